Context: an optimization exercise on an open-source flow, tuned for small area. The choices shown serve that exercise and are no tape-out recipe.
At most, simulation tests tie the RTL to the original design; equivalence was not proved.
Order is by start time. A run may have started before the one above it ended, and the first run may already hold edits.
Some runs may be left out. An edit can pass the tests and still lose a function that they never use.
Only the layout flow was run in run 1; the RTL was not checked for function there.
The clock cells of runs 4 to 10 and 12 to 15 come from the design's own scripts or RTL, not from TritonCTS.
The clock input has no modelled driver; a real chip could not lean on it and would need a root buffer or a full tree.

==> design/flow/design.v <==
`timescale 1ns / 1ps
module Elevator(input CLK,
					input RST,
					input [1:0] mode,
					input [3:0] request,
					output reg[3:0] currentFloor1,
					output reg[3:0] currentFloor2,
					output reg doorOpen1, 
					output reg doorOpen2, 
					output reg [3:0] listingLeds,
					output reg listBusy,
					output reg state);
reg [3:0] taskPool[0:7];
reg [3:0] currentTask1;
reg [3:0] currentTask2;
integer i; 
integer j; 
always@(posedge CLK) begin
	if (RST) begin
		currentFloor1  <= 1;
		currentFloor2  <= 1;
		doorOpen1 <=1;
		doorOpen2 <=1;
		listingLeds <=4'b0000;
		listBusy  <= 0;
		state  <= 0;
		taskPool[0]  <= 0;
		taskPool[1]  <= 0;
		taskPool[2]  <= 0;
		taskPool[3]  <= 0;
		taskPool[4]  <= 0;
		taskPool[5]  <= 0;
		taskPool[6]  <= 0;
		taskPool[7]  <= 0;
		currentTask1  <= 0;
		currentTask2  <= 0;
		i  <= 0;
		j  <= 0;
	end
	else if (state == 0) begin
		if (mode == 0) begin
			if (taskPool[0] != request && taskPool[1] != request &&
				 taskPool[2] != request && taskPool[3] != request &&
				 taskPool[4] != request && taskPool[5] != request &&
				 taskPool[6] != request && taskPool[7] != request && i < 8) begin
				state <= 0;
				listBusy <= 0;
				listingLeds <= 0;
				doorOpen1 <= doorOpen1;
				doorOpen2 <= doorOpen2;
				currentFloor1 <= currentFloor1;
				currentFloor2 <= currentFloor2;
				currentTask1 <= 0;
				currentTask2 <= 0;	
				taskPool[i] <= request;
				i <= i + 1;
				j <= 0;
			end
		end
		else if (mode == 1) begin
			if (i > j) begin
				state <= 0;
				listBusy <= 1;
				listingLeds <= taskPool[j];
				doorOpen1 <= doorOpen1;
				doorOpen2 <= doorOpen2;
				currentFloor1 <= currentFloor1;
				currentFloor2 <= currentFloor2;
				currentTask1 <= 0;
				currentTask2 <= 0;
				i <= i;
				j <= j + 1;
			end
			else begin
				state <= 0;
				listBusy <= 0;
				listingLeds <= 0;
				doorOpen1 <= doorOpen1;
				doorOpen2 <= doorOpen2;
				currentFloor1 <= currentFloor1;
				currentFloor2 <= currentFloor2;
				currentTask1 <= 0;
				currentTask2 <= 0;
				i <= i;
				j <= 0;
			end
		end
		else if (mode == 2 && request != 0) begin
			if (taskPool[0] == request) begin
				state <= 0;
				listBusy <= 0;
				listingLeds <= 0;
				doorOpen1 <= doorOpen1;
				doorOpen2 <= doorOpen2;
				currentFloor1 <= currentFloor1;
				currentFloor2 <= currentFloor2;	
				currentTask1 <= 0;
				currentTask2 <= 0;			
				taskPool[0] <= taskPool[1];				
				taskPool[1] <= taskPool[2];				
				taskPool[2] <= taskPool[3];				
				taskPool[3] <= taskPool[4];
				taskPool[4] <= taskPool[5];
				taskPool[5] <= taskPool[6];
				taskPool[6] <= taskPool[7];
				taskPool[7] <= 0;
				i <= i - 1;
				j <= 0;
			end
			else if (taskPool[1] == request) begin
				state <= 0;
				listBusy <= 0;
				listingLeds <= 0;
				doorOpen1 <= doorOpen1;
				doorOpen2 <= doorOpen2;
				currentFloor1 <= currentFloor1;
				currentFloor2 <= currentFloor2;	
				currentTask1 <= 0;
				currentTask2 <= 0;			
				taskPool[0] <= taskPool[0];				
				taskPool[1] <= taskPool[2];				
				taskPool[2] <= taskPool[3];				
				taskPool[3] <= taskPool[4];
				taskPool[4] <= taskPool[5];
				taskPool[5] <= taskPool[6];
				taskPool[6] <= taskPool[7];
				taskPool[7] <= 0;
				i <= i - 1;
				j <= 0;
			end
			else if (taskPool[2] == request) begin
				state <= 0;
				listBusy <= 0;
				listingLeds <= 0;
				doorOpen1 <= doorOpen1;
				doorOpen2 <= doorOpen2;
				currentFloor1 <= currentFloor1;
				currentFloor2 <= currentFloor2;
				currentTask1 <= 0;
				currentTask2 <= 0;				
				taskPool[0] <= taskPool[0];				
				taskPool[1] <= taskPool[1];				
				taskPool[2] <= taskPool[3];				
				taskPool[3] <= taskPool[4];
				taskPool[4] <= taskPool[5];
				taskPool[5] <= taskPool[6];
				taskPool[6] <= taskPool[7];
				taskPool[7] <= 0;
				i <= i - 1;
				j <= 0;
			end
			else if (taskPool[3] == request) begin
				state <= 0;
				listBusy <= 0;
				listingLeds <= 0;
				doorOpen1 <= doorOpen1;
				doorOpen2 <= doorOpen2;
				currentFloor1 <= currentFloor1;
				currentFloor2 <= currentFloor2;
				currentTask1 <= 0;
				currentTask2 <= 0;			
				taskPool[0] <= taskPool[0];				
				taskPool[1] <= taskPool[1];				
				taskPool[2] <= taskPool[2];				
				taskPool[3] <= taskPool[4];
				taskPool[4] <= taskPool[5];
				taskPool[5] <= taskPool[6];
				taskPool[6] <= taskPool[7];
				taskPool[7] <= 0;
				i <= i - 1;
				j <= 0;
			end
			else if (taskPool[4] == request) begin
				state <= 0;
				listBusy <= 0;
				listingLeds <= 0;
				doorOpen1 <= doorOpen1;
				doorOpen2 <= doorOpen2;
				currentFloor1 <= currentFloor1;
				currentFloor2 <= currentFloor2;
				currentTask1 <= 0;
				currentTask2 <= 0;			
				taskPool[0] <= taskPool[0];				
				taskPool[1] <= taskPool[1];				
				taskPool[2] <= taskPool[2];				
				taskPool[3] <= taskPool[3];
				taskPool[4] <= taskPool[5];
				taskPool[5] <= taskPool[6];
				taskPool[6] <= taskPool[7];
				taskPool[7] <= 0;
				i <= i - 1;
				j <= 0;
			end
			else if (taskPool[5] == request) begin
				state <= 0;
				listBusy <= 0;
				listingLeds <= 0;
				doorOpen1 <= doorOpen1;
				doorOpen2 <= doorOpen2;
				currentFloor1 <= currentFloor1;
				currentFloor2 <= currentFloor2;
				currentTask1 <= 0;
				currentTask2 <= 0;			
				taskPool[0] <= taskPool[0];				
				taskPool[1] <= taskPool[1];				
				taskPool[2] <= taskPool[2];				
				taskPool[3] <= taskPool[3];
				taskPool[4] <= taskPool[4];
				taskPool[5] <= taskPool[6];
				taskPool[6] <= taskPool[7];
				taskPool[7] <= 0;
				i <= i - 1;
				j <= 0;
			end
			else if (taskPool[6] == request) begin
				state <= 0;
				listBusy <= 0;
				listingLeds <= 0;
				doorOpen1 <= doorOpen1;
				doorOpen2 <= doorOpen2;
				currentFloor1 <= currentFloor1;
				currentFloor2 <= currentFloor2;
				currentTask1 <= 0;
				currentTask2 <= 0;				
				taskPool[0] <= taskPool[0];				
				taskPool[1] <= taskPool[1];				
				taskPool[2] <= taskPool[2];				
				taskPool[3] <= taskPool[3];
				taskPool[4] <= taskPool[4];
				taskPool[5] <= taskPool[5];
				taskPool[6] <= taskPool[7];
				taskPool[7] <= 0;
				i <= i - 1;
				j <= 0;
			end
			else if (taskPool[7] == request) begin
				state <= 0;
				listBusy <= 0;
				listingLeds <= 0;
				doorOpen1 <= doorOpen1;
				doorOpen2 <= doorOpen2;
				currentFloor1 <= currentFloor1;
				currentFloor2 <= currentFloor2;
				currentTask1 <= 0;
				currentTask2 <= 0;			
				taskPool[0] <= taskPool[0];				
				taskPool[1] <= taskPool[1];				
				taskPool[2] <= taskPool[2];				
				taskPool[3] <= taskPool[3];
				taskPool[4] <= taskPool[4];
				taskPool[5] <= taskPool[5];
				taskPool[6] <= taskPool[6];
				taskPool[7] <= 0;
				i <= i - 1;
				j <= 0;
			end
		end
		else if (mode == 3) begin
			listBusy <= 0;
			listingLeds <= 0;
			currentTask1 <= taskPool[0];
			currentTask2 <= taskPool[1];			
			taskPool[0] <= taskPool[2];				
			taskPool[1] <= taskPool[3];				
			taskPool[2] <= taskPool[4];				
			taskPool[3] <= taskPool[5];
			taskPool[4] <= taskPool[6];
			taskPool[5] <= taskPool[7];
			taskPool[6] <= 0;
			taskPool[7] <= 0;
			j <= 0;
			if (taskPool[0] != 0 && taskPool[1] != 0) begin
				i <= i - 2;
				state <= 1;
				doorOpen1 <= 0;
				doorOpen2 <= 0;
				if (taskPool[0] > currentFloor1) currentFloor1 <= currentFloor1 + 1;
				else if (taskPool[0] < currentFloor1) currentFloor1 <= currentFloor1 - 1;
				if (taskPool[1] > currentFloor2) currentFloor2 <= currentFloor2 + 1;
				else if (taskPool[1] < currentFloor2) currentFloor2 <= currentFloor2 - 1;
				if ((taskPool[0] == currentFloor1 || taskPool[0] == currentFloor1 - 1 ||taskPool[0] == currentFloor1 + 1) &&
					 (taskPool[1] == currentFloor2 || taskPool[1] == currentFloor2 - 1 ||taskPool[1] == currentFloor2 + 1)) begin
					if (i == 2) state <= 0;
					doorOpen1 <= 1;
					doorOpen2 <= 1;
					currentTask1 <= 0;
					currentTask2 <= 0;
				end
				else if (taskPool[0] == currentFloor1 || taskPool[0] == currentFloor1 - 1 ||taskPool[0] == currentFloor1 + 1) begin
					doorOpen1 <= 1;
					currentTask1 <= 0;
				end
				else if (taskPool[1] == currentFloor2 || taskPool[1] == currentFloor2 - 1 ||taskPool[1] == currentFloor2 + 1) begin
					doorOpen2 <= 1;
					currentTask2 <= 0;
				end
			end
			else if (taskPool[0] != 0) begin
				i <= i - 1;
				state <= 1;
				doorOpen1 <= 0;
				doorOpen2 <= 1;
				if (taskPool[0] > currentFloor1) currentFloor1 <= currentFloor1 + 1;
				else if (taskPool[0] < currentFloor1) currentFloor1 <= currentFloor1 - 1;
				if (taskPool[0] == currentFloor1 || taskPool[0] == currentFloor1 - 1 ||taskPool[0] == currentFloor1 + 1) begin
					if (i == 1) state <= 0;
					doorOpen1 <= 1;
					currentTask1 <= 0;
				end
			end
			else begin
				i <= i;
				state <= 0;
				doorOpen1 <= 1;
				doorOpen2 <= 1;
			end
			if (i > 2) state <= 1;
		end
	end
	else if (state == 1) begin
		listBusy <= 0;
		listingLeds <= 0;
		if (currentTask1 == 0 && currentTask2 == 0) begin
			currentTask1 <= taskPool[0];
			currentTask2 <= taskPool[1];			
			taskPool[0] <= taskPool[2];				
			taskPool[1] <= taskPool[3];				
			taskPool[2] <= taskPool[4];				
			taskPool[3] <= taskPool[5];
			taskPool[4] <= taskPool[6];
			taskPool[5] <= taskPool[7];
			taskPool[6] <= 0;
			taskPool[7] <= 0;
			j <= 0;
			if (taskPool[0] != 0 && taskPool[1] != 0) begin
				i <= i - 2;
				state <= 1;
				doorOpen1 <= 0;
				doorOpen2 <= 0;
				if (taskPool[0] > currentFloor1) currentFloor1 <= currentFloor1 + 1;
				else if (taskPool[0] < currentFloor1) currentFloor1 <= currentFloor1 - 1;
				if (taskPool[1] > currentFloor2) currentFloor2 <= currentFloor2 + 1;
				else if (taskPool[1] < currentFloor2) currentFloor2 <= currentFloor2 - 1;
				if ((taskPool[0] == currentFloor1 || taskPool[0] == currentFloor1 - 1 ||taskPool[0] == currentFloor1 + 1) &&
					 (taskPool[1] == currentFloor2 || taskPool[1] == currentFloor2 - 1 ||taskPool[1] == currentFloor2 + 1)) begin
					if (i == 2) state <= 0;
					doorOpen1 <= 1;
					doorOpen2 <= 1;
					currentTask1 <= 0;
					currentTask2 <= 0;
				end
				else if (taskPool[0] == currentFloor1 || taskPool[0] == currentFloor1 - 1 ||taskPool[0] == currentFloor1 + 1) begin
					doorOpen1 <= 1;
					currentTask1 <= 0;
				end
				else if (taskPool[1] == currentFloor2 || taskPool[1] == currentFloor2 - 1 ||taskPool[1] == currentFloor2 + 1) begin
					doorOpen2 <= 1;
					currentTask2 <= 0;
				end
			end
			else if (taskPool[0] != 0) begin
				i <= i - 1;
				state <= 1;
				doorOpen1 <= 0;
				doorOpen2 <= 1;
				if (taskPool[0] > currentFloor1) currentFloor1 <= currentFloor1 + 1;
				else if (taskPool[0] < currentFloor1) currentFloor1 <= currentFloor1 - 1;
				if (taskPool[0] == currentFloor1 || taskPool[0] == currentFloor1 - 1 ||taskPool[0] == currentFloor1 + 1) begin
					if (i == 1) state <= 0;
					doorOpen1 <= 1;
					currentTask1 <= 0;
				end
			end
			else begin
				i <= i;
				state <= 0;
				doorOpen1 <= 1;
				doorOpen2 <= 1;
			end
			if (i > 2) state <= 1;
		end
		else if (currentTask1 == 0) begin
			currentTask1 <= taskPool[0];		
			taskPool[0] <= taskPool[1];				
			taskPool[1] <= taskPool[2];				
			taskPool[2] <= taskPool[3];				
			taskPool[3] <= taskPool[4];
			taskPool[4] <= taskPool[5];
			taskPool[5] <= taskPool[6];
			taskPool[6] <= taskPool[7];
			taskPool[7] <= 0;
			j <= 0;
			if (currentTask2 > currentFloor2) currentFloor2 <= currentFloor2 + 1;
			else if (currentTask2 < currentFloor2) currentFloor2 <= currentFloor2 - 1;
			if (taskPool[0] != 0) begin
				i <= i - 1;
				state <= 1;
				doorOpen1 <= 0;
				if (taskPool[0] > currentFloor1) currentFloor1 <= currentFloor1 + 1;
				else if (taskPool[0] < currentFloor1) currentFloor1 <= currentFloor1 - 1;	
				if ((taskPool[0] == currentFloor1 || taskPool[0] == currentFloor1 - 1 ||taskPool[0] == currentFloor1 + 1) &&
					 (currentTask2 == currentFloor2 || currentTask2 == currentFloor2 - 1 || currentTask2 == currentFloor2 + 1)) begin
					if (i == 1) state <= 0;
					doorOpen1 <= 1;
					doorOpen2 <= 1;
					currentTask1 <= 0;
					currentTask2 <= 0;
				end
				else if (taskPool[0] == currentFloor1 || taskPool[0] == currentFloor1 - 1 ||taskPool[0] == currentFloor1 + 1) begin
					doorOpen1 <= 1;
					currentTask1 <= 0;
				end
				else if (currentTask2 == currentFloor2 || currentTask2 == currentFloor2 - 1 || currentTask2 == currentFloor2 + 1) begin
					doorOpen2 <= 1;
					currentTask2 <= 0;
				end
			end
			else begin
				state <= 1;
				doorOpen1 <= 1;
				currentTask1 <= 0;
				if (currentTask2 == currentFloor2 || currentTask2 == currentFloor2 - 1 || currentTask2 == currentFloor2 + 1) begin
					state <= 0;
					doorOpen2 <= 1;
					currentTask2 <= 0;
				end
			end
			if (i > 1) state <= 1;
		end
		else if (currentTask2 == 0) begin
			currentTask2 <= taskPool[0];		
			taskPool[0] <= taskPool[1];				
			taskPool[1] <= taskPool[2];				
			taskPool[2] <= taskPool[3];				
			taskPool[3] <= taskPool[4];
			taskPool[4] <= taskPool[5];
			taskPool[5] <= taskPool[6];
			taskPool[6] <= taskPool[7];
			taskPool[7] <= 0;
			j <= 0;
			if (currentTask1 > currentFloor1) currentFloor1 <= currentFloor1 + 1;
			else if (currentTask1 < currentFloor1) currentFloor1 <= currentFloor1 - 1;
			if (taskPool[0] != 0) begin
				i <= i - 1;
				state <= 1;
				doorOpen2 <= 0;
				if (taskPool[0] > currentFloor2) currentFloor2 <= currentFloor2 + 1;
				else if (taskPool[0] < currentFloor2) currentFloor2 <= currentFloor2 - 1;	
				if ((taskPool[0] == currentFloor2 || taskPool[0] == currentFloor2 - 1 ||taskPool[0] == currentFloor2 + 1) &&
					 (currentTask1 == currentFloor1 || currentTask1 == currentFloor1 - 1 || currentTask1 == currentFloor1 + 1)) begin
					if (i == 1) state <= 0;
					doorOpen1 <= 1;
					doorOpen2 <= 1;
					currentTask1 <= 0;
					currentTask2 <= 0;
				end
				else if (taskPool[0] == currentFloor2 || taskPool[0] == currentFloor2 - 1 ||taskPool[0] == currentFloor2 + 1) begin
					doorOpen2 <= 1;
					currentTask2 <= 0;
				end
				else if (currentTask1 == currentFloor1 || currentTask1 == currentFloor1 - 1 || currentTask1 == currentFloor1 + 1) begin
					doorOpen1 <= 1;
					currentTask1 <= 0;
				end
			end
			else begin
				state <= 1;
				doorOpen2 <= 1;
				currentTask2 <= 0;
				if (currentTask1 == currentFloor1 || currentTask1 == currentFloor1 - 1 || currentTask1 == currentFloor1 + 1) begin
					state <= 0;
					doorOpen1 <= 1;
					currentTask1 <= 0;
				end
			end
			if (i > 1) state <= 1;
		end
		else begin
			state <= 1;
			j <= 0;
			if (currentTask1 > currentFloor1) currentFloor1 <= currentFloor1 + 1;
			else if (currentTask1 < currentFloor1) currentFloor1 <= currentFloor1 - 1;
			if (currentTask2 > currentFloor2) currentFloor2 <= currentFloor2 + 1;
			else if (currentTask2 < currentFloor2) currentFloor2 <= currentFloor2 - 1;
			if ((currentTask1 == currentFloor1 || currentTask1 == currentFloor1 - 1 || currentTask1 == currentFloor1 + 1) &&
				 (currentTask2 == currentFloor2 || currentTask2 == currentFloor2 - 1 || currentTask2 == currentFloor2 + 1)) begin
				if (i == 0) state <= 0;
				doorOpen1 <= 1;
				doorOpen2 <= 1;
				currentTask1 <= 0;
				currentTask2 <= 0;
			end
			else if (currentTask1 == currentFloor1 || currentTask1 == currentFloor1 - 1 || currentTask1 == currentFloor1 + 1) begin
				doorOpen1 <= 1;
				currentTask1 <= 0;
			end
			else if (currentTask2 == currentFloor2 || currentTask2 == currentFloor2 - 1 ||currentTask2 == currentFloor2 + 1) begin
				doorOpen2 <= 1;
				currentTask2 <= 0;
			end
			if (i > 0) state <= 1;
		end
	end
end
endmodule
==> design/flow/run.sh <==
#!/bin/bash
# synth_recipe.tcl (not shown) runs the flow's synth.tcl, then flattens the netlist and writes it again
# the make line also repeats each setting of config.mk as NAME=value (left out here)
make -C /OpenROAD-flow-scripts/flow DESIGN_CONFIG=/design/flow/config.mk WORK_HOME=/design/flow/orfs CLKGATE_MAP_FILE= SYNTH_SCRIPT=/design/flow/synth_recipe.tcl finish
==> design/flow/config.mk <==
export PLATFORM = sky130hd
export DESIGN_NAME = Elevator
export DESIGN_NICKNAME = Elevator
export VERILOG_FILES = /design/flow/design.v
export SDC_FILE = /design/flow/constraint.sdc
export NUM_CORES = 4
export LEC_CHECK = 0
export CAP_MARGIN = 20
export CORE_MARGIN = 2
export CORE_UTILIZATION = 40
export SLEW_MARGIN = 20
==> design/flow/constraint.sdc <==
create_clock -name core_clock -period 10.0 [get_ports {CLK}]
set_input_delay 2.0000 -clock core_clock [delete_from_list [all_inputs] [get_ports {CLK}]]
set_output_delay 2.0000 -clock core_clock [all_outputs]
set_load 0.01 [all_outputs]
==> results of run 1 <==
## worst max-delay path: cells and delay by family
family / cells / cell delay [ns]
and+or+nand+nor: 5 / 1.79
buffers and inverters: 1 / 1.10
xor gates and xnor gates: 1 / 0.22
AOI/OAI and AO/OA: 2 / 1.12
## cells in the mapped netlist, types with 9 or more instances
master	number	area, um^2
sky130_fd_sc_hd__nor3_1	47	235
sky130_fd_sc_hd__a211oi_1	19	143
sky130_fd_sc_hd__a22o_1	10	87.6
sky130_fd_sc_hd__a311oi_1	9	78.8
sky130_fd_sc_hd__edfxtp_1	28	841
sky130_fd_sc_hd__dfxtp_1	95	1900
sky130_fd_sc_hd__a22oi_1	16	120
sky130_fd_sc_hd__a221o_1	18	180
sky130_fd_sc_hd__a31oi_1	22	138
sky130_fd_sc_hd__nand2_1	124	465
sky130_fd_sc_hd__ha_1	66	826
sky130_fd_sc_hd__o211ai_1	12	90.1
sky130_fd_sc_hd__nor2b_1	22	138
sky130_fd_sc_hd__o21ai_0	72	360
sky130_fd_sc_hd__inv_1	68	255
sky130_fd_sc_hd__o31ai_1	11	82.6
sky130_fd_sc_hd__xnor2_1	75	657
sky130_fd_sc_hd__or4_1	15	113
sky130_fd_sc_hd__nand4_1	41	257
sky130_fd_sc_hd__buf_2	16	80.1
sky130_fd_sc_hd__a21oi_1	91	455
sky130_fd_sc_hd__xor2_1	20	175
sky130_fd_sc_hd__nand2b_1	21	131
sky130_fd_sc_hd__and2_1	12	75.1
sky130_fd_sc_hd__o21a_1	11	82.6
sky130_fd_sc_hd__nor2_1	151	567
sky130_fd_sc_hd__o22ai_1	16	100
sky130_fd_sc_hd__clkbuf_1	83	312
sky130_fd_sc_hd__or3_1	13	81.3
sky130_fd_sc_hd__nand3_1	76	380
sky130_fd_sc_hd__nor4_1	27	169
sky130_fd_sc_hd__mux2i_1	18	180
sky130_fd_sc_hd__and3_1	33	206
sky130_fd_sc_hd__and4_1	15	131
sky130_fd_sc_hd__o221ai_1	15	131
## stage by stage
step	instances	setup slack, ns
after global routing	1887	3.62
after CTS	1887	4.09
final	1887	4.07
after detailed placement	1855	3.68
after floorplan	1535	5.22
after global placement	1855	3.86
## layout by cell type, fill, tap and decap left out, types with 41 or more instances in the layout
| master | count |
|---|---|
| sky130_fd_sc_hd__o21ai_0 | 72 |
| sky130_fd_sc_hd__ha_1 | 66 |
| sky130_fd_sc_hd__nand3_1 | 76 |
| sky130_fd_sc_hd__inv_1 | 68 |
| sky130_fd_sc_hd__xnor2_1 | 75 |
| sky130_fd_sc_hd__a21oi_1 | 91 |
| sky130_fd_sc_hd__nand4_1 | 41 |
| sky130_fd_sc_hd__nor3_1 | 47 |
| sky130_fd_sc_hd__dfxtp_1 | 95 |
| sky130_fd_sc_hd__nor2_1 | 150 |
| sky130_fd_sc_hd__nand2_1 | 124 |
## layout make-up
type                            instances  area [um^2]  area share [%]
Clock buffer                           20          479            3.75
Tap cell                              384          480            3.76
Timing Repair Buffer                   40          353            2.76
Inverter                               69          259            2.03
Clock inverter                         12          206            1.62
Multi-Input combinational cell       1239         8250            64.6
Sequential cell                       123         2740            21.5
## layer usage
| layer | track usage (%) | vias to the layer above |
|---|---|---|
| li1 | - | 5714 |
| met1 | 37.2 | 5902 |
| met2 | 42.0 | 610 |
| met3 | 3.96 | 102 |
| met4 | 10.1 | 0 |
| met5 | 0 | - |
## registers in the layout (all words and copies together), names as in the netlist, named ones only
signal         cells
listingLeds        4
currentTask2       4
doorOpen2          1
currentTask1       4
listBusy           1
currentFloor2      4
taskPool          32
doorOpen1          1
currentFloor1      4
j                 32
i                 32
state              1
## kinds of logic (layout without fill, tap and decap cells)
logic type                 after synthesis  count (layout)  share of synthesized area, %
adders and majority gates               66              66                          7.08
AOI/OAI and AO/OA                      415             415                          24.8
buffers and inverters                  173             141                          5.81
DFF                                    123             123                          23.5
muxes                                   30              30                          3.48
xor gates and xnor gates                95              95                          7.14
and+or+nand+nor                        633             633                          28.1
## path summary, 6_finish.rpt
| check | from | to | slack [ns] | cells after the start |
|---|---|---|---|---|
| setup / recovery | request[2] | j[24]$_SDFFE_PP0P_ | 4.07 | 9 |
| hold / removal | listBusy$_SDFFE_PP0P_ | listBusy$_SDFFE_PP0P_ | 0.48 | 2 |
| setup reg to reg | taskPool[1][2]$_DFFE_PP_ | j[24]$_SDFFE_PP0P_ | 6.04 | 8 |
| hold reg to reg | listBusy$_SDFFE_PP0P_ | listBusy$_SDFFE_PP0P_ | 0.48 | 2 |
==> flow_metrics.py, run 1 <==
metrics = {
    "route": {
        "number_of_drc_violations_after_detailed_routing": 0,
        "route.detailed.wl_per_inst_um": 21.8,
        "drtPass1Iterations": 7,
        "wl_met2_um": 18300,
        "met1Wirelength_um": 18300,
        "ant_nets": 0,
        "num_vias": 12300,
        "drt-initial-drc-count": 1474,
        "highest-signal-layer": "met4",
        "met3WireLength_um": 3270,
        "wirelength_um": 41200,
        "detail_route.vias_per_cell": 6.53,
    },
    "timing": {
        "setup-violations-final": 0,
        "rsz_0062_raised_after_global_routing": "false",
        "slew_headroom_pct": 26.6,
        "holdWs_ns": 0.483,
        "final_min_period_over_clock_period_pct": 59.3,
        "final_period_minus_worst_setup_slack_ns": 5.93,
        "tightestPinTransition_ns": 1.09,
        "setup_total_negative_slack_ns": 0,
        "drv_slew": 0,
        "fin_skew_ns": 0.0128,
        "number_of_failing_hold_endpoints_at_the_final_stage": 0,
        "maxClockFrequency_ghz": 0.169,
    },
    "setup_path": {
        "slowest_stage": "sky130_fd_sc_hd__clkdlybuf4s50_1",
        "delay_of_the_slowest_cell_on_the_worst_path_ns": 1.10,
        "crit_path_most_repeated_cell": "sky130_fd_sc_hd__nand3_1",
        "worstPathMaxFanout": 21,
        "worst-endpoint-required_ns": 10.32,
        "crit_path_start_kind": "input port",
        "critical_path.cell_chain": "clkdlybuf4s50_1 -> xnor2_1 -> nand4_1 -> nand3_1 -> o311ai_1 -> nand3_1 -> nand2_1 -> nor2_1 -> a2111oi_0",
        "worst-setup-path-type": "input port to register",
        "end_kind": "register",
        "critical_path_arrival_ns": 6.26,
    },
    "clock_network": {
        "ctsLongestPathBuffers": 2,
        "post-cts-setup-buffers": 0,
        "cts-resized-gates": 0,
        "cts_made_buffers": 17,
        "worst_setup_hold_path_clk_slew_ns": 0.06,
        "cts_tree": "yes",
        "hold_buffer_count_at_cts": 0,
        "clock_tree.root_cell": "sky130_fd_sc_hd__clkbuf_16",
        "clkLatencyLatePin_ns": 0.44,
        "cts.sinks": 123,
        "cts.htree.levels": 4,
    },
    "floorplan": {
        "die_height_um": 175,
        "fp_rows": 62,
        "core_region_area_um2": 28700,
        "floorplan.initialDensity_pct": 40.6,
        "io_pins": 24,
        "dieArea_um2": 30500,
        "die-width_um": 175,
    },
    "global_routing": {
        "global_route_wire_length_before_repair_um": 65600,
        "grt_usage_pct": 26.8,
        "grt_max_degree": 48,
        "grt_pass1_vias": 11500,
        "grt_antenna_before_repair": 0,
        "grt_overflow": 0,
    },
    "synthesis": {
        "netlist_instances": 1535,
        "post_synth_cell_types": 87,
        "number_of_warnings_printed_during_yosys_synthesis": 1,
        "sequential_area_share_after_synthesis_pct": 23.5,
        "post_synth_instance_area_um2": 11700,
        "postSynthNetCount": 1609,
        "synth.avg_cell_area_um2": 7.59,
        "seq_cells_post_synth": 123,
        "synth_enable_flop_cells": 28,
        "synthArstFlopShare_pct": 0,
        "synthFlopType": "sky130_fd_sc_hd__dfxtp_1",
    },
    "final_layout": {
        "finalCoreUtilization_pct": 44.5,
        "filler_cell_count": 2952,
        "insertedDiodeCount": 0,
        "drive_above_1_share_pct": 6.19,
        "flow.area_growth_from_synthesis_pct": 9.57,
        "final_nets": 1564,
        "stdcell_area_um2": 12800,
    },
    "placed_design": {
        "postPlaceCellArea_um2": 12100,
        "gp_congestion": 0.967,
        "number_of_i_o_port_buffers": 23,
        "dp.final_hpwl_um": 29900,
    },
    "flow_run": {
        "max_cap_viol_count": 0,
    },
    "status": {
        "outcome": "finished clean",
    },
    "min_path": {
        "hold_class": "register to register",
    },
}
Power of run 1 is not shown: the default activity estimate is doubtful for this run.
==> inputs of run 2 (changes only) <==
==> design/flow/design.v (replaced) <==
`timescale 1ns / 1ps
module Elevator(input CLK,
                input RST,
                input [1:0] mode,
                input [3:0] request,
                output [3:0] currentFloor1,
                output [3:0] currentFloor2,
                output doorOpen1,
                output doorOpen2,
                output [3:0] listingLeds,
                output listBusy,
                output reg state);
reg [3:0] pool [0:7];
reg [3:0] task1, task2;
reg [3:0] floor1, floor2;
reg       lb;         
reg [2:0] lk;         
assign currentFloor1 = floor1;
assign currentFloor2 = floor2;
assign doorOpen1 = (task1 == 4'd0);
assign doorOpen2 = (task2 == 4'd0);
assign listBusy = lb;
assign listingLeds = lb ? pool[lk] : 4'd0;
wire [7:0] nz;
wire [7:0] m;
genvar g;
generate for (g = 0; g < 8; g = g + 1) begin : g_flags
  assign nz[g] = (pool[g] != 4'd0);
  assign m[g]  = (pool[g] == request);
end endgenerate
wire idle = !state;
wire work = state | (mode == 2'd3);
wire add  = idle & (mode == 2'd0) & ~|m & ~nz[7];
wire del  = idle & (mode == 2'd2) & (request != 4'd0);
wire lst  = idle & (mode == 2'd1);
wire [7:0] s;
assign s[0] = m[0];
generate for (g = 1; g < 8; g = g + 1) begin : g_pre
  assign s[g] = s[g-1] | m[g];
end endgenerate
wire delok = del & s[7];
wire [7:0] w;
assign w[0] = ~nz[0];
generate for (g = 1; g < 8; g = g + 1) begin : g_w
  assign w[g] = ~nz[g] & nz[g-1];
end endgenerate
wire r1 = doorOpen1;
wire r2 = doorOpen2;
wire [3:0] e1 = r1 ? pool[0] : task1;
wire [3:0] e2 = r2 ? (r1 ? pool[1] : pool[0]) : task2;
wire sh2 = r1 & r2;
wire sh1 = r1 ^ r2;
wire [3:0] nf1 = (e1 > floor1) ? floor1 + 4'd1 :
                 ((e1 < floor1) && (e1 != 4'd0)) ? floor1 - 4'd1 : floor1;
wire [3:0] nf2 = (e2 > floor2) ? floor2 + 4'd1 :
                 ((e2 < floor2) && (e2 != 4'd0)) ? floor2 - 4'd1 : floor2;
wire [3:0] nt1 = (nf1 == e1) ? 4'd0 : e1;
wire [3:0] nt2 = (nf2 == e2) ? 4'd0 : e2;
wire [3:0] head = sh2 ? pool[2] : sh1 ? pool[1] : pool[0];
wire nstate = (nt1 != 4'd0) | (nt2 != 4'd0) | (head != 4'd0);
wire [2:0] ln = lb ? lk + 3'd1 : 3'd0;
wire lnb = nz[ln] & ~(lb & (lk == 3'd7));
integer k;
always @(posedge CLK) begin
  if (RST) begin
    floor1 <= 4'd1;
    floor2 <= 4'd1;
    task1 <= 4'd0;
    task2 <= 4'd0;
    state <= 1'b0;
    lb <= 1'b0;
    for (k = 0; k < 8; k = k + 1) pool[k] <= 4'd0;
  end else begin
    if (work) begin
      floor1 <= nf1;
      floor2 <= nf2;
      task1 <= nt1;
      task2 <= nt2;
      state <= nstate;
      lb <= 1'b0;
      for (k = 0; k < 8; k = k + 1)
        if (sh2) pool[k] <= (k < 6) ? pool[k+2] : 4'd0;
        else if (sh1) pool[k] <= (k < 7) ? pool[k+1] : 4'd0;
    end else if (add) begin
      lb <= 1'b0;
      for (k = 0; k < 8; k = k + 1)
        if (w[k]) pool[k] <= request;
    end else if (delok) begin
      lb <= 1'b0;
      for (k = 0; k < 8; k = k + 1)
        if (s[k]) pool[k] <= (k < 7) ? pool[k+1] : 4'd0;
    end else if (lst) begin
      lb <= lnb;
      lk <= ln;
    end
  end
end
endmodule
==> flow_metrics.py, run 2 <==
metrics = {
    "status": {
        "outcome": "finished clean",
    },
    "synthesis": {
        "seq_cells_post_synth": 53,
        "post_synth_instance_area_um2": 4320,
        "synth_enable_flop_cells": 3,
        "synthDominantCellAreaShare_pct": 23.2,
        "sequential_area_share_after_synthesis_pct": 25.3,
        "synthArstFlopShare_pct": 0,
        "synth_common_cells": "sky130_fd_sc_hd__dfxtp_1 (50), sky130_fd_sc_hd__nor2_1 (34), sky130_fd_sc_hd__nand2_1 (33), sky130_fd_sc_hd__nor3_1 (33), sky130_fd_sc_hd__xnor2_1 (31)",
        "ys_top_cells_by_area": "sky130_fd_sc_hd__dfxtp_1 (23%), sky130_fd_sc_hd__xnor2_1 (6.3%), sky130_fd_sc_hd__ha_1 (5.5%), sky130_fd_sc_hd__a221oi_1 (4.3%), sky130_fd_sc_hd__a31o_2 (4.3%)",
        "number_of_warnings_printed_during_yosys_synthesis": 2,
        "netlist_instances": 522,
        "synth.largest_area_cell": "sky130_fd_sc_hd__dfxtp_1",
        "synthFlopType": "sky130_fd_sc_hd__dfxtp_1",
        "synth.avg_cell_area_um2": 8.27,
        "post_synth_cell_types": 67,
        "synthMostInstantiatedCell": "sky130_fd_sc_hd__dfxtp_1",
        "postSynthNetCount": 549,
    },
    "global_routing": {
        "grt_pass1_vias": 3779,
        "grt_usage_pct": 21.7,
        "grt_overflow": 0,
        "grt_antenna_before_repair": 0,
        "grt_max_degree": 43,
        "global_route_wire_length_before_repair_um": 20000,
    },
    "floorplan": {
        "dieArea_um2": 11600,
        "core_region_area_um2": 10400,
        "floorplan.initialDensity_pct": 41.5,
        "fp_rows": 37,
        "die_height_um": 108,
        "io_pins": 24,
        "die-width_um": 108,
    },
    "route": {
        "drtPass1Iterations": 5,
        "route.detailed.wl_per_inst_um": 19.2,
        "drt-initial-drc-count": 349,
        "detail_route.vias_per_cell": 6.28,
        "wirelength_um": 12600,
        "num_vias": 4112,
        "ant_nets": 0,
        "number_of_drc_violations_after_detailed_routing": 0,
    },
    "setup_path": {
        "cpLargestDelayFamily": "simple AND/OR/NAND/NOR gates",
        "critical_path_arrival_ns": 5.35,
        "critical_path.cell_chain": "clkdlybuf4s50_1 -> xor2_1 -> nor4_2 -> nor3_1 -> and4_1 -> and3b_1 -> o31ai_2 -> nor3_1 -> a31o_2",
        "crit_path_start_kind": "input port",
        "end_kind": "register",
        "worstPathMaxFanout": 19,
        "crit_path_most_repeated_cell": "sky130_fd_sc_hd__nor3_1",
        "worst-endpoint-required_ns": 10.21,
        "timing.critical_path.buf_inv": 1,
        "worst-setup-path-type": "input port to register",
        "slowest_stage": "sky130_fd_sc_hd__clkdlybuf4s50_1",
        "delay_of_the_slowest_cell_on_the_worst_path_ns": 0.93,
    },
    "timing": {
        "slew_headroom_pct": 40.3,
        "rsz_0062_raised_after_global_routing": "false",
        "setup_total_negative_slack_ns": 0,
        "final_min_period_over_clock_period_pct": 51.4,
        "tightestPinTransition_ns": 0.890,
        "fin_skew_ns": 0.0109,
        "drv_slew": 0,
        "setup-violations-final": 0,
        "number_of_failing_hold_endpoints_at_the_final_stage": 0,
        "final_period_minus_worst_setup_slack_ns": 5.14,
        "maxClockFrequency_ghz": 0.194,
    },
    "placed_design": {
        "dp.final_hpwl_um": 8900,
        "gp_congestion": 0.919,
        "number_of_i_o_port_buffers": 23,
    },
    "clock_network": {
        "cts_made_buffers": 5,
        "cts_tree": "yes",
        "cts.sinks": 53,
        "clock_tree.root_cell": "sky130_fd_sc_hd__clkbuf_8",
        "worst_setup_hold_path_clk_slew_ns": 0.10,
        "cts-resized-gates": 0,
        "hold_buffer_count_at_cts": 0,
        "post-cts-setup-buffers": 0,
        "ctsLongestPathBuffers": 2,
        "cts.htree.levels": 2,
        "clkLatencyLatePin_ns": 0.32,
    },
    "final_layout": {
        "filler_cell_count": 1037,
        "final_nets": 545,
        "largest_register": "pool",
        "drive_above_1_share_pct": 11.2,
        "finalCoreUtilization_pct": 44.8,
        "most-common-layout-cells": "sky130_fd_sc_hd__dfxtp_1 (50), sky130_fd_sc_hd__nand2_1 (33), sky130_fd_sc_hd__nor3_1 (33), sky130_fd_sc_hd__nor2_1 (33), sky130_fd_sc_hd__xnor2_1 (31)",
        "flow.area_growth_from_synthesis_pct": 8.14,
        "insertedDiodeCount": 0,
        "largest_reg_flops": 32,
        "most_common_cell_after_layout_fill_and_taps_aside": "sky130_fd_sc_hd__dfxtp_1",
    },
    "flow_run": {
        "max_cap_viol_count": 0,
    },
    "min_path": {
        "hold_class": "register to register",
    },
}
[run 2: final cells by class]
| cell class | count | area [um^2] | area share (%) |
|---|---|---|---|
| inverters | 21 | 78.8 | 1.69 |
| clock buffers | 5 | 68.8 | 1.47 |
| repair buffers | 25 | 245 | 5.25 |
| clock inverters | 3 | 20.0 | 0.429 |
| multi-input cells | 412 | 3000 | 64.1 |
| well taps | 136 | 170 | 3.64 |
| flip-flops and latches | 53 | 1090 | 23.4 |
[run 2: path summary, 6_finish.rpt]
kind	slack, ns	to	depth (start not counted)	startpoint
worst max-delay path	4.86	pool[2][1]$_SDFFE_PP0P_	9	request[0]
worst min-delay path	0.52	floor1[3]$_SDFFE_PP0N_	2	floor1[3]$_SDFFE_PP0N_
worst max register to register	5.66	task2[1]$_SDFFE_PP0N_	13	task1[2]$_SDFFE_PP0N_
worst min register to register	0.52	floor1[3]$_SDFFE_PP0N_	2	floor1[3]$_SDFFE_PP0N_
[run 2: worst reg2reg max path, delay by kind of cell (launching register included)]
kind	cells	cell delay [ns]
AOI/OAI and AO/OA	7	2.10
adders and majority gates	1	0.31
buffers and inverters	1	0.10
DFF	1	0.36
muxes	1	0.28
and+or+nand+nor	3	1.09
[run 2: through the flow]
step	cell area (um^2)	std cells	hold slack (ns)	worst slack, ns
finish	4670	655	0.516	4.86
global route	4670	655	0.566	4.64
CTS	4670	655	0.521	4.97
detailed placement	4580	647	0.500	4.64
global placement	4580	647	0.500	4.37
floorplan	4320	522	0.486	5.87
[run 2: logic make-up after synthesis]
family,after synthesis,synth area share [%]
buf+inv,57,5.42
compound gates,154,28.5
simple gates,171,20.6
xor+xnor,47,9.53
mux,21,5.16
flops,53,25.3
fa+ha+maj,19,5.51
[run 2: per-layer routing]
layer	part of all wire [%]	wire length, um	vias to the layer above	GRT usage, %
met5	0	0	-	0
met4	1.7	219	0	7.51
met3	6.9	865	21	2.91
met2	43	5420	163	32.3
met1	48	6070	1949	31.8
li1	-	-	1979	-
Power of run 2 is not shown: the default activity estimate is doubtful for this run.
==> inputs of run 3 (changes only) <==
--- a/design/flow/design.v
+++ b/design/flow/design.v
@@ -14,10 +14,10 @@
 reg [3:0] task1, task2;
 reg [3:0] floor1, floor2;
-reg       lb;         
-reg [2:0] lk;         
+wire [2:0] lk = task1[2:0];
+wire       lb = ~state & task2[0];
 assign currentFloor1 = floor1;
 assign currentFloor2 = floor2;
-assign doorOpen1 = (task1 == 4'd0);
-assign doorOpen2 = (task2 == 4'd0);
+assign doorOpen1 = ~state | (task1 == 4'd0);
+assign doorOpen2 = ~state | (task2 == 4'd0);
 assign listBusy = lb;
 assign listingLeds = lb ? pool[lk] : 4'd0;
@@ -69,5 +69,4 @@
     task2 <= 4'd0;
     state <= 1'b0;
-    lb <= 1'b0;
     for (k = 0; k < 8; k = k + 1) pool[k] <= 4'd0;
   end else begin
@@ -78,19 +77,18 @@
       task2 <= nt2;
       state <= nstate;
-      lb <= 1'b0;
       for (k = 0; k < 8; k = k + 1)
         if (sh2) pool[k] <= (k < 6) ? pool[k+2] : 4'd0;
         else if (sh1) pool[k] <= (k < 7) ? pool[k+1] : 4'd0;
     end else if (add) begin
-      lb <= 1'b0;
+      task2[0] <= 1'b0;
       for (k = 0; k < 8; k = k + 1)
         if (w[k]) pool[k] <= request;
     end else if (delok) begin
-      lb <= 1'b0;
+      task2[0] <= 1'b0;
       for (k = 0; k < 8; k = k + 1)
         if (s[k]) pool[k] <= (k < 7) ? pool[k+1] : 4'd0;
     end else if (lst) begin
-      lb <= lnb;
-      lk <= ln;
+      task2[0] <= lnb;
+      task1[2:0] <= ln;
     end
   end
==> design/flow/flow/run.sh (new file) <==
#!/bin/bash
# Own flow: the standard synthesis, then the combinational logic re-mapped
# for area with ABC (flip-flops kept as the standard synthesis made them), then
# the standard layout from floorplan on, with the smallest buffers on the
# ports.  Each tool's output goes to a log file in this folder.
set -euo pipefail
W=$(pwd)
F=$W/flow
YOSYS=$FLOW_HOME/../tools/install/yosys/bin/yosys
[ -x "$YOSYS" ] || YOSYS=yosys
R=$W/orfs/results/$FLOW_PLATFORM/Elevator/base
LIB=$FLOW_HOME/platforms/$FLOW_PLATFORM/lib/sky130_fd_sc_hd__tt_025C_1v80.lib

bash standard.sh synth > $W/log_std_synth.log 2>&1
cp $R/1_2_yosys.v $W/std_1_2_yosys.v

pids=()
for s in a1 a2 a3; do
  ( cd $W && LIBERTY=$LIB IN_V=$W/std_1_2_yosys.v ABC_SCRIPT=$F/$s.abc OUT_V=$W/rs_$s.v OUT_STAT=$W/rs_$s.stat \
      $YOSYS -c $F/resynth.tcl > $W/log_resynth_$s.log 2>&1 ) &
  pids+=($!)
done
for p in "${pids[@]}"; do wait $p || true; done

best=""; besta=""
for s in a1 a2 a3; do
  [ -s $W/rs_$s.v ] && [ -s $W/rs_$s.stat ] || continue
  a=$(grep 'Chip area' $W/rs_$s.stat | awk '{print $NF}')
  [ -n "$a" ] || continue
  if [ -z "$besta" ] || awk "BEGIN{exit !($a < $besta)}"; then best=$s; besta=$a; fi
done
echo "resynth choice: ${best:-none} ${besta:-}" > $W/log_choice.log
if [ -n "$best" ]; then
  cp $W/rs_$best.v $R/1_2_yosys.v
  rm -f $R/1_synth.odb $R/1_synth.sdc
fi

bash standard.sh finish "BUFFER_PORTS_ARGS=-buffer_cell sky130_fd_sc_hd__buf_1" > $W/log_std_finish.log 2>&1
==> design/flow/flow/a1.abc (new file) <==
strash
balance -l; resub -K 6 -l; rewrite -l; resub -K 6 -N 2 -l; refactor -l; resub -K 8 -l; balance -l; resub -K 8 -N 2 -l; rewrite -l; resub -K 10 -l; rewrite -z -l; resub -K 10 -N 2 -l; balance -l; resub -K 12 -l; refactor -z -l; resub -K 12 -N 2 -l; rewrite -z -l; balance -l
balance -l; resub -K 6 -l; rewrite -l; resub -K 6 -N 2 -l; refactor -l; resub -K 8 -l; balance -l; resub -K 8 -N 2 -l; rewrite -l; resub -K 10 -l; rewrite -z -l; resub -K 10 -N 2 -l; balance -l; resub -K 12 -l; refactor -z -l; resub -K 12 -N 2 -l; rewrite -z -l; balance -l
&get -n
&deepsyn -T 60
&put
balance -l; resub -K 6 -l; rewrite -l; resub -K 6 -N 2 -l; refactor -l; resub -K 8 -l; balance -l; resub -K 8 -N 2 -l; rewrite -l; resub -K 10 -l; rewrite -z -l; resub -K 10 -N 2 -l; balance -l; resub -K 12 -l; refactor -z -l; resub -K 12 -N 2 -l; rewrite -z -l; balance -l
&get -n
&dch -f
&nf -R 1000
&put
==> design/flow/flow/a2.abc (new file) <==
strash
&get -n
&deepsyn -T 60
&put
&get -n
&dch -f
&nf -a -R 1000
&put
==> design/flow/flow/a3.abc (new file) <==
strash
&get -n
&deepsyn -T 90
&put
&get -n
&dch -f
&nf -R 1000
&put
==> design/flow/flow/resynth.tcl (new file) <==
# Re-map the combinational logic of the standard synthesis netlist for area.
# The flip-flops stay as they are (same instances, names and cells).
yosys -import
set lib $::env(LIBERTY)
read_liberty -ignore_miss_func $lib
read_verilog $::env(IN_V)
hierarchy -top $::env(FLOW_TOP)
blackbox sky130_fd_sc_hd__dfxtp_* sky130_fd_sc_hd__edfxtp_* sky130_fd_sc_hd__dfrtp_* sky130_fd_sc_hd__dfstp_* sky130_fd_sc_hd__dfxbp_* sky130_fd_sc_hd__dfrbp_* sky130_fd_sc_hd__dfsbp_* sky130_fd_sc_hd__dfbbp_* sky130_fd_sc_hd__dfbbn_* sky130_fd_sc_hd__dfrtn_* sky130_fd_sc_hd__sdf* sky130_fd_sc_hd__sedf* sky130_fd_sc_hd__dl*
flatten
hierarchy -top $::env(FLOW_TOP)
opt -purge
abc -script $::env(ABC_SCRIPT) -liberty $lib -dont_use *probe* -dont_use *lpflow* -dont_use *clkinv* -dont_use *clkbuf* -dont_use *dly* -dont_use *clkdly*
opt_clean -purge
hilomap -singleton -hicell sky130_fd_sc_hd__conb_1 HI -locell sky130_fd_sc_hd__conb_1 LO
splitnets
opt_clean -purge
tee -o $::env(OUT_STAT) stat -liberty $lib
write_verilog -noattr -nohex -nodec $::env(OUT_V)
==> design/flow/standard.sh (new file) <==
#!/bin/bash
# synth_recipe.tcl (not shown) runs the flow's synth.tcl, then flattens the netlist and writes it again
# the make line also repeats each setting of config.mk as NAME=value (left out here)
make -C /OpenROAD-flow-scripts/flow DESIGN_CONFIG=/design/flow/config.mk WORK_HOME=/design/flow/orfs CLKGATE_MAP_FILE= SYNTH_SCRIPT=/design/flow/synth_recipe.tcl "${@:-finish}"
removed: design/flow/run.sh
==> flow_metrics.py, run 3 <==
metrics = {
    "clock_network": {
        "cts.htree.levels": 2,
        "ctsLongestPathBuffers": 2,
        "cts-resized-gates": 0,
        "worst_setup_hold_path_clk_slew_ns": 0.10,
        "cts_made_buffers": 5,
        "post-cts-setup-buffers": 0,
        "clock_tree.root_cell": "sky130_fd_sc_hd__clkbuf_8",
        "clkLatencyLatePin_ns": 0.31,
        "hold_buffer_count_at_cts": 0,
        "cts.sinks": 49,
        "cts_tree": "yes",
    },
    "timing": {
        "maxClockFrequency_ghz": 0.182,
        "slew_headroom_pct": 38.2,
        "setup_total_negative_slack_ns": 0,
        "drv_slew": 0,
        "setup-violations-final": 0,
        "final_min_period_over_clock_period_pct": 54.8,
        "rsz_0062_raised_after_global_routing": "false",
        "fin_skew_ns": 0.0139,
        "final_period_minus_worst_setup_slack_ns": 5.48,
        "number_of_failing_hold_endpoints_at_the_final_stage": 0,
        "tightestPinTransition_ns": 0.924,
    },
    "global_routing": {
        "grt_usage_pct": 24.5,
        "grt_max_degree": 22,
        "grt_antenna_before_repair": 0,
        "global_route_wire_length_before_repair_um": 17200,
        "grt_overflow": 0,
        "grt_pass1_vias": 3311,
    },
    "final_layout": {
        "most-common-layout-cells": "sky130_fd_sc_hd__nor2_1 (60), sky130_fd_sc_hd__dfxtp_1 (49), sky130_fd_sc_hd__nand2_1 (44)",
        "final_nets": 461,
        "drive_above_1_share_pct": 2.65,
        "largest_reg_flops": 32,
        "insertedDiodeCount": 0,
        "filler_cell_count": 807,
        "most_common_cell_after_layout_fill_and_taps_aside": "sky130_fd_sc_hd__nor2_1",
        "largest_register": "pool",
        "flow.area_growth_from_synthesis_pct": 10.4,
    },
    "route": {
        "route.detailed.wl_per_inst_um": 19.3,
        "num_vias": 3640,
        "drt-initial-drc-count": 572,
        "ant_nets": 0,
        "drtPass1Iterations": 6,
        "number_of_drc_violations_after_detailed_routing": 0,
        "wirelength_um": 10700,
        "detail_route.vias_per_cell": 6.56,
    },
    "placed_design": {
        "number_of_i_o_port_buffers": 23,
        "dp.final_hpwl_um": 7620,
        "gp_congestion": 1.01,
    },
    "floorplan": {
        "fp_rows": 32,
        "core_region_area_um2": 7810,
        "die_height_um": 94.1,
        "io_pins": 24,
        "dieArea_um2": 8850,
        "die-width_um": 94.1,
        "floorplan.initialDensity_pct": 41.6,
    },
    "setup_path": {
        "worst-endpoint-required_ns": 10.21,
        "critical_path_cell_count": 14,
        "cpLargestDelayFamily": "compound AO/OA/AOI/OAI gates",
        "worst-setup-path-type": "input port to register",
        "crit_path_most_repeated_cell": "sky130_fd_sc_hd__a41oi_1",
        "delay_of_the_slowest_cell_on_the_worst_path_ns": 0.55,
        "reg2reg_depth": 17,
        "timing.critical_path.buf_inv": 1,
        "critical_path.cell_chain": "buf_1 -> xor2_1 -> o41ai_1 -> a41oi_1 -> o41ai_1 -> a41oi_1 -> nand2_1 -> a41oi_1 -> o21ai_0 -> o31ai_1 -> or3_1 -> nor3_1 -> nor2_1 -> a22o_1",
        "critical_path_arrival_ns": 5.70,
        "end_kind": "register",
        "slowest_stage": "sky130_fd_sc_hd__buf_1",
        "worstPathMaxFanout": 11,
        "crit_path_start_kind": "input port",
    },
    "synthesis": {
        "postSynthNetCount": 427,
        "synth.avg_cell_area_um2": 7.75,
        "number_of_warnings_printed_during_yosys_synthesis": 2,
        "post_synth_instance_area_um2": 3250,
        "netlist_instances": 419,
    },
    "status": {
        "outcome": "finished clean",
    },
    "flow_run": {
        "max_cap_viol_count": 0,
    },
    "min_path": {
        "worst_hold_path.num_cells": 2,
        "hold_class": "register to register",
    },
}
run 3: final cells by class:
type | instances | area (um^2) | share of cell area [%]
well taps | 102 | 128 | 3.56
clock buffers | 6 | 82.6 | 2.30
inverters | 6 | 22.5 | 0.628
multi-input cells | 364 | 2250 | 62.7
flip-flops and latches | 49 | 981 | 27.4
repair buffers | 27 | 116 | 3.24
clock inverters | 1 | 7.51 | 0.209
run 3: worst min-delay path: stages, from the launching register on:
cell and delay (ns):
sky130_fd_sc_hd__dfxtp_1 0.34, sky130_fd_sc_hd__nand2_1 0.05, sky130_fd_sc_hd__o21ai_0 0.06
run 3: final timing paths:
kind | to | start | slack, ns
worst max-delay path | pool[3][0]$_SDFFE_PP0P_ | request[0] | 4.52
worst min-delay path | task2[2]$_SDFFE_PP0N_ | task2[2]$_SDFFE_PP0N_ | 0.49
worst max register to register | state$_SDFFE_PP0N_ | task1[0]$_SDFFE_PP0P_ | 4.85
worst min register to register | task2[2]$_SDFFE_PP0N_ | task2[2]$_SDFFE_PP0N_ | 0.49
run 3: through the flow:
step                      std cells  worst slack (ns)  util, %  area [um^2]  hold WS [ns]
final                           555              4.52     45.9         3590         0.491
after detailed placement        548              4.37     44.7         3490         0.482
after global placement          548              4.63     44.7         3490         0.466
after CTS                       555              4.62     45.9         3580         0.496
after global routing            555              4.30     45.9         3590         0.538
after floorplan                 419              5.43        -         3250         0.439
run 3: per-layer routing:
| layer | routed length (um) | GRT usage (%) |
|---|---|---|
| met1 | 4670 | 33.2 |
| met2 | 4710 | 38.2 |
| met3 | 1010 | 5.46 |
| met4 | 330 | 8.70 |
| met5 | 0 | 0 |
Power of run 3 is not shown: the default activity estimate is doubtful for this run.
==> inputs of run 4 (changes only) <==
--- a/design/flow/design.v
+++ b/design/flow/design.v
@@ -51,12 +51,18 @@
 wire sh2 = r1 & r2;
 wire sh1 = r1 ^ r2;
-wire [3:0] nf1 = (e1 > floor1) ? floor1 + 4'd1 :
-                 ((e1 < floor1) && (e1 != 4'd0)) ? floor1 - 4'd1 : floor1;
-wire [3:0] nf2 = (e2 > floor2) ? floor2 + 4'd1 :
-                 ((e2 < floor2) && (e2 != 4'd0)) ? floor2 - 4'd1 : floor2;
-wire [3:0] nt1 = (nf1 == e1) ? 4'd0 : e1;
-wire [3:0] nt2 = (nf2 == e2) ? 4'd0 : e2;
-wire [3:0] head = sh2 ? pool[2] : sh1 ? pool[1] : pool[0];
-wire nstate = (nt1 != 4'd0) | (nt2 != 4'd0) | (head != 4'd0);
+wire [4:0] d1 = {1'b0, e1} - {1'b0, floor1};
+wire [4:0] d2 = {1'b0, e2} - {1'b0, floor2};
+wire up1 = ~d1[4] & (d1[3:0] != 4'd0);
+wire up2 = ~d2[4] & (d2[3:0] != 4'd0);
+wire dn1 = d1[4] & (e1 != 4'd0);
+wire dn2 = d2[4] & (e2 != 4'd0);
+wire [3:0] nf1 = floor1 + {dn1, dn1, dn1, up1 | dn1};
+wire [3:0] nf2 = floor2 + {dn2, dn2, dn2, up2 | dn2};
+wire adj1 = (d1 == 5'd0) | (d1 == 5'd1) | (d1 == 5'h1f) | (e1 == 4'd0);
+wire adj2 = (d2 == 5'd0) | (d2 == 5'd1) | (d2 == 5'h1f) | (e2 == 4'd0);
+wire [3:0] nt1 = adj1 ? 4'd0 : e1;
+wire [3:0] nt2 = adj2 ? 4'd0 : e2;
+wire head_nz = sh2 ? nz[2] : sh1 ? nz[1] : nz[0];
+wire nstate = ~adj1 | ~adj2 | head_nz;
 wire [2:0] ln = lb ? lk + 3'd1 : 3'd0;
 wire lnb = nz[ln] & ~(lb & (lk == 3'd7));
==> design/flow/flow/run.sh (replaced) <==
#!/bin/bash
# Own flow:
#  1. the standard synthesis (standard.sh synth);
#  2. its combinational logic re-mapped for area with ABC, keeping every
#     flip-flop instance, name and cell (resynth.tcl; several ABC scripts are
#     tried and the smallest netlist is kept);
#  3. the standard layout from floorplan on, with buf_1 port buffers and a
#     one-level clock tree built by hand before CTS (cts_manual.tcl).
# Each tool's output goes to a log file of its own in this folder.
set -euo pipefail
W=$(pwd)
F=$W/flow
YOSYS=$FLOW_HOME/../tools/install/yosys/bin/yosys
[ -x "$YOSYS" ] || YOSYS=yosys
R=$W/orfs/results/$FLOW_PLATFORM/Elevator/base
LIB=$FLOW_HOME/platforms/$FLOW_PLATFORM/lib/sky130_fd_sc_hd__tt_025C_1v80.lib

bash standard.sh synth > $W/log_std_synth.log 2>&1
cp $R/1_2_yosys.v $W/std_1_2_yosys.v

scripts="b1 b2 b3 b4"
pids=()
for s in $scripts; do
  ( cd $W && FLOW_TOP=$FLOW_TOP LIBERTY=$LIB IN_V=$W/std_1_2_yosys.v ABC_SCRIPT=$F/$s.abc \
      OUT_V=$W/rs_$s.v OUT_STAT=$W/rs_$s.stat \
      timeout 900 $YOSYS -c $F/resynth.tcl > $W/log_resynth_$s.log 2>&1 ) &
  pids+=($!)
done
for p in "${pids[@]}"; do wait $p || true; done

best=""; besta=""
for s in $scripts; do
  [ -s $W/rs_$s.v ] && [ -s $W/rs_$s.stat ] || continue
  a=$(grep 'Chip area' $W/rs_$s.stat | awk '{print $NF}')
  [ -n "$a" ] || continue
  if [ -z "$besta" ] || awk "BEGIN{exit !($a < $besta)}"; then best=$s; besta=$a; fi
done
echo "resynth choice: ${best:-none} ${besta:-}" > $W/log_choice.log
if [ -n "$best" ]; then
  cp $W/rs_$best.v $R/1_2_yosys.v
  rm -f $R/1_synth.odb $R/1_synth.sdc
fi

export BUFFER_PORTS_ARGS="-buffer_cell sky130_fd_sc_hd__buf_1"
export PRE_CTS_TCL=$F/cts_manual.tcl
export MANUAL_CTS_SLEW=0.110
bash standard.sh finish "BUFFER_PORTS_ARGS=$BUFFER_PORTS_ARGS" "PRE_CTS_TCL=$PRE_CTS_TCL" > $W/log_std_finish.log 2>&1
==> design/flow/flow/b1.abc (new file) <==
strash
balance -l; resub -K 6 -l; rewrite -l; resub -K 6 -N 2 -l; refactor -l; resub -K 8 -l; balance -l; resub -K 8 -N 2 -l; rewrite -l; resub -K 10 -l; rewrite -z -l; resub -K 10 -N 2 -l; balance -l; resub -K 12 -l; refactor -z -l; resub -K 12 -N 2 -l; rewrite -z -l; balance -l
balance -l; resub -K 6 -l; rewrite -l; resub -K 6 -N 2 -l; refactor -l; resub -K 8 -l; balance -l; resub -K 8 -N 2 -l; rewrite -l; resub -K 10 -l; rewrite -z -l; resub -K 10 -N 2 -l; balance -l; resub -K 12 -l; refactor -z -l; resub -K 12 -N 2 -l; rewrite -z -l; balance -l
&get -n
&deepsyn -T 60
&put
balance -l; resub -K 6 -l; rewrite -l; resub -K 6 -N 2 -l; refactor -l; resub -K 8 -l; balance -l; resub -K 8 -N 2 -l; rewrite -l; resub -K 10 -l; rewrite -z -l; resub -K 10 -N 2 -l; balance -l; resub -K 12 -l; refactor -z -l; resub -K 12 -N 2 -l; rewrite -z -l; balance -l
&get -n
&dch -f
&nf -R 1000
&put
==> design/flow/flow/b2.abc (new file) <==
strash
balance -l; resub -K 6 -l; rewrite -l; resub -K 6 -N 2 -l; refactor -l; resub -K 8 -l; balance -l; resub -K 8 -N 2 -l; rewrite -l; resub -K 10 -l; rewrite -z -l; resub -K 10 -N 2 -l; balance -l; resub -K 12 -l; refactor -z -l; resub -K 12 -N 2 -l; rewrite -z -l; balance -l
balance -l; resub -K 6 -l; rewrite -l; resub -K 6 -N 2 -l; refactor -l; resub -K 8 -l; balance -l; resub -K 8 -N 2 -l; rewrite -l; resub -K 10 -l; rewrite -z -l; resub -K 10 -N 2 -l; balance -l; resub -K 12 -l; refactor -z -l; resub -K 12 -N 2 -l; rewrite -z -l; balance -l
&get -n
&deepsyn -T 60
&put
balance -l; resub -K 6 -l; rewrite -l; resub -K 6 -N 2 -l; refactor -l; resub -K 8 -l; balance -l; resub -K 8 -N 2 -l; rewrite -l; resub -K 10 -l; rewrite -z -l; resub -K 10 -N 2 -l; balance -l; resub -K 12 -l; refactor -z -l; resub -K 12 -N 2 -l; rewrite -z -l; balance -l
dch -f
amap
==> design/flow/flow/b3.abc (new file) <==
strash
balance -l; resub -K 6 -l; rewrite -l; resub -K 6 -N 2 -l; refactor -l; resub -K 8 -l; balance -l; resub -K 8 -N 2 -l; rewrite -l; resub -K 10 -l; rewrite -z -l; resub -K 10 -N 2 -l; balance -l; resub -K 12 -l; refactor -z -l; resub -K 12 -N 2 -l; rewrite -z -l; balance -l
balance -l; resub -K 6 -l; rewrite -l; resub -K 6 -N 2 -l; refactor -l; resub -K 8 -l; balance -l; resub -K 8 -N 2 -l; rewrite -l; resub -K 10 -l; rewrite -z -l; resub -K 10 -N 2 -l; balance -l; resub -K 12 -l; refactor -z -l; resub -K 12 -N 2 -l; rewrite -z -l; balance -l
&get -n
&deepsyn -T 60
&put
balance -l; resub -K 6 -l; rewrite -l; resub -K 6 -N 2 -l; refactor -l; resub -K 8 -l; balance -l; resub -K 8 -N 2 -l; rewrite -l; resub -K 10 -l; rewrite -z -l; resub -K 10 -N 2 -l; balance -l; resub -K 12 -l; refactor -z -l; resub -K 12 -N 2 -l; rewrite -z -l; balance -l
&get -n
&dch -f
&nf -a -F 5 -A 5 -R 1000
&put
==> design/flow/flow/b4.abc (new file) <==
strash
balance -l; resub -K 6 -l; rewrite -l; resub -K 6 -N 2 -l; refactor -l; resub -K 8 -l; balance -l; resub -K 8 -N 2 -l; rewrite -l; resub -K 10 -l; rewrite -z -l; resub -K 10 -N 2 -l; balance -l; resub -K 12 -l; refactor -z -l; resub -K 12 -N 2 -l; rewrite -z -l; balance -l
balance -l; resub -K 6 -l; rewrite -l; resub -K 6 -N 2 -l; refactor -l; resub -K 8 -l; balance -l; resub -K 8 -N 2 -l; rewrite -l; resub -K 10 -l; rewrite -z -l; resub -K 10 -N 2 -l; balance -l; resub -K 12 -l; refactor -z -l; resub -K 12 -N 2 -l; rewrite -z -l; balance -l
&get -n
&deepsyn -T 60
&put
balance -l; resub -K 6 -l; rewrite -l; resub -K 6 -N 2 -l; refactor -l; resub -K 8 -l; balance -l; resub -K 8 -N 2 -l; rewrite -l; resub -K 10 -l; rewrite -z -l; resub -K 10 -N 2 -l; balance -l; resub -K 12 -l; refactor -z -l; resub -K 12 -N 2 -l; rewrite -z -l; balance -l
&get -n
&synch2
&nf -R 1000
&put
==> design/flow/flow/cts_manual.tcl (new file) <==
# PRE_CTS_TCL hook: a one-level clock tree made by hand.  The clock port
# drives K clock buffers of one type; each drives one cluster of flip-flops
# (k-means on their placed positions).  K grows until the estimated slew at
# every flip-flop clock pin is below the target.  TritonCTS is then skipped.
set cts_buf   [expr {[info exists ::env(MANUAL_CTS_BUF)] ? $::env(MANUAL_CTS_BUF) : "sky130_fd_sc_hd__clkbuf_8"}]
set cts_kmin  [expr {[info exists ::env(MANUAL_CTS_KMIN)] ? $::env(MANUAL_CTS_KMIN) : 3}]
set cts_slew  [expr {[info exists ::env(MANUAL_CTS_SLEW)] ? $::env(MANUAL_CTS_SLEW) : 0.100}]

proc mcts_kmeans {sinks K} {
  set n [llength $sinks]
  set sorted [lsort -integer -index 1 $sinks]
  set cents {}
  for {set k 0} {$k < $K} {incr k} {
    set s [lindex $sorted [expr {int(($k + 0.5) * $n / $K)}]]
    lappend cents [list [lindex $s 1] [lindex $s 2]]
  }
  set assign {}
  for {set iter 0} {$iter < 30} {incr iter} {
    set assign {}
    foreach s $sinks {
      set best 0; set bd 1e30
      for {set k 0} {$k < $K} {incr k} {
        set c [lindex $cents $k]
        set d [expr {abs([lindex $s 1] - [lindex $c 0]) + abs([lindex $s 2] - [lindex $c 1])}]
        if {$d < $bd} { set bd $d; set best $k }
      }
      lappend assign $best
    }
    set newc {}
    for {set k 0} {$k < $K} {incr k} {
      set sx 0; set sy 0; set m 0
      foreach s $sinks a $assign {
        if {$a == $k} { set sx [expr {$sx + [lindex $s 1]}]; set sy [expr {$sy + [lindex $s 2]}]; incr m }
      }
      if {$m > 0} { lappend newc [list [expr {$sx / $m}] [expr {$sy / $m}]] } else { lappend newc [lindex $cents $k] }
    }
    set cents $newc
  }
  return [list $assign $cents]
}

set block [ord::get_db_block]
set cts_port [expr {[info exists ::env(MANUAL_CTS_PORT)] ? $::env(MANUAL_CTS_PORT) : "CLK"}]
set clk_port_net [[$block findBTerm $cts_port] getNet]
$clk_port_net setSigType CLOCK
set master [[ord::get_db] findMaster $cts_buf]
set sinks {}
foreach it [$clk_port_net getITerms] {
  set b [[$it getInst] getBBox]
  lappend sinks [list $it [expr {([$b xMin] + [$b xMax]) / 2}] [expr {([$b yMin] + [$b yMax]) / 2}]]
}
set core [$block getCoreArea]
set_propagated_clock [all_clocks]
for {set K $cts_kmin} {$K <= 12} {incr K} {
  lassign [mcts_kmeans $sinks $K] assign cents
  set made {}
  for {set k 0} {$k < $K} {incr k} {
    set inst [odb::dbInst_create $block $master clkbuf_leaf_$k]
    set net [odb::dbNet_create $block clknet_leaf_$k]
    $net setSigType CLOCK
    foreach s $sinks a $assign {
      if {$a == $k} { set it [lindex $s 0]; $it disconnect; $it connect $net }
    }
    [$inst findITerm A] connect $clk_port_net
    [$inst findITerm X] connect $net
    set c [lindex $cents $k]
    set x [expr {max([$core xMin], min([$core xMax] - [$master getWidth], [lindex $c 0]))}]
    set y [expr {max([$core yMin], min([$core yMax] - [$master getHeight], [lindex $c 1]))}]
    $inst setLocation $x $y
    $inst setPlacementStatus PLACED
    lappend made [list $inst $net]
  }
  estimate_parasitics -placement
  set mx 0
  foreach s $sinks {
    set it [lindex $s 0]
    set p [get_pins [[$it getInst] getName]/[[$it getMTerm] getName]]
    set sl [get_property $p slew_max]
    if {$sl > $mx} { set mx $sl }
  }
  puts "manual CTS: $K x $cts_buf, estimated max clock pin slew [format %.1f [expr {$mx * 1000.0}]] ps"
  if {$mx <= $cts_slew || $K == 12} { break }
  foreach m $made {
    lassign $m inst net
    foreach it [$net getITerms] { $it disconnect; if {[$it getInst] ne $inst} { $it connect $clk_port_net } }
    odb::dbInst_destroy $inst
    odb::dbNet_destroy $net
  }
}

rename clock_tree_synthesis mcts_unused_clock_tree_synthesis
proc clock_tree_synthesis {args} { puts "clock tree already built by the PRE_CTS_TCL hook" }
--- a/design/flow/config.mk
+++ b/design/flow/config.mk
@@ -8,4 +8,6 @@
 export CAP_MARGIN = 20
 export CORE_MARGIN = 2
-export CORE_UTILIZATION = 40
+export CORE_UTILIZATION = 60
+export GPL_TIMING_DRIVEN = 0
+export PLACE_DENSITY = 0.75
 export SLEW_MARGIN = 20
removed: design/flow/flow/a1.abc
removed: design/flow/flow/a2.abc
removed: design/flow/flow/a3.abc
==> flow_metrics.py, run 4 <==
metrics = {
    "route": {
        "ant_nets": 0,
        "num_vias": 3446,
        "wirelength_um": 9650,
        "route.detailed.wl_per_inst_um": 18.8,
        "detail_route.vias_per_cell": 6.72,
        "number_of_drc_violations_after_detailed_routing": 0,
        "drtPass1Iterations": 5,
        "drt-initial-drc-count": 386,
    },
    "status": {
        "outcome": "finished clean",
    },
    "timing": {
        "worst_slack_ns": 2.89,
        "slew_headroom_pct": 24.4,
        "final_min_period_over_clock_period_pct": 71.1,
        "number_of_failing_hold_endpoints_at_the_final_stage": 0,
        "fin_skew_ns": 0.0171,
        "tightestPinTransition_ns": 1.13,
        "drv_slew": 0,
        "rsz_0062_raised_after_global_routing": "false",
        "setup-violations-final": 0,
        "final_period_minus_worst_setup_slack_ns": 7.11,
        "maxClockFrequency_ghz": 0.141,
        "setup_total_negative_slack_ns": 0,
    },
    "setup_path": {
        "crit_path_start_kind": "input port",
        "end_kind": "register",
        "worst-endpoint-required_ns": 10.03,
        "worstPathMaxFanout": 18,
        "critical_path_arrival_ns": 7.13,
        "worst-setup-path-type": "input port to register",
    },
    "placed_design": {
        "place_worst_setup_slack_ns": 2.92,
        "postPlaceCellArea_um2": 3350,
        "gp_congestion": 1.00,
        "number_of_i_o_port_buffers": 23,
        "dp.final_hpwl_um": 6770,
    },
    "min_path": {
        "hold_class": "register to register",
    },
    "global_routing": {
        "grt_usage_pct": 32.3,
        "grt_overflow": 0,
        "grt_pass1_vias": 3176,
        "grt_antenna_before_repair": 0,
        "grt_max_degree": 26,
        "global_route_wire_length_before_repair_um": 15900,
    },
    "final_layout": {
        "insertedDiodeCount": 0,
        "final_nets": 453,
        "flow.area_growth_from_synthesis_pct": 7.99,
        "most-common-layout-cells": "sky130_fd_sc_hd__nand2_1 (58), sky130_fd_sc_hd__dfxtp_1 (49), sky130_fd_sc_hd__o21ai_0 (41)",
        "largest_reg_flops": 32,
        "stdcell_area_um2": 3420,
        "filler_cell_count": 451,
        "drive_above_1_share_pct": 1.81,
        "largest_register": "pool",
        "most_common_cell_after_layout_fill_and_taps_aside": "sky130_fd_sc_hd__nand2_1",
    },
    "clock_network": {
        "clkLatencyLatePin_ns": 0.15,
        "hold_buffer_count_at_cts": 0,
        "worst_setup_hold_path_clk_slew_ns": 0.08,
        "post-cts-setup-buffers": 0,
        "cts-resized-gates": 0,
    },
    "floorplan": {
        "dieArea_um2": 5870,
        "fp_rows": 26,
        "floorplan.initialDensity_pct": 61.9,
        "io_pins": 24,
        "die-width_um": 76.6,
        "core_region_area_um2": 5110,
        "die_height_um": 76.6,
    },
    "synthesis": {
        "post_synth_instance_area_um2": 3160,
        "number_of_warnings_printed_during_yosys_synthesis": 2,
        "postSynthNetCount": 423,
        "synth.avg_cell_area_um2": 7.62,
        "netlist_instances": 415,
    },
    "flow_run": {
        "max_cap_viol_count": 0,
    },
}
-- run 4: changes by cell type in the layout (fill, tap and decap cells not counted), sizes merged, moves of 6 or more --
| cell | delta |
|---|---|
| o21ai | +9 |
| nor2 | -20 |
| a211oi | -6 |
| a21oi | +8 |
| a22o | -17 |
| nand2 | +14 |
| xnor2 | -15 |
-- run 4: through the flow --
step                      hold slack (ns)  utilization [%]  instances
final                               0.497             66.9        513
after global routing                0.528             66.9        513
after CTS                           0.494             66.8        513
after detailed placement            0.476             65.7        509
after global placement              0.463             65.3        508
after floorplan                     0.442                -        415
-- run 4: worst paths after layout --
kind,start,endpoint,slack [ns],depth (start not counted)
worst max-delay path,request[0],pool[5][1]$_SDFFE_PP0P_,2.89,17
worst min-delay path,task2[1]$_SDFFE_PP0N_,task2[1]$_SDFFE_PP0N_,0.50,2
worst max register to register,task1[0]$_SDFFE_PP0P_,pool[5][1]$_SDFFE_PP0P_,4.80,13
worst min register to register,task2[1]$_SDFFE_PP0N_,task2[1]$_SDFFE_PP0N_,0.50,2
-- run 4: final cells by class --
cell class                      instances  area [um^2]  area share [%]
Timing Repair Buffer                   24          103            3.00
Tap cell                               70         87.6            2.56
Multi-Input combinational cell        357         2160            63.1
Buffer                                  4         55.1            1.61
Inverter                                9         33.8           0.989
Sequential cell                        49          981            28.7
-- run 4: critical path: stages --
cell,delay [ns]
sky130_fd_sc_hd__buf_1,0.62
sky130_fd_sc_hd__xor2_1,0.16
sky130_fd_sc_hd__nor4_1,0.33
sky130_fd_sc_hd__a41oi_1,0.11
sky130_fd_sc_hd__o41a_1,0.16
sky130_fd_sc_hd__nand3_1,0.11
sky130_fd_sc_hd__nor2_1,0.25
sky130_fd_sc_hd__nor2_2,0.51
sky130_fd_sc_hd__buf_8,0.24
sky130_fd_sc_hd__nand2_1,0.21
sky130_fd_sc_hd__o21ai_0,0.23
sky130_fd_sc_hd__nor2b_1,0.47
sky130_fd_sc_hd__a21boi_0,0.77
sky130_fd_sc_hd__o21ai_0,0.21
sky130_fd_sc_hd__a21oi_1,0.36
sky130_fd_sc_hd__or2_0,0.24
sky130_fd_sc_hd__o21ai_0,0.12
-- run 4: routing by layer --
layer / vias up / wire length [um] / track usage, % / part of all wire (%)
li1: 1627 / - / - / -
met1: 1629 / 4170 / 45.7 / 43
met2: 168 / 4490 / 53.1 / 47
met3: 22 / 784 / 3.32 / 8.1
met4: 0 / 197 / 7.64 / 2.0
met5: - / 0 / 0 / 0
Power of run 4 is not shown: the default activity estimate is doubtful for this run.
==> inputs of run 5 (changes only) <==
--- a/design/flow/design.v
+++ b/design/flow/design.v
@@ -14,6 +14,6 @@
 reg [3:0] task1, task2;
 reg [3:0] floor1, floor2;
-wire [2:0] lk = task1[2:0];
-wire       lb = ~state & task2[0];
+wire [7:0] lp = {task2, task1};
+wire       lb = ~state & (lp != 8'd0);
 assign currentFloor1 = floor1;
 assign currentFloor2 = floor2;
@@ -21,5 +21,12 @@
 assign doorOpen2 = ~state | (task2 == 4'd0);
 assign listBusy = lb;
-assign listingLeds = lb ? pool[lk] : 4'd0;
+reg [3:0] leds;
+integer q;
+always @* begin
+  leds = 4'd0;
+  for (q = 0; q < 8; q = q + 1)
+    leds = leds | ({4{lp[q]}} & pool[q]);
+end
+assign listingLeds = state ? 4'd0 : leds;
 wire [7:0] nz;
 wire [7:0] m;
@@ -65,6 +72,5 @@
 wire head_nz = sh2 ? nz[2] : sh1 ? nz[1] : nz[0];
 wire nstate = ~adj1 | ~adj2 | head_nz;
-wire [2:0] ln = lb ? lk + 3'd1 : 3'd0;
-wire lnb = nz[ln] & ~(lb & (lk == 3'd7));
+wire [7:0] lpn = {lp[6:0], ~lb} & nz;
 integer k;
 always @(posedge CLK) begin
@@ -87,14 +93,16 @@
         else if (sh1) pool[k] <= (k < 7) ? pool[k+1] : 4'd0;
     end else if (add) begin
-      task2[0] <= 1'b0;
+      task1 <= 4'd0;
+      task2 <= 4'd0;
       for (k = 0; k < 8; k = k + 1)
         if (w[k]) pool[k] <= request;
     end else if (delok) begin
-      task2[0] <= 1'b0;
+      task1 <= 4'd0;
+      task2 <= 4'd0;
       for (k = 0; k < 8; k = k + 1)
         if (s[k]) pool[k] <= (k < 7) ? pool[k+1] : 4'd0;
     end else if (lst) begin
-      task2[0] <= lnb;
-      task1[2:0] <= ln;
+      task1 <= lpn[3:0];
+      task2 <= lpn[7:4];
     end
   end
--- a/design/flow/flow/run.sh
+++ b/design/flow/flow/run.sh
@@ -19,5 +19,5 @@
 cp $R/1_2_yosys.v $W/std_1_2_yosys.v
 
-scripts="b1 b2 b3 b4"
+scripts="b1 b3 b3s1 b3s2"
 pids=()
 for s in $scripts; do
==> design/flow/flow/b3s1.abc (new file) <==
strash
balance -l; resub -K 6 -l; rewrite -l; resub -K 6 -N 2 -l; refactor -l; resub -K 8 -l; balance -l; resub -K 8 -N 2 -l; rewrite -l; resub -K 10 -l; rewrite -z -l; resub -K 10 -N 2 -l; balance -l; resub -K 12 -l; refactor -z -l; resub -K 12 -N 2 -l; rewrite -z -l; balance -l
balance -l; resub -K 6 -l; rewrite -l; resub -K 6 -N 2 -l; refactor -l; resub -K 8 -l; balance -l; resub -K 8 -N 2 -l; rewrite -l; resub -K 10 -l; rewrite -z -l; resub -K 10 -N 2 -l; balance -l; resub -K 12 -l; refactor -z -l; resub -K 12 -N 2 -l; rewrite -z -l; balance -l
&get -n
&deepsyn -S 1 -T 60
&put
balance -l; resub -K 6 -l; rewrite -l; resub -K 6 -N 2 -l; refactor -l; resub -K 8 -l; balance -l; resub -K 8 -N 2 -l; rewrite -l; resub -K 10 -l; rewrite -z -l; resub -K 10 -N 2 -l; balance -l; resub -K 12 -l; refactor -z -l; resub -K 12 -N 2 -l; rewrite -z -l; balance -l
&get -n
&dch -f
&nf -a -F 5 -A 5 -R 1000
&put
==> design/flow/flow/b3s2.abc (new file) <==
strash
balance -l; resub -K 6 -l; rewrite -l; resub -K 6 -N 2 -l; refactor -l; resub -K 8 -l; balance -l; resub -K 8 -N 2 -l; rewrite -l; resub -K 10 -l; rewrite -z -l; resub -K 10 -N 2 -l; balance -l; resub -K 12 -l; refactor -z -l; resub -K 12 -N 2 -l; rewrite -z -l; balance -l
balance -l; resub -K 6 -l; rewrite -l; resub -K 6 -N 2 -l; refactor -l; resub -K 8 -l; balance -l; resub -K 8 -N 2 -l; rewrite -l; resub -K 10 -l; rewrite -z -l; resub -K 10 -N 2 -l; balance -l; resub -K 12 -l; refactor -z -l; resub -K 12 -N 2 -l; rewrite -z -l; balance -l
&get -n
&deepsyn -S 2 -T 60
&put
balance -l; resub -K 6 -l; rewrite -l; resub -K 6 -N 2 -l; refactor -l; resub -K 8 -l; balance -l; resub -K 8 -N 2 -l; rewrite -l; resub -K 10 -l; rewrite -z -l; resub -K 10 -N 2 -l; balance -l; resub -K 12 -l; refactor -z -l; resub -K 12 -N 2 -l; rewrite -z -l; balance -l
&get -n
&dch -f
&nf -a -F 5 -A 5 -R 1000
&put
--- a/design/flow/flow/cts_manual.tcl
+++ b/design/flow/flow/cts_manual.tcl
@@ -1,8 +1,8 @@
 # PRE_CTS_TCL hook: a one-level clock tree made by hand.  The clock port
 # drives K clock buffers of one type; each drives one cluster of flip-flops
-# (k-means on their placed positions).  K grows until the estimated slew at
-# every flip-flop clock pin is below the target.  TritonCTS is then skipped.
-set cts_buf   [expr {[info exists ::env(MANUAL_CTS_BUF)] ? $::env(MANUAL_CTS_BUF) : "sky130_fd_sc_hd__clkbuf_8"}]
-set cts_kmin  [expr {[info exists ::env(MANUAL_CTS_KMIN)] ? $::env(MANUAL_CTS_KMIN) : 3}]
+# (k-means on their placed positions).  The (K, buffer) pairs are tried from
+# the smallest total buffer area up, and the first whose estimated slew at
+# every flip-flop clock pin is below the target is kept.  TritonCTS is then
+# skipped.
 set cts_slew  [expr {[info exists ::env(MANUAL_CTS_SLEW)] ? $::env(MANUAL_CTS_SLEW) : 0.100}]
 
@@ -44,5 +44,4 @@
 set clk_port_net [[$block findBTerm $cts_port] getNet]
 $clk_port_net setSigType CLOCK
-set master [[ord::get_db] findMaster $cts_buf]
 set sinks {}
 foreach it [$clk_port_net getITerms] {
@@ -52,5 +51,19 @@
 set core [$block getCoreArea]
 set_propagated_clock [all_clocks]
-for {set K $cts_kmin} {$K <= 12} {incr K} {
+set cands {}
+foreach bn {sky130_fd_sc_hd__clkbuf_8 sky130_fd_sc_hd__clkbuf_16} {
+  set bm [[ord::get_db] findMaster $bn]
+  for {set K 2} {$K <= 12} {incr K} {
+    lappend cands [list [expr {$K * [$bm getWidth]}] $K $bn]
+  }
+}
+set cands [lsort -integer -index 0 $cands]
+set ncand [llength $cands]
+set ci 0
+foreach cand $cands {
+  incr ci
+  lassign $cand _ K cts_buf
+  set master [[ord::get_db] findMaster $cts_buf]
+  if {$K > [llength $sinks]} { continue }
   lassign [mcts_kmeans $sinks $K] assign cents
   set made {}
@@ -80,5 +93,5 @@
   }
   puts "manual CTS: $K x $cts_buf, estimated max clock pin slew [format %.1f [expr {$mx * 1000.0}]] ps"
-  if {$mx <= $cts_slew || $K == 12} { break }
+  if {$mx <= $cts_slew || $ci == $ncand} { break }
   foreach m $made {
     lassign $m inst net
removed: design/flow/flow/b2.abc
removed: design/flow/flow/b4.abc
==> flow_metrics.py, run 5 <==
metrics = {
    "status": {
        "outcome": "finished clean",
    },
    "floorplan": {
        "io_pins": 24,
        "fp_rows": 26,
        "floorplan.initialDensity_pct": 61.2,
        "core_region_area_um2": 5010,
        "die_height_um": 75.5,
        "dieArea_um2": 5700,
        "die-width_um": 75.5,
    },
    "setup_path": {
        "worst-setup-path-type": "input port to register",
        "critical_path.cell_chain": "buf_1 -> xnor2_1 -> nand4_1 -> o41a_1 -> o41a_1 -> nand3_1 -> nor4_2 -> o21bai_1 -> inv_1 -> a21o_1 -> o22ai_1 -> nand2b_1 -> nor2_1 -> a22oi_1 -> o21ai_0",
        "reg2reg_depth": 14,
        "worstPathMaxFanout": 15,
        "crit_path_start_kind": "input port",
        "worst-endpoint-required_ns": 10.09,
        "critical_path_arrival_ns": 6.17,
        "end_kind": "register",
        "slowest_stage": "sky130_fd_sc_hd__nor2_1",
        "delay_of_the_slowest_cell_on_the_worst_path_ns": 0.76,
        "crit_path_most_repeated_cell": "sky130_fd_sc_hd__o41a_1",
    },
    "final_layout": {
        "flow.area_growth_from_synthesis_pct": 8.85,
        "final_nets": 425,
        "largest_register": "pool",
        "insertedDiodeCount": 0,
        "most-common-layout-cells": "sky130_fd_sc_hd__dfxtp_1 (49), sky130_fd_sc_hd__nand2_1 (41), sky130_fd_sc_hd__nor2_1 (39), sky130_fd_sc_hd__a21oi_1 (39), sky130_fd_sc_hd__o21ai_0 (33)",
        "most_common_cell_after_layout_fill_and_taps_aside": "sky130_fd_sc_hd__dfxtp_1",
        "drive_above_1_share_pct": 2.41,
        "largest_reg_flops": 32,
    },
    "timing": {
        "setup_total_negative_slack_ns": 0,
        "drv_slew": 0,
        "tightestPinTransition_ns": 0.975,
        "number_of_failing_hold_endpoints_at_the_final_stage": 0,
        "rsz_0062_raised_after_global_routing": "false",
        "slew_headroom_pct": 34.7,
        "final_period_minus_worst_setup_slack_ns": 6.07,
        "maxClockFrequency_ghz": 0.165,
        "setup-violations-final": 0,
        "final_min_period_over_clock_period_pct": 60.7,
        "fin_skew_ns": 0.0139,
    },
    "clock_network": {
        "clkLatencyLatePin_ns": 0.16,
        "hold_buffer_count_at_cts": 0,
        "cts-resized-gates": 0,
        "post-cts-setup-buffers": 0,
        "worst_setup_hold_path_clk_slew_ns": 0.10,
    },
    "global_routing": {
        "grt_overflow": 0,
        "grt_antenna_before_repair": 0,
        "global_route_wire_length_before_repair_um": 14600,
        "grt_pass1_vias": 2875,
        "grt_usage_pct": 32.7,
        "grt_max_degree": 24,
    },
    "route": {
        "detail_route.vias_per_cell": 6.87,
        "drt-initial-drc-count": 482,
        "num_vias": 3333,
        "number_of_drc_violations_after_detailed_routing": 0,
        "route.detailed.wl_per_inst_um": 19.2,
        "ant_nets": 0,
        "wirelength_um": 9320,
        "drtPass1Iterations": 8,
    },
    "min_path": {
        "worst_hold_path.num_cells": 1,
        "hold_class": "register to register",
    },
    "synthesis": {
        "synth.avg_cell_area_um2": 7.95,
        "number_of_warnings_printed_during_yosys_synthesis": 2,
        "post_synth_instance_area_um2": 3070,
        "postSynthNetCount": 394,
        "netlist_instances": 386,
    },
    "placed_design": {
        "dp.final_hpwl_um": 6870,
        "gp_congestion": 0.979,
        "number_of_i_o_port_buffers": 23,
    },
    "flow_run": {
        "max_cap_viol_count": 0,
    },
}
-- run 5: changes by cell type in the layout (fill, tap and decap cells not counted), moves of 5 or more --
cell / previous run / this run
sky130_fd_sc_hd__o21bai_1: 1 / 6
sky130_fd_sc_hd__a31oi_1: 2 / 7
sky130_fd_sc_hd__o22ai_1: 12 / 1
sky130_fd_sc_hd__a222oi_1: 0 / 7
sky130_fd_sc_hd__o21ai_0: 41 / 33
sky130_fd_sc_hd__o221ai_1: 5 / 0
sky130_fd_sc_hd__xnor2_1: 13 / 19
sky130_fd_sc_hd__a32oi_1: 2 / 8
sky130_fd_sc_hd__nor4_1: 10 / 4
sky130_fd_sc_hd__xor2_1: 21 / 16
sky130_fd_sc_hd__a221oi_1: 1 / 8
sky130_fd_sc_hd__a21boi_0: 6 / 0
sky130_fd_sc_hd__nand2_1: 58 / 41
-- run 5: layout make-up --
cell class,count,area (um^2)
multi-input cells,329,2080
fillers,446,1670
repair buffers,26,121
inverters,8,30.0
flip-flops and latches,49,981
plain buffers,3,41.3
well taps,70,87.6
-- run 5: critical path: cells and delay by family --
kind | cells | cell delay, ns
xor gates and xnor gates | 1 | 0.15
buffers and inverters | 2 | 0.69
AOI/OAI and AO/OA | 7 | 1.45
and+or+nand+nor | 5 | 1.87
-- run 5: layer usage --
layer	vias to the layer above	global-route usage [%]	wire length, um
li1	1566	-	-
met1	1554	47.9	4060
met2	189	52.8	4220
met3	24	3.57	848
met4	0	5.26	187
met5	-	0	0
-- run 5: metrics by stage --
step	setup WS [ns]	util, %	cell area [um^2]	hold slack, ns	instances
6_report	3.93	66.7	3340	0.537	485
5_1_grt	3.65	66.7	3340	0.570	485
4_1_cts	4.05	66.4	3330	0.538	485
3_5_place_dp	3.91	65.6	3290	0.517	482
3_3_place_gp	2.96	64.7	3240	0.506	479
2_1_floorplan	4.71	-	3070	0.495	386
-- run 5: worst paths after layout --
| kind | start | to | slack [ns] |
|---|---|---|---|
| worst max register to register | pool[4][1]$_SDFFE_PP0P_ | pool[4][0]$_SDFFE_PP0P_ | 5.92 |
| worst min-delay path | floor1[2]$_SDFFE_PP0N_ | floor1[2]$_SDFFE_PP0N_ | 0.54 |
| worst min register to register | floor1[2]$_SDFFE_PP0N_ | floor1[2]$_SDFFE_PP0N_ | 0.54 |
| worst max-delay path | request[1] | pool[4][0]$_SDFFE_PP0P_ | 3.93 |
Power of run 5 is not shown: the default activity estimate is doubtful for this run.
==> inputs of run 6 (changes only) <==
--- a/design/flow/flow/run.sh
+++ b/design/flow/flow/run.sh
@@ -5,5 +5,6 @@
 #     flip-flop instance, name and cell (resynth.tcl; several ABC scripts are
 #     tried and the smallest netlist is kept);
-#  3. the standard layout from floorplan on, with buf_1 port buffers and a
+#  3. the standard layout from floorplan on, with buf_1 port buffers,
+#     no large buffers for repair_design (resize_dont_use.tcl) and a
 #     one-level clock tree built by hand before CTS (cts_manual.tcl).
 # Each tool's output goes to a log file of its own in this folder.
@@ -19,13 +20,17 @@
 cp $R/1_2_yosys.v $W/std_1_2_yosys.v
 
-scripts="b1 b3 b3s1 b3s2"
-pids=()
-for s in $scripts; do
-  ( cd $W && FLOW_TOP=$FLOW_TOP LIBERTY=$LIB IN_V=$W/std_1_2_yosys.v ABC_SCRIPT=$F/$s.abc \
-      OUT_V=$W/rs_$s.v OUT_STAT=$W/rs_$s.stat \
-      timeout 900 $YOSYS -c $F/resynth.tcl > $W/log_resynth_$s.log 2>&1 ) &
-  pids+=($!)
-done
-for p in "${pids[@]}"; do wait $p || true; done
+scripts="b1 b3 b3s1 b3s2 e2 b1s1 b3s3 e2s5"
+run_batch() {
+  local pids=()
+  for s in "$@"; do
+    ( cd $W && FLOW_TOP=$FLOW_TOP LIBERTY=$LIB IN_V=$W/std_1_2_yosys.v ABC_SCRIPT=$F/$s.abc \
+        OUT_V=$W/rs_$s.v OUT_STAT=$W/rs_$s.stat \
+        timeout 900 $YOSYS -c $F/resynth.tcl > $W/log_resynth_$s.log 2>&1 ) &
+    pids+=($!)
+  done
+  for p in "${pids[@]}"; do wait $p || true; done
+}
+run_batch b1 b3 b3s1 b3s2
+run_batch e2 b1s1 b3s3 e2s5
 
 best=""; besta=""
@@ -45,3 +50,4 @@
 export PRE_CTS_TCL=$F/cts_manual.tcl
 export MANUAL_CTS_SLEW=0.110
-bash standard.sh finish "BUFFER_PORTS_ARGS=$BUFFER_PORTS_ARGS" "PRE_CTS_TCL=$PRE_CTS_TCL" > $W/log_std_finish.log 2>&1
+export PRE_RESIZE_TCL=$F/resize_dont_use.tcl
+bash standard.sh finish "BUFFER_PORTS_ARGS=$BUFFER_PORTS_ARGS" "PRE_CTS_TCL=$PRE_CTS_TCL" "PRE_RESIZE_TCL=$PRE_RESIZE_TCL" > $W/log_std_finish.log 2>&1
==> design/flow/flow/b1s1.abc (new file) <==
strash
balance -l; resub -K 6 -l; rewrite -l; resub -K 6 -N 2 -l; refactor -l; resub -K 8 -l; balance -l; resub -K 8 -N 2 -l; rewrite -l; resub -K 10 -l; rewrite -z -l; resub -K 10 -N 2 -l; balance -l; resub -K 12 -l; refactor -z -l; resub -K 12 -N 2 -l; rewrite -z -l; balance -l
balance -l; resub -K 6 -l; rewrite -l; resub -K 6 -N 2 -l; refactor -l; resub -K 8 -l; balance -l; resub -K 8 -N 2 -l; rewrite -l; resub -K 10 -l; rewrite -z -l; resub -K 10 -N 2 -l; balance -l; resub -K 12 -l; refactor -z -l; resub -K 12 -N 2 -l; rewrite -z -l; balance -l
&get -n
&deepsyn -S 1 -T 60
&put
balance -l; resub -K 6 -l; rewrite -l; resub -K 6 -N 2 -l; refactor -l; resub -K 8 -l; balance -l; resub -K 8 -N 2 -l; rewrite -l; resub -K 10 -l; rewrite -z -l; resub -K 10 -N 2 -l; balance -l; resub -K 12 -l; refactor -z -l; resub -K 12 -N 2 -l; rewrite -z -l; balance -l
&get -n
&dch -f
&nf -R 1000
&put
==> design/flow/flow/b3s3.abc (new file) <==
strash
balance -l; resub -K 6 -l; rewrite -l; resub -K 6 -N 2 -l; refactor -l; resub -K 8 -l; balance -l; resub -K 8 -N 2 -l; rewrite -l; resub -K 10 -l; rewrite -z -l; resub -K 10 -N 2 -l; balance -l; resub -K 12 -l; refactor -z -l; resub -K 12 -N 2 -l; rewrite -z -l; balance -l
balance -l; resub -K 6 -l; rewrite -l; resub -K 6 -N 2 -l; refactor -l; resub -K 8 -l; balance -l; resub -K 8 -N 2 -l; rewrite -l; resub -K 10 -l; rewrite -z -l; resub -K 10 -N 2 -l; balance -l; resub -K 12 -l; refactor -z -l; resub -K 12 -N 2 -l; rewrite -z -l; balance -l
&get -n
&deepsyn -S 3 -T 60
&put
balance -l; resub -K 6 -l; rewrite -l; resub -K 6 -N 2 -l; refactor -l; resub -K 8 -l; balance -l; resub -K 8 -N 2 -l; rewrite -l; resub -K 10 -l; rewrite -z -l; resub -K 10 -N 2 -l; balance -l; resub -K 12 -l; refactor -z -l; resub -K 12 -N 2 -l; rewrite -z -l; balance -l
&get -n
&dch -f
&nf -a -F 5 -A 5 -R 1000
&put
==> design/flow/flow/e2.abc (new file) <==
strash
balance -l; resub -K 6 -l; rewrite -l; resub -K 6 -N 2 -l; refactor -l; resub -K 8 -l; balance -l; resub -K 8 -N 2 -l; rewrite -l; resub -K 10 -l; rewrite -z -l; resub -K 10 -N 2 -l; balance -l; resub -K 12 -l; refactor -z -l; resub -K 12 -N 2 -l; rewrite -z -l; balance -l
balance -l; resub -K 6 -l; rewrite -l; resub -K 6 -N 2 -l; refactor -l; resub -K 8 -l; balance -l; resub -K 8 -N 2 -l; rewrite -l; resub -K 10 -l; rewrite -z -l; resub -K 10 -N 2 -l; balance -l; resub -K 12 -l; refactor -z -l; resub -K 12 -N 2 -l; rewrite -z -l; balance -l
&get -n
&deepsyn -T 60
&put
balance -l; resub -K 6 -l; rewrite -l; resub -K 6 -N 2 -l; refactor -l; resub -K 8 -l; balance -l; resub -K 8 -N 2 -l; rewrite -l; resub -K 10 -l; rewrite -z -l; resub -K 10 -N 2 -l; balance -l; resub -K 12 -l; refactor -z -l; resub -K 12 -N 2 -l; rewrite -z -l; balance -l
&get -n
&dch -f
&nf -a -F 5 -A 5 -R 1000
&put
strash
&get -n
&dch -f
&nf -a -F 5 -A 5 -R 1000
&put
==> design/flow/flow/e2s5.abc (new file) <==
strash
balance -l; resub -K 6 -l; rewrite -l; resub -K 6 -N 2 -l; refactor -l; resub -K 8 -l; balance -l; resub -K 8 -N 2 -l; rewrite -l; resub -K 10 -l; rewrite -z -l; resub -K 10 -N 2 -l; balance -l; resub -K 12 -l; refactor -z -l; resub -K 12 -N 2 -l; rewrite -z -l; balance -l
balance -l; resub -K 6 -l; rewrite -l; resub -K 6 -N 2 -l; refactor -l; resub -K 8 -l; balance -l; resub -K 8 -N 2 -l; rewrite -l; resub -K 10 -l; rewrite -z -l; resub -K 10 -N 2 -l; balance -l; resub -K 12 -l; refactor -z -l; resub -K 12 -N 2 -l; rewrite -z -l; balance -l
&get -n
&deepsyn -S 5 -T 60
&put
balance -l; resub -K 6 -l; rewrite -l; resub -K 6 -N 2 -l; refactor -l; resub -K 8 -l; balance -l; resub -K 8 -N 2 -l; rewrite -l; resub -K 10 -l; rewrite -z -l; resub -K 10 -N 2 -l; balance -l; resub -K 12 -l; refactor -z -l; resub -K 12 -N 2 -l; rewrite -z -l; balance -l
&get -n
&dch -f
&nf -a -F 5 -A 5 -R 1000
&put
strash
&get -n
&dch -f
&nf -a -F 5 -A 5 -R 1000
&put
==> design/flow/flow/resize_dont_use.tcl (new file) <==
# PRE_RESIZE_TCL hook: repair_design fixes the few slow, heavily loaded nets
# with small buffers or resizing rather than with the largest buffers.
set_dont_use [list sky130_fd_sc_hd__buf_6 sky130_fd_sc_hd__buf_8 sky130_fd_sc_hd__buf_12 \
  sky130_fd_sc_hd__buf_16 sky130_fd_sc_hd__bufbuf_8 sky130_fd_sc_hd__bufbuf_16 \
  sky130_fd_sc_hd__clkbuf_8 sky130_fd_sc_hd__clkbuf_16]
--- a/design/flow/config.mk
+++ b/design/flow/config.mk
@@ -8,6 +8,6 @@
 export CAP_MARGIN = 20
 export CORE_MARGIN = 2
-export CORE_UTILIZATION = 60
+export CORE_UTILIZATION = 70
 export GPL_TIMING_DRIVEN = 0
-export PLACE_DENSITY = 0.75
+export PLACE_DENSITY = 0.85
 export SLEW_MARGIN = 20
==> flow_metrics.py, run 6 <==
metrics = {
    "synthesis": {
        "netlist_instances": 382,
        "synth.avg_cell_area_um2": 7.99,
        "post_synth_instance_area_um2": 3050,
        "number_of_warnings_printed_during_yosys_synthesis": 2,
        "postSynthNetCount": 390,
    },
    "setup_path": {
        "delay_of_the_slowest_cell_on_the_worst_path_ns": 0.66,
        "r2r-end": "pool[4][0]$_SDFFE_PP0P_",
        "worstPathMaxFanout": 18,
        "worst-r2r-setup-slack_ns": 4.29,
        "worst-endpoint-required_ns": 10.10,
        "end_kind": "register",
        "worst-setup-path-type": "input port to register",
        "reg2reg_depth": 19,
        "slowest_stage": "sky130_fd_sc_hd__nor3_2",
        "r2r_start": "pool[0][0]$_SDFFE_PP0P_",
        "cpLargestDelayFamily": "compound AO/OA/AOI/OAI gates",
        "timing.critical_path.buf_inv": 3,
        "critical_path_arrival_ns": 7.65,
        "critical_path.cell_chain": "buf_1 -> xor2_1 -> nor4_1 -> nor4_1 -> o41a_1 -> o41ai_1 -> a41oi_1 -> o41ai_1 -> a41o_1 -> a41o_1 -> nor3_2 -> a21o_1 -> inv_1 -> a21oi_1 -> inv_1 -> o22ai_1 -> nand2b_1 -> nor2b_2 -> a22oi_1 -> o21ai_0",
        "crit_path_start_kind": "input port",
    },
    "final_layout": {
        "largest_register": "pool",
        "final_nets": 419,
        "flow.area_growth_from_synthesis_pct": 7.34,
        "insertedDiodeCount": 0,
        "drive_above_1_share_pct": 2.44,
        "most-common-layout-cells": "sky130_fd_sc_hd__dfxtp_1 (49), sky130_fd_sc_hd__o21ai_0 (45), sky130_fd_sc_hd__nor2_1 (36)",
        "largest_reg_flops": 32,
        "most_common_cell_after_layout_fill_and_taps_aside": "sky130_fd_sc_hd__dfxtp_1",
        "stdcell_area_um2": 3270,
    },
    "clock_network": {
        "clkLatencyLatePin_ns": 0.16,
        "hold_buffer_count_at_cts": 0,
        "cts-resized-gates": 0,
        "worst_setup_hold_path_clk_slew_ns": 0.11,
        "post-cts-setup-buffers": 0,
    },
    "timing": {
        "number_of_failing_hold_endpoints_at_the_final_stage": 0,
        "setup_total_negative_slack_ns": 0,
        "final_period_minus_worst_setup_slack_ns": 7.55,
        "slew_headroom_pct": 45.5,
        "drv_slew": 0,
        "maxClockFrequency_ghz": 0.133,
        "final_min_period_over_clock_period_pct": 75.5,
        "tightestPinTransition_ns": 0.813,
        "fin_skew_ns": 0.0146,
        "setup-violations-final": 0,
        "rsz_0062_raised_after_global_routing": "false",
    },
    "floorplan": {
        "die-width_um": 70.0,
        "dieArea_um2": 4900,
        "fp_rows": 24,
        "core_region_area_um2": 4260,
        "floorplan.initialDensity_pct": 71.5,
        "io_pins": 24,
        "die_height_um": 70.0,
    },
    "route": {
        "drt-initial-drc-count": 471,
        "num_vias": 3419,
        "number_of_drc_violations_after_detailed_routing": 0,
        "ant_nets": 0,
        "drtPass1Iterations": 7,
        "detail_route.vias_per_cell": 7.42,
        "wirelength_um": 9230,
        "route.detailed.wl_per_inst_um": 20.0,
    },
    "min_path": {
        "min_from": "floor2[1]$_SDFFE_PP0N_",
        "worst_hold_path.num_cells": 1,
        "hold_class": "register to register",
        "timing.hold.worst_endpoint": "floor2[1]$_SDFFE_PP0N_",
    },
    "placed_design": {
        "dp.final_hpwl_um": 6470,
        "gp_congestion": 1.05,
        "postPlaceCellArea_um2": 3220,
        "number_of_i_o_port_buffers": 23,
    },
    "global_routing": {
        "grt_antenna_before_repair": 0,
        "grt_pass1_vias": 3026,
        "global_route_wire_length_before_repair_um": 14900,
        "grt_overflow": 0,
        "grt_max_degree": 30,
        "grt_usage_pct": 36.8,
    },
    "flow_run": {
        "max_cap_viol_count": 0,
    },
    "status": {
        "outcome": "finished clean",
    },
}
run 6: per-stage QoR:
stage / worst slack [ns] / hold slack (ns) / utilization (%) / std cells
2_1_floorplan: 3.97 / 0.497 / - / 382
4_1_cts: 2.53 / 0.530 / 76.4 / 461
3_5_place_dp: 2.40 / 0.508 / 75.5 / 458
3_3_place_gp: 2.02 / 0.501 / 75.1 / 457
5_1_grt: 2.09 / 0.556 / 76.8 / 461
6_report: 2.45 / 0.533 / 76.8 / 461
run 6: final cells by class:
class | instances | area (um^2)
multi-input combinational | 327 | 2070
buffer | 3 | 41.3
tap | 52 | 65.1
inverter | 6 | 22.5
sequential | 49 | 981
fill | 345 | 990
timing repair buffer | 24 | 95.1
run 6: how the worst max path moves through the flow:
| stage | startpoint | endpoint | slack [ns] | depth (start not counted) |
|---|---|---|---|---|
| 2_1_floorplan | request[3] | pool[0][1]$_SDFFE_PP0P_ | 3.97 | 19 |
| 3_3_place_gp | request[0] | pool[4][1]$_SDFFE_PP0P_ | 2.02 | 20 |
| 3_5_place_dp | request[0] | pool[4][0]$_SDFFE_PP0P_ | 2.40 | 20 |
| 4_1_cts | request[0] | pool[2][0]$_SDFFE_PP0P_ | 2.53 | 20 |
| 5_1_grt | request[1] | pool[4][2]$_SDFFE_PP0P_ | 2.09 | 20 |
| 6_report | request[1] | pool[4][0]$_SDFFE_PP0P_ | 2.45 | 20 |
run 6: metal layers:
| metal | vias up | global-route usage (%) | share of wire [%] |
|---|---|---|---|
| li1 | 1556 | - | - |
| met1 | 1559 | 53.3 | 40 |
| met2 | 245 | 56.5 | 44 |
| met3 | 59 | 5.19 | 12 |
| met4 | 0 | 12.8 | 4.8 |
| met5 | - | 0 | 0 |
run 6: worst register-to-register path, stage by stage, from the launching register on:
cell,delay [ns]
sky130_fd_sc_hd__dfxtp_1,0.55
sky130_fd_sc_hd__xor2_1,0.20
sky130_fd_sc_hd__nor4_1,0.10
sky130_fd_sc_hd__nor4_1,0.47
sky130_fd_sc_hd__o41a_1,0.27
sky130_fd_sc_hd__o41ai_1,0.11
sky130_fd_sc_hd__a41oi_1,0.29
sky130_fd_sc_hd__o41ai_1,0.17
sky130_fd_sc_hd__a41o_1,0.26
sky130_fd_sc_hd__a41o_1,0.23
sky130_fd_sc_hd__nor3_2,0.66
sky130_fd_sc_hd__a21o_1,0.18
sky130_fd_sc_hd__inv_1,0.05
sky130_fd_sc_hd__a21oi_1,0.52
sky130_fd_sc_hd__inv_1,0.21
sky130_fd_sc_hd__o22ai_1,0.29
sky130_fd_sc_hd__nand2b_1,0.19
sky130_fd_sc_hd__nor2b_2,0.60
sky130_fd_sc_hd__a22oi_1,0.21
sky130_fd_sc_hd__o21ai_0,0.10
Power of run 6 is not shown: the default activity estimate is doubtful for this run.
==> inputs of run 7 (changes only) <==
==> design/flow/design.v (replaced) <==
`timescale 1ns / 1ps
module Elevator(input CLK,
                input RST,
                input [1:0] mode,
                input [3:0] request,
                output [3:0] currentFloor1,
                output [3:0] currentFloor2,
                output doorOpen1,
                output doorOpen2,
                output [3:0] listingLeds,
                output listBusy,
                output reg state);
reg  [31:0] poolv;
reg  [7:0]  lp;
reg  [3:0]  floor1, floor2;
wire [3:0] pool [0:9];
wire [7:0] nz;
wire [7:0] m;
genvar g;
generate for (g = 0; g < 8; g = g + 1) begin : g_slot
  assign pool[g] = poolv[4*g +: 4];
  assign nz[g] = (pool[g] != 4'd0);
  assign m[g]  = (pool[g] == request);
end endgenerate
assign pool[8] = 4'd0;
assign pool[9] = 4'd0;
assign currentFloor1 = floor1;
assign currentFloor2 = floor2;
assign doorOpen1 = ~state | ~nz[0];
assign doorOpen2 = ~state | ~nz[1];
wire lb = (lp != 8'd0);
assign listBusy = lb;
reg [3:0] leds;
integer q;
always @* begin
  leds = 4'd0;
  for (q = 0; q < 8; q = q + 1)
    leds = leds | ({4{lp[q]}} & pool[q]);
end
assign listingLeds = leds;
wire idle = ~state;
wire work = state | (mode == 2'd3);
wire add  = idle & (mode == 2'd0) & ~|m & ~nz[7];
wire del  = idle & (mode == 2'd2) & (request != 4'd0);
wire lst  = idle & (mode == 2'd1);
wire [7:0] s;
assign s[0] = m[0];
generate for (g = 1; g < 8; g = g + 1) begin : g_pre
  assign s[g] = s[g-1] | m[g];
end endgenerate
wire delok = del & s[7];
wire [7:0] w;
assign w[0] = ~nz[0];
generate for (g = 1; g < 8; g = g + 1) begin : g_w
  assign w[g] = ~nz[g] & nz[g-1];
end endgenerate
wire r1 = state & ~nz[0];
wire r2 = state & ~nz[1];
wire [3:0] e1 = r1 ? pool[2] : pool[0];
wire [3:0] e2 = r2 ? (r1 ? pool[3] : pool[2]) : pool[1];
wire sh2 = r1 & r2;
wire sh1 = r1 ^ r2;
wire [4:0] d1 = {1'b0, e1} - {1'b0, floor1};
wire [4:0] d2 = {1'b0, e2} - {1'b0, floor2};
wire up1 = ~d1[4] & (d1[3:0] != 4'd0);
wire up2 = ~d2[4] & (d2[3:0] != 4'd0);
wire dn1 = d1[4] & (e1 != 4'd0);
wire dn2 = d2[4] & (e2 != 4'd0);
wire [3:0] nf1 = floor1 + {dn1, dn1, dn1, up1 | dn1};
wire [3:0] nf2 = floor2 + {dn2, dn2, dn2, up2 | dn2};
wire adj1 = (d1 == 5'd0) | (d1 == 5'd1) | (d1 == 5'h1f) | (e1 == 4'd0);
wire adj2 = (d2 == 5'd0) | (d2 == 5'd1) | (d2 == 5'h1f) | (e2 == 4'd0);
wire [3:0] nt1 = adj1 ? 4'd0 : e1;
wire [3:0] nt2 = adj2 ? 4'd0 : e2;
wire head_nz = sh2 ? nz[4] : sh1 ? nz[3] : nz[2];
wire nstate = ~adj1 | ~adj2 | head_nz;
wire [7:0] lpn = {lp[6:0], ~lb} & nz;
wire [31:0] poolnx;
generate for (g = 0; g < 8; g = g + 1) begin : g_next
  wire [3:0] wk = (g == 0) ? nt1 :
                  (g == 1) ? nt2 :
                  sh2 ? pool[g+2] : sh1 ? pool[g+1] : pool[g];
  wire [3:0] ik = (add & w[g]) ? request :
                  (delok & s[g]) ? pool[g+1] : pool[g];
  assign poolnx[4*g +: 4] = work ? wk : ik;
end endgenerate
always @(posedge CLK) begin
  if (RST) begin
    poolv <= 32'd0;
    lp <= 8'd0;
    floor1 <= 4'd1;
    floor2 <= 4'd1;
    state <= 1'b0;
  end else begin
    poolv <= poolnx;
    if (work) begin
      floor1 <= nf1;
      floor2 <= nf2;
      state <= nstate;
      lp <= 8'd0;
    end else if (add | delok) begin
      lp <= 8'd0;
    end else if (lst) begin
      lp <= lpn;
    end
  end
end
endmodule
--- a/design/flow/flow/run.sh
+++ b/design/flow/flow/run.sh
@@ -20,5 +20,5 @@
 cp $R/1_2_yosys.v $W/std_1_2_yosys.v
 
-scripts="b1 b3 b3s1 b3s2 e2 b1s1 b3s3 e2s5"
+scripts="b1 b3 e2 e2s5 e2s7 e2s8 e2s9 b3s3"
 run_batch() {
   local pids=()
@@ -31,6 +31,6 @@
   for p in "${pids[@]}"; do wait $p || true; done
 }
-run_batch b1 b3 b3s1 b3s2
-run_batch e2 b1s1 b3s3 e2s5
+run_batch b1 b3 e2 e2s5
+run_batch e2s7 e2s8 e2s9 b3s3
 
 best=""; besta=""
==> design/flow/flow/e2s7.abc (new file) <==
strash
balance -l; resub -K 6 -l; rewrite -l; resub -K 6 -N 2 -l; refactor -l; resub -K 8 -l; balance -l; resub -K 8 -N 2 -l; rewrite -l; resub -K 10 -l; rewrite -z -l; resub -K 10 -N 2 -l; balance -l; resub -K 12 -l; refactor -z -l; resub -K 12 -N 2 -l; rewrite -z -l; balance -l
balance -l; resub -K 6 -l; rewrite -l; resub -K 6 -N 2 -l; refactor -l; resub -K 8 -l; balance -l; resub -K 8 -N 2 -l; rewrite -l; resub -K 10 -l; rewrite -z -l; resub -K 10 -N 2 -l; balance -l; resub -K 12 -l; refactor -z -l; resub -K 12 -N 2 -l; rewrite -z -l; balance -l
&get -n
&deepsyn -S 7 -T 60
&put
balance -l; resub -K 6 -l; rewrite -l; resub -K 6 -N 2 -l; refactor -l; resub -K 8 -l; balance -l; resub -K 8 -N 2 -l; rewrite -l; resub -K 10 -l; rewrite -z -l; resub -K 10 -N 2 -l; balance -l; resub -K 12 -l; refactor -z -l; resub -K 12 -N 2 -l; rewrite -z -l; balance -l
&get -n
&dch -f
&nf -a -F 5 -A 5 -R 1000
&put
strash
&get -n
&dch -f
&nf -a -F 5 -A 5 -R 1000
&put
==> design/flow/flow/e2s8.abc (new file) <==
strash
balance -l; resub -K 6 -l; rewrite -l; resub -K 6 -N 2 -l; refactor -l; resub -K 8 -l; balance -l; resub -K 8 -N 2 -l; rewrite -l; resub -K 10 -l; rewrite -z -l; resub -K 10 -N 2 -l; balance -l; resub -K 12 -l; refactor -z -l; resub -K 12 -N 2 -l; rewrite -z -l; balance -l
balance -l; resub -K 6 -l; rewrite -l; resub -K 6 -N 2 -l; refactor -l; resub -K 8 -l; balance -l; resub -K 8 -N 2 -l; rewrite -l; resub -K 10 -l; rewrite -z -l; resub -K 10 -N 2 -l; balance -l; resub -K 12 -l; refactor -z -l; resub -K 12 -N 2 -l; rewrite -z -l; balance -l
&get -n
&deepsyn -S 8 -T 60
&put
balance -l; resub -K 6 -l; rewrite -l; resub -K 6 -N 2 -l; refactor -l; resub -K 8 -l; balance -l; resub -K 8 -N 2 -l; rewrite -l; resub -K 10 -l; rewrite -z -l; resub -K 10 -N 2 -l; balance -l; resub -K 12 -l; refactor -z -l; resub -K 12 -N 2 -l; rewrite -z -l; balance -l
&get -n
&dch -f
&nf -a -F 5 -A 5 -R 1000
&put
strash
&get -n
&dch -f
&nf -a -F 5 -A 5 -R 1000
&put
==> design/flow/flow/e2s9.abc (new file) <==
strash
balance -l; resub -K 6 -l; rewrite -l; resub -K 6 -N 2 -l; refactor -l; resub -K 8 -l; balance -l; resub -K 8 -N 2 -l; rewrite -l; resub -K 10 -l; rewrite -z -l; resub -K 10 -N 2 -l; balance -l; resub -K 12 -l; refactor -z -l; resub -K 12 -N 2 -l; rewrite -z -l; balance -l
balance -l; resub -K 6 -l; rewrite -l; resub -K 6 -N 2 -l; refactor -l; resub -K 8 -l; balance -l; resub -K 8 -N 2 -l; rewrite -l; resub -K 10 -l; rewrite -z -l; resub -K 10 -N 2 -l; balance -l; resub -K 12 -l; refactor -z -l; resub -K 12 -N 2 -l; rewrite -z -l; balance -l
&get -n
&deepsyn -S 9 -T 60
&put
balance -l; resub -K 6 -l; rewrite -l; resub -K 6 -N 2 -l; refactor -l; resub -K 8 -l; balance -l; resub -K 8 -N 2 -l; rewrite -l; resub -K 10 -l; rewrite -z -l; resub -K 10 -N 2 -l; balance -l; resub -K 12 -l; refactor -z -l; resub -K 12 -N 2 -l; rewrite -z -l; balance -l
&get -n
&dch -f
&nf -a -F 5 -A 5 -R 1000
&put
strash
&get -n
&dch -f
&nf -a -F 5 -A 5 -R 1000
&put
removed: design/flow/flow/b1s1.abc
removed: design/flow/flow/b3s1.abc
removed: design/flow/flow/b3s2.abc
==> flow_metrics.py, run 7 <==
metrics = {
    "synthesis": {
        "synth.avg_cell_area_um2": 8.07,
        "postSynthNetCount": 374,
        "number_of_warnings_printed_during_yosys_synthesis": 1,
        "netlist_instances": 366,
        "post_synth_instance_area_um2": 2960,
    },
    "route": {
        "drt-initial-drc-count": 580,
        "ant_nets": 0,
        "route.detailed.wl_per_inst_um": 19.9,
        "detail_route.vias_per_cell": 7.40,
        "drtPass1Iterations": 9,
        "num_vias": 3278,
        "number_of_drc_violations_after_detailed_routing": 0,
        "wirelength_um": 8830,
    },
    "final_layout": {
        "drive_above_1_share_pct": 1.53,
        "most_common_cell_after_layout_fill_and_taps_aside": "sky130_fd_sc_hd__dfxtp_1",
        "flow.area_growth_from_synthesis_pct": 6.86,
        "final_nets": 403,
        "finalCoreUtilization_pct": 78.4,
        "largestRegisters": "poolv x32, lp x8",
        "stdcell_area_um2": 3160,
        "largest_reg_flops": 32,
        "largest_register": "poolv",
        "insertedDiodeCount": 0,
        "most-common-layout-cells": "sky130_fd_sc_hd__dfxtp_1 (49), sky130_fd_sc_hd__nor2_1 (43), sky130_fd_sc_hd__nand2_1 (35)",
    },
    "timing": {
        "number_of_failing_hold_endpoints_at_the_final_stage": 0,
        "rsz_0062_raised_after_global_routing": "false",
        "final_min_period_over_clock_period_pct": 55.8,
        "holdWs_ns": 0.550,
        "drv_slew": 0,
        "final_period_minus_worst_setup_slack_ns": 5.58,
        "maxClockFrequency_ghz": 0.179,
        "setup_total_negative_slack_ns": 0,
        "setup-violations-final": 0,
        "tightestPinTransition_ns": 0.969,
        "slew_headroom_pct": 35.4,
        "fin_skew_ns": 0.00531,
    },
    "setup_path": {
        "delay_of_the_slowest_cell_on_the_worst_path_ns": 0.70,
        "critical_path_arrival_ns": 5.68,
        "worstPathMaxFanout": 15,
        "slowest_stage": "sky130_fd_sc_hd__buf_1",
        "critical_path.cell_chain": "buf_1 -> xor2_1 -> nor4_1 -> a41o_1 -> a41oi_1 -> nand3_1 -> a21o_1 -> a41oi_1 -> o41ai_1 -> nand2b_1 -> or2_0 -> o32ai_1 -> a22o_1",
        "worst-setup-path-type": "input port to register",
        "crit_path_start_kind": "input port",
        "crit_path_most_repeated_cell": "sky130_fd_sc_hd__a41oi_1",
        "end_kind": "register",
        "worst-endpoint-required_ns": 10.10,
    },
    "floorplan": {
        "floorplan.initialDensity_pct": 73.4,
        "dieArea_um2": 4760,
        "die_height_um": 69.0,
        "die-width_um": 69.0,
        "core_region_area_um2": 4030,
        "fp_rows": 23,
        "io_pins": 24,
    },
    "placed_design": {
        "dp.final_hpwl_um": 6230,
        "gp_congestion": 1.00,
        "postPlaceCellArea_um2": 3110,
        "number_of_i_o_port_buffers": 23,
    },
    "clock_network": {
        "worst_setup_hold_path_clk_slew_ns": 0.09,
        "hold_buffer_count_at_cts": 0,
        "clkLatencyLatePin_ns": 0.16,
        "post-cts-setup-buffers": 0,
        "cts-resized-gates": 0,
    },
    "min_path": {
        "hold_class": "register to register",
    },
    "flow_run": {
        "max_cap_viol_count": 0,
    },
    "global_routing": {
        "grt_overflow": 0,
        "grt_usage_pct": 36.9,
        "grt_max_degree": 28,
        "grt_antenna_before_repair": 0,
        "global_route_wire_length_before_repair_um": 13300,
        "grt_pass1_vias": 2726,
    },
    "status": {
        "outcome": "finished clean",
    },
}
==> run 7: cell type report <==
cell class                 count  area (um^2)
tap                           50         62.6
multi-input combinational    306         1940
timing repair buffer          24         92.6
buffer                         3         41.3
fill                         326          871
sequential                    49          981
inverter                      11         41.3
==> run 7: path summary, 6_finish.rpt <==
path	start	end	slack, ns	cells after the start
worst min register to register	poolv[20]$_SDFFE_PP0P_	poolv[20]$_SDFFE_PP0P_	0.55	2
worst max-delay path	request[2]	poolv[19]$_SDFFE_PP0P_	4.42	13
worst max register to register	poolv[2]$_SDFFE_PP0P_	floor2[2]$_SDFFE_PP0N_	6.34	13
worst min-delay path	poolv[20]$_SDFFE_PP0P_	poolv[20]$_SDFFE_PP0P_	0.55	2
==> run 7: worst max-delay path: cells and delay by family <==
| family | cells | cell delay (ns) |
|---|---|---|
| AO/OA/AOI/OAI | 7 | 1.79 |
| AND/OR/NAND/NOR | 4 | 0.96 |
| buffers and inverters | 1 | 0.70 |
| XOR/XNOR | 1 | 0.21 |
==> run 7: routing by layer <==
metal / global-route usage, % / vias to the layer above / part of all wire, %
met4: 12.0 / 0 / 2.6
met5: 0 / - / 0
met3: 6.33 / 41 / 14
met2: 55.2 / 261 / 42
met1: 53.6 / 1486 / 41
li1: - / 1490 / -
==> run 7: stage by stage <==
stage | setup slack (ns) | std cells
after global routing | 4.25 | 443
after CTS | 4.56 | 442
after detailed placement | 4.41 | 439
after global placement | 4.48 | 439
final | 4.42 | 443
after floorplan | 5.63 | 366
Power of run 7 is not shown: the default activity estimate is doubtful for this run.
==> inputs of run 8 (changes only) <==
--- a/design/flow/design.v
+++ b/design/flow/design.v
@@ -12,5 +12,5 @@
                 output reg state);
 reg  [31:0] poolv;
-reg  [7:0]  lp;
+reg  [4:0]  lj;
 reg  [3:0]  floor1, floor2;
 wire [3:0] pool [0:9];
@@ -29,5 +29,7 @@
 assign doorOpen1 = ~state | ~nz[0];
 assign doorOpen2 = ~state | ~nz[1];
-wire lb = (lp != 8'd0);
+wire [7:0] lp = {lj[3] & ~lj[2], lj[2] & ~lj[1], lj[1] & ~lj[0], lj[4] & lj[0],
+                 lj[3] & ~lj[4], lj[2] & ~lj[3], lj[1] & ~lj[2], lj[0] & ~lj[1]};
+wire lb = lj[0] | lj[3];
 assign listBusy = lb;
 reg [3:0] leds;
@@ -75,5 +77,6 @@
 wire head_nz = sh2 ? nz[4] : sh1 ? nz[3] : nz[2];
 wire nstate = ~adj1 | ~adj2 | head_nz;
-wire [7:0] lpn = {lp[6:0], ~lb} & nz;
+wire ladv = |({lp[6:0], ~lb} & nz);
+wire [4:0] ljn = ladv ? {lj[3:0], ~lj[4]} : 5'd0;
 wire [31:0] poolnx;
 generate for (g = 0; g < 8; g = g + 1) begin : g_next
@@ -88,5 +91,5 @@
   if (RST) begin
     poolv <= 32'd0;
-    lp <= 8'd0;
+    lj <= 5'd0;
     floor1 <= 4'd1;
     floor2 <= 4'd1;
@@ -98,9 +101,9 @@
       floor2 <= nf2;
       state <= nstate;
-      lp <= 8'd0;
+      lj <= 5'd0;
     end else if (add | delok) begin
-      lp <= 8'd0;
+      lj <= 5'd0;
     end else if (lst) begin
-      lp <= lpn;
+      lj <= ljn;
     end
   end
==> flow_metrics.py, run 8 <==
metrics = {
    "status": {
        "outcome": "finished clean",
    },
    "floorplan": {
        "core_region_area_um2": 4030,
        "die_height_um": 68.8,
        "fp_rows": 23,
        "die-width_um": 68.8,
        "floorplan.initialDensity_pct": 73.0,
        "io_pins": 24,
        "dieArea_um2": 4730,
    },
    "clock_network": {
        "hold_buffer_count_at_cts": 0,
        "clkLatencyLatePin_ns": 0.16,
        "cts-resized-gates": 0,
        "worst_setup_hold_path_clk_slew_ns": 0.11,
        "post-cts-setup-buffers": 0,
    },
    "setup_path": {
        "crit_path_start_kind": "input port",
        "critical_path_arrival_ns": 6.17,
        "end_kind": "register",
        "delay_of_the_slowest_cell_on_the_worst_path_ns": 0.91,
        "slowest_stage": "sky130_fd_sc_hd__o311ai_1",
        "worstPathMaxFanout": 15,
        "worst-setup-path-type": "input port to register",
        "timing.critical_path.buf_inv": 1,
        "critical_path_cell_count": 12,
        "crit_path_most_repeated_cell": "sky130_fd_sc_hd__a41oi_1",
        "worst-endpoint-required_ns": 10.01,
        "reg2reg_depth": 11,
        "worst-r2r-setup-slack_ns": 6.02,
        "critical_path.cell_chain": "buf_1 -> xor2_1 -> nor4_1 -> a41oi_1 -> o41ai_1 -> a41oi_1 -> nand2_1 -> a41oi_1 -> o21ai_0 -> or4b_1 -> o311ai_1 -> a21oi_1",
        "cpLargestDelayFamily": "compound AO/OA/AOI/OAI gates",
    },
    "route": {
        "drt-initial-drc-count": 638,
        "detail_route.vias_per_cell": 7.12,
        "drtPass1Iterations": 7,
        "route.detailed.wl_per_inst_um": 19.0,
        "num_vias": 3246,
        "ant_nets": 0,
        "wirelength_um": 8660,
        "number_of_drc_violations_after_detailed_routing": 0,
    },
    "final_layout": {
        "largestRegisters": "poolv x32, lj x5",
        "filler_cell_count": 317,
        "most-common-layout-cells": "sky130_fd_sc_hd__nor2_1 (49), sky130_fd_sc_hd__dfxtp_1 (46), sky130_fd_sc_hd__nand2_1 (40)",
        "register_area_um2": 921,
        "largest_reg_flops": 32,
        "most_common_cell_after_layout_fill_and_taps_aside": "sky130_fd_sc_hd__nor2_1",
        "largest_register": "poolv",
        "final_nets": 416,
        "insertedDiodeCount": 0,
        "flow.area_growth_from_synthesis_pct": 6.72,
        "multi_input_area_um2": 2000,
        "drive_above_1_share_pct": 1.23,
    },
    "timing": {
        "drv_slew": 0,
        "final_period_minus_worst_setup_slack_ns": 6.16,
        "final_min_period_over_clock_period_pct": 61.6,
        "setup-violations-final": 0,
        "fin_skew_ns": 0.0155,
        "rsz_0062_raised_after_global_routing": "false",
        "tightestPinTransition_ns": 1.06,
        "maxClockFrequency_ghz": 0.162,
        "slew_headroom_pct": 29.6,
        "number_of_failing_hold_endpoints_at_the_final_stage": 0,
        "setup_total_negative_slack_ns": 0,
    },
    "global_routing": {
        "grt_max_degree": 27,
        "grt_antenna_before_repair": 0,
        "grt_usage_pct": 37.0,
        "grt_overflow": 0,
        "global_route_wire_length_before_repair_um": 13600,
        "grt_pass1_vias": 2840,
    },
    "flow_run": {
        "max_cap_viol_count": 0,
    },
    "synthesis": {
        "netlist_instances": 380,
        "post_synth_instance_area_um2": 2940,
        "synth.avg_cell_area_um2": 7.74,
        "postSynthNetCount": 388,
        "number_of_warnings_printed_during_yosys_synthesis": 1,
    },
    "placed_design": {
        "gp_congestion": 1.09,
        "dp.final_hpwl_um": 6150,
        "number_of_i_o_port_buffers": 23,
    },
    "min_path": {
        "worst_hold_path.num_cells": 1,
        "hold_class": "register to register",
    },
}
[run 8: cell types whose count changed in the layout (fill, tap and decap cells not counted), moves of 5 or more]
cell,previous run,this run
sky130_fd_sc_hd__nor2_1,43,49
sky130_fd_sc_hd__o21ai_0,21,35
sky130_fd_sc_hd__a21oi_1,17,26
sky130_fd_sc_hd__o22ai_1,13,4
sky130_fd_sc_hd__nor2b_1,2,10
sky130_fd_sc_hd__nand2_1,35,40
sky130_fd_sc_hd__a32o_1,7,0
sky130_fd_sc_hd__a22oi_1,20,14
sky130_fd_sc_hd__inv_1,11,6
[run 8: cell type report]
| class | count | share of cell area (%) |
|---|---|---|
| multi-input cells | 328 | 63.8 |
| well taps | 50 | 1.99 |
| inverters | 6 | 0.718 |
| flip-flops and latches | 46 | 29.3 |
| repair buffers | 23 | 2.79 |
| plain buffers | 3 | 1.32 |
[run 8: worst paths after layout]
check	from	endpoint
worst min-delay path	floor1[1]$_SDFFE_PP0N_	floor1[1]$_SDFFE_PP0N_
worst max register to register	poolv[2]$_SDFFE_PP0P_	poolv[17]$_SDFFE_PP0P_
worst min register to register	floor1[1]$_SDFFE_PP0N_	floor1[1]$_SDFFE_PP0N_
worst max-delay path	request[1]	poolv[17]$_SDFFE_PP0P_
[run 8: through the flow]
stage / worst slack [ns] / cell area (um^2) / util (%) / hold WS, ns / std cells
after floorplan: 5.00 / 2940 / - / 0.474 / 380
after global placement: 3.62 / 3090 / 76.7 / 0.505 / 453
after detailed placement: 3.82 / 3100 / 76.8 / 0.522 / 453
after CTS: 3.99 / 3140 / 77.9 / 0.546 / 456
after global routing: 3.53 / 3140 / 77.9 / 0.570 / 456
final: 3.84 / 3140 / 77.9 / 0.538 / 456
[run 8: layer usage]
metal / GRT usage [%] / up-vias / wire, um
met5: 0 / - / 0
met4: 14.0 / 0 / 288
met3: 7.14 / 36 / 1070
met2: 54.3 / 238 / 3670
met1: 53.3 / 1454 / 3640
li1: - / 1518 / -
Power of run 8 is not shown: the default activity estimate is doubtful for this run.
==> inputs of run 9 (changes only) <==
--- a/design/flow/design.v
+++ b/design/flow/design.v
@@ -12,5 +12,6 @@
                 output reg state);
 reg  [31:0] poolv;
-reg  [4:0]  lj;
+reg        lb;
+reg  [2:0]  lk;
 reg  [3:0]  floor1, floor2;
 wire [3:0] pool [0:9];
@@ -29,16 +30,6 @@
 assign doorOpen1 = ~state | ~nz[0];
 assign doorOpen2 = ~state | ~nz[1];
-wire [7:0] lp = {lj[3] & ~lj[2], lj[2] & ~lj[1], lj[1] & ~lj[0], lj[4] & lj[0],
-                 lj[3] & ~lj[4], lj[2] & ~lj[3], lj[1] & ~lj[2], lj[0] & ~lj[1]};
-wire lb = lj[0] | lj[3];
 assign listBusy = lb;
-reg [3:0] leds;
-integer q;
-always @* begin
-  leds = 4'd0;
-  for (q = 0; q < 8; q = q + 1)
-    leds = leds | ({4{lp[q]}} & pool[q]);
-end
-assign listingLeds = leds;
+assign listingLeds = lb ? pool[lk] : 4'd0;
 wire idle = ~state;
 wire work = state | (mode == 2'd3);
@@ -77,6 +68,6 @@
 wire head_nz = sh2 ? nz[4] : sh1 ? nz[3] : nz[2];
 wire nstate = ~adj1 | ~adj2 | head_nz;
-wire ladv = |({lp[6:0], ~lb} & nz);
-wire [4:0] ljn = ladv ? {lj[3:0], ~lj[4]} : 5'd0;
+wire [2:0] ln = lb ? lk + 3'd1 : 3'd0;
+wire lnb = nz[ln] & ~(lb & (lk == 3'd7));
 wire [31:0] poolnx;
 generate for (g = 0; g < 8; g = g + 1) begin : g_next
@@ -91,5 +82,5 @@
   if (RST) begin
     poolv <= 32'd0;
-    lj <= 5'd0;
+    lb <= 1'b0;
     floor1 <= 4'd1;
     floor2 <= 4'd1;
@@ -101,9 +92,10 @@
       floor2 <= nf2;
       state <= nstate;
-      lj <= 5'd0;
+      lb <= 1'b0;
     end else if (add | delok) begin
-      lj <= 5'd0;
+      lb <= 1'b0;
     end else if (lst) begin
-      lj <= ljn;
+      lb <= lnb;
+      lk <= ln;
     end
   end
==> flow_metrics.py, run 9 <==
metrics = {
    "status": {
        "outcome": "finished clean",
    },
    "floorplan": {
        "die-width_um": 68.9,
        "io_pins": 24,
        "die_height_um": 68.9,
        "core_region_area_um2": 4030,
        "fp_rows": 23,
        "floorplan.initialDensity_pct": 73.1,
        "dieArea_um2": 4740,
    },
    "setup_path": {
        "delay_of_the_slowest_cell_on_the_worst_path_ns": 0.88,
        "end_kind": "register",
        "crit_path_start": "request[1]",
        "worst-endpoint-required_ns": 10.09,
        "worstPathMaxFanout": 15,
        "crit_path_most_repeated_cell": "sky130_fd_sc_hd__a41o_1",
        "critical_path.cell_chain": "buf_1 -> xor2_1 -> nor4_1 -> a41oi_1 -> o41ai_1 -> a41o_1 -> a41oi_1 -> o41ai_1 -> a41o_1 -> a41o_1 -> nor2_1 -> nand3_1 -> o31ai_1 -> o22ai_1 -> a21oi_1",
        "slowest_stage": "sky130_fd_sc_hd__o31ai_1",
        "critical_path_arrival_ns": 6.57,
        "crit_path_start_kind": "input port",
        "r2r_start": "poolv[2]$_SDFFE_PP0P_",
        "worst-setup-path-type": "input port to register",
    },
    "final_layout": {
        "most_common_cell_after_layout_fill_and_taps_aside": "sky130_fd_sc_hd__dfxtp_1",
        "final_nets": 415,
        "largest_register": "poolv",
        "flow.area_growth_from_synthesis_pct": 6.71,
        "largest_reg_flops": 32,
        "most-common-layout-cells": "sky130_fd_sc_hd__dfxtp_1 (42), sky130_fd_sc_hd__nand2_1 (41), sky130_fd_sc_hd__nor2_1 (36), sky130_fd_sc_hd__a21oi_1 (36), sky130_fd_sc_hd__o21ai_0 (26)",
        "drive_above_1_share_pct": 1.23,
        "insertedDiodeCount": 0,
        "finalCoreUtilization_pct": 78.0,
        "largestRegisters": "poolv x32, floor1 x4, floor2 x4",
    },
    "route": {
        "wirelength_um": 8990,
        "drt-initial-drc-count": 503,
        "route.detailed.wl_per_inst_um": 19.8,
        "num_vias": 3367,
        "highest-signal-layer": "met4",
        "drtPass1Iterations": 8,
        "detail_route.vias_per_cell": 7.40,
        "met1Wirelength_um": 3530,
        "met3WireLength_um": 1180,
        "wl_met2_um": 3920,
        "ant_nets": 0,
        "number_of_drc_violations_after_detailed_routing": 0,
    },
    "min_path": {
        "min_from": "floor2[3]$_SDFFE_PP0N_",
        "hold_class": "register to register",
    },
    "timing": {
        "number_of_failing_hold_endpoints_at_the_final_stage": 0,
        "rsz_0062_raised_after_global_routing": "false",
        "final_period_minus_worst_setup_slack_ns": 6.49,
        "final_min_period_over_clock_period_pct": 64.9,
        "drv_slew": 0,
        "setup-violations-final": 0,
        "setup_total_negative_slack_ns": 0,
        "fin_skew_ns": 0.0187,
        "maxClockFrequency_ghz": 0.154,
        "slew_headroom_pct": 27.8,
        "tightestPinTransition_ns": 1.08,
    },
    "flow_run": {
        "max_cap_viol_count": 0,
    },
    "synthesis": {
        "number_of_warnings_printed_during_yosys_synthesis": 1,
        "post_synth_instance_area_um2": 2950,
        "postSynthNetCount": 387,
        "netlist_instances": 379,
        "synth.avg_cell_area_um2": 7.77,
    },
    "placed_design": {
        "gp_congestion": 0.984,
        "number_of_i_o_port_buffers": 23,
        "dp.final_hpwl_um": 6310,
    },
    "global_routing": {
        "grt_antenna_before_repair": 0,
        "grt_overflow": 0,
        "grt_max_degree": 27,
        "grt_usage_pct": 38.3,
        "grt_pass1_vias": 2914,
        "global_route_wire_length_before_repair_um": 13900,
    },
    "clock_network": {
        "worst_setup_hold_path_clk_slew_ns": 0.09,
        "cts-resized-gates": 0,
        "post-cts-setup-buffers": 0,
        "clkLatencyLatePin_ns": 0.15,
        "hold_buffer_count_at_cts": 0,
    },
}
==> run 9: final cells by class <==
class	instances	area [um^2]
plain buffers	3	41.3
fillers	300	886
inverters	9	33.8
multi-input cells	325	1990
flip-flops and latches	45	931
well taps	50	62.6
repair buffers	23	87.6
==> run 9: critical path, delay by kind of cell <==
kind,cells,cell delay [ns]
AOI/OAI and AO/OA,10,3.04
xor gates and xnor gates,1,0.21
buffers and inverters,1,0.78
and+or+nand+nor,3,0.53
==> run 9: worst paths after layout <==
path	slack, ns	end	cells past startpoint
max	3.51	poolv[21]$_SDFFE_PP0P_	15
min	0.58	floor2[3]$_SDFFE_PP0N_	2
max reg2reg	5.49	poolv[7]$_SDFFE_PP0P_	16
min reg2reg	0.58	floor2[3]$_SDFFE_PP0N_	2
==> run 9: through the flow <==
step	cells	hold WS [ns]	setup WS (ns)	area [um^2]
after floorplan	379	0.493	5.18	2950
after detailed placement	452	0.564	3.59	3100
after CTS	455	0.574	3.76	3140
after global placement	452	0.536	3.65	3090
final	455	0.576	3.51	3140
after global routing	455	0.605	3.22	3140
==> run 9: per-layer routing <==
layer	vias to the layer above	global-route usage, %
met5	-	0
met4	0	11.0
met3	55	5.19
met2	284	63.8
met1	1499	51.7
li1	1529	-
Power of run 9 is not shown: the default activity estimate is doubtful for this run.
==> inputs of run 10 (changes only) <==
--- a/design/flow/design.v
+++ b/design/flow/design.v
@@ -12,6 +12,5 @@
                 output reg state);
 reg  [31:0] poolv;
-reg        lb;
-reg  [2:0]  lk;
+reg  [7:0]  lp;
 reg  [3:0]  floor1, floor2;
 wire [3:0] pool [0:9];
@@ -30,6 +29,14 @@
 assign doorOpen1 = ~state | ~nz[0];
 assign doorOpen2 = ~state | ~nz[1];
+wire lb = (lp != 8'd0);
 assign listBusy = lb;
-assign listingLeds = lb ? pool[lk] : 4'd0;
+reg [3:0] leds;
+integer q;
+always @* begin
+  leds = 4'd0;
+  for (q = 0; q < 8; q = q + 1)
+    leds = leds | ({4{lp[q]}} & pool[q]);
+end
+assign listingLeds = leds;
 wire idle = ~state;
 wire work = state | (mode == 2'd3);
@@ -68,34 +75,42 @@
 wire head_nz = sh2 ? nz[4] : sh1 ? nz[3] : nz[2];
 wire nstate = ~adj1 | ~adj2 | head_nz;
-wire [2:0] ln = lb ? lk + 3'd1 : 3'd0;
-wire lnb = nz[ln] & ~(lb & (lk == 3'd7));
+wire [7:0] lpn = {lp[6:0], ~lb} & nz;
+wire nrst = ~RST;
+wire wk_s2 = nrst & work & sh2;
+wire wk_s1 = nrst & work & sh1;
+wire wk_k  = nrst & work & ~sh1 & ~sh2;
+wire id_a  = nrst & ~work & add;
+wire id_d  = nrst & ~work & delok;
+wire id_k  = nrst & ~work;
+wire nt1s  = nrst & work & ~adj1;
+wire nt2s  = nrst & work & ~adj2;
 wire [31:0] poolnx;
 generate for (g = 0; g < 8; g = g + 1) begin : g_next
-  wire [3:0] wk = (g == 0) ? nt1 :
-                  (g == 1) ? nt2 :
-                  sh2 ? pool[g+2] : sh1 ? pool[g+1] : pool[g];
-  wire [3:0] ik = (add & w[g]) ? request :
-                  (delok & s[g]) ? pool[g+1] : pool[g];
-  assign poolnx[4*g +: 4] = work ? wk : ik;
+  wire sd = id_d & s[g];
+  wire sk = (id_k & ~(delok & s[g])) | ((g >= 2) ? wk_k : 1'b0);
+  wire s1 = sd | ((g >= 2) ? wk_s1 : 1'b0);
+  wire s2 = (g >= 2) ? wk_s2 : 1'b0;
+  wire sr = id_a & w[g];
+  wire [3:0] tn = (g == 0) ? ({4{nt1s}} & e1) : (g == 1) ? ({4{nt2s}} & e2) : 4'd0;
+  assign poolnx[4*g +: 4] = ({4{sk}} & pool[g]) | ({4{s1}} & pool[g+1]) |
+                            ({4{s2}} & pool[g+2]) | ({4{sr}} & request) | tn;
 end endgenerate
 always @(posedge CLK) begin
+  poolv <= poolnx;
   if (RST) begin
-    poolv <= 32'd0;
-    lb <= 1'b0;
+    lp <= 8'd0;
     floor1 <= 4'd1;
     floor2 <= 4'd1;
     state <= 1'b0;
   end else begin
-    poolv <= poolnx;
     if (work) begin
       floor1 <= nf1;
       floor2 <= nf2;
       state <= nstate;
-      lb <= 1'b0;
+      lp <= 8'd0;
     end else if (add | delok) begin
-      lb <= 1'b0;
+      lp <= 8'd0;
     end else if (lst) begin
-      lb <= lnb;
-      lk <= ln;
+      lp <= lpn;
     end
   end
--- a/design/flow/flow/run.sh
+++ b/design/flow/flow/run.sh
@@ -20,5 +20,5 @@
 cp $R/1_2_yosys.v $W/std_1_2_yosys.v
 
-scripts="b1 b3 e2 e2s5 e2s7 e2s8 e2s9 b3s3"
+scripts="e2 e2s1 e2s2 e2s3 e2s4 e2s5 e2s7 e2s8 e2s9 e2s10 b3 b3s3"
 run_batch() {
   local pids=()
@@ -31,6 +31,7 @@
   for p in "${pids[@]}"; do wait $p || true; done
 }
-run_batch b1 b3 e2 e2s5
-run_batch e2s7 e2s8 e2s9 b3s3
+run_batch e2 e2s1 e2s2 e2s3
+run_batch e2s4 e2s5 e2s7 e2s8
+run_batch e2s9 e2s10 b3 b3s3
 
 best=""; besta=""
--- a/design/flow/flow/cts_manual.tcl
+++ b/design/flow/flow/cts_manual.tcl
@@ -52,7 +52,7 @@
 set_propagated_clock [all_clocks]
 set cands {}
-foreach bn {sky130_fd_sc_hd__clkbuf_8 sky130_fd_sc_hd__clkbuf_16} {
+foreach bn {sky130_fd_sc_hd__clkbuf_4 sky130_fd_sc_hd__clkbuf_8 sky130_fd_sc_hd__clkbuf_16} {
   set bm [[ord::get_db] findMaster $bn]
-  for {set K 2} {$K <= 12} {incr K} {
+  for {set K 1} {$K <= 4} {incr K} {
     lappend cands [list [expr {$K * [$bm getWidth]}] $K $bn]
   }
==> design/flow/flow/e2s1.abc (new file) <==
strash
balance -l; resub -K 6 -l; rewrite -l; resub -K 6 -N 2 -l; refactor -l; resub -K 8 -l; balance -l; resub -K 8 -N 2 -l; rewrite -l; resub -K 10 -l; rewrite -z -l; resub -K 10 -N 2 -l; balance -l; resub -K 12 -l; refactor -z -l; resub -K 12 -N 2 -l; rewrite -z -l; balance -l
balance -l; resub -K 6 -l; rewrite -l; resub -K 6 -N 2 -l; refactor -l; resub -K 8 -l; balance -l; resub -K 8 -N 2 -l; rewrite -l; resub -K 10 -l; rewrite -z -l; resub -K 10 -N 2 -l; balance -l; resub -K 12 -l; refactor -z -l; resub -K 12 -N 2 -l; rewrite -z -l; balance -l
&get -n
&deepsyn -S 1 -T 60
&put
balance -l; resub -K 6 -l; rewrite -l; resub -K 6 -N 2 -l; refactor -l; resub -K 8 -l; balance -l; resub -K 8 -N 2 -l; rewrite -l; resub -K 10 -l; rewrite -z -l; resub -K 10 -N 2 -l; balance -l; resub -K 12 -l; refactor -z -l; resub -K 12 -N 2 -l; rewrite -z -l; balance -l
&get -n
&dch -f
&nf -a -F 5 -A 5 -R 1000
&put
strash
&get -n
&dch -f
&nf -a -F 5 -A 5 -R 1000
&put
==> design/flow/flow/e2s10.abc (new file) <==
strash
balance -l; resub -K 6 -l; rewrite -l; resub -K 6 -N 2 -l; refactor -l; resub -K 8 -l; balance -l; resub -K 8 -N 2 -l; rewrite -l; resub -K 10 -l; rewrite -z -l; resub -K 10 -N 2 -l; balance -l; resub -K 12 -l; refactor -z -l; resub -K 12 -N 2 -l; rewrite -z -l; balance -l
balance -l; resub -K 6 -l; rewrite -l; resub -K 6 -N 2 -l; refactor -l; resub -K 8 -l; balance -l; resub -K 8 -N 2 -l; rewrite -l; resub -K 10 -l; rewrite -z -l; resub -K 10 -N 2 -l; balance -l; resub -K 12 -l; refactor -z -l; resub -K 12 -N 2 -l; rewrite -z -l; balance -l
&get -n
&deepsyn -S 10 -T 60
&put
balance -l; resub -K 6 -l; rewrite -l; resub -K 6 -N 2 -l; refactor -l; resub -K 8 -l; balance -l; resub -K 8 -N 2 -l; rewrite -l; resub -K 10 -l; rewrite -z -l; resub -K 10 -N 2 -l; balance -l; resub -K 12 -l; refactor -z -l; resub -K 12 -N 2 -l; rewrite -z -l; balance -l
&get -n
&dch -f
&nf -a -F 5 -A 5 -R 1000
&put
strash
&get -n
&dch -f
&nf -a -F 5 -A 5 -R 1000
&put
==> design/flow/flow/e2s2.abc (new file) <==
strash
balance -l; resub -K 6 -l; rewrite -l; resub -K 6 -N 2 -l; refactor -l; resub -K 8 -l; balance -l; resub -K 8 -N 2 -l; rewrite -l; resub -K 10 -l; rewrite -z -l; resub -K 10 -N 2 -l; balance -l; resub -K 12 -l; refactor -z -l; resub -K 12 -N 2 -l; rewrite -z -l; balance -l
balance -l; resub -K 6 -l; rewrite -l; resub -K 6 -N 2 -l; refactor -l; resub -K 8 -l; balance -l; resub -K 8 -N 2 -l; rewrite -l; resub -K 10 -l; rewrite -z -l; resub -K 10 -N 2 -l; balance -l; resub -K 12 -l; refactor -z -l; resub -K 12 -N 2 -l; rewrite -z -l; balance -l
&get -n
&deepsyn -S 2 -T 60
&put
balance -l; resub -K 6 -l; rewrite -l; resub -K 6 -N 2 -l; refactor -l; resub -K 8 -l; balance -l; resub -K 8 -N 2 -l; rewrite -l; resub -K 10 -l; rewrite -z -l; resub -K 10 -N 2 -l; balance -l; resub -K 12 -l; refactor -z -l; resub -K 12 -N 2 -l; rewrite -z -l; balance -l
&get -n
&dch -f
&nf -a -F 5 -A 5 -R 1000
&put
strash
&get -n
&dch -f
&nf -a -F 5 -A 5 -R 1000
&put
==> design/flow/flow/e2s3.abc (new file) <==
strash
balance -l; resub -K 6 -l; rewrite -l; resub -K 6 -N 2 -l; refactor -l; resub -K 8 -l; balance -l; resub -K 8 -N 2 -l; rewrite -l; resub -K 10 -l; rewrite -z -l; resub -K 10 -N 2 -l; balance -l; resub -K 12 -l; refactor -z -l; resub -K 12 -N 2 -l; rewrite -z -l; balance -l
balance -l; resub -K 6 -l; rewrite -l; resub -K 6 -N 2 -l; refactor -l; resub -K 8 -l; balance -l; resub -K 8 -N 2 -l; rewrite -l; resub -K 10 -l; rewrite -z -l; resub -K 10 -N 2 -l; balance -l; resub -K 12 -l; refactor -z -l; resub -K 12 -N 2 -l; rewrite -z -l; balance -l
&get -n
&deepsyn -S 3 -T 60
&put
balance -l; resub -K 6 -l; rewrite -l; resub -K 6 -N 2 -l; refactor -l; resub -K 8 -l; balance -l; resub -K 8 -N 2 -l; rewrite -l; resub -K 10 -l; rewrite -z -l; resub -K 10 -N 2 -l; balance -l; resub -K 12 -l; refactor -z -l; resub -K 12 -N 2 -l; rewrite -z -l; balance -l
&get -n
&dch -f
&nf -a -F 5 -A 5 -R 1000
&put
strash
&get -n
&dch -f
&nf -a -F 5 -A 5 -R 1000
&put
==> design/flow/flow/e2s4.abc (new file) <==
strash
balance -l; resub -K 6 -l; rewrite -l; resub -K 6 -N 2 -l; refactor -l; resub -K 8 -l; balance -l; resub -K 8 -N 2 -l; rewrite -l; resub -K 10 -l; rewrite -z -l; resub -K 10 -N 2 -l; balance -l; resub -K 12 -l; refactor -z -l; resub -K 12 -N 2 -l; rewrite -z -l; balance -l
balance -l; resub -K 6 -l; rewrite -l; resub -K 6 -N 2 -l; refactor -l; resub -K 8 -l; balance -l; resub -K 8 -N 2 -l; rewrite -l; resub -K 10 -l; rewrite -z -l; resub -K 10 -N 2 -l; balance -l; resub -K 12 -l; refactor -z -l; resub -K 12 -N 2 -l; rewrite -z -l; balance -l
&get -n
&deepsyn -S 4 -T 60
&put
balance -l; resub -K 6 -l; rewrite -l; resub -K 6 -N 2 -l; refactor -l; resub -K 8 -l; balance -l; resub -K 8 -N 2 -l; rewrite -l; resub -K 10 -l; rewrite -z -l; resub -K 10 -N 2 -l; balance -l; resub -K 12 -l; refactor -z -l; resub -K 12 -N 2 -l; rewrite -z -l; balance -l
&get -n
&dch -f
&nf -a -F 5 -A 5 -R 1000
&put
strash
&get -n
&dch -f
&nf -a -F 5 -A 5 -R 1000
&put
removed: design/flow/flow/b1.abc
==> flow_metrics.py, run 10 <==
metrics = {
    "status": {
        "outcome": "finished clean",
    },
    "setup_path": {
        "reg2reg_depth": 13,
        "end_kind": "register",
        "worst-r2r-setup-slack_ns": 6.06,
        "critical_path_arrival_ns": 5.98,
        "worstPathMaxFanout": 12,
        "worst-endpoint-required_ns": 10.07,
        "worst-setup-path-type": "input port to register",
        "r2r_start": "poolv[2]$_DFF_P_",
        "r2r-end": "poolv[2]$_DFF_P_",
        "crit_path_start_kind": "input port",
    },
    "clock_network": {
        "worst_setup_hold_path_clk_slew_ns": 0.09,
        "clkLatencyLatePin_ns": 0.16,
        "hold_buffer_count_at_cts": 0,
        "post-cts-setup-buffers": 0,
        "cts-resized-gates": 0,
    },
    "timing": {
        "fin_skew_ns": 0.00878,
        "setup_total_negative_slack_ns": 0,
        "maxClockFrequency_ghz": 0.169,
        "setup-violations-final": 0,
        "final_min_period_over_clock_period_pct": 59.1,
        "drv_slew": 0,
        "tightestPinTransition_ns": 1.12,
        "slew_headroom_pct": 25.0,
        "number_of_failing_hold_endpoints_at_the_final_stage": 0,
        "final_period_minus_worst_setup_slack_ns": 5.91,
        "rsz_0062_raised_after_global_routing": "false",
    },
    "route": {
        "route.detailed.wl_per_inst_um": 19.9,
        "number_of_drc_violations_after_detailed_routing": 0,
        "detail_route.vias_per_cell": 7.39,
        "drt-initial-drc-count": 624,
        "drtPass1Iterations": 6,
        "wirelength_um": 8650,
        "num_vias": 3214,
        "ant_nets": 0,
    },
    "global_routing": {
        "global_route.peak_usage_layer": "met2",
        "grt_pass1_vias": 2662,
        "grt_overflow": 0,
        "grt_max_degree": 20,
        "use_met2_pct": 57.2,
        "grt_util_met3_pct": 6.74,
        "global_route_wire_length_before_repair_um": 13300,
        "grt_usage_pct": 37.4,
        "grt_antenna_before_repair": 0,
        "grt_util_met1_pct": 53.6,
    },
    "synthesis": {
        "number_of_warnings_printed_during_yosys_synthesis": 1,
        "post_synth_instance_area_um2": 2890,
        "postSynthNetCount": 367,
        "netlist_instances": 359,
        "synth.avg_cell_area_um2": 8.04,
    },
    "placed_design": {
        "number_of_i_o_port_buffers": 23,
        "dp.final_hpwl_um": 6270,
        "gp_congestion": 1.04,
    },
    "floorplan": {
        "die_height_um": 68.2,
        "die-width_um": 68.2,
        "floorplan.initialDensity_pct": 72.7,
        "io_pins": 24,
        "dieArea_um2": 4650,
        "core_region_area_um2": 3970,
        "fp_rows": 23,
    },
    "final_layout": {
        "insertedDiodeCount": 0,
        "largest_reg_flops": 32,
        "most_common_cell_after_layout_fill_and_taps_aside": "sky130_fd_sc_hd__nand2_1",
        "filler_cell_count": 314,
        "largestRegisters": "poolv x32, lp x8",
        "flow.area_growth_from_synthesis_pct": 6.81,
        "most-common-layout-cells": "sky130_fd_sc_hd__nand2_1 (51), sky130_fd_sc_hd__dfxtp_1 (49), sky130_fd_sc_hd__o21ai_0 (39)",
        "drive_above_1_share_pct": 1.04,
        "final_nets": 395,
        "largest_register": "poolv",
    },
    "min_path": {
        "min_from": "floor1[3]$_SDFFE_PP0P_",
        "worst_hold_path.num_cells": 2,
        "hold_class": "register to register",
        "timing.hold.worst_endpoint": "floor1[3]$_SDFFE_PP0P_",
    },
    "flow_run": {
        "max_cap_viol_count": 0,
    },
}
run 10: per-stage QoR:
| step | hold WS [ns] | std cells | util (%) | area (um^2) | setup WS [ns] |
|---|---|---|---|---|---|
| after CTS | 0.520 | 435 | 77.4 | 3080 | 4.25 |
| final | 0.521 | 435 | 77.6 | 3080 | 4.09 |
| after floorplan | 0.474 | 359 | - | 2890 | 5.46 |
| after global routing | 0.562 | 435 | 77.6 | 3080 | 3.85 |
| after detailed placement | 0.507 | 432 | 76.4 | 3030 | 4.08 |
| after global placement | 0.499 | 432 | 76.4 | 3030 | 4.21 |
run 10: how the worst max path moves through the flow:
| stage | startpoint | endpoint | slack [ns] |
|---|---|---|---|
| 2_1_floorplan | request[2] | poolv[23]$_DFF_P_ | 5.46 |
| 5_1_grt | request[0] | poolv[2]$_DFF_P_ | 3.85 |
| 3_5_place_dp | request[1] | poolv[16]$_DFF_P_ | 4.08 |
| 3_3_place_gp | request[2] | poolv[2]$_DFF_P_ | 4.21 |
| 4_1_cts | request[1] | poolv[16]$_DFF_P_ | 4.25 |
| 6_report | request[2] | poolv[2]$_DFF_P_ | 4.09 |
run 10: final cells by class:
class,count,area [um^2],share of cell area (%)
plain buffers,3,41.3,1.34
inverters,4,15.0,0.487
multi-input cells,306,1900,61.5
flip-flops and latches,49,981,31.8
well taps,50,62.6,2.03
repair buffers,23,86.3,2.80
run 10: metal layers:
metal  vias up  part of all wire, %  wire length, um
li1       1458                    -                -
met1      1468                   41             3510
met2       246                   43             3740
met3        42                   13             1110
met4         0                  3.4              293
met5         -                    0                0
run 10: worst max-delay path, cell delays in order:
cell and delay, ns:
sky130_fd_sc_hd__buf_1 0.57, sky130_fd_sc_hd__xnor2_1 0.13, sky130_fd_sc_hd__nand4_1 0.15, sky130_fd_sc_hd__o41a_1 0.18, sky130_fd_sc_hd__o41ai_1 0.12, sky130_fd_sc_hd__a41oi_1 0.29
sky130_fd_sc_hd__o41ai_1 0.20, sky130_fd_sc_hd__a41oi_1 0.29, sky130_fd_sc_hd__o41ai_1 0.20, sky130_fd_sc_hd__a41oi_1 0.29, sky130_fd_sc_hd__nand2_1 0.12, sky130_fd_sc_hd__nor3_1 0.72
sky130_fd_sc_hd__nand2_1 0.43, sky130_fd_sc_hd__o21ai_0 0.29
Power of run 10 is not shown: the default activity estimate is doubtful for this run.
==> inputs of run 11 (changes only) <==
--- a/design/flow/config.mk
+++ b/design/flow/config.mk
@@ -8,6 +8,6 @@
 export CAP_MARGIN = 20
 export CORE_MARGIN = 2
-export CORE_UTILIZATION = 70
+export CORE_UTILIZATION = 85
 export GPL_TIMING_DRIVEN = 0
-export PLACE_DENSITY = 0.85
+export PLACE_DENSITY = 0.92
 export SLEW_MARGIN = 20
==> flow_metrics.py, run 11 <==
metrics = {
    "status": {
        "outcome": "stopped before the end",
        "haltStage": "3_1_place_gp_skip_io",
        "error": "[ERROR GPL-0301] Utilization 103.092 % exceeds 100%.",
    },
    "synthesis": {
        "postSynthNetCount": 367,
        "number_of_warnings_printed_during_yosys_synthesis": 1,
        "post_synth_instance_area_um2": 2890,
        "netlist_instances": 359,
        "synth.avg_cell_area_um2": 8.04,
    },
    "floorplan": {
        "die_height_um": 62.3,
        "floorplan.initialDensity_pct": 87.2,
        "die-width_um": 62.3,
        "fp_rows": 21,
    },
}
==> inputs of run 12 (changes only) <==
--- a/design/flow/flow/run.sh
+++ b/design/flow/flow/run.sh
@@ -20,5 +20,6 @@
 cp $R/1_2_yosys.v $W/std_1_2_yosys.v
 
-scripts="e2 e2s1 e2s2 e2s3 e2s4 e2s5 e2s7 e2s8 e2s9 e2s10 b3 b3s3"
+scripts="e2"
+for i in $(seq 1 23); do scripts="$scripts e2s$i"; done
 run_batch() {
   local pids=()
@@ -31,7 +32,11 @@
   for p in "${pids[@]}"; do wait $p || true; done
 }
-run_batch e2 e2s1 e2s2 e2s3
-run_batch e2s4 e2s5 e2s7 e2s8
-run_batch e2s9 e2s10 b3 b3s3
+# four at a time (the layout has 4 CPUs)
+set -- $scripts
+while [ $# -gt 0 ]; do
+  batch=()
+  for j in 1 2 3 4; do [ $# -gt 0 ] && { batch+=("$1"); shift; }; done
+  run_batch "${batch[@]}"
+done
 
 best=""; besta=""
==> design/flow/flow/e2s11.abc (new file) <==
strash
balance -l; resub -K 6 -l; rewrite -l; resub -K 6 -N 2 -l; refactor -l; resub -K 8 -l; balance -l; resub -K 8 -N 2 -l; rewrite -l; resub -K 10 -l; rewrite -z -l; resub -K 10 -N 2 -l; balance -l; resub -K 12 -l; refactor -z -l; resub -K 12 -N 2 -l; rewrite -z -l; balance -l
balance -l; resub -K 6 -l; rewrite -l; resub -K 6 -N 2 -l; refactor -l; resub -K 8 -l; balance -l; resub -K 8 -N 2 -l; rewrite -l; resub -K 10 -l; rewrite -z -l; resub -K 10 -N 2 -l; balance -l; resub -K 12 -l; refactor -z -l; resub -K 12 -N 2 -l; rewrite -z -l; balance -l
&get -n
&deepsyn -S 11 -T 60
&put
balance -l; resub -K 6 -l; rewrite -l; resub -K 6 -N 2 -l; refactor -l; resub -K 8 -l; balance -l; resub -K 8 -N 2 -l; rewrite -l; resub -K 10 -l; rewrite -z -l; resub -K 10 -N 2 -l; balance -l; resub -K 12 -l; refactor -z -l; resub -K 12 -N 2 -l; rewrite -z -l; balance -l
&get -n
&dch -f
&nf -a -F 5 -A 5 -R 1000
&put
strash
&get -n
&dch -f
&nf -a -F 5 -A 5 -R 1000
&put
==> design/flow/flow/e2s12.abc (new file) <==
strash
balance -l; resub -K 6 -l; rewrite -l; resub -K 6 -N 2 -l; refactor -l; resub -K 8 -l; balance -l; resub -K 8 -N 2 -l; rewrite -l; resub -K 10 -l; rewrite -z -l; resub -K 10 -N 2 -l; balance -l; resub -K 12 -l; refactor -z -l; resub -K 12 -N 2 -l; rewrite -z -l; balance -l
balance -l; resub -K 6 -l; rewrite -l; resub -K 6 -N 2 -l; refactor -l; resub -K 8 -l; balance -l; resub -K 8 -N 2 -l; rewrite -l; resub -K 10 -l; rewrite -z -l; resub -K 10 -N 2 -l; balance -l; resub -K 12 -l; refactor -z -l; resub -K 12 -N 2 -l; rewrite -z -l; balance -l
&get -n
&deepsyn -S 12 -T 60
&put
balance -l; resub -K 6 -l; rewrite -l; resub -K 6 -N 2 -l; refactor -l; resub -K 8 -l; balance -l; resub -K 8 -N 2 -l; rewrite -l; resub -K 10 -l; rewrite -z -l; resub -K 10 -N 2 -l; balance -l; resub -K 12 -l; refactor -z -l; resub -K 12 -N 2 -l; rewrite -z -l; balance -l
&get -n
&dch -f
&nf -a -F 5 -A 5 -R 1000
&put
strash
&get -n
&dch -f
&nf -a -F 5 -A 5 -R 1000
&put
==> design/flow/flow/e2s13.abc (new file) <==
strash
balance -l; resub -K 6 -l; rewrite -l; resub -K 6 -N 2 -l; refactor -l; resub -K 8 -l; balance -l; resub -K 8 -N 2 -l; rewrite -l; resub -K 10 -l; rewrite -z -l; resub -K 10 -N 2 -l; balance -l; resub -K 12 -l; refactor -z -l; resub -K 12 -N 2 -l; rewrite -z -l; balance -l
balance -l; resub -K 6 -l; rewrite -l; resub -K 6 -N 2 -l; refactor -l; resub -K 8 -l; balance -l; resub -K 8 -N 2 -l; rewrite -l; resub -K 10 -l; rewrite -z -l; resub -K 10 -N 2 -l; balance -l; resub -K 12 -l; refactor -z -l; resub -K 12 -N 2 -l; rewrite -z -l; balance -l
&get -n
&deepsyn -S 13 -T 60
&put
balance -l; resub -K 6 -l; rewrite -l; resub -K 6 -N 2 -l; refactor -l; resub -K 8 -l; balance -l; resub -K 8 -N 2 -l; rewrite -l; resub -K 10 -l; rewrite -z -l; resub -K 10 -N 2 -l; balance -l; resub -K 12 -l; refactor -z -l; resub -K 12 -N 2 -l; rewrite -z -l; balance -l
&get -n
&dch -f
&nf -a -F 5 -A 5 -R 1000
&put
strash
&get -n
&dch -f
&nf -a -F 5 -A 5 -R 1000
&put
==> design/flow/flow/e2s14.abc (new file) <==
strash
balance -l; resub -K 6 -l; rewrite -l; resub -K 6 -N 2 -l; refactor -l; resub -K 8 -l; balance -l; resub -K 8 -N 2 -l; rewrite -l; resub -K 10 -l; rewrite -z -l; resub -K 10 -N 2 -l; balance -l; resub -K 12 -l; refactor -z -l; resub -K 12 -N 2 -l; rewrite -z -l; balance -l
balance -l; resub -K 6 -l; rewrite -l; resub -K 6 -N 2 -l; refactor -l; resub -K 8 -l; balance -l; resub -K 8 -N 2 -l; rewrite -l; resub -K 10 -l; rewrite -z -l; resub -K 10 -N 2 -l; balance -l; resub -K 12 -l; refactor -z -l; resub -K 12 -N 2 -l; rewrite -z -l; balance -l
&get -n
&deepsyn -S 14 -T 60
&put
balance -l; resub -K 6 -l; rewrite -l; resub -K 6 -N 2 -l; refactor -l; resub -K 8 -l; balance -l; resub -K 8 -N 2 -l; rewrite -l; resub -K 10 -l; rewrite -z -l; resub -K 10 -N 2 -l; balance -l; resub -K 12 -l; refactor -z -l; resub -K 12 -N 2 -l; rewrite -z -l; balance -l
&get -n
&dch -f
&nf -a -F 5 -A 5 -R 1000
&put
strash
&get -n
&dch -f
&nf -a -F 5 -A 5 -R 1000
&put
==> design/flow/flow/e2s15.abc (new file) <==
strash
balance -l; resub -K 6 -l; rewrite -l; resub -K 6 -N 2 -l; refactor -l; resub -K 8 -l; balance -l; resub -K 8 -N 2 -l; rewrite -l; resub -K 10 -l; rewrite -z -l; resub -K 10 -N 2 -l; balance -l; resub -K 12 -l; refactor -z -l; resub -K 12 -N 2 -l; rewrite -z -l; balance -l
balance -l; resub -K 6 -l; rewrite -l; resub -K 6 -N 2 -l; refactor -l; resub -K 8 -l; balance -l; resub -K 8 -N 2 -l; rewrite -l; resub -K 10 -l; rewrite -z -l; resub -K 10 -N 2 -l; balance -l; resub -K 12 -l; refactor -z -l; resub -K 12 -N 2 -l; rewrite -z -l; balance -l
&get -n
&deepsyn -S 15 -T 60
&put
balance -l; resub -K 6 -l; rewrite -l; resub -K 6 -N 2 -l; refactor -l; resub -K 8 -l; balance -l; resub -K 8 -N 2 -l; rewrite -l; resub -K 10 -l; rewrite -z -l; resub -K 10 -N 2 -l; balance -l; resub -K 12 -l; refactor -z -l; resub -K 12 -N 2 -l; rewrite -z -l; balance -l
&get -n
&dch -f
&nf -a -F 5 -A 5 -R 1000
&put
strash
&get -n
&dch -f
&nf -a -F 5 -A 5 -R 1000
&put
==> design/flow/flow/e2s16.abc (new file) <==
strash
balance -l; resub -K 6 -l; rewrite -l; resub -K 6 -N 2 -l; refactor -l; resub -K 8 -l; balance -l; resub -K 8 -N 2 -l; rewrite -l; resub -K 10 -l; rewrite -z -l; resub -K 10 -N 2 -l; balance -l; resub -K 12 -l; refactor -z -l; resub -K 12 -N 2 -l; rewrite -z -l; balance -l
balance -l; resub -K 6 -l; rewrite -l; resub -K 6 -N 2 -l; refactor -l; resub -K 8 -l; balance -l; resub -K 8 -N 2 -l; rewrite -l; resub -K 10 -l; rewrite -z -l; resub -K 10 -N 2 -l; balance -l; resub -K 12 -l; refactor -z -l; resub -K 12 -N 2 -l; rewrite -z -l; balance -l
&get -n
&deepsyn -S 16 -T 60
&put
balance -l; resub -K 6 -l; rewrite -l; resub -K 6 -N 2 -l; refactor -l; resub -K 8 -l; balance -l; resub -K 8 -N 2 -l; rewrite -l; resub -K 10 -l; rewrite -z -l; resub -K 10 -N 2 -l; balance -l; resub -K 12 -l; refactor -z -l; resub -K 12 -N 2 -l; rewrite -z -l; balance -l
&get -n
&dch -f
&nf -a -F 5 -A 5 -R 1000
&put
strash
&get -n
&dch -f
&nf -a -F 5 -A 5 -R 1000
&put
==> design/flow/flow/e2s17.abc (new file) <==
strash
balance -l; resub -K 6 -l; rewrite -l; resub -K 6 -N 2 -l; refactor -l; resub -K 8 -l; balance -l; resub -K 8 -N 2 -l; rewrite -l; resub -K 10 -l; rewrite -z -l; resub -K 10 -N 2 -l; balance -l; resub -K 12 -l; refactor -z -l; resub -K 12 -N 2 -l; rewrite -z -l; balance -l
balance -l; resub -K 6 -l; rewrite -l; resub -K 6 -N 2 -l; refactor -l; resub -K 8 -l; balance -l; resub -K 8 -N 2 -l; rewrite -l; resub -K 10 -l; rewrite -z -l; resub -K 10 -N 2 -l; balance -l; resub -K 12 -l; refactor -z -l; resub -K 12 -N 2 -l; rewrite -z -l; balance -l
&get -n
&deepsyn -S 17 -T 60
&put
balance -l; resub -K 6 -l; rewrite -l; resub -K 6 -N 2 -l; refactor -l; resub -K 8 -l; balance -l; resub -K 8 -N 2 -l; rewrite -l; resub -K 10 -l; rewrite -z -l; resub -K 10 -N 2 -l; balance -l; resub -K 12 -l; refactor -z -l; resub -K 12 -N 2 -l; rewrite -z -l; balance -l
&get -n
&dch -f
&nf -a -F 5 -A 5 -R 1000
&put
strash
&get -n
&dch -f
&nf -a -F 5 -A 5 -R 1000
&put
==> design/flow/flow/e2s18.abc (new file) <==
strash
balance -l; resub -K 6 -l; rewrite -l; resub -K 6 -N 2 -l; refactor -l; resub -K 8 -l; balance -l; resub -K 8 -N 2 -l; rewrite -l; resub -K 10 -l; rewrite -z -l; resub -K 10 -N 2 -l; balance -l; resub -K 12 -l; refactor -z -l; resub -K 12 -N 2 -l; rewrite -z -l; balance -l
balance -l; resub -K 6 -l; rewrite -l; resub -K 6 -N 2 -l; refactor -l; resub -K 8 -l; balance -l; resub -K 8 -N 2 -l; rewrite -l; resub -K 10 -l; rewrite -z -l; resub -K 10 -N 2 -l; balance -l; resub -K 12 -l; refactor -z -l; resub -K 12 -N 2 -l; rewrite -z -l; balance -l
&get -n
&deepsyn -S 18 -T 60
&put
balance -l; resub -K 6 -l; rewrite -l; resub -K 6 -N 2 -l; refactor -l; resub -K 8 -l; balance -l; resub -K 8 -N 2 -l; rewrite -l; resub -K 10 -l; rewrite -z -l; resub -K 10 -N 2 -l; balance -l; resub -K 12 -l; refactor -z -l; resub -K 12 -N 2 -l; rewrite -z -l; balance -l
&get -n
&dch -f
&nf -a -F 5 -A 5 -R 1000
&put
strash
&get -n
&dch -f
&nf -a -F 5 -A 5 -R 1000
&put
==> design/flow/flow/e2s19.abc (new file) <==
strash
balance -l; resub -K 6 -l; rewrite -l; resub -K 6 -N 2 -l; refactor -l; resub -K 8 -l; balance -l; resub -K 8 -N 2 -l; rewrite -l; resub -K 10 -l; rewrite -z -l; resub -K 10 -N 2 -l; balance -l; resub -K 12 -l; refactor -z -l; resub -K 12 -N 2 -l; rewrite -z -l; balance -l
balance -l; resub -K 6 -l; rewrite -l; resub -K 6 -N 2 -l; refactor -l; resub -K 8 -l; balance -l; resub -K 8 -N 2 -l; rewrite -l; resub -K 10 -l; rewrite -z -l; resub -K 10 -N 2 -l; balance -l; resub -K 12 -l; refactor -z -l; resub -K 12 -N 2 -l; rewrite -z -l; balance -l
&get -n
&deepsyn -S 19 -T 60
&put
balance -l; resub -K 6 -l; rewrite -l; resub -K 6 -N 2 -l; refactor -l; resub -K 8 -l; balance -l; resub -K 8 -N 2 -l; rewrite -l; resub -K 10 -l; rewrite -z -l; resub -K 10 -N 2 -l; balance -l; resub -K 12 -l; refactor -z -l; resub -K 12 -N 2 -l; rewrite -z -l; balance -l
&get -n
&dch -f
&nf -a -F 5 -A 5 -R 1000
&put
strash
&get -n
&dch -f
&nf -a -F 5 -A 5 -R 1000
&put
==> design/flow/flow/e2s20.abc (new file) <==
strash
balance -l; resub -K 6 -l; rewrite -l; resub -K 6 -N 2 -l; refactor -l; resub -K 8 -l; balance -l; resub -K 8 -N 2 -l; rewrite -l; resub -K 10 -l; rewrite -z -l; resub -K 10 -N 2 -l; balance -l; resub -K 12 -l; refactor -z -l; resub -K 12 -N 2 -l; rewrite -z -l; balance -l
balance -l; resub -K 6 -l; rewrite -l; resub -K 6 -N 2 -l; refactor -l; resub -K 8 -l; balance -l; resub -K 8 -N 2 -l; rewrite -l; resub -K 10 -l; rewrite -z -l; resub -K 10 -N 2 -l; balance -l; resub -K 12 -l; refactor -z -l; resub -K 12 -N 2 -l; rewrite -z -l; balance -l
&get -n
&deepsyn -S 20 -T 60
&put
balance -l; resub -K 6 -l; rewrite -l; resub -K 6 -N 2 -l; refactor -l; resub -K 8 -l; balance -l; resub -K 8 -N 2 -l; rewrite -l; resub -K 10 -l; rewrite -z -l; resub -K 10 -N 2 -l; balance -l; resub -K 12 -l; refactor -z -l; resub -K 12 -N 2 -l; rewrite -z -l; balance -l
&get -n
&dch -f
&nf -a -F 5 -A 5 -R 1000
&put
strash
&get -n
&dch -f
&nf -a -F 5 -A 5 -R 1000
&put
==> design/flow/flow/e2s21.abc (new file) <==
strash
balance -l; resub -K 6 -l; rewrite -l; resub -K 6 -N 2 -l; refactor -l; resub -K 8 -l; balance -l; resub -K 8 -N 2 -l; rewrite -l; resub -K 10 -l; rewrite -z -l; resub -K 10 -N 2 -l; balance -l; resub -K 12 -l; refactor -z -l; resub -K 12 -N 2 -l; rewrite -z -l; balance -l
balance -l; resub -K 6 -l; rewrite -l; resub -K 6 -N 2 -l; refactor -l; resub -K 8 -l; balance -l; resub -K 8 -N 2 -l; rewrite -l; resub -K 10 -l; rewrite -z -l; resub -K 10 -N 2 -l; balance -l; resub -K 12 -l; refactor -z -l; resub -K 12 -N 2 -l; rewrite -z -l; balance -l
&get -n
&deepsyn -S 21 -T 60
&put
balance -l; resub -K 6 -l; rewrite -l; resub -K 6 -N 2 -l; refactor -l; resub -K 8 -l; balance -l; resub -K 8 -N 2 -l; rewrite -l; resub -K 10 -l; rewrite -z -l; resub -K 10 -N 2 -l; balance -l; resub -K 12 -l; refactor -z -l; resub -K 12 -N 2 -l; rewrite -z -l; balance -l
&get -n
&dch -f
&nf -a -F 5 -A 5 -R 1000
&put
strash
&get -n
&dch -f
&nf -a -F 5 -A 5 -R 1000
&put
==> design/flow/flow/e2s22.abc (new file) <==
strash
balance -l; resub -K 6 -l; rewrite -l; resub -K 6 -N 2 -l; refactor -l; resub -K 8 -l; balance -l; resub -K 8 -N 2 -l; rewrite -l; resub -K 10 -l; rewrite -z -l; resub -K 10 -N 2 -l; balance -l; resub -K 12 -l; refactor -z -l; resub -K 12 -N 2 -l; rewrite -z -l; balance -l
balance -l; resub -K 6 -l; rewrite -l; resub -K 6 -N 2 -l; refactor -l; resub -K 8 -l; balance -l; resub -K 8 -N 2 -l; rewrite -l; resub -K 10 -l; rewrite -z -l; resub -K 10 -N 2 -l; balance -l; resub -K 12 -l; refactor -z -l; resub -K 12 -N 2 -l; rewrite -z -l; balance -l
&get -n
&deepsyn -S 22 -T 60
&put
balance -l; resub -K 6 -l; rewrite -l; resub -K 6 -N 2 -l; refactor -l; resub -K 8 -l; balance -l; resub -K 8 -N 2 -l; rewrite -l; resub -K 10 -l; rewrite -z -l; resub -K 10 -N 2 -l; balance -l; resub -K 12 -l; refactor -z -l; resub -K 12 -N 2 -l; rewrite -z -l; balance -l
&get -n
&dch -f
&nf -a -F 5 -A 5 -R 1000
&put
strash
&get -n
&dch -f
&nf -a -F 5 -A 5 -R 1000
&put
==> design/flow/flow/e2s23.abc (new file) <==
strash
balance -l; resub -K 6 -l; rewrite -l; resub -K 6 -N 2 -l; refactor -l; resub -K 8 -l; balance -l; resub -K 8 -N 2 -l; rewrite -l; resub -K 10 -l; rewrite -z -l; resub -K 10 -N 2 -l; balance -l; resub -K 12 -l; refactor -z -l; resub -K 12 -N 2 -l; rewrite -z -l; balance -l
balance -l; resub -K 6 -l; rewrite -l; resub -K 6 -N 2 -l; refactor -l; resub -K 8 -l; balance -l; resub -K 8 -N 2 -l; rewrite -l; resub -K 10 -l; rewrite -z -l; resub -K 10 -N 2 -l; balance -l; resub -K 12 -l; refactor -z -l; resub -K 12 -N 2 -l; rewrite -z -l; balance -l
&get -n
&deepsyn -S 23 -T 60
&put
balance -l; resub -K 6 -l; rewrite -l; resub -K 6 -N 2 -l; refactor -l; resub -K 8 -l; balance -l; resub -K 8 -N 2 -l; rewrite -l; resub -K 10 -l; rewrite -z -l; resub -K 10 -N 2 -l; balance -l; resub -K 12 -l; refactor -z -l; resub -K 12 -N 2 -l; rewrite -z -l; balance -l
&get -n
&dch -f
&nf -a -F 5 -A 5 -R 1000
&put
strash
&get -n
&dch -f
&nf -a -F 5 -A 5 -R 1000
&put
==> design/flow/flow/e2s6.abc (new file) <==
strash
balance -l; resub -K 6 -l; rewrite -l; resub -K 6 -N 2 -l; refactor -l; resub -K 8 -l; balance -l; resub -K 8 -N 2 -l; rewrite -l; resub -K 10 -l; rewrite -z -l; resub -K 10 -N 2 -l; balance -l; resub -K 12 -l; refactor -z -l; resub -K 12 -N 2 -l; rewrite -z -l; balance -l
balance -l; resub -K 6 -l; rewrite -l; resub -K 6 -N 2 -l; refactor -l; resub -K 8 -l; balance -l; resub -K 8 -N 2 -l; rewrite -l; resub -K 10 -l; rewrite -z -l; resub -K 10 -N 2 -l; balance -l; resub -K 12 -l; refactor -z -l; resub -K 12 -N 2 -l; rewrite -z -l; balance -l
&get -n
&deepsyn -S 6 -T 60
&put
balance -l; resub -K 6 -l; rewrite -l; resub -K 6 -N 2 -l; refactor -l; resub -K 8 -l; balance -l; resub -K 8 -N 2 -l; rewrite -l; resub -K 10 -l; rewrite -z -l; resub -K 10 -N 2 -l; balance -l; resub -K 12 -l; refactor -z -l; resub -K 12 -N 2 -l; rewrite -z -l; balance -l
&get -n
&dch -f
&nf -a -F 5 -A 5 -R 1000
&put
strash
&get -n
&dch -f
&nf -a -F 5 -A 5 -R 1000
&put
--- a/design/flow/config.mk
+++ b/design/flow/config.mk
@@ -8,6 +8,6 @@
 export CAP_MARGIN = 20
 export CORE_MARGIN = 2
-export CORE_UTILIZATION = 85
+export CORE_UTILIZATION = 70
 export GPL_TIMING_DRIVEN = 0
-export PLACE_DENSITY = 0.92
+export PLACE_DENSITY = 0.85
 export SLEW_MARGIN = 20
removed: design/flow/flow/b3.abc
removed: design/flow/flow/b3s3.abc
==> flow_metrics.py, run 12 <==
metrics = {
    "route": {
        "detail_route.vias_per_cell": 7.58,
        "ant_nets": 0,
        "drt-initial-drc-count": 502,
        "wirelength_um": 8660,
        "drtPass1Iterations": 8,
        "number_of_drc_violations_after_detailed_routing": 0,
        "route.detailed.wl_per_inst_um": 20.4,
        "num_vias": 3215,
    },
    "final_layout": {
        "final_nets": 384,
        "largestRegisters": "poolv x32, lp x8",
        "largest_reg_flops": 32,
        "finalNonFillerCells": 424,
        "most-common-layout-cells": "sky130_fd_sc_hd__dfxtp_1 (49), sky130_fd_sc_hd__nand2_1 (42), sky130_fd_sc_hd__o21ai_0 (39)",
        "largest_register": "poolv",
        "drive_above_1_share_pct": 1.07,
        "insertedDiodeCount": 0,
        "most_common_cell_after_layout_fill_and_taps_aside": "sky130_fd_sc_hd__dfxtp_1",
        "flow.area_growth_from_synthesis_pct": 7.27,
    },
    "floorplan": {
        "die-width_um": 68.1,
        "die_height_um": 68.1,
        "core_region_area_um2": 3970,
        "fp_rows": 23,
        "dieArea_um2": 4640,
        "io_pins": 24,
        "floorplan.initialDensity_pct": 72.4,
    },
    "setup_path": {
        "worst-endpoint-required_ns": 10.09,
        "worst-r2r-setup-slack_ns": 5.73,
        "crit_path_start_kind": "input port",
        "timing.critical_path.buf_inv": 1,
        "reg2reg_depth": 15,
        "end_kind": "register",
        "cpLargestDelayFamily": "simple AND/OR/NAND/NOR gates",
        "critical_path_arrival_ns": 5.92,
        "critical_path_cell_count": 15,
        "delay_of_the_slowest_cell_on_the_worst_path_ns": 0.57,
        "critical_path.cell_chain": "buf_1 -> xnor2_1 -> nand4_1 -> a21boi_0 -> o41a_1 -> o41a_1 -> o41a_1 -> o41a_1 -> o41a_1 -> o41ai_1 -> or4_1 -> nor3_1 -> nor3b_1 -> nand2_1 -> nand3_1",
        "slowest_stage": "sky130_fd_sc_hd__buf_1",
        "worstPathMaxFanout": 11,
        "worst-setup-path-type": "input port to register",
        "crit_path_most_repeated_cell": "sky130_fd_sc_hd__o41a_1",
    },
    "synthesis": {
        "number_of_warnings_printed_during_yosys_synthesis": 1,
        "netlist_instances": 348,
        "synth.avg_cell_area_um2": 8.26,
        "postSynthNetCount": 356,
        "post_synth_instance_area_um2": 2880,
    },
    "timing": {
        "final_period_minus_worst_setup_slack_ns": 5.83,
        "rsz_0062_raised_after_global_routing": "false",
        "number_of_failing_hold_endpoints_at_the_final_stage": 0,
        "tightestPinTransition_ns": 1.09,
        "setup-violations-final": 0,
        "maxClockFrequency_ghz": 0.171,
        "fin_skew_ns": 0.0131,
        "slew_headroom_pct": 26.5,
        "holdWs_ns": 0.529,
        "drv_slew": 0,
        "final_min_period_over_clock_period_pct": 58.3,
        "setup_total_negative_slack_ns": 0,
    },
    "clock_network": {
        "post-cts-setup-buffers": 0,
        "clkLatencyLatePin_ns": 0.16,
        "hold_buffer_count_at_cts": 0,
        "cts-resized-gates": 0,
        "worst_setup_hold_path_clk_slew_ns": 0.08,
    },
    "placed_design": {
        "gp_congestion": 0.990,
        "numPlacedInstances": 422,
        "number_of_i_o_port_buffers": 23,
        "dp.final_hpwl_um": 6100,
    },
    "min_path": {
        "hold_class": "register to register",
        "worst_hold_path.num_cells": 2,
    },
    "status": {
        "outcome": "finished clean",
    },
    "global_routing": {
        "grt_max_degree": 27,
        "grt_overflow": 0,
        "grt_antenna_before_repair": 0,
        "global_route_wire_length_before_repair_um": 13500,
        "grt_pass1_vias": 2775,
        "grt_usage_pct": 37.8,
    },
    "flow_run": {
        "max_cap_viol_count": 0,
    },
}
[run 12: worst paths after layout]
check | from | endpoint
max reg2reg | poolv[2]$_DFF_P_ | floor2[2]$_SDFFE_PP0P_
min | floor2[3]$_SDFFE_PP0P_ | floor2[3]$_SDFFE_PP0P_
max | request[3] | poolv[20]$_DFF_P_
min reg2reg | floor2[3]$_SDFFE_PP0P_ | floor2[3]$_SDFFE_PP0P_
[run 12: per-layer routing]
| metal | GRT usage [%] | part of all wire [%] |
|---|---|---|
| met5 | 0 | 0 |
| met4 | 15.0 | 3.0 |
| met3 | 6.41 | 13 |
| met2 | 58.3 | 45 |
| met1 | 52.4 | 39 |
[run 12: cell type report]
class | instances | area, um^2
Multi-Input combinational cell | 292 | 1870
Sequential cell | 49 | 981
Fill cell | 317 | 887
Timing Repair Buffer | 24 | 91.3
Tap cell | 50 | 62.6
Buffer | 2 | 50.0
Inverter | 7 | 26.3
[run 12: worst min-delay path, stage by stage, from the launching register on]
cell and delay (ns):
sky130_fd_sc_hd__dfxtp_1 0.36, sky130_fd_sc_hd__inv_1 0.07, sky130_fd_sc_hd__a211oi_1 0.05
[run 12: through the flow]
| step | worst slack, ns | area (um^2) | utilization, % |
|---|---|---|---|
| 2_1_floorplan | 5.33 | 2880 | - |
| 3_3_place_gp | 4.26 | 3020 | 76.1 |
| 3_5_place_dp | 4.21 | 3030 | 76.4 |
| 4_1_cts | 4.35 | 3080 | 77.7 |
| 5_1_grt | 3.87 | 3080 | 77.7 |
| 6_report | 4.17 | 3080 | 77.7 |
Power of run 12 is not shown: the default activity estimate is doubtful for this run.
==> inputs of run 13 (changes only) <==
--- a/design/flow/flow/run.sh
+++ b/design/flow/flow/run.sh
@@ -55,5 +55,5 @@
 export BUFFER_PORTS_ARGS="-buffer_cell sky130_fd_sc_hd__buf_1"
 export PRE_CTS_TCL=$F/cts_manual.tcl
-export MANUAL_CTS_SLEW=0.110
+export MANUAL_CTS_SLEW=0.118
 export PRE_RESIZE_TCL=$F/resize_dont_use.tcl
 bash standard.sh finish "BUFFER_PORTS_ARGS=$BUFFER_PORTS_ARGS" "PRE_CTS_TCL=$PRE_CTS_TCL" "PRE_RESIZE_TCL=$PRE_RESIZE_TCL" > $W/log_std_finish.log 2>&1
--- a/design/flow/flow/cts_manual.tcl
+++ b/design/flow/flow/cts_manual.tcl
@@ -1,13 +1,26 @@
 # PRE_CTS_TCL hook: a one-level clock tree made by hand.  The clock port
 # drives K clock buffers of one type; each drives one cluster of flip-flops
-# (k-means on their placed positions).  The (K, buffer) pairs are tried from
-# the smallest total buffer area up, and the first whose estimated slew at
-# every flip-flop clock pin is below the target is kept.  TritonCTS is then
+# (k-means on their placed positions, from four different starts).  The
+# (K, buffer) pairs are tried from the smallest total buffer area up, and the
+# first whose estimated slew at every flip-flop clock pin is below the target
+# is kept.  TritonCTS is then
 # skipped.
 set cts_slew  [expr {[info exists ::env(MANUAL_CTS_SLEW)] ? $::env(MANUAL_CTS_SLEW) : 0.100}]
 
-proc mcts_kmeans {sinks K} {
+proc mcts_kmeans {sinks K init} {
   set n [llength $sinks]
-  set sorted [lsort -integer -index 1 $sinks]
+  set keyed {}
+  foreach s $sinks {
+    set x [lindex $s 1]; set y [lindex $s 2]
+    switch $init {
+      0 { set key $x }
+      1 { set key $y }
+      2 { set key [expr {$x + $y}] }
+      default { set key [expr {$x - $y}] }
+    }
+    lappend keyed [list $key $s]
+  }
+  set sorted {}
+  foreach ks [lsort -integer -index 0 $keyed] { lappend sorted [lindex $ks 1] }
   set cents {}
   for {set k 0} {$k < $K} {incr k} {
@@ -61,10 +74,13 @@
 set ncand [llength $cands]
 set ci 0
-foreach cand $cands {
+set tries {}
+foreach cand $cands { foreach init {0 1 2 3} { lappend tries [concat $cand $init] } }
+set ncand [llength $tries]
+foreach cand $tries {
   incr ci
-  lassign $cand _ K cts_buf
+  lassign $cand _ K cts_buf init
   set master [[ord::get_db] findMaster $cts_buf]
   if {$K > [llength $sinks]} { continue }
-  lassign [mcts_kmeans $sinks $K] assign cents
+  lassign [mcts_kmeans $sinks $K $init] assign cents
   set made {}
   for {set k 0} {$k < $K} {incr k} {
@@ -92,5 +108,5 @@
     if {$sl > $mx} { set mx $sl }
   }
-  puts "manual CTS: $K x $cts_buf, estimated max clock pin slew [format %.1f [expr {$mx * 1000.0}]] ps"
+  puts "manual CTS: $K x $cts_buf (start $init), estimated max clock pin slew [format %.1f [expr {$mx * 1000.0}]] ps"
   if {$mx <= $cts_slew || $ci == $ncand} { break }
   foreach m $made {
==> flow_metrics.py, run 13 <==
metrics = {
    "placed_design": {
        "dp.final_hpwl_um": 6100,
        "gp_congestion": 0.990,
        "number_of_i_o_port_buffers": 23,
    },
    "timing": {
        "rsz_0062_raised_after_global_routing": "false",
        "tightestPinTransition_ns": 1.12,
        "final_period_minus_worst_setup_slack_ns": 5.84,
        "number_of_failing_hold_endpoints_at_the_final_stage": 0,
        "final_min_period_over_clock_period_pct": 58.4,
        "maxClockFrequency_ghz": 0.171,
        "setup-violations-final": 0,
        "slew_headroom_pct": 25.2,
        "fin_skew_ns": 0.0393,
        "drv_slew": 0,
        "setup_total_negative_slack_ns": 0,
    },
    "final_layout": {
        "multi_input_area_um2": 1870,
        "most-common-layout-cells": "sky130_fd_sc_hd__dfxtp_1 (49), sky130_fd_sc_hd__nand2_1 (42), sky130_fd_sc_hd__o21ai_0 (39)",
        "final_nets": 385,
        "flow.area_growth_from_synthesis_pct": 6.96,
        "largest_reg_flops": 32,
        "insertedDiodeCount": 0,
        "largest_register": "poolv",
        "register_area_um2": 981,
        "most_common_cell_after_layout_fill_and_taps_aside": "sky130_fd_sc_hd__dfxtp_1",
        "largestRegisters": "poolv x32, lp x8",
        "drive_above_1_share_pct": 1.33,
        "filler_cell_count": 316,
    },
    "setup_path": {
        "worst-endpoint-required_ns": 10.07,
        "worst-r2r-setup-slack_ns": 5.72,
        "reg2reg_depth": 15,
        "r2r_start": "poolv[1]$_DFF_P_",
        "worst-setup-path-type": "input port to register",
        "worstPathMaxFanout": 11,
        "endpoint": "poolv[20]$_DFF_P_",
        "crit_path_start": "request[3]",
        "crit_path_start_kind": "input port",
        "end_kind": "register",
        "critical_path_arrival_ns": 5.91,
        "r2r-end": "floor2[2]$_SDFFE_PP0P_",
    },
    "route": {
        "drt-initial-drc-count": 405,
        "ant_nets": 0,
        "detail_route.vias_per_cell": 7.52,
        "route.detailed.wl_per_inst_um": 20.3,
        "num_vias": 3194,
        "wirelength_um": 8620,
        "number_of_drc_violations_after_detailed_routing": 0,
        "drtPass1Iterations": 7,
    },
    "global_routing": {
        "grt_max_degree": 23,
        "grt_antenna_before_repair": 0,
        "grt_overflow": 0,
        "grt_pass1_vias": 2781,
        "grt_usage_pct": 37.1,
        "global_route_wire_length_before_repair_um": 13300,
    },
    "min_path": {
        "hold_class": "register to register",
    },
    "clock_network": {
        "worst_setup_hold_path_clk_slew_ns": 0.10,
        "hold_buffer_count_at_cts": 0,
        "cts-resized-gates": 0,
        "clkLatencyLatePin_ns": 0.17,
        "post-cts-setup-buffers": 0,
    },
    "floorplan": {
        "die-width_um": 68.1,
        "floorplan.initialDensity_pct": 72.4,
        "fp_rows": 23,
        "core_region_area_um2": 3970,
        "die_height_um": 68.1,
        "dieArea_um2": 4640,
        "io_pins": 24,
    },
    "synthesis": {
        "post_synth_instance_area_um2": 2880,
        "netlist_instances": 348,
        "synth.avg_cell_area_um2": 8.26,
        "postSynthNetCount": 356,
        "number_of_warnings_printed_during_yosys_synthesis": 1,
    },
    "flow_run": {
        "max_cap_viol_count": 0,
    },
    "status": {
        "outcome": "finished clean",
    },
}
[run 13: cell count changes in the layout (fill, tap and decap cells not counted)]
cell / delta
sky130_fd_sc_hd__clkbuf_16: -2
sky130_fd_sc_hd__clkbuf_8: +3
[run 13: metal layers]
layer  vias to the layer above  wire (um)  track usage [%]
li1                       1439          -                -
met1                      1457       3400             50.2
met2                       249       3780             57.2
met3                        49       1100             6.41
met4                         0        351             17.3
met5                         -          0                0
[run 13: area by class of cell]
class,instances,share of cell area [%]
Multi-Input combinational cell,292,60.9
Sequential cell,49,31.9
Tap cell,50,2.03
Buffer,3,1.34
Timing Repair Buffer,24,2.97
Inverter,7,0.854
[run 13: metrics by stage]
step | hold slack, ns | setup slack, ns | instances | utilization [%] | instance area (um^2)
after floorplan | 0.493 | 5.33 | 348 | - | 2880
after global placement | 0.495 | 4.26 | 421 | 76.1 | 3020
after detailed placement | 0.514 | 4.21 | 422 | 76.4 | 3030
after CTS | 0.527 | 4.33 | 425 | 77.4 | 3080
after global routing | 0.555 | 3.84 | 425 | 77.4 | 3080
final | 0.524 | 4.16 | 425 | 77.4 | 3080
[run 13: critical path, stage by stage]
cell,delay (ns)
sky130_fd_sc_hd__buf_1,0.56
sky130_fd_sc_hd__xnor2_1,0.13
sky130_fd_sc_hd__nand4_1,0.15
sky130_fd_sc_hd__a21boi_0,0.28
sky130_fd_sc_hd__o41a_1,0.22
sky130_fd_sc_hd__o41a_1,0.16
sky130_fd_sc_hd__o41a_1,0.16
sky130_fd_sc_hd__o41a_1,0.18
sky130_fd_sc_hd__o41a_1,0.18
sky130_fd_sc_hd__o41ai_1,0.12
sky130_fd_sc_hd__or4_1,0.52
sky130_fd_sc_hd__nor3_1,0.41
sky130_fd_sc_hd__nor3b_1,0.55
sky130_fd_sc_hd__nand2_1,0.11
sky130_fd_sc_hd__nand3_1,0.15
[run 13: worst min path at each step]
stage / start / to / slack (ns) / cells after the start
2_1_floorplan: poolv[31]$_DFF_P_ / poolv[23]$_DFF_P_ / 0.49 / 2
3_3_place_gp: floor2[3]$_SDFFE_PP0P_ / floor2[3]$_SDFFE_PP0P_ / 0.50 / 2
3_5_place_dp: floor2[3]$_SDFFE_PP0P_ / floor2[3]$_SDFFE_PP0P_ / 0.51 / 2
4_1_cts: floor2[3]$_SDFFE_PP0P_ / floor2[3]$_SDFFE_PP0P_ / 0.53 / 2
5_1_grt: floor2[3]$_SDFFE_PP0P_ / floor2[3]$_SDFFE_PP0P_ / 0.56 / 2
6_report: floor2[3]$_SDFFE_PP0P_ / floor2[3]$_SDFFE_PP0P_ / 0.52 / 2
Power of run 13 is not shown: the default activity estimate is doubtful for this run.
==> inputs of run 14 (changes only) <==
--- a/design/flow/design.v
+++ b/design/flow/design.v
@@ -12,5 +12,5 @@
                 output reg state);
 reg  [31:0] poolv;
-reg  [7:0]  lp;
+reg  [4:0]  lj;
 reg  [3:0]  floor1, floor2;
 wire [3:0] pool [0:9];
@@ -29,5 +29,7 @@
 assign doorOpen1 = ~state | ~nz[0];
 assign doorOpen2 = ~state | ~nz[1];
-wire lb = (lp != 8'd0);
+wire [7:0] lp = {lj[3] & ~lj[2], lj[2] & ~lj[1], lj[1] & ~lj[0], lj[4] & lj[0],
+                 lj[3] & ~lj[4], lj[2] & ~lj[3], lj[1] & ~lj[2], lj[0] & ~lj[1]};
+wire lb = lj[0] | lj[3];
 assign listBusy = lb;
 reg [3:0] leds;
@@ -75,5 +77,6 @@
 wire head_nz = sh2 ? nz[4] : sh1 ? nz[3] : nz[2];
 wire nstate = ~adj1 | ~adj2 | head_nz;
-wire [7:0] lpn = {lp[6:0], ~lb} & nz;
+wire ladv = |({lp[6:0], ~lb} & nz);
+wire [4:0] ljn = ladv ? {lj[3:0], ~lj[4]} : 5'd0;
 wire nrst = ~RST;
 wire wk_s2 = nrst & work & sh2;
@@ -99,5 +102,5 @@
   poolv <= poolnx;
   if (RST) begin
-    lp <= 8'd0;
+    lj <= 5'd0;
     floor1 <= 4'd1;
     floor2 <= 4'd1;
@@ -108,9 +111,9 @@
       floor2 <= nf2;
       state <= nstate;
-      lp <= 8'd0;
+      lj <= 5'd0;
     end else if (add | delok) begin
-      lp <= 8'd0;
+      lj <= 5'd0;
     end else if (lst) begin
-      lp <= lpn;
+      lj <= ljn;
     end
   end
--- a/design/flow/flow/run.sh
+++ b/design/flow/flow/run.sh
@@ -55,5 +55,5 @@
 export BUFFER_PORTS_ARGS="-buffer_cell sky130_fd_sc_hd__buf_1"
 export PRE_CTS_TCL=$F/cts_manual.tcl
-export MANUAL_CTS_SLEW=0.118
+export MANUAL_CTS_SLEW=0.110
 export PRE_RESIZE_TCL=$F/resize_dont_use.tcl
 bash standard.sh finish "BUFFER_PORTS_ARGS=$BUFFER_PORTS_ARGS" "PRE_CTS_TCL=$PRE_CTS_TCL" "PRE_RESIZE_TCL=$PRE_RESIZE_TCL" > $W/log_std_finish.log 2>&1
==> flow_metrics.py, run 14 <==
metrics = {
    "setup_path": {
        "r2r-end": "poolv[9]$_DFF_P_",
        "crit_path_start": "request[3]",
        "worstPathMaxFanout": 11,
        "r2r_start": "poolv[3]$_DFF_P_",
        "worst-setup-path-type": "input port to register",
        "end_kind": "register",
        "worst-r2r-setup-slack_ns": 6.20,
        "critical_path_arrival_ns": 5.96,
        "crit_path_start_kind": "input port",
        "reg2reg_depth": 14,
        "worst-endpoint-required_ns": 10.10,
    },
    "route": {
        "route.detailed.wl_per_inst_um": 20.5,
        "num_vias": 3304,
        "drtPass1Iterations": 7,
        "wirelength_um": 9140,
        "number_of_drc_violations_after_detailed_routing": 0,
        "drt-initial-drc-count": 703,
        "ant_nets": 0,
        "detail_route.vias_per_cell": 7.42,
    },
    "min_path": {
        "min_from": "poolv[19]$_DFF_P_",
        "hold_class": "register to register",
        "timing.hold.worst_endpoint": "poolv[19]$_DFF_P_",
        "worst_hold_path.num_cells": 2,
    },
    "placed_design": {
        "gp_congestion": 1.01,
        "numPlacedInstances": 442,
        "dp.final_hpwl_um": 6380,
        "number_of_i_o_port_buffers": 23,
    },
    "timing": {
        "slew_headroom_pct": 32.0,
        "fin_skew_ns": 0.0154,
        "rsz_0062_raised_after_global_routing": "false",
        "setup_total_negative_slack_ns": 0,
        "tightestPinTransition_ns": 1.02,
        "final_period_minus_worst_setup_slack_ns": 5.86,
        "setup-violations-final": 0,
        "drv_slew": 0,
        "maxClockFrequency_ghz": 0.171,
        "number_of_failing_hold_endpoints_at_the_final_stage": 0,
        "final_min_period_over_clock_period_pct": 58.6,
    },
    "final_layout": {
        "largest_reg_flops": 32,
        "most-common-layout-cells": "sky130_fd_sc_hd__nand2_1 (69), sky130_fd_sc_hd__dfxtp_1 (46), sky130_fd_sc_hd__nor2_1 (35)",
        "flow.area_growth_from_synthesis_pct": 6.82,
        "drive_above_1_share_pct": 1.01,
        "most_common_cell_after_layout_fill_and_taps_aside": "sky130_fd_sc_hd__nand2_1",
        "largest_register": "poolv",
        "largestRegisters": "poolv x32, lj x5",
        "finalNonFillerCells": 445,
        "insertedDiodeCount": 0,
        "final_nets": 405,
    },
    "global_routing": {
        "grt_usage_pct": 40.2,
        "grt_overflow": 0,
        "global_route_wire_length_before_repair_um": 14300,
        "grt_max_degree": 18,
        "grt_pass1_vias": 2987,
        "grt_antenna_before_repair": 0,
    },
    "floorplan": {
        "floorplan.initialDensity_pct": 72.5,
        "fp_rows": 23,
        "die-width_um": 68.1,
        "io_pins": 24,
        "core_region_area_um2": 3970,
        "die_height_um": 68.1,
        "dieArea_um2": 4640,
    },
    "clock_network": {
        "worst_setup_hold_path_clk_slew_ns": 0.10,
        "clkLatencyLatePin_ns": 0.16,
        "cts-resized-gates": 0,
        "post-cts-setup-buffers": 0,
        "hold_buffer_count_at_cts": 0,
    },
    "synthesis": {
        "post_synth_instance_area_um2": 2880,
        "number_of_warnings_printed_during_yosys_synthesis": 1,
        "synth.avg_cell_area_um2": 7.81,
        "netlist_instances": 369,
        "postSynthNetCount": 377,
    },
    "status": {
        "outcome": "finished clean",
    },
    "flow_run": {
        "max_cap_viol_count": 0,
    },
}
## run 14: stage by stage
step	util, %	hold slack (ns)	cell area, um^2	setup slack (ns)
6_report	77.5	0.545	3080	4.14
5_1_grt	77.5	0.560	3080	4.04
4_1_cts	77.5	0.532	3080	4.27
3_5_place_dp	76.4	0.520	3040	4.19
3_3_place_gp	76.3	0.520	3030	4.50
2_1_floorplan	-	0.474	2880	5.73
## run 14: area by class of cell
| type | instances | area [um^2] |
|---|---|---|
| plain buffers | 3 | 41.3 |
| multi-input cells | 318 | 1950 |
| fillers | 309 | 895 |
| inverters | 5 | 18.8 |
| well taps | 50 | 62.6 |
| repair buffers | 23 | 86.3 |
| flip-flops and latches | 46 | 921 |
## run 14: critical path, cell delays in order
cell                       delay [ns]
sky130_fd_sc_hd__buf_1           0.62
sky130_fd_sc_hd__xnor2_1         0.18
sky130_fd_sc_hd__nand4_1         0.17
sky130_fd_sc_hd__o41a_1          0.19
sky130_fd_sc_hd__o41ai_1         0.14
sky130_fd_sc_hd__a41oi_1         0.32
sky130_fd_sc_hd__o41ai_1         0.23
sky130_fd_sc_hd__a41oi_1         0.36
sky130_fd_sc_hd__o41ai_1         0.21
sky130_fd_sc_hd__a41oi_1         0.29
sky130_fd_sc_hd__nand3_1         0.13
sky130_fd_sc_hd__nor2_1          0.23
sky130_fd_sc_hd__and2_0          0.53
sky130_fd_sc_hd__a222oi_1        0.22
sky130_fd_sc_hd__nand2_1         0.13
## run 14: how the worst max path moves through the flow
| stage | end | slack (ns) | cells past startpoint |
|---|---|---|---|
| finish | poolv[9]$_DFF_P_ | 4.14 | 15 |
| global route | poolv[18]$_DFF_P_ | 4.04 | 15 |
| CTS | poolv[9]$_DFF_P_ | 4.27 | 15 |
| detailed placement | poolv[9]$_DFF_P_ | 4.19 | 15 |
| global placement | poolv[6]$_DFF_P_ | 4.50 | 15 |
| floorplan | poolv[9]$_DFF_P_ | 5.73 | 14 |
## run 14: routing by layer
| layer | global-route usage (%) | vias to the layer above | share of wire [%] |
|---|---|---|---|
| met4 | 17.5 | 0 | 3.8 |
| met2 | 66.5 | 290 | 46 |
| met1 | 50.7 | 1477 | 37 |
| li1 | - | 1483 | - |
| met3 | 7.57 | 54 | 13 |
| met5 | 0 | - | 0 |
Power of run 14 is not shown: the default activity estimate is doubtful for this run.
==> inputs of run 15 (changes only) <==
--- a/design/flow/design.v
+++ b/design/flow/design.v
@@ -12,5 +12,6 @@
                 output reg state);
 reg  [31:0] poolv;
-reg  [4:0]  lj;
+reg        lb;
+reg  [2:0]  lk;
 reg  [3:0]  floor1, floor2;
 wire [3:0] pool [0:9];
@@ -29,16 +30,6 @@
 assign doorOpen1 = ~state | ~nz[0];
 assign doorOpen2 = ~state | ~nz[1];
-wire [7:0] lp = {lj[3] & ~lj[2], lj[2] & ~lj[1], lj[1] & ~lj[0], lj[4] & lj[0],
-                 lj[3] & ~lj[4], lj[2] & ~lj[3], lj[1] & ~lj[2], lj[0] & ~lj[1]};
-wire lb = lj[0] | lj[3];
 assign listBusy = lb;
-reg [3:0] leds;
-integer q;
-always @* begin
-  leds = 4'd0;
-  for (q = 0; q < 8; q = q + 1)
-    leds = leds | ({4{lp[q]}} & pool[q]);
-end
-assign listingLeds = leds;
+assign listingLeds = lb ? pool[lk] : 4'd0;
 wire idle = ~state;
 wire work = state | (mode == 2'd3);
@@ -77,6 +68,6 @@
 wire head_nz = sh2 ? nz[4] : sh1 ? nz[3] : nz[2];
 wire nstate = ~adj1 | ~adj2 | head_nz;
-wire ladv = |({lp[6:0], ~lb} & nz);
-wire [4:0] ljn = ladv ? {lj[3:0], ~lj[4]} : 5'd0;
+wire [2:0] ln = lb ? lk + 3'd1 : 3'd0;
+wire lnb = nz[ln] & ~(lb & (lk == 3'd7));
 wire nrst = ~RST;
 wire wk_s2 = nrst & work & sh2;
@@ -102,5 +93,5 @@
   poolv <= poolnx;
   if (RST) begin
-    lj <= 5'd0;
+    lb <= 1'b0;
     floor1 <= 4'd1;
     floor2 <= 4'd1;
@@ -111,9 +102,10 @@
       floor2 <= nf2;
       state <= nstate;
-      lj <= 5'd0;
+      lb <= 1'b0;
     end else if (add | delok) begin
-      lj <= 5'd0;
+      lb <= 1'b0;
     end else if (lst) begin
-      lj <= ljn;
+      lb <= lnb;
+      lk <= ln;
     end
   end
==> flow_metrics.py, run 15 <==
metrics = {
    "synthesis": {
        "synth.avg_cell_area_um2": 7.53,
        "post_synth_instance_area_um2": 2890,
        "netlist_instances": 384,
        "postSynthNetCount": 392,
        "number_of_warnings_printed_during_yosys_synthesis": 1,
    },
    "clock_network": {
        "hold_buffer_count_at_cts": 0,
        "cts-resized-gates": 0,
        "worst_setup_hold_path_clk_slew_ns": 0.11,
        "clkLatencyLatePin_ns": 0.16,
        "post-cts-setup-buffers": 0,
    },
    "timing": {
        "number_of_failing_hold_endpoints_at_the_final_stage": 0,
        "final_min_period_over_clock_period_pct": 58.5,
        "rsz_0062_raised_after_global_routing": "false",
        "maxClockFrequency_ghz": 0.171,
        "slew_headroom_pct": 32.5,
        "setup-violations-final": 0,
        "drv_slew": 0,
        "fin_skew_ns": 0.0160,
        "tightestPinTransition_ns": 1.00,
        "setup_total_negative_slack_ns": 0,
        "final_period_minus_worst_setup_slack_ns": 5.85,
    },
    "status": {
        "outcome": "finished clean",
    },
    "floorplan": {
        "floorplan.initialDensity_pct": 72.3,
        "dieArea_um2": 4660,
        "die-width_um": 68.3,
        "die_height_um": 68.3,
        "core_region_area_um2": 4000,
        "io_pins": 24,
        "fp_rows": 23,
    },
    "final_layout": {
        "flow.area_growth_from_synthesis_pct": 6.96,
        "largest_register": "poolv",
        "register_area_um2": 931,
        "most-common-layout-cells": "sky130_fd_sc_hd__nand2_1 (53), sky130_fd_sc_hd__o21ai_0 (48), sky130_fd_sc_hd__nor2_1 (47)",
        "drive_above_1_share_pct": 1.22,
        "filler_cell_count": 320,
        "most_common_cell_after_layout_fill_and_taps_aside": "sky130_fd_sc_hd__nand2_1",
        "largest_reg_flops": 32,
        "final_nets": 421,
        "largestRegisters": "poolv x32, floor1 x4, floor2 x4",
        "insertedDiodeCount": 0,
        "multi_input_area_um2": 1950,
    },
    "setup_path": {
        "crit_path_most_repeated_cell": "sky130_fd_sc_hd__o41ai_1",
        "critical_path_arrival_ns": 5.93,
        "worst-endpoint-required_ns": 10.07,
        "critical_path.cell_chain": "buf_1 -> xnor2_1 -> nand4_1 -> o41a_1 -> o41a_1 -> o41ai_1 -> a41oi_1 -> o41ai_1 -> a41oi_1 -> o41ai_1 -> nor3_1 -> nand2_1 -> nor3_1 -> nand2_1 -> nor2_1 -> a21oi_1 -> o21ai_0",
        "worstPathMaxFanout": 12,
        "crit_path_start_kind": "input port",
        "worst-setup-path-type": "input port to register",
        "delay_of_the_slowest_cell_on_the_worst_path_ns": 0.61,
        "end_kind": "register",
        "slowest_stage": "sky130_fd_sc_hd__buf_1",
    },
    "global_routing": {
        "grt_overflow": 0,
        "grt_antenna_before_repair": 0,
        "grt_pass1_vias": 2814,
        "grt_max_degree": 20,
        "grt_usage_pct": 37.9,
        "global_route_wire_length_before_repair_um": 13700,
    },
    "route": {
        "num_vias": 3314,
        "drt-initial-drc-count": 531,
        "number_of_drc_violations_after_detailed_routing": 0,
        "drtPass1Iterations": 6,
        "detail_route.vias_per_cell": 7.19,
        "wirelength_um": 8880,
        "route.detailed.wl_per_inst_um": 19.3,
        "ant_nets": 0,
    },
    "placed_design": {
        "dp.final_hpwl_um": 6290,
        "number_of_i_o_port_buffers": 23,
        "gp_congestion": 1.01,
    },
    "min_path": {
        "hold_class": "register to register",
    },
    "flow_run": {
        "max_cap_viol_count": 0,
    },
}
[run 15: cell type report]
cell class / instances / area share [%]
multi-input combinational: 335 / 63.1
sequential: 45 / 30.1
timing repair buffer: 24 / 2.95
tap: 50 / 2.02
buffer: 3 / 1.33
inverter: 4 / 0.485
[run 15: per-stage QoR]
step	hold WS, ns	area [um^2]	util, %	cells	setup slack [ns]
floorplan	0.476	2890	-	384	5.49
global placement	0.518	3040	76.0	457	4.29
detailed placement	0.529	3050	76.3	458	4.15
CTS	0.542	3090	77.4	461	4.30
global route	0.571	3090	77.4	461	3.81
finish	0.552	3090	77.4	461	4.15
[run 15: worst max-delay path: cells and delay by family]
family                 cells  cell delay, ns
buffers and inverters      1            0.61
AO/OA/AOI/OAI              9            1.67
XOR/XNOR                   1            0.17
AND/OR/NAND/NOR            6            1.48
[run 15: final timing paths]
path	cells after the start	from	slack, ns	end
max reg2reg	14	poolv[0]$_DFF_P_	5.69	floor2[2]$_SDFFE_PP0N_
min	2	poolv[30]$_DFF_P_	0.55	poolv[26]$_DFF_P_
max	17	request[3]	4.15	poolv[2]$_DFF_P_
min reg2reg	2	poolv[30]$_DFF_P_	0.55	poolv[26]$_DFF_P_
[run 15: metal layers]
layer | track usage [%] | wire length [um] | vias up
met5 | 0 | 0 | -
met4 | 14.2 | 229 | 0
met3 | 6.09 | 951 | 35
met2 | 62.9 | 4180 | 250
met1 | 49.3 | 3520 | 1492
li1 | - | - | 1537
Power of run 15 is not shown: the default activity estimate is doubtful for this run.

re-timing with driven ports:
In the flow no input, the clock included, has a driving cell. The finished layouts below were timed again as built, in two steps. Step 1, drivers: a clkbuf_16 drives CLK and a buf_2 each remaining input, both assumed. Step 2 adds t to the input delays and takes it off the output delays; t is the mean of the earliest and latest rising clock arrival at the registers after step 1. Input paths then give back, and output paths get back, about the clock's delay inside the block. Three values: ideal ports, drivers, drivers and shift; two values: the first two.
| run | t, ns | setup slack, ns | worst setup path after step 2 |
|---|---|---|---|
| run 1 | 0.488 | 4.066 / 4.093 / 3.605 | input to register |
| run 2 | 0.345 | 4.855 / 4.865 / 4.521 | input to register |
| run 3 | 0.336 | 4.516 / 4.518 / 4.182 | input to register |
| run 4 | 0.212 | 2.895 / 2.938 / 2.727 | input to register |
| run 5 | 0.205 | 3.926 / 3.952 / 3.747 | input to register |
| run 6 | 0.209 | 2.453 / 2.483 / 2.274 | input to register |
| run 7 | 0.207 | 4.425 / 4.451 / 4.244 | input to register |
| run 8 | 0.208 | 3.840 / 3.863 / 3.656 | input to register |
| run 9 | 0.201 | 3.514 / 3.541 / 3.341 | input to register |
| run 10 | 0.206 | 4.086 / 4.111 / 3.905 | input to register |
| run 12 | 0.204 | 4.166 / 4.190 / 3.987 | input to register |
| run 13 | 0.207 | 4.161 / 4.189 / 3.982 | input to register |
| run 14 | 0.206 | 4.140 / 4.167 / 3.961 | input to register |
| run 15 | 0.204 | 4.147 / 4.171 / 3.967 | input to register |
After both steps every run listed still meets setup and hold. The setup slack of run 1, which loses most, moves by +0.027 ns with the drivers and by -0.461 ns with both steps.
